Background: an optimization exercise with open tools, aiming at small area. Do not read the settings as production practice.
RTL that was checked went through simulation tests only; none was proved equivalent to the original.
The runs stand in the order in which they began. Some may have run side by side, so a run need not build on the results above it, and the first need not be the original design.
Some runs may be left out. An edit can pass the tests and still lose a function that they never use.
The RTL of runs 2 to 7 was laid out without a check of its function.

<file path="config.mk">
export PLATFORM = sky130hd
export DESIGN_NAME = CORDIC_tanInv_sqrt
export DESIGN_NICKNAME = CORDIC_tanInv_sqrt
export VERILOG_FILES = /design/flow/design.v
export SDC_FILE = /design/flow/constraint.sdc
export NUM_CORES = 4
export LEC_CHECK = 0
export CAP_MARGIN = 20
export CORE_MARGIN = 2
export CORE_UTILIZATION = 45
export SLEW_MARGIN = 20
</file>
<file path="constraint.sdc">
create_clock -name core_clock -period 7.0 [get_ports {clk}]
set_input_delay 1.4000 -clock core_clock [delete_from_list [all_inputs] [get_ports {clk}]]
set_output_delay 1.4000 -clock core_clock [all_outputs]
set_load 0.01 [all_outputs]
</file>
<file path="design.v">
module CORDIC_tanInv_sqrt(
    output [15:0] X0,   
    output [15:0] Y0,   
    output [15:0] Z0,   
    input  [15:0] Xin,
    input  [15:0] Yin,
    input  [15:0] Zin,   
    input  clk
);
    wire signed [15:0] x_reg [15:0];
    wire signed [15:0] y_reg [15:0];
    wire signed [15:0] z_reg [15:0];
    wire [15:0] x_reg_sh [15:0];
    wire [15:0] y_reg_sh [15:0];
    wire [15:0] sum_x [15:0];
    wire [15:0] sum_y [15:0];
    wire [15:0] sum_z [15:0];
    wire [15:0] y_co;
    wire [15:0] alpha[15:0];
    assign alpha[0]  = 16'h1921;
    assign alpha[1]  = 16'h0ed6;
    assign alpha[2]  = 16'h07d6;
    assign alpha[3]  = 16'h03fa;
    assign alpha[4]  = 16'h01ff;
    assign alpha[5]  = 16'h00ff;
    assign alpha[6]  = 16'h007f;
    assign alpha[7]  = 16'h003f;
    assign alpha[8]  = 16'h001f;
    assign alpha[9]  = 16'h000f;
    assign alpha[10] = 16'h0007;
    assign alpha[11] = 16'h0003;
    assign alpha[12] = 16'h0001;
    assign alpha[13] = 16'h0001;
    assign alpha[14] = 16'h0001;
    assign alpha[15] = 16'h0000;
    Register rx0(x_reg[0], Xin, clk);
    Register ry0(y_reg[0], Yin, clk);
    Register rz0(z_reg[0], Zin, clk);
    assign x_reg_sh[0] = x_reg[0] >>> 0;
    assign y_reg_sh[0] = y_reg[0] >>> 0;
    not n0(y_co[0], y_reg[0][15]);   
    adder_sub ax0(sum_x[0], , x_reg[0], y_reg_sh[0], y_reg[0][15]);
    adder_sub ay0(sum_y[0], , y_reg[0], x_reg_sh[0], y_co[0]);
    adder_sub az0(sum_z[0], , z_reg[0], alpha[0], y_reg[0][15]);
    genvar i;
    generate
        for (i=1; i<16; i=i+1) begin : vectoring_stages
            Register rx(x_reg[i], sum_x[i-1], clk);
            Register ry(y_reg[i], sum_y[i-1], clk);
            Register rz(z_reg[i], sum_z[i-1], clk);
            assign x_reg_sh[i] = x_reg[i] >>> i;
            assign y_reg_sh[i] = y_reg[i] >>> i;
            not yn(y_co[i], y_reg[i][15]);
            adder_sub ax(sum_x[i], , x_reg[i], y_reg_sh[i], y_reg[i][15]);
            adder_sub ay(sum_y[i], , y_reg[i], x_reg_sh[i], y_co[i]);
            adder_sub az(sum_z[i], , z_reg[i], alpha[i], y_reg[i][15]);
        end
    endgenerate
    Register rx16(X0, sum_x[15], clk);
    Register ry16(Y0, sum_y[15], clk);
    Register rz16(Z0, sum_z[15], clk);
endmodule
module adder_sub(
    output signed [15:0] sum,
    output               carry,     
    input  signed [15:0] in1,
    input  signed [15:0] in2,
    input                cin        
);
    assign carry = 0;   
    assign sum = cin ? (in1 - in2) : (in1 + in2);
endmodule
module Register(
    output reg [15:0] q,
    input      [15:0] d,
    input             clk
);
    always @(posedge clk) begin
        q <= d;
    end
endmodule
</file>
<file path="run.sh">
#!/bin/bash
# synth_recipe.tcl (not shown) runs the flow's synth.tcl, then flattens the netlist and writes it again
# the make line also repeats each setting of config.mk as NAME=value (left out here)
make -C /OpenROAD-flow-scripts/flow DESIGN_CONFIG=/design/flow/config.mk WORK_HOME=/design/flow/orfs CLKGATE_MAP_FILE= SYNTH_SCRIPT=/design/flow/synth_recipe.tcl finish
</file>
==> impl_metrics.tcl, run 1 <==
set metrics [dict create \
    hpwl_mm 93.6 \
    via_count 40053 \
    ctsHoldBuffers 0 \
    fillers 10771 \
    tightest_slew_ps 1060 \
    drt_iter0_markers 1814 \
    clock_skew_ps 26.2 \
    rsz0062_at_grt "no" \
    ys.flop_type "dfxtp_1" \
    die_height_um 345 \
    critPathLaunchType "flop" \
    hold_viol_final 0 \
    crit_type "flop to flop" \
    clkSlewWorstSetupHoldPaths_ps 60 \
    final_nets 6809 \
    r2r-start "vectoring_stages[11].ry.q[15]$_DFF_P_" \
    cts_buffer_depth 3 \
    wl_per_cell_um 15.4 \
    area_growth_pct 11.3 \
    root_buffer "clkbuf_16" \
    reg2reg_to "vectoring_stages[12].ry.q[15]$_DFF_P_" \
    yosys_warnings 2 \
    period_needed_ps 3670 \
    routed_wirelength_mm 116 \
    fmax_ghz 0.273 \
    num_rows 124 \
    grt_max_degree 53 \
    ant_nets 0 \
    die-area_um2 119000 \
    hold_slack_ps 319 \
    dr_wl_met2_mm 56.9 \
    gr-total-overflow 0 \
    setup_viol 0 \
    highest_layer "met5" \
    async_reset_ff_share_pct 0 \
    synth_cell_types 80 \
    h-tree-depth 3 \
    fin_area_um2 58100 \
    synth_nets 6668 \
    critPathArrivalTime_ps 4210 \
    critical_path_required_ps 7540 \
    slew_headroom_pct 29.0 \
    cts_made_buffers 92 \
    cts_tree "yes" \
    run_status "complete, no violations" \
    synth.avg_cell_area_um2 9.01 \
    setup.worst_path.end_class "flop" \
    crit_fanout 30 \
    r2r_cells 13 \
    design.core.area_um2 115000 \
    hold_class "flop to flop" \
    synth.cell_area_um2 52200 \
    maxSlewViolCount 0 \
    cts.repair.resized 0 \
    grt_pass1_wl_mm 191 \
    layout-drive-gt1-share_pct 3.68 \
    met3_length_mm 3.31 \
    whs_endpoint "rz16.q[1]$_DFF_P_" \
    grt_pass1_vias 39099 \
    clock_sinks 815 \
    die_x_um 345 \
    port_buffers 96 \
    synth-seq-cells 815 \
    gp_congestion 0.870 \
    period_share_pct 52.4 \
    remaining_drc_errors 0 \
    postSynthCellCount 5796 \
    whs_path_depth 0 \
    m1WireLength_mm 51.8 \
    drv_cap 0 \
    r2r_slack_ps 3330 \
    initial_core_util_pct 45.5 \
    via_per_inst 5.32 \
    clk_latency_ps 680 \
    firstDrtPassIters 5 \
    tns_ps 0 \
    grtUsageTotal_pct 19.3 \
    min_from "vectoring_stages[15].rz.q[1]$_DFF_P_" \
    post-cts-setup-buffer-count 0 \
    io_pins 97 \
    place_area_um2 55000 \
    synth_edf_count 0 \
    antenna_found_initial 3 \
    synth-seq-area-share_pct 31.2 \
]
-- area by class of cell --
type | count | area [um2] | area share [%]
clock buffers | 119 | 2560 | 4.41
well taps | 1512 | 1890 | 3.25
clock inverters | 50 | 608 | 1.05
inverters | 333 | 1250 | 2.15
flip-flops and latches | 815 | 16300 | 28.1
multi-input cells | 4582 | 34400 | 59.2
repair buffers | 113 | 1090 | 1.87
diodes | 2 | 5.00 | 0.00861
-- synthesized netlist by cell type (all sizes together), types with 10 or more instances --
| cell | count | area (um2) |
|---|---|---|
| a211o | 18 | 158 |
| a211oi | 47 | 358 |
| a21boi | 15 | 113 |
| a21o | 226 | 1700 |
| a21oi | 589 | 2950 |
| a221oi | 14 | 123 |
| a31o | 10 | 87.6 |
| a31oi | 57 | 357 |
| a41oi | 11 | 104 |
| and2 | 17 | 106 |
| and3 | 47 | 294 |
| buf | 13 | 55.1 |
| clkbuf | 53 | 199 |
| dfxtp | 815 | 16300 |
| fa | 48 | 961 |
| ha | 775 | 9700 |
| inv | 330 | 1240 |
| mux2 | 17 | 191 |
| mux2i | 23 | 230 |
| nand2 | 271 | 1020 |
| nand2b | 102 | 638 |
| nand3 | 78 | 390 |
| nand4 | 22 | 138 |
| nor2 | 437 | 1640 |
| nor2b | 75 | 469 |
| nor3 | 108 | 541 |
| nor3b | 14 | 105 |
| nor4 | 38 | 244 |
| o211ai | 30 | 225 |
| o21a | 121 | 908 |
| o21ai | 310 | 1550 |
| o21bai | 59 | 443 |
| o311ai | 15 | 131 |
| o31a | 20 | 175 |
| o31ai | 12 | 90.1 |
| o41ai | 25 | 234 |
| or3 | 35 | 219 |
| or4 | 16 | 120 |
| xnor2 | 527 | 4620 |
| xor2 | 246 | 2150 |
-- registers in the layout, summed over array words and instances (netlist names) --
| signal | cells |
|---|---|
| rx16.q | 16 |
| ry16.q | 16 |
| vectoring_stages.ry.q | 240 |
| rz0.q | 16 |
| rx0.q | 16 |
| vectoring_stages.rx.q | 239 |
| vectoring_stages.rz.q | 240 |
| ry0.q | 16 |
| rz16.q | 16 |
-- per-stage QoR --
step,util (%),setup WS [ps],cells
6_report,50.7,3330,7526
5_1_grt,50.7,2850,7525
4_1_cts,50.7,3310,7524
3_5_place_dp,47.9,3320,7355
3_3_place_gp,47.9,3400,7355
2_1_floorplan,-,3410,5796
-- layout by cell type, fill, tap and decap left out, types with 47 or more instances in the layout --
cell,n
clkdlybuf4s50_1,96
a31oi_1,57
nor2b_1,75
nor2_1,437
dfxtp_1,814
a21o_1,226
o21bai_1,59
o21a_1,121
xnor2_1,527
ha_1,775
inv_1,330
clkbuf_16,92
nand2b_1,102
and3_1,47
fa_1,48
nand2_1,271
xor2_1,246
nor3_1,108
a21oi_1,589
nand3_1,78
o21ai_0,301
-- cell families after synthesis --
group           count (synthesis)  synth area share [%]
compound gates               1652                  19.8
xor+xnor                      773                  13.0
fa+ha+maj                     823                  20.4
buf+inv                       399                  2.88
flops                         815                  31.2
mux                            40                 0.807
simple gates                 1294                  11.9
-- critical path: stages (launching register included) --
cell and delay [ps]:
dfxtp_1 300, buf_4 320, clkinv_1 420, nor2_1 360, a21oi_1 130, ha_1 290
a21oi_1 180, o21ai_0 130, and3_1 230, a221o_1 350, a21oi_1 150, o21ai_1 110
a2111oi_0 430, nor3_1 100
-- metal layers --
metal / global-route usage, % / vias up
li1: - / 20902
met1: 23.1 / 18395
met2: 35.4 / 554
met3: 2.45 / 200
met4: 6.68 / 2
met5: 0 / -
-- worst max-delay path by stage --
stage / endpoint / start
final: vectoring_stages[12].ry.q[15]$_DFF_P_ / vectoring_stages[11].ry.q[15]$_DFF_P_
after global routing: vectoring_stages[12].ry.q[15]$_DFF_P_ / vectoring_stages[11].ry.q[15]$_DFF_P_
after CTS: vectoring_stages[12].ry.q[15]$_DFF_P_ / vectoring_stages[11].ry.q[15]$_DFF_P_
after detailed placement: vectoring_stages[12].ry.q[15]$_DFF_P_ / vectoring_stages[11].ry.q[15]$_DFF_P_
after global placement: vectoring_stages[12].ry.q[15]$_DFF_P_ / vectoring_stages[11].ry.q[15]$_DFF_P_
after floorplan: vectoring_stages[15].ry.q[12]$_DFF_P_ / vectoring_stages[14].ry.q[15]$_DFF_P_
Power of run 1 is left out: the tool's default activity adds up to more than one toggle a clock period on the data nets, which glitch-free logic cannot reach.
--- run 2: outline of the changes from run 1 ---
design.v: 81 -> 5573 lines; modules unchanged: 0
  CORDIC_tanInv_sqrt: edited, 62 -> 5573 lines, shown in part
  removed: adder_sub, Register
==> module CORDIC_tanInv_sqrt, changes in run 2, first 53 of 5630 lines <==
@@ -1,62 +1,5573 @@
 module CORDIC_tanInv_sqrt(
-    output [15:0] X0,   
-    output [15:0] Y0,   
-    output [15:0] Z0,   
+    output [15:0] X0,
+    output [15:0] Y0,
+    output [15:0] Z0,
     input  [15:0] Xin,
     input  [15:0] Yin,
-    input  [15:0] Zin,   
+    input  [15:0] Zin,
     input  clk
 );
-    wire signed [15:0] x_reg [15:0];
-    wire signed [15:0] y_reg [15:0];
-    wire signed [15:0] z_reg [15:0];
-    wire [15:0] x_reg_sh [15:0];
-    wire [15:0] y_reg_sh [15:0];
-    wire [15:0] sum_x [15:0];
-    wire [15:0] sum_y [15:0];
-    wire [15:0] sum_z [15:0];
-    wire [15:0] y_co;
-    wire [15:0] alpha[15:0];
-    assign alpha[0]  = 16'h1921;
-    assign alpha[1]  = 16'h0ed6;
-    assign alpha[2]  = 16'h07d6;
-    assign alpha[3]  = 16'h03fa;
-    assign alpha[4]  = 16'h01ff;
-    assign alpha[5]  = 16'h00ff;
-    assign alpha[6]  = 16'h007f;
-    assign alpha[7]  = 16'h003f;
-    assign alpha[8]  = 16'h001f;
-    assign alpha[9]  = 16'h000f;
-    assign alpha[10] = 16'h0007;
-    assign alpha[11] = 16'h0003;
-    assign alpha[12] = 16'h0001;
-    assign alpha[13] = 16'h0001;
-    assign alpha[14] = 16'h0001;
-    assign alpha[15] = 16'h0000;
-    Register rx0(x_reg[0], Xin, clk);
-    Register ry0(y_reg[0], Yin, clk);
-    Register rz0(z_reg[0], Zin, clk);
-    assign x_reg_sh[0] = x_reg[0] >>> 0;
-    assign y_reg_sh[0] = y_reg[0] >>> 0;
-    not n0(y_co[0], y_reg[0][15]);   
-    adder_sub ax0(sum_x[0], , x_reg[0], y_reg_sh[0], y_reg[0][15]);
-    adder_sub ay0(sum_y[0], , y_reg[0], x_reg_sh[0], y_co[0]);
-    adder_sub az0(sum_z[0], , z_reg[0], alpha[0], y_reg[0][15]);
-    genvar i;
-    generate
-        for (i=1; i<16; i=i+1) begin : vectoring_stages
-            Register rx(x_reg[i], sum_x[i-1], clk);
==> impl_metrics.tcl, run 2 <==
set metrics [dict create \
    async_reset_ff_share_pct 0 \
    clock_skew_ps 19.8 \
    yosys.area_share.xor_xnor_pct 8.85 \
    antenna_found_initial 0 \
    grtUsageTotal_pct 12.0 \
    layout-drive-gt1-share_pct 7.17 \
    synth_cell_types 15 \
    synth_most_common_cell "dfxtp_1" \
    setup_viol 0 \
    io_pins 97 \
    r2r-start "e0_15$_DFF_P_" \
    synth.area.mux_share_pct 0 \
    critical_path_required_ps 7530 \
    crit_type "flop to flop" \
    die_x_um 274 \
    period_needed_ps 6690 \
    gr-total-overflow 0 \
    firstDrtPassIters 3 \
    hpwl_mm 31.7 \
    whs_path_depth 0 \
    r2r_slack_ps 310 \
    synth_area_leaders "dfxtp_1, fa_1, ha_1, xnor2_1, inv_1" \
    via_count 14339 \
    tns_ps 0 \
    period_share_pct 95.6 \
    synth-simple-area-share_pct 0.202 \
    h-tree-depth 3 \
    root_buffer "clkbuf_16" \
    clkSlewWorstSetupHoldPaths_ps 60 \
    whs_endpoint "zo_4$_DFF_P_" \
    crit_fanout 4 \
    port_buffers 96 \
    area_growth_pct 14.1 \
    pre_cts_ws_ps 97.2 \
    cts_made_buffers 88 \
    slew_headroom_pct 35.0 \
    hold_class "flop to flop" \
    tightest_slew_ps 973 \
    hold_viol_final 0 \
    die_height_um 274 \
    final_nets 3118 \
    synth.avg_cell_area_um2 14.6 \
    reg2reg_to "e1_15$_DFF_P_" \
    routed_wirelength_mm 40.7 \
    synth_top_family_by_area "adder cells" \
    num_rows 99 \
    min_from "z15_4$_DFF_P_" \
    cts_tree "yes" \
    grt_pass1_wl_mm 73.2 \
    yosysTopAreaCell "dfxtp_1" \
    grt_pass1_vias 16316 \
    synth-seq-area-share_pct 50.6 \
    final_common_cell "dfxtp_1" \
    gp_congestion 0.733 \
    synth_top_area_share_pct 50.6 \
    via_per_inst 4.22 \
    critPathArrivalTime_ps 7220 \
    postSynthCellCount 2245 \
    synth_edf_count 0 \
    clock_sinks 831 \
    drt_iter0_markers 208 \
    die-area_um2 75200 \
    yosys_warnings 1 \
    maxSlewViolCount 0 \
    synth-seq-cells 831 \
    cts_buffer_depth 3 \
    wl_per_cell_um 12.0 \
    drv_cap 0 \
    remaining_drc_errors 0 \
    synth.cell_area_um2 32900 \
    run_status "complete, no violations" \
    diodes 0 \
    synth_nets 2981 \
    ant_nets 0 \
    ctsHoldBuffers 0 \
    critPathLaunchType "flop" \
    final_cell_mix "dfxtp_1, fa_1, inv_1" \
    synth_compound_area_share_pct 0.0381 \
    fillers 6136 \
    design.core.area_um2 72600 \
    r2r_cells 17 \
    synthAdderAreaFrac_pct 35.2 \
    rsz0062_at_grt "no" \
    grt_max_degree 18 \
    clk_latency_ps 620 \
    initial_core_util_pct 45.3 \
    ys.flop_type "dfxtp_1" \
    synth_common_cells "dfxtp_1, fa_1, inv_1, ha_1, xnor2_1" \
    setup_slack_ps 311 \
    setup.worst_path.end_class "flop" \
    fmax_ghz 0.150 \
]
[run 2: repair_timing]
action,4_1_cts,5_1_grt
endpoints found under the setup margin,0,5
setup buffers,0,0
resized for setup,0,4
[run 2: kinds of logic after synthesis]
logic type	count (synthesis)
flip-flops	831
buffers and inverters	384
adder cells (fa/ha/maj)	687
XOR/XNOR	330
AND/OR/NAND/NOR	11
AO/OA/AOI/OAI	2
[run 2: layout make-up]
| cell class | instances | area, um2 | share of cell area [%] |
|---|---|---|---|
| Inverter | 303 | 1140 | 3.03 |
| Multi-Input combinational cell | 1030 | 14600 | 38.8 |
| Tap cell | 959 | 1200 | 3.20 |
| Timing Repair Buffer | 128 | 1200 | 3.20 |
| Clock buffer | 131 | 2600 | 6.92 |
| Sequential cell | 831 | 16600 | 44.4 |
| Clock inverter | 19 | 173 | 0.460 |
[run 2: routing by layer]
| metal | vias to the layer above | wire (um) | global-route usage [%] |
|---|---|---|---|
| met4 | 0 | 1200 | 4.33 |
| met1 | 7057 | 14600 | 11.7 |
| met2 | 165 | 23300 | 24.1 |
| met5 | - | 0 | 0 |
| met3 | 85 | 1540 | 2.82 |
| li1 | 7032 | - | - |
[run 2: through the flow]
step                      hold WS [ps]  instance area, um2  cells  util [%]
after global placement             310               34700   3251      47.8
after CTS                          324               37500   3401      51.7
after detailed placement           312               34700   3251      47.8
final                              323               37500   3401      51.7
after floorplan                    310               32900   2245         -
after global routing               322               37500   3401      51.7
[run 2: how the worst max path moves through the flow]
stage / startpoint / endpoint / slack (ps)
floorplan: e1_15$_DFF_P_ / x2_15$_DFF_P_ / 40
global placement: e1_15$_DFF_P_ / x2_15$_DFF_P_ / 140
detailed placement: e1_15$_DFF_P_ / x2_15$_DFF_P_ / 100
CTS: e1_15$_DFF_P_ / x2_15$_DFF_P_ / 60
global route: e1_15$_DFF_P_ / x2_15$_DFF_P_ / 30
finish: e0_15$_DFF_P_ / e1_15$_DFF_P_ / 310
[run 2: worst max-delay path: stages, from the launching register on]
cell,delay (ps)
dfxtp_1,420
xor2_1,260
inv_1,100
fa_1,420
fa_1,390
fa_1,390
fa_1,400
fa_1,400
fa_1,400
fa_1,390
fa_1,400
fa_1,400
fa_1,410
fa_1,420
fa_1,420
fa_1,410
fa_1,390
xnor2_1,180
Power of run 2 is left out for the same reason.
==> run 3, diff against run 2 <==
--- a/config.mk
+++ b/config.mk
@@ -9,3 +9,4 @@
 export CORE_MARGIN = 2
 export CORE_UTILIZATION = 45
+export CTS_BUF_LIST = sky130_fd_sc_hd__clkbuf_4
 export SLEW_MARGIN = 20
==> impl_metrics.tcl, run 3 <==
set metrics [dict create \
    r2r_slack_ps 280 \
    firstDrtPassIters 4 \
    tns_ps 0 \
    yosysTopAreaCell "dfxtp_1" \
    critical_path_required_ps 7930 \
    reg2reg_to "x2_15$_DFF_P_" \
    synth_area_leaders "dfxtp_1, fa_1, ha_1, xnor2_1, inv_1" \
    cp_num_buf_inv 2 \
    via_per_inst 4.17 \
    rsz0062_at_grt "no" \
    via_count 15129 \
    min_from "z15_5$_DFF_P_" \
    critPathLaunchType "flop" \
    cts_buffer_depth 3 \
    die_x_um 274 \
    synth-seq-cells 831 \
    grt_max_degree 19 \
    drt_iter0_markers 229 \
    port_buffers 96 \
    met3_usage_pct 4.12 \
    setup.worst_path.end_class "flop" \
    final_nets 3239 \
    synth-seq-area-share_pct 50.6 \
    grt_pass1_wl_mm 75.1 \
    area_growth_pct 13.8 \
    whs_endpoint "zo_5$_DFF_P_" \
    gr-total-overflow 0 \
    critPathArrivalTime_ps 7650 \
    period_share_pct 95.9 \
    hold_class "flop to flop" \
    crit_chain "xor2_1 -> inv_1 -> fa_1 -> fa_1 -> fa_1 -> fa_1 -> fa_1 -> fa_1 -> fa_1 -> fa_1 -> fa_1 -> fa_1 -> fa_1 -> fa_1 -> fa_1 -> fa_1 -> inv_1 -> ha_1 -> xor2_1" \
    slew_headroom_pct 35.1 \
    period_needed_ps 6720 \
    r2r-start "e1_15$_DFF_P_" \
    tightest_slew_ps 973 \
    grt_util_met1_pct 11.1 \
    setup_slack_ps 284 \
    synth_most_common_cell "dfxtp_1" \
    design.core.area_um2 72600 \
    setup_viol 0 \
    whs_path_depth 0 \
    io_pins 97 \
    hold_viol_final 0 \
    num_rows 99 \
    async_reset_ff_share_pct 0 \
    synth_edf_count 0 \
    pre_cts_ws_ps 97.2 \
    grtUsageTotal_pct 12.4 \
    clk_latency_ps 1020 \
    cts_tree "yes" \
    critPathMostFrequentCell "fa_1" \
    grt_use_met2_pct 24.4 \
    layout-drive-gt1-share_pct 14.1 \
    die-area_um2 75200 \
    synth.cell_area_um2 32900 \
    synth_nets 2981 \
    cts_made_buffers 209 \
    final_cell_mix "dfxtp_1, fa_1, inv_1" \
    wl_per_cell_um 11.5 \
    hpwl_mm 31.7 \
    root_buffer "clkbuf_4" \
    yosys_warnings 1 \
    r2r_cells 19 \
    crit_fanout 6 \
    maxSlewViolCount 0 \
    crit_type "flop to flop" \
    gp_congestion 0.733 \
    initial_core_util_pct 45.3 \
    die_height_um 274 \
    h-tree-depth 4 \
    synth.avg_cell_area_um2 14.6 \
    clock_sinks 831 \
    remaining_drc_errors 0 \
    clkSlewWorstSetupHoldPaths_ps 60 \
    ys.flop_type "dfxtp_1" \
    clock_skew_ps 67.9 \
    run_status "complete, no violations" \
    slowest_stage "fa_1" \
    critical_path.top_delay_family "adder cells" \
    routed_wirelength_mm 41.6 \
    postSynthCellCount 2245 \
    drv_cap 0 \
    grt_pass1_vias 17415 \
    ant_nets 0 \
    synth_common_cells "dfxtp_1, fa_1, inv_1, ha_1, xnor2_1" \
    antenna_found_initial 2 \
    fmax_ghz 0.149 \
    top_usage_layer "met2" \
    synth_top_area_share_pct 50.6 \
    final_common_cell "dfxtp_1" \
    cp_slowest_stage_delay_ps 450 \
    synth_cell_types 15 \
]
run 3: cell type report:
cell class	instances	area, um2
Inverter	303	1140
Sequential cell	831	16600
Antenna cell	5	12.5
Tap cell	959	1200
Clock buffer	301	2260
Timing Repair Buffer	128	1200
Clock inverter	72	388
Fill cell	6298	35200
Multi-Input combinational cell	1030	14600
run 3: worst max path at each step:
| stage | start | endpoint | slack (ps) | cells after the start |
|---|---|---|---|---|
| 4_1_cts | e1_15$_DFF_P_ | x2_15$_DFF_P_ | 80 | 19 |
| 6_report | e1_15$_DFF_P_ | x2_15$_DFF_P_ | 280 | 19 |
| 2_1_floorplan | e1_15$_DFF_P_ | x2_15$_DFF_P_ | 40 | 20 |
| 3_5_place_dp | e1_15$_DFF_P_ | x2_15$_DFF_P_ | 100 | 19 |
| 5_1_grt | e1_15$_DFF_P_ | x2_15$_DFF_P_ | 3 | 19 |
| 3_3_place_gp | e1_15$_DFF_P_ | x2_15$_DFF_P_ | 140 | 19 |
run 3: worst reg2reg max path: stages, from the launching register on:
cell	delay [ps]
dfxtp_4	410
xor2_1	230
inv_1	120
fa_1	450
fa_1	390
fa_1	390
fa_1	400
fa_1	390
fa_1	390
fa_1	390
fa_1	400
fa_1	390
fa_1	400
fa_1	400
fa_1	390
fa_1	390
fa_1	360
inv_1	70
ha_1	160
xor2_1	140
run 3: cell families (layout without fill, tap and decap cells):
| logic type | count (synthesis) | count (layout) | synth area share [%] |
|---|---|---|---|
| other | 0 | 5 | 0 |
| adder cells (fa/ha/maj) | 687 | 687 | 35.2 |
| AO/OA/AOI/OAI | 2 | 2 | 0.0381 |
| flip-flops | 831 | 831 | 50.6 |
| AND/OR/NAND/NOR | 11 | 11 | 0.202 |
| buffers and inverters | 384 | 804 | 5.12 |
| XOR/XNOR | 330 | 330 | 8.85 |
run 3: layer usage:
layer / wire length, um / share of wire, %
met5: 0 / 0
met4: 979 / 2.4
met3: 2030 / 4.9
met2: 24200 / 58
met1: 14400 / 35
run 3: timing repair:
action | in CTS | in global routing
resized for setup | 0 | 3
endpoints found under the setup margin | 0 | 5
hold buffers | 0 | 0
setup buffers | 0 | 0
run 3: stage by stage:
| step | std cells | area (um2) | util, % | hold slack [ps] |
|---|---|---|---|---|
| floorplan | 2245 | 32900 | - | 310 |
| CTS | 3624 | 37400 | 51.5 | 281 |
| global placement | 3251 | 34700 | 47.8 | 310 |
| detailed placement | 3251 | 34700 | 47.8 | 312 |
| finish | 3629 | 37400 | 51.5 | 284 |
| global route | 3629 | 37400 | 51.5 | 260 |
Power of run 3 is left out for the same reason.
==> run 4, diff against run 3 <==
--- a/config.mk
+++ b/config.mk
@@ -9,4 +9,6 @@
 export CORE_MARGIN = 2
 export CORE_UTILIZATION = 45
-export CTS_BUF_LIST = sky130_fd_sc_hd__clkbuf_4
+export CTS_BUF_LIST = sky130_fd_sc_hd__clkbuf_8
+export CTS_CLUSTER_DIAMETER = 50
+export CTS_CLUSTER_SIZE = 16
 export SLEW_MARGIN = 20
==> impl_metrics.tcl, run 4 <==
set metrics [dict create \
    run_status "complete, no violations" \
    setup.worst_path.end_class "flop" \
    synth_top_area_share_pct 50.6 \
    antenna_found_initial 1 \
    drt_iter0_markers 271 \
    hold_class "flop to flop" \
    top_usage_layer "met2" \
    layout-drive-gt1-share_pct 8.20 \
    synth.cell_area_um2 32900 \
    routed_wirelength_mm 40.6 \
    critical_path_required_ps 7600 \
    period_share_pct 95.6 \
    ctsHoldBuffers 0 \
    synth-seq-area-share_pct 50.6 \
    slew_headroom_pct 35.4 \
    final_common_cell "dfxtp_1" \
    yosysTopAreaCell "dfxtp_1" \
    via_per_inst 4.21 \
    synth_edf_count 0 \
    h-tree-depth 3 \
    root_buffer "clkbuf_8" \
    gr-total-overflow 0 \
    synth_most_common_cell "dfxtp_1" \
    io_pins 97 \
    synth_area_leaders "dfxtp_1, fa_1, ha_1, xnor2_1, inv_1" \
    maxSlewViolCount 0 \
    synth_common_cells "dfxtp_1, fa_1, inv_1, ha_1, xnor2_1" \
    grt_util_met1_pct 11.7 \
    gp_congestion 0.733 \
    post-cts-setup-buffer-count 0 \
    ant_nets 0 \
    setup_viol 0 \
    yosys_warnings 1 \
    cts_made_buffers 86 \
    design.core.area_um2 72600 \
    postSynthCellCount 2245 \
    final_nets 3116 \
    place_area_um2 34700 \
    ys.flop_type "dfxtp_1" \
    synth.avg_cell_area_um2 14.6 \
    fillers 6276 \
    die_x_um 274 \
    crit_fanout 4 \
    setup_slack_ps 309 \
    drv_cap 0 \
    clock_sinks 831 \
    grt_use_met2_pct 23.9 \
    met3_usage_pct 2.46 \
    cts.repair.resized 0 \
    final_cell_mix "dfxtp_1, fa_1, inv_1" \
    fmax_ghz 0.149 \
    grtUsageTotal_pct 12.0 \
    clock_skew_ps 42.9 \
    wl_per_cell_um 11.9 \
    period_needed_ps 6690 \
    r2r_slack_ps 310 \
    remaining_drc_errors 0 \
    regArea_um2 16600 \
    synth_nets 2981 \
    cts_tree "yes" \
    port_buffers 96 \
    grt_pass1_wl_mm 73.0 \
    clk_latency_ps 690 \
    synth_cell_types 15 \
    crit_type "flop to flop" \
    cts_buffer_depth 3 \
    fin_area_um2 36600 \
    pre_cts_ws_ps 97.2 \
    rsz0062_at_grt "no" \
    hold_viol_final 0 \
    critPathArrivalTime_ps 7290 \
    tns_ps 0 \
    critPathLaunchType "flop" \
    hpwl_mm 31.7 \
    via_count 14350 \
    async_reset_ff_share_pct 0 \
    initial_core_util_pct 45.3 \
    clkSlewWorstSetupHoldPaths_ps 90 \
    synth-seq-cells 831 \
    num_rows 99 \
    tightest_slew_ps 968 \
    multi_input_area_um2 14600 \
    die-area_um2 75200 \
    grt_pass1_vias 16231 \
    area_growth_pct 11.5 \
    die_height_um 274 \
    grt_max_degree 18 \
    firstDrtPassIters 4 \
]
run 4: path summary, 6_finish.rpt:
kind | startpoint | to | cells past startpoint
max | e0_15$_DFF_P_ | e1_15$_DFF_P_ | 17
min | z0_0$_DFF_P_ | z1_0$_DFF_P_ | 0
max reg2reg | e0_15$_DFF_P_ | e1_15$_DFF_P_ | 17
min reg2reg | z0_0$_DFF_P_ | z1_0$_DFF_P_ | 0
run 4: final cells by class:
class                           instances  area share [%]
Clock buffer                           95            3.57
Tap cell                              959            3.27
Sequential cell                       831            45.4
Inverter                              303            3.10
Clock inverter                         63            1.61
Multi-Input combinational cell       1030            39.7
Timing Repair Buffer                  128            3.28
Antenna cell                            1         0.00683
run 4: cell families (layout without fill, tap and decap cells):
logic type | count (synthesis) | after routing | synth area share (%)
flops | 831 | 831 | 50.6
fa+ha+maj | 687 | 687 | 35.2
buf+inv | 384 | 589 | 5.12
xor+xnor | 330 | 330 | 8.85
simple gates | 11 | 11 | 0.202
compound gates | 2 | 2 | 0.0381
other cells | 0 | 1 | 0
run 4: per-stage QoR:
stage,hold WS (ps),std cells,utilization [%]
global placement,310,3251,47.8
floorplan,310,2245,-
detailed placement,312,3251,47.8
CTS,331,3409,50.5
global route,341,3410,50.5
finish,329,3410,50.5
run 4: metal layers:
layer  vias to the layer above  part of all wire, %
met1                      7050                   36
li1                       7031                    -
met3                       103                  3.7
met2                       166                   57
met4                         0                  3.4
met5                         -                    0
run 4: worst max-delay path, stage by stage (launching register included):
cell and delay [ps]:
dfxtp_1 430, xor2_1 260, inv_1 100, fa_1 420, fa_1 390, fa_1 390, fa_1 400, fa_1 400
fa_1 400, fa_1 390, fa_1 400, fa_1 400, fa_1 410, fa_1 420, fa_1 420, fa_1 410
fa_1 390, xnor2_1 180
Power of run 4 is left out for the same reason.
==> run 5, diff against run 4 <==
--- a/config.mk
+++ b/config.mk
@@ -9,6 +9,6 @@
 export CORE_MARGIN = 2
 export CORE_UTILIZATION = 45
-export CTS_BUF_LIST = sky130_fd_sc_hd__clkbuf_8
-export CTS_CLUSTER_DIAMETER = 50
-export CTS_CLUSTER_SIZE = 16
+export CTS_BUF_LIST = sky130_fd_sc_hd__clkbuf_16
+export CTS_CLUSTER_DIAMETER = 60
+export CTS_CLUSTER_SIZE = 30
 export SLEW_MARGIN = 20
==> impl_metrics.tcl, run 5 <==
set metrics [dict create \
    h-tree-depth 2 \
    ctsHoldBuffers 0 \
    grt_pass1_wl_mm 72.1 \
    via_per_inst 4.22 \
    critPathLaunchType "flop" \
    fmax_ghz 0.149 \
    period_needed_ps 6700 \
    synth_area_leaders "dfxtp_1, fa_1, ha_1, xnor2_1, inv_1" \
    layout-drive-gt1-share_pct 6.26 \
    synth_common_cells "dfxtp_1, fa_1, inv_1, ha_1, xnor2_1" \
    die_x_um 274 \
    synth-seq-area-share_pct 50.6 \
    cts_tree "yes" \
    antenna_found_initial 0 \
    critPathArrivalTime_ps 7250 \
    wl_per_cell_um 12.0 \
    whs_endpoint "zo_1$_DFF_P_" \
    cp-startpoint "e2_15$_DFF_P_" \
    hpwl_mm 31.7 \
    gp_congestion 0.733 \
    clkSlewWorstSetupHoldPaths_ps 90 \
    drv_cap 0 \
    setup_viol 0 \
    final_util_pct 50.7 \
    synth_edf_count 0 \
    via_count 14159 \
    grtUsageTotal_pct 11.7 \
    synth_cell_types 15 \
    run_status "complete, no violations" \
    synth_most_common_cell "dfxtp_1" \
    synth.avg_cell_area_um2 14.6 \
    yosys_warnings 1 \
    io_pins 97 \
    rsz0062_at_grt "no" \
    tightest_slew_ps 970 \
    die-area_um2 75200 \
    initial_core_util_pct 45.3 \
    remaining_drc_errors 0 \
    root_buffer "clkbuf_16" \
    r2r-start "e2_15$_DFF_P_" \
    async_reset_ff_share_pct 0 \
    synth_nets 2981 \
    port_buffers 96 \
    min_from "z15_1$_DFF_P_" \
    diodes 0 \
    crit_type "flop to flop" \
    hold_class "flop to flop" \
    design.core.area_um2 72600 \
    final_common_cell "dfxtp_1" \
    clk_latency_ps 640 \
    cp_slowest_stage_delay_ps 600 \
    hold_viol_final 0 \
    synth.cell_area_um2 32900 \
    synth-seq-cells 831 \
    clock_skew_ps 32.8 \
    ant_nets 0 \
    whs_path_depth 0 \
    r2r_slack_ps 300 \
    grt_pass1_vias 15971 \
    hold_slack_ps 326 \
    num_rows 99 \
    r2r_cells 19 \
    postSynthCellCount 2245 \
    die_height_um 274 \
    grt_max_degree 31 \
    drt_iter0_markers 294 \
    slew_headroom_pct 35.3 \
    ys.flop_type "dfxtp_1" \
    yosysTopAreaCell "dfxtp_1" \
    period_share_pct 95.8 \
    synth_top_area_share_pct 50.6 \
    area_growth_pct 12.0 \
    setup.worst_path.end_class "flop" \
    firstDrtPassIters 4 \
    slowest_stage "dfxtp_1" \
    critical_path_required_ps 7550 \
    crit_chain "xor2_1 -> inv_1 -> fa_1 -> fa_1 -> fa_1 -> fa_1 -> fa_1 -> fa_1 -> fa_1 -> fa_1 -> fa_1 -> fa_1 -> fa_1 -> fa_1 -> fa_1 -> inv_1 -> ha_1 -> ha_1 -> xor2_1" \
    critPathMostFrequentCell "fa_1" \
    cts_buffer_depth 3 \
    final_nets 3085 \
    cts_made_buffers 55 \
    tns_ps 0 \
    clock_sinks 831 \
    crit_fanout 7 \
    final_cell_mix "dfxtp_1, fa_1, inv_1" \
    gr-total-overflow 0 \
    reg2reg_to "x3_15$_DFF_P_" \
    routed_wirelength_mm 40.1 \
    maxSlewViolCount 0 \
]
## run 5: how the worst max path moves through the flow
stage | slack [ps] | cells after the start | to
2_1_floorplan | 40 | 20 | x2_15$_DFF_P_
3_3_place_gp | 140 | 19 | x2_15$_DFF_P_
3_5_place_dp | 100 | 19 | x2_15$_DFF_P_
4_1_cts | 70 | 19 | x2_15$_DFF_P_
5_1_grt | 30 | 19 | x3_15$_DFF_P_
6_report | 300 | 19 | x3_15$_DFF_P_
## run 5: critical path, delay by kind of cell, from the launching register on
family / cells / cell delay (ps)
adders and majority gates: 15 / 5450
DFF: 1 / 600
xor gates and xnor gates: 2 / 400
buffers and inverters: 2 / 170
## run 5: layout make-up
class	count	area, um2
fillers	6191	35800
well taps	959	1200
multi-input cells	1030	14600
flip-flops and latches	831	16600
inverters	303	1140
repair buffers	128	1200
clock buffers	57	1430
clock inverters	47	627
## run 5: kinds of logic (layout without fill, tap and decap cells)
family                     after synthesis  after routing  synth area share [%]
DFF                                    831            831                  50.6
xor gates and xnor gates               330            330                  8.85
adders and majority gates              687            687                  35.2
and+or+nand+nor                         11             11                 0.202
AOI/OAI and AO/OA                        2              2                0.0381
buffers and inverters                  384            535                  5.12
## run 5: per-layer routing
layer | vias up | wire length [um] | GRT usage, %
li1 | 6959 | - | -
met1 | 6998 | 14700 | 11.8
met2 | 125 | 23000 | 24.0
met3 | 77 | 1280 | 2.01
met4 | 0 | 1090 | 3.76
met5 | - | 0 | 0
## run 5: per-stage QoR
step	cell area, um2	setup WS (ps)	std cells
2_1_floorplan	32900	40.2	2245
3_3_place_gp	34700	137	3251
3_5_place_dp	34700	97.2	3251
4_1_cts	36800	69.2	3355
5_1_grt	36800	27.5	3355
6_report	36800	297	3355
## run 5: what timing repair did
item,CTS,global route
setup endpoints to repair,0,5
gates resized for setup,0,4
buffers inserted,0,0
Power of run 5 is left out for the same reason.
## Run 6: large edit since run 5, in outline
design.v: 5573 -> 5227 lines; modules unchanged: 0
  CORDIC_tanInv_sqrt: edited, 5573 -> 5227 lines, shown in part
==> module CORDIC_tanInv_sqrt, changes in run 6, first 111 of 6939 lines <==
@@ -226,16 +226,16 @@
     wire t217;
     wire t218;
-    wire s219;
-    wire c220;
+    wire t219;
+    wire t220;
     wire t221;
     wire t222;
-    wire s223;
-    wire c224;
+    wire t223;
+    wire t224;
     wire t225;
     wire t226;
-    wire s227;
-    wire c228;
-    wire s229;
-    wire c230;
+    wire t227;
+    wire t228;
+    wire t229;
+    wire t230;
     wire t231;
     wire t232;
@@ -246,123 +246,123 @@
     wire s237;
     wire c238;
-    wire t239;
-    wire t240;
-    wire t241;
-    wire t242;
-    wire t243;
-    wire t244;
-    wire t245;
-    wire t246;
-    wire t247;
-    wire t248;
-    wire t249;
-    wire t250;
-    wire t251;
-    wire t252;
-    wire t253;
-    wire t254;
-    wire t255;
-    wire t256;
-    wire t257;
-    wire t258;
+    wire s239;
+    wire c240;
+    wire s241;
+    wire c242;
+    wire s243;
+    wire c244;
+    wire s245;
+    wire c246;
+    wire s247;
+    wire c248;
+    wire s249;
+    wire c250;
+    wire s251;
+    wire c252;
+    wire s253;
+    wire c254;
+    wire s255;
+    wire c256;
+    wire s257;
+    wire c258;
     wire t259;
-    wire s260;
-    wire c261;
-    wire s262;
-    wire c263;
-    wire s264;
-    wire c265;
-    wire s266;
-    wire c267;
-    wire s268;
-    wire c269;
-    wire s270;
-    wire c271;
-    wire s272;
-    wire c273;
-    wire s274;
-    wire c275;
-    wire s276;
-    wire c277;
-    wire s278;
-    wire c279;
-    wire s280;
-    wire c281;
-    wire s282;
-    wire c283;
-    wire s284;
-    wire c285;
-    wire t286;
-    wire t287;
-    wire t288;
-    wire t289;
-    wire t290;
-    wire t291;
-    wire t292;
-    wire t293;
-    wire t294;
-    wire t295;
-    wire t296;
-    wire t297;
-    wire t298;
-    wire t299;
-    wire t300;
-    wire t301;
--- a/config.mk
+++ b/config.mk
@@ -9,6 +9,6 @@
 export CORE_MARGIN = 2
 export CORE_UTILIZATION = 45
-export CTS_BUF_LIST = sky130_fd_sc_hd__clkbuf_16
-export CTS_CLUSTER_DIAMETER = 60
-export CTS_CLUSTER_SIZE = 30
+export CTS_BUF_LIST = sky130_fd_sc_hd__clkbuf_8
+export CTS_CLUSTER_DIAMETER = 50
+export CTS_CLUSTER_SIZE = 16
 export SLEW_MARGIN = 20
==> impl_metrics.tcl, run 6 <==
set metrics [dict create \
    final_common_cell "dfxtp_1" \
    final_nets 2930 \
    port_buffers 96 \
    die_x_um 269 \
    hpwl_mm 30.3 \
    clock_sinks 840 \
    design.core.area_um2 69700 \
    antenna_found_initial 1 \
    dp_cells 3168 \
    run_status "complete, no violations" \
    yosysTopAreaCell "dfxtp_1" \
    top_usage_layer "met2" \
    drv_cap 0 \
    setup_slack_ps 272 \
    cts_tree "yes" \
    initial_core_util_pct 45.3 \
    synth_cell_types 25 \
    met3_usage_pct 2.78 \
    synth.cell_area_um2 31500 \
    routed_wirelength_mm 39.1 \
    critPathLaunchType "flop" \
    slew_headroom_pct 36.5 \
    regArea_um2 16800 \
    yosys_warnings 1 \
    firstDrtPassIters 3 \
    drt_iter0_markers 261 \
    cts_buffer_depth 3 \
    area_growth_pct 11.6 \
    via_count 13489 \
    synth_nets 2803 \
    tightest_slew_ps 951 \
    post-cts-setup-buffer-count 0 \
    async_reset_ff_share_pct 0 \
    final_cells 3326 \
    fillers 6021 \
    io_pins 97 \
    critPathArrivalTime_ps 7290 \
    clk_latency_ps 690 \
    hold_viol_final 0 \
    cts_made_buffers 87 \
    hold_slack_ps 297 \
    clock_skew_ps 31.7 \
    pre_cts_ws_ps 254 \
    die-area_um2 72200 \
    rsz0062_at_grt "no" \
    synth_common_cells "dfxtp_1, fa_1, inv_1, xnor2_1, ha_1" \
    wl_per_cell_um 11.8 \
    grtUsageTotal_pct 12.1 \
    grt_pass1_wl_mm 70.3 \
    ant_nets 0 \
    grt_max_degree 20 \
    multi_input_area_um2 12800 \
    grt_util_met1_pct 11.9 \
    period_needed_ps 6730 \
    num_rows 97 \
    remaining_drc_errors 0 \
    crit_type "flop to flop" \
    via_per_inst 4.06 \
    root_buffer "clkbuf_8" \
    die_height_um 269 \
    hold_class "flop to flop" \
    grt_pass1_vias 15289 \
    setup_viol 0 \
    critical_path_required_ps 7560 \
    period_share_pct 96.1 \
    crit_fanout 9 \
    layout-drive-gt1-share_pct 7.59 \
    grt_use_met2_pct 24.1 \
    cts.repair.resized 0 \
    synth-seq-area-share_pct 53.3 \
    clkSlewWorstSetupHoldPaths_ps 90 \
    gp_congestion 0.753 \
    ys.flop_type "dfxtp_1" \
    synth-seq-cells 840 \
    synth_top_area_share_pct 53.3 \
    maxSlewViolCount 0 \
    fmax_ghz 0.149 \
    h-tree-depth 3 \
    synth_area_leaders "dfxtp_1, fa_1, xnor2_1, ha_1, inv_1" \
    synth_edf_count 0 \
    synth_most_common_cell "dfxtp_1" \
    final_cell_mix "dfxtp_1, fa_1, inv_1" \
    postSynthCellCount 2190 \
    tns_ps 0 \
    synth.avg_cell_area_um2 14.4 \
    ctsHoldBuffers 0 \
    setup.worst_path.end_class "flop" \
    gr-total-overflow 0 \
]
## run 6: final cells by class
| cell class | instances | area share, % |
|---|---|---|
| Clock buffer | 96 | 3.75 |
| Timing Repair Buffer | 120 | 3.24 |
| Antenna cell | 1 | 0.00711 |
| Multi-Input combinational cell | 908 | 36.4 |
| Inverter | 360 | 3.84 |
| Tap cell | 940 | 3.34 |
| Clock inverter | 61 | 1.63 |
| Sequential cell | 840 | 47.8 |
## run 6: cell families (layout without fill, tap and decap cells)
kind of cell             Yosys count  after routing  synth area share (%)
buffers and inverters            442            637                  6.05
AND/OR/NAND/NOR                   10             10                 0.155
AO/OA/AOI/OAI                     10             10                 0.214
adder cells (fa/ha/maj)          565            565                  31.2
multiplexers                       5              5                 0.178
XOR/XNOR                         318            318                  8.89
other                              0              1                     0
flip-flops                       840            840                  53.3
## run 6: stage by stage
stage	utilization, %	instance area, um2
after floorplan	-	31500
after global placement	47.8	33300
after detailed placement	47.8	33300
after CTS	50.5	35200
after global routing	50.5	35200
final	50.5	35200
## run 6: worst max-delay path, stage by stage (launching register included)
cell     delay [ps]
dfxtp_1         630
xnor2_1         140
ha_1            210
fa_1            390
fa_1            390
fa_1            390
fa_1            390
fa_1            390
fa_1            390
fa_1            390
fa_1            410
fa_1            400
fa_1            390
fa_1            390
fa_1            390
fa_1            400
fa_1            390
xnor2_1         130
## run 6: metal layers
metal  routed length (um)  up-vias
met5                    0        -
met4                 1150        0
met3                 1430       83
met2                22500      161
met1                14100     6539
li1                     -     6706
## run 6: final timing paths
| kind | depth (start not counted) | slack, ps | to | start |
|---|---|---|---|---|
| min reg2reg | 0 | 300 | z13_5$_DFF_P_ | z12_5$_DFF_P_ |
| max reg2reg | 17 | 270 | e3_15$_DFF_P_ | e2_15$_DFF_P_ |
| max | 17 | 270 | e3_15$_DFF_P_ | e2_15$_DFF_P_ |
| min | 0 | 300 | z13_5$_DFF_P_ | z12_5$_DFF_P_ |
Power of run 6 is left out for the same reason.
--- run 7: outline of the changes from run 6 ---
design.v: 5227 -> 4640 lines; modules unchanged: 0
  CORDIC_tanInv_sqrt: edited, 5227 -> 4632 lines, shown in part
  fa_m: new, 4 lines
  ha_m: new, 4 lines
==> module CORDIC_tanInv_sqrt, changes in run 7, first 119 of 6904 lines <==
@@ -24,98 +24,155 @@
     wire t15;
     wire s16;
+    wire c16;
+    wire s17;
     wire c17;
     wire s18;
+    wire c18;
+    wire s19;
     wire c19;
     wire s20;
+    wire c20;
+    wire s21;
     wire c21;
     wire s22;
+    wire c22;
+    wire s23;
     wire c23;
     wire s24;
+    wire c24;
+    wire s25;
     wire c25;
     wire s26;
+    wire c26;
+    wire s27;
     wire c27;
     wire s28;
+    wire c28;
+    wire s29;
     wire c29;
     wire s30;
-    wire c31;
-    wire s32;
-    wire c33;
-    wire s34;
-    wire c35;
-    wire s36;
-    wire c37;
-    wire s38;
-    wire c39;
-    wire s40;
-    wire c41;
-    wire s42;
-    wire c43;
-    wire s44;
-    wire c45;
+    wire c30;
+    wire t31;
+    wire t32;
+    wire t33;
+    wire t34;
+    wire t35;
+    wire t36;
+    wire t37;
+    wire t38;
+    wire t39;
+    wire t40;
+    wire t41;
+    wire t42;
+    wire t43;
+    wire t44;
+    wire t45;
     wire t46;
-    wire t47;
-    wire t48;
-    wire t49;
-    wire t50;
-    wire t51;
-    wire t52;
-    wire t53;
-    wire t54;
-    wire t55;
-    wire t56;
-    wire t57;
-    wire t58;
-    wire t59;
-    wire t60;
-    wire t61;
+    wire s47;
+    wire c47;
+    wire s48;
+    wire c48;
+    wire s49;
+    wire c49;
+    wire s50;
+    wire c50;
+    wire s51;
+    wire c51;
+    wire s52;
+    wire c52;
+    wire s53;
+    wire c53;
+    wire s54;
+    wire c54;
+    wire s55;
+    wire c55;
+    wire s56;
+    wire c56;
+    wire s57;
+    wire c57;
+    wire s58;
+    wire c58;
+    wire s59;
+    wire c59;
+    wire s60;
+    wire c60;
+    wire s61;
+    wire c61;
     wire t62;
-    wire t63;
+    wire nn63;
     wire s64;
+    wire c64;
+    wire s65;
     wire c65;
     wire s66;
+    wire c66;
+    wire s67;
     wire c67;
==> module fa_m as of run 7 <==
module fa_m(input a, input b, input c, output s, output co);
    assign s = a ^ b ^ c;
    assign co = (a & b) | (a & c) | (b & c);
endmodule
==> module ha_m as of run 7 <==
module ha_m(input a, input b, output s, output co);
    assign s = a ^ b;
    assign co = a & b;
endmodule
--- a/config.mk
+++ b/config.mk
@@ -6,4 +6,5 @@
 export NUM_CORES = 4
 export LEC_CHECK = 0
+export ABC_AREA = 1
 export CAP_MARGIN = 20
 export CORE_MARGIN = 2
@@ -13,2 +14,3 @@
 export CTS_CLUSTER_SIZE = 16
 export SLEW_MARGIN = 20
+export SYNTH_HIERARCHICAL = 1
==> impl_metrics.tcl, run 7 <==
set metrics [dict create \
    die-area_um2 71900 \
    setup_viol 0 \
    period_needed_ps 6720 \
    design.core.area_um2 68800 \
    rsz0062_at_grt "no" \
    yosys.area_share.xor_xnor_pct 8.09 \
    slew_headroom_pct 41.6 \
    final_nets 2796 \
    synth.area.mux_share_pct 0 \
    hpwl_mm 31.7 \
    clk_latency_ps 680 \
    die_height_um 268 \
    run_status "complete, no violations" \
    synth.cell_area_um2 31400 \
    via_count 13046 \
    crit_fanout 8 \
    cp-startpoint "e6_15$_DFF_P_" \
    initial_core_util_pct 45.6 \
    slowest_stage "dfxtp_1" \
    min_from "z7_7$_DFF_P_" \
    layout-drive-gt1-share_pct 8.24 \
    critPathArrivalTime_ps 7270 \
    synth_common_cells "dfxtp_1, fa_1, xnor2_1, ha_1, inv_1" \
    synth_top_family_by_area "adder cells" \
    synthAdderAreaFrac_pct 33.4 \
    grtUsageTotal_pct 12.4 \
    synth_top_area_share_pct 53.6 \
    h-tree-depth 3 \
    port_buffers 96 \
    hold_viol_final 0 \
    grt_max_degree 19 \
    yosysTopAreaCell "dfxtp_1" \
    fillers 5795 \
    routed_wirelength_mm 40.3 \
    die_x_um 268 \
    synth-seq-area-share_pct 53.6 \
    synth_nets 2670 \
    ant_nets 0 \
    firstDrtPassIters 4 \
    cts_made_buffers 85 \
    synth_area_leaders "dfxtp_1, fa_1, ha_1, xnor2_1, inv_1" \
    clock_sinks 840 \
    crit_chain "xnor2_1 -> ha_1 -> fa_1 -> fa_1 -> fa_1 -> fa_1 -> fa_1 -> fa_1 -> fa_1 -> fa_1 -> fa_1 -> fa_1 -> fa_1 -> fa_1 -> fa_1 -> fa_1 -> xnor2_1" \
    grt_pass1_wl_mm 71.1 \
    critical_path_required_ps 7550 \
    area_growth_pct 11.4 \
    tightest_slew_ps 874 \
    synth_compound_area_share_pct 0 \
    maxSlewViolCount 0 \
    remaining_drc_errors 0 \
    cts_buffer_depth 3 \
    setup.worst_path.end_class "flop" \
    antenna_found_initial 1 \
    synth-simple-area-share_pct 0.841 \
    synth_most_common_cell "dfxtp_1" \
    postSynthCellCount 2024 \
    synth_cell_types 14 \
    gp_congestion 0.762 \
    cts_tree "yes" \
    synth_edf_count 0 \
    num_rows 96 \
    gr-total-overflow 0 \
    yosys_warnings 7 \
    hold_class "flop to flop" \
    drt_iter0_markers 358 \
    critPathLaunchType "flop" \
    async_reset_ff_share_pct 0 \
    final_cell_mix "dfxtp_1, fa_1, xnor2_1" \
    wl_per_cell_um 12.8 \
    drv_cap 0 \
    via_per_inst 4.14 \
    synth-seq-cells 840 \
    cp_slowest_stage_delay_ps 590 \
    root_buffer "clkbuf_8" \
    ys.flop_type "dfxtp_1" \
    crit_type "flop to flop" \
    io_pins 97 \
    clkSlewWorstSetupHoldPaths_ps 90 \
    period_share_pct 96.0 \
    clock_skew_ps 48.2 \
    tns_ps 0 \
    r2r-start "e6_15$_DFF_P_" \
    grt_pass1_vias 15330 \
    fmax_ghz 0.149 \
    final_common_cell "dfxtp_1" \
    synth.avg_cell_area_um2 15.5 \
    critPathMostFrequentCell "fa_1" \
]
## run 7: changes by cell type after synthesis, sizes merged, moves of 3 or more
cell   before  now
nand2       5   21
o21a        3    0
xnor2     279  254
nand3       1   32
inv       360  160
mux2        5    0
xor2       39   36
buf        81   84
fa        370  403
## run 7: repair_timing
action / CTS / global route
hold buffers: 0 / 0
setup buffers: 0 / 0
resized for setup: 0 / 2
setup endpoints to repair: 0 / 2
## run 7: final cells by class
| class | instances | area [um2] | area share (%) |
|---|---|---|---|
| Clock inverter | 64 | 619 | 1.77 |
| Multi-Input combinational cell | 940 | 13300 | 38.0 |
| Inverter | 160 | 601 | 1.72 |
| Timing Repair Buffer | 123 | 1170 | 3.35 |
| Sequential cell | 840 | 16800 | 48.1 |
| Antenna cell | 2 | 5.00 | 0.0143 |
| Tap cell | 931 | 1160 | 3.33 |
| Clock buffer | 93 | 1280 | 3.66 |
## run 7: logic make-up after synthesis
| kind of cell | count (synthesis) |
|---|---|
| DFF | 840 |
| adders and majority gates | 597 |
| xor gates and xnor gates | 290 |
| buffers and inverters | 244 |
| and+or+nand+nor | 53 |
## run 7: routing by layer
metal,GRT usage (%),wire (um)
met1,12.4,14600
met2,24.8,23300
met3,2.68,1320
met4,4.48,1130
met5,0,0
## run 7: path summary, 6_finish.rpt
check	cells after the start	slack [ps]	endpoint
max reg2reg	17	280	e7_15$_DFF_P_
min	0	320	z8_7$_DFF_P_
min reg2reg	0	320	z8_7$_DFF_P_
max	17	280	e7_15$_DFF_P_
## run 7: through the flow
stage | util, % | hold slack [ps] | area (um2) | worst slack (ps) | cells
final | 50.8 | 323 | 35000 | 277 | 3153
after global routing | 50.8 | 327 | 35000 | 4.00 | 3153
after CTS | 50.8 | 324 | 34900 | 203 | 3151
after detailed placement | 48.0 | 312 | 33000 | 244 | 2994
after global placement | 48.0 | 310 | 33000 | 297 | 2994
after floorplan | - | 310 | 31400 | 86.7 | 2024
## run 7: Yosys stat by module (local to each module, per instance)
module / times used / area (um2) / flip-flops and latches
fa_m: 403 / 20.0 / 0
CORDIC_tanInv_sqrt: 1 / 20900 / 840
ha_m: 192 / 12.5 / 0
## run 7: worst max-delay path, delay by kind of cell (launching register included)
kind	cells	cell delay, ps
XOR/XNOR	2	260
adder cells (fa/ha/maj)	15	5780
flip-flops	1	590
Power of run 7 is left out for the same reason.
--- run 8: outline of the changes from run 7 ---
design.v: 4640 -> 4204 lines; modules unchanged: 2
  CORDIC_tanInv_sqrt: edited, 4632 -> 4196 lines, shown in part
==> module CORDIC_tanInv_sqrt, changes in run 8, first 110 of 4240 lines <==
@@ -660,5 +660,5 @@
     wire c429;
     wire t430;
-    wire nn431;
+    wire t431;
     wire t432;
     wire t433;
@@ -676,23 +676,14 @@
     wire t445;
     wire t446;
-    wire t447;
-    wire s448;
-    wire c448;
-    wire s449;
-    wire c449;
-    wire s450;
-    wire c450;
-    wire s451;
-    wire c451;
-    wire s452;
-    wire c452;
-    wire s453;
-    wire c453;
-    wire s454;
-    wire c454;
-    wire s455;
-    wire c455;
-    wire s456;
-    wire c456;
+    wire nn447;
+    wire t448;
+    wire t449;
+    wire t450;
+    wire t451;
+    wire t452;
+    wire t453;
+    wire t454;
+    wire t455;
+    wire t456;
     wire s457;
     wire c457;
@@ -707,15 +698,24 @@
     wire s462;
     wire c462;
-    wire t463;
-    wire t464;
-    wire t465;
-    wire t466;
-    wire t467;
-    wire t468;
-    wire t469;
-    wire t470;
-    wire t471;
+    wire s463;
+    wire c463;
+    wire s464;
+    wire c464;
+    wire s465;
+    wire c465;
+    wire s466;
+    wire c466;
+    wire s467;
+    wire c467;
+    wire s468;
+    wire c468;
+    wire s469;
+    wire c469;
+    wire s470;
+    wire c470;
+    wire s471;
+    wire c471;
     wire t472;
-    wire t473;
+    wire nn473;
     wire t474;
     wire t475;
@@ -723,14 +723,9 @@
     wire t477;
     wire t478;
-    wire s479;
-    wire c479;
-    wire s480;
-    wire c480;
-    wire s481;
-    wire c481;
-    wire s482;
-    wire c482;
-    wire s483;
-    wire c483;
+    wire t479;
+    wire t480;
+    wire t481;
+    wire t482;
+    wire t483;
     wire s484;
     wire c484;
@@ -753,6 +748,8 @@
     wire s493;
     wire c493;
-    wire t494;
-    wire nn495;
+    wire s494;
+    wire c494;
+    wire s495;
+    wire c495;
     wire s496;
     wire c496;
@@ -762,5 +759,4 @@
     wire c498;
     wire s499;
--- a/config.mk
+++ b/config.mk
@@ -9,8 +9,8 @@
 export CAP_MARGIN = 20
 export CORE_MARGIN = 2
-export CORE_UTILIZATION = 45
+export CORE_UTILIZATION = 60
 export CTS_BUF_LIST = sky130_fd_sc_hd__clkbuf_8
-export CTS_CLUSTER_DIAMETER = 50
-export CTS_CLUSTER_SIZE = 16
+export CTS_CLUSTER_DIAMETER = 40
+export CTS_CLUSTER_SIZE = 20
 export SLEW_MARGIN = 20
 export SYNTH_HIERARCHICAL = 1
==> impl_metrics.tcl, run 8 <==
set metrics [dict create \
    async_reset_ff_share_pct 0 \
    initial_core_util_pct 61.0 \
    firstDrtPassIters 4 \
    synth_compound_area_share_pct 0 \
    multi_input_area_um2 13000 \
    synth.avg_cell_area_um2 16.1 \
    io_pins 97 \
    synth_cell_types 13 \
    area_growth_pct 13.2 \
    hold_viol_final 0 \
    gr-total-overflow 0 \
    crit_chain "xnor2_1 -> fa_1 -> fa_1 -> fa_1 -> fa_1 -> fa_1 -> fa_1 -> fa_1 -> fa_1 -> fa_1 -> fa_1 -> fa_1 -> fa_1 -> fa_1 -> fa_1 -> fa_1 -> xnor2_1" \
    whs_path_depth 0 \
    setup_viol 0 \
    num_rows 82 \
    critPathArrivalTime_ps 7340 \
    regArea_um2 16800 \
    drv_cap 0 \
    synth_nets 2560 \
    critPathLaunchType "flop" \
    final_cell_mix "dfxtp_1, fa_1, ha_1" \
    cts_made_buffers 105 \
    cts_tree "yes" \
    yosys.area_share.xor_xnor_pct 6.56 \
    synth-seq-cells 837 \
    period_share_pct 96.5 \
    port_buffers 96 \
    grt_pass1_vias 14809 \
    ys.flop_type "dfxtp_1" \
    r2r_cells 17 \
    synth.cell_area_um2 30700 \
    yosysTopAreaCell "dfxtp_1" \
    r2r_slack_ps 240 \
    clkSlewWorstSetupHoldPaths_ps 80 \
    setup.worst_path.end_class "flop" \
    layout-drive-gt1-share_pct 11.1 \
    fillers 3540 \
    clk_latency_ps 700 \
    via_per_inst 4.50 \
    postSynthCellCount 1914 \
    cts_buffer_depth 3 \
    critPathMostFrequentCell "fa_1" \
    hpwl_mm 31.7 \
    slew_headroom_pct 31.2 \
    cp_slowest_stage_delay_ps 430 \
    root_buffer "clkbuf_8" \
    r2r-start "y9_15$_DFF_P_" \
    antenna_found_initial 0 \
    die-area_um2 53000 \
    crit_type "flop to flop" \
    critical_path_required_ps 7590 \
    design.core.area_um2 50400 \
    final_nets 2718 \
    reg2reg_to "y10_15$_DFF_P_" \
    tightest_slew_ps 1020 \
    die_x_um 230 \
    remaining_drc_errors 0 \
    h-tree-depth 3 \
    yosys_warnings 7 \
    synth_edf_count 0 \
    run_status "complete, no violations" \
    synth-simple-area-share_pct 0.806 \
    tns_ps 0 \
    diodes 0 \
    ctsHoldBuffers 0 \
    synth_top_area_share_pct 54.5 \
    clock_skew_ps 25.7 \
    ant_nets 0 \
    maxSlewViolCount 0 \
    drt_iter0_markers 259 \
    crit_fanout 4 \
    die_height_um 230 \
    grtUsageTotal_pct 17.3 \
    synthAdderAreaFrac_pct 34.7 \
    clock_sinks 837 \
    fmax_ghz 0.148 \
    slowest_stage "fa_1" \
    period_needed_ps 6760 \
    final_common_cell "dfxtp_1" \
    synth_common_cells "dfxtp_1, fa_1, ha_1, xnor2_1, inv_1" \
    via_count 12751 \
    synth_top_family_by_area "adder cells" \
    routed_wirelength_mm 40.8 \
    synth-seq-area-share_pct 54.5 \
    hold_class "flop to flop" \
    synth_area_leaders "dfxtp_1, fa_1, ha_1, xnor2_1, xor2_1" \
    synth_most_common_cell "dfxtp_1" \
    rsz0062_at_grt "no" \
    grt_max_degree 21 \
    whs_endpoint "z2_4$_DFF_P_" \
    grt_pass1_wl_mm 72.0 \
    wl_per_cell_um 14.4 \
    synth.area.mux_share_pct 0 \
    gp_congestion 0.772 \
    min_from "z1_4$_DFF_P_" \
]
run 8: worst max-delay path by stage:
stage                  start              to  slack (ps)  depth (start not counted)
2_1_floorplan  e0_15$_DFF_P_   x1_15$_DFF_P_         110                         20
3_3_place_gp   e0_15$_DFF_P_   e1_15$_DFF_P_         210                         17
3_5_place_dp   e0_15$_DFF_P_   e1_15$_DFF_P_         110                         17
4_1_cts        e5_15$_DFF_P_   y6_15$_DFF_P_          60                         21
5_1_grt         e0_0$_DFF_P_   x1_15$_DFF_P_          10                         18
6_report       y9_15$_DFF_P_  y10_15$_DFF_P_         240                         17
run 8: worst max-delay path: cells and delay by family (launching register included):
family,cells,cell delay [ps]
xor gates and xnor gates,2,300
adders and majority gates,15,5990
DFF,1,360
run 8: final cells by class:
class / instances / area share [%]
Tap cell: 672 / 2.42
Multi-Input combinational cell: 887 / 37.3
Inverter: 116 / 1.25
Clock buffer: 111 / 4.39
Sequential cell: 837 / 48.2
Timing Repair Buffer: 125 / 3.39
Clock inverter: 87 / 3.05
run 8: layer usage:
| metal | part of all wire [%] | track usage, % | vias to the layer above |
|---|---|---|---|
| li1 | - | - | 6166 |
| met1 | 42 | 21.1 | 6339 |
| met2 | 52 | 30.7 | 157 |
| met3 | 3.4 | 3.87 | 89 |
| met4 | 2.5 | 5.50 | 0 |
| met5 | 0 | 0 | - |
run 8: per-stage QoR:
stage | setup slack (ps) | std cells | hold slack (ps) | utilization [%] | instance area (um2)
global route | 12.1 | 2835 | 321 | 69.1 | 34800
CTS | 62.4 | 2835 | 313 | 69.0 | 34800
global placement | 213 | 2637 | 310 | 63.9 | 32200
detailed placement | 110 | 2637 | 312 | 63.9 | 32200
finish | 244 | 2835 | 321 | 69.1 | 34800
floorplan | 110 | 1914 | 310 | - | 30700
run 8: repair_timing:
item	CTS	global route
hold endpoints to repair	0	0
resized for setup	0	6
setup buffers	0	0
setup endpoints to repair	0	7
run 8: logic make-up after synthesis:
kind of cell	Yosys count
flip-flops	837
adder cells (fa/ha/maj)	597
XOR/XNOR	230
buffers and inverters	190
AND/OR/NAND/NOR	60
run 8: per-module statistics from Yosys (local to each module, per instance):
module | flops+latches | times used | cells inside
CORDIC_tanInv_sqrt | 837 | 1 | 1319
fa_m | 0 | 427 | 1
ha_m | 0 | 168 | 1
Power of run 8 is left out for the same reason.
==> run 9, diff against run 8 <==
--- a/config.mk
+++ b/config.mk
@@ -9,8 +9,8 @@
 export CAP_MARGIN = 20
 export CORE_MARGIN = 2
-export CORE_UTILIZATION = 60
+export CORE_UTILIZATION = 45
 export CTS_BUF_LIST = sky130_fd_sc_hd__clkbuf_8
-export CTS_CLUSTER_DIAMETER = 40
-export CTS_CLUSTER_SIZE = 20
+export CTS_CLUSTER_DIAMETER = 50
+export CTS_CLUSTER_SIZE = 16
 export SLEW_MARGIN = 20
 export SYNTH_HIERARCHICAL = 1
==> impl_metrics.tcl, run 9 <==
set metrics [dict create \
    crit_type "flop to flop" \
    final_cell_mix "dfxtp_1, fa_1, ha_1" \
    crit_cells 17 \
    hold_viol_final 0 \
    slowest_stage "fa_1" \
    crit_fanout 3 \
    grt_pass1_wl_mm 69.4 \
    final_common_cell "dfxtp_1" \
    yosys_warnings 7 \
    synth_area_leaders "dfxtp_1, fa_1, ha_1, xnor2_1, xor2_1" \
    layout-drive-gt1-share_pct 10.1 \
    cts_made_buffers 85 \
    slew_headroom_pct 41.1 \
    remaining_drc_errors 0 \
    met3_length_mm 1.38 \
    cp_num_buf_inv 0 \
    die_x_um 265 \
    ctsHoldBuffers 0 \
    synth_common_cells "dfxtp_1, fa_1, ha_1, xnor2_1, inv_1" \
    setup.worst_path.end_class "flop" \
    synth_top_area_share_pct 54.5 \
    port_buffers 96 \
    clk_latency_ps 670 \
    ant_nets 0 \
    ys.flop_type "dfxtp_1" \
    fmax_ghz 0.146 \
    setup_viol 0 \
    final_cells 2993 \
    initial_core_util_pct 45.6 \
    clkSlewWorstSetupHoldPaths_ps 90 \
    async_reset_ff_share_pct 0 \
    gr-total-overflow 0 \
    synth_nets 2560 \
    routed_wirelength_mm 39.7 \
    antenna_found_initial 1 \
    cts_buffer_depth 3 \
    yosysTopAreaCell "dfxtp_1" \
    dr_wl_met2_mm 21.7 \
    drt_iter0_markers 284 \
    grtUsageTotal_pct 12.3 \
    root_buffer "clkbuf_8" \
    clock_sinks 837 \
    grt_pass1_vias 14760 \
    critical_path_required_ps 7520 \
    dp_cells 2840 \
    wl_per_cell_um 13.3 \
    synth_cell_types 13 \
    num_rows 95 \
    synth-seq-cells 837 \
    tightest_slew_ps 877 \
    area_growth_pct 12.2 \
    r2r_cells 17 \
    multi_input_area_um2 13000 \
    run_status "complete, no violations" \
    io_pins 97 \
    m1WireLength_mm 15.3 \
    synth.cell_area_um2 30700 \
    critPathMostFrequentCell "fa_1" \
    synth.avg_cell_area_um2 16.1 \
    via_per_inst 4.20 \
    design.core.area_um2 67400 \
    h-tree-depth 3 \
    critPathLaunchType "flop" \
    grt_max_degree 19 \
    final_nets 2700 \
    fillers 5560 \
    critical_path.top_delay_family "adder cells" \
    cts_tree "yes" \
    via_count 12557 \
    post-cts-setup-buffer-count 0 \
    die-area_um2 70400 \
    crit_chain "xnor2_1 -> fa_1 -> fa_1 -> fa_1 -> fa_1 -> fa_1 -> fa_1 -> fa_1 -> fa_1 -> fa_1 -> fa_1 -> fa_1 -> fa_1 -> fa_1 -> fa_1 -> fa_2 -> xnor2_2" \
    synth_edf_count 0 \
    clock_skew_ps 25.5 \
    whs_path_depth 0 \
    gp_congestion 0.745 \
    rsz0062_at_grt "no" \
    hold_class "flop to flop" \
    final_util_pct 51.1 \
    drv_cap 0 \
    hpwl_mm 31.2 \
    firstDrtPassIters 4 \
    maxSlewViolCount 0 \
    cp_slowest_stage_delay_ps 420 \
    period_needed_ps 6830 \
    regArea_um2 16800 \
    synth-seq-area-share_pct 54.5 \
    postSynthCellCount 1914 \
    synth_most_common_cell "dfxtp_1" \
    critPathArrivalTime_ps 7350 \
    die_height_um 265 \
    period_share_pct 97.5 \
    highest_layer "met4" \
]
run 9: worst paths after layout:
check / startpoint / end / slack (ps)
worst max-delay path: y8_15$_DFF_P_ / y9_15$_DFF_P_ / 170
worst min-delay path: z10_8$_DFF_P_ / z11_8$_DFF_P_ / 310
worst max register to register: y8_15$_DFF_P_ / y9_15$_DFF_P_ / 170
worst min register to register: z10_8$_DFF_P_ / z11_8$_DFF_P_ / 310
run 9: cell families (layout without fill, tap and decap cells):
family | Yosys count | count (layout) | synth area share [%]
xor+xnor | 230 | 230 | 6.56
fa+ha+maj | 597 | 597 | 34.7
flops | 837 | 837 | 54.5
other cells | 0 | 1 | 0
buf+inv | 190 | 395 | 3.35
simple gates | 60 | 60 | 0.806
run 9: repair_timing:
item,in CTS,in global routing
endpoints found under the hold margin,0,0
resized for setup,3,22
gates cloned,0,0
pin swaps,0,0
endpoints found under the setup margin,2,12
run 9: layout make-up:
cell class,instances,area share (%)
sequential,837,48.7
clock buffer,95,3.79
antenna,1,0.00726
tap,873,3.17
inverter,116,1.26
clock inverter,57,1.81
timing repair buffer,127,3.51
multi-input combinational,887,37.8
run 9: metrics by stage:
| stage | worst slack, ps | hold WS, ps | area (um2) | TNS, ps |
|---|---|---|---|---|
| floorplan | 110 | 310 | 30700 | 0 |
| CTS | 26.0 | 300 | 34400 | 0 |
| global placement | -119 | 310 | 32500 | -119 |
| global route | 4.54 | 310 | 34500 | 0 |
| detailed placement | -104 | 312 | 32500 | -104 |
| finish | 173 | 308 | 34500 | 0 |
run 9: modules after synthesis, one instance, submodules excluded:
module / cells inside / cell area, um2 / flip-flops and latches / copies in the design
CORDIC_tanInv_sqrt: 1319 / 20100 / 837 / 1
fa_m: 1 / 20.0 / 0 / 427
ha_m: 1 / 12.5 / 0 / 168
run 9: routing by layer:
| layer | global-route usage [%] | up-vias |
|---|---|---|
| met5 | 0 | - |
| met4 | 4.72 | 0 |
| met3 | 2.72 | 105 |
| met2 | 23.5 | 167 |
| met1 | 13.2 | 6186 |
| li1 | - | 6099 |
Power of run 9 is left out for the same reason.
==> run 10, diff against run 9 <==
==> flow/run.sh (new file) <==
#!/bin/bash
# Own flow: the standard layout, but with the smallest buffer as the port buffer.
set -euo pipefail
bash standard.sh BUFFER_PORTS_ARGS="-buffer_cell sky130_fd_sc_hd__buf_1" finish > standard_flow.log 2>&1
==> standard.sh (new file) <==
#!/bin/bash
# synth_recipe.tcl (not shown) runs the flow's synth.tcl, then flattens the netlist and writes it again
# the make line also repeats each setting of config.mk as NAME=value (left out here)
make -C /OpenROAD-flow-scripts/flow DESIGN_CONFIG=/design/flow/config.mk WORK_HOME=/design/flow/orfs CLKGATE_MAP_FILE= SYNTH_SCRIPT=/design/flow/synth_recipe.tcl "${@:-finish}"
removed: run.sh
==> impl_metrics.tcl, run 10 <==
set metrics [dict create \
    period_share_pct 97.0 \
    wl_per_cell_um 13.2 \
    grt_pass1_vias 14660 \
    die_x_um 265 \
    yosys_warnings 7 \
    synth_cell_types 13 \
    post-cts-setup-buffer-count 0 \
    critical_path_required_ps 7550 \
    hpwl_mm 31.3 \
    cts_buffer_depth 3 \
    final_common_cell "dfxtp_1" \
    die-area_um2 70400 \
    yosysTopAreaCell "dfxtp_1" \
    grtUsageTotal_pct 12.3 \
    final_cell_mix "dfxtp_1, fa_1, ha_1" \
    crit_fanout 3 \
    io_pins 97 \
    antenna_found_initial 2 \
    synth_edf_count 0 \
    fin_area_um2 33600 \
    via_count 12477 \
    synth.avg_cell_area_um2 16.1 \
    initial_core_util_pct 45.6 \
    grt_max_degree 19 \
    critPathArrivalTime_ps 7340 \
    synth-seq-cells 837 \
    critPathMostFrequentCell "fa_1" \
    remaining_drc_errors 0 \
    fillers 5747 \
    clk_latency_ps 670 \
    crit_chain "xnor2_1 -> fa_1 -> fa_1 -> fa_1 -> fa_1 -> fa_1 -> fa_1 -> fa_1 -> fa_1 -> fa_1 -> fa_1 -> fa_1 -> fa_1 -> fa_1 -> fa_1 -> fa_2 -> xnor2_2" \
    clock_skew_ps 32.1 \
    root_buffer "clkbuf_8" \
    gp_congestion 0.763 \
    ant_nets 0 \
    gr-total-overflow 0 \
    critPathLaunchType "flop" \
    postSynthCellCount 1914 \
    synth_most_common_cell "dfxtp_1" \
    run_status "complete, no violations" \
    synth_nets 2560 \
    design.core.area_um2 67400 \
    die_height_um 265 \
    clock_sinks 837 \
    h-tree-depth 3 \
    place_area_um2 31900 \
    fmax_ghz 0.147 \
    maxSlewViolCount 0 \
    cts_tree "yes" \
    grt_pass1_wl_mm 69.2 \
    setup_viol 0 \
    hold_class "flop to flop" \
    cp_slowest_stage_delay_ps 410 \
    port_buffers 96 \
    cts_made_buffers 78 \
    synth.cell_area_um2 30700 \
    area_growth_pct 9.32 \
    slew_headroom_pct 43.0 \
    synth_top_area_share_pct 54.5 \
    synth-seq-area-share_pct 54.5 \
    firstDrtPassIters 6 \
    drt_iter0_markers 294 \
    tightest_slew_ps 850 \
    regArea_um2 16800 \
    clkSlewWorstSetupHoldPaths_ps 90 \
    num_rows 95 \
    drv_cap 0 \
    synth_area_leaders "dfxtp_1, fa_1, ha_1, xnor2_1, xor2_1" \
    ys.flop_type "dfxtp_1" \
    synth_common_cells "dfxtp_1, fa_1, ha_1, xnor2_1, inv_1" \
    async_reset_ff_share_pct 0 \
    layout-drive-gt1-share_pct 8.84 \
    period_needed_ps 6790 \
    via_per_inst 4.19 \
    crit_type "flop to flop" \
    slowest_stage "fa_1" \
    setup.worst_path.end_class "flop" \
    final_nets 2693 \
    routed_wirelength_mm 39.4 \
    multi_input_area_um2 13000 \
    hold_viol_final 0 \
]
-- run 10: cell count changes in the layout (fill, tap and decap cells not counted), sizes merged --
cell,delta
buf,+96
bufinv,-4
clkbuf,-8
clkdlybuf4s50,-96
clkinv,+2
clkinvlp,-1
diode,+2
inv,-5
-- run 10: worst max-delay path, delay by kind of cell, from the launching register on --
kind / cells / cell delay, ps
XOR/XNOR: 2 / 320
flip-flops: 1 / 370
adder cells (fa/ha/maj): 15 / 6000
-- run 10: layer usage --
| metal | wire length, um | up-vias | track usage, % | share of wire (%) |
|---|---|---|---|---|
| met1 | 15000 | 6183 | 13.1 | 38 |
| met3 | 1770 | 65 | 3.03 | 4.5 |
| met5 | 0 | - | 0 | 0 |
| met4 | 860 | 0 | 3.99 | 2.2 |
| met2 | 21800 | 153 | 23.6 | 55 |
| li1 | - | 6076 | - | - |
-- run 10: final cells by class --
class                           count  share of cell area [%]
Clock inverter                     49                    1.35
Sequential cell                   837                    49.9
Tap cell                          873                    3.25
Inverter                          116                    1.30
Multi-Input combinational cell    887                    38.7
Timing Repair Buffer              127                    1.86
Clock buffer                       87                    3.57
Antenna cell                        3                  0.0224
-- run 10: path summary, 6_finish.rpt --
kind / startpoint / to / slack [ps] / depth (start not counted)
worst max-delay path: y9_15$_DFF_P_ / y10_15$_DFF_P_ / 210 / 17
worst min-delay path: z5_11$_DFF_P_ / z6_11$_DFF_P_ / 310 / 0
worst min register to register: z5_11$_DFF_P_ / z6_11$_DFF_P_ / 310 / 0
worst max register to register: y9_15$_DFF_P_ / y10_15$_DFF_P_ / 210 / 17
-- run 10: through the flow --
stage / hold WS (ps) / setup slack [ps] / instances / util [%] / setup TNS, ps
after detailed placement: 312 / -129 / 2840 / 47.3 / -129
after global placement: 310 / -106 / 2840 / 47.3 / -106
after floorplan: 310 / 110 / 1914 / - / 0
after CTS: 312 / 14.4 / 2976 / 49.8 / 0
final: 312 / 210 / 2979 / 49.8 / 0
after global routing: 319 / -3.15 / 2979 / 49.8 / -3.15
-- run 10: modules after synthesis (local to each module, per instance) --
| module | times used | flip-flops and latches | area [um2] | cells inside |
|---|---|---|---|---|
| CORDIC_tanInv_sqrt | 1 | 837 | 20100 | 1319 |
| fa_m | 427 | 0 | 20.0 | 1 |
| ha_m | 168 | 0 | 12.5 | 1 |
-- run 10: kinds of logic (layout without fill, tap and decap cells) --
| kind of cell | count (synthesis) | in the layout | share of synthesized area, % |
|---|---|---|---|
| DFF | 837 | 837 | 54.5 |
| adders and majority gates | 597 | 597 | 34.7 |
| xor gates and xnor gates | 230 | 230 | 6.56 |
| buffers and inverters | 190 | 379 | 3.35 |
| and+or+nand+nor | 60 | 60 | 0.806 |
| other | 0 | 3 | 0 |
-- run 10: timing repair --
| item | 4_1_cts | 5_1_grt |
|---|---|---|
| hold endpoints to repair | 0 | 0 |
| resized for setup | 2 | 15 |
| hold buffers | 0 | 0 |
| setup endpoints to repair | 2 | 10 |
| pin swaps | 0 | 1 |
Power of run 10 is left out for the same reason.
==> run 11, diff against run 10 <==
==> flow/run.sh (replaced) <==
#!/bin/bash
# Own flow: the standard layout with the smallest buffer as the port buffer and
# a clock tree without dummy loads.
set -euo pipefail
bash standard.sh BUFFER_PORTS_ARGS="-buffer_cell sky130_fd_sc_hd__buf_1" \
  CTS_ARGS="-sink_clustering_enable -repair_clock_nets -buf_list sky130_fd_sc_hd__clkbuf_8 -sink_clustering_size 16 -sink_clustering_max_diameter 50 -dont_use_dummy_load" finish > standard_flow.log 2>&1
==> impl_metrics.tcl, run 11 <==
set metrics [dict create \
    firstDrtPassIters 6 \
    synth_top_area_share_pct 54.5 \
    cp_slowest_stage_delay_ps 430 \
    maxSlewViolCount 0 \
    drt_iter0_markers 305 \
    crit_chain "xnor2_1 -> fa_1 -> fa_1 -> fa_1 -> fa_1 -> fa_1 -> fa_1 -> fa_1 -> fa_1 -> fa_1 -> fa_1 -> fa_1 -> fa_1 -> fa_1 -> fa_1 -> fa_1 -> xnor2_1" \
    min_from "z5_11$_DFF_P_" \
    whs_path_depth 0 \
    die-area_um2 70400 \
    drv_cap 0 \
    synth.cell_area_um2 30700 \
    routed_wirelength_mm 39.2 \
    setup_slack_ps 212 \
    r2r-start "x12_12$_DFF_P_" \
    via_per_inst 4.23 \
    io_pins 97 \
    period_needed_ps 6790 \
    yosysTopAreaCell "dfxtp_1" \
    cts_buffer_depth 3 \
    h-tree-depth 3 \
    slew_headroom_pct 43.0 \
    top_usage_layer "met2" \
    grt_use_met2_pct 23.6 \
    clkSlewWorstSetupHoldPaths_ps 90 \
    clk_latency_ps 660 \
    num_rows 95 \
    critical_path.top_delay_family "adder cells" \
    via_count 12363 \
    die_x_um 265 \
    crit_type "flop to flop" \
    grt_pass1_vias 14585 \
    wl_per_cell_um 13.4 \
    reg2reg_to "y13_15$_DFF_P_" \
    yosys_warnings 7 \
    synth_most_common_cell "dfxtp_1" \
    ys.flop_type "dfxtp_1" \
    period_share_pct 97.0 \
    clock_skew_ps 71.9 \
    grt_pass1_wl_mm 68.8 \
    post-cts-setup-buffer-count 0 \
    cts_made_buffers 78 \
    setup_viol 0 \
    critPathLaunchType "flop" \
    final_nets 2693 \
    r2r_slack_ps 210 \
    critical_path_required_ps 7530 \
    whs_endpoint "z6_11$_DFF_P_" \
    synth_edf_count 0 \
    critPathArrivalTime_ps 7320 \
    area_growth_pct 7.44 \
    hpwl_mm 31.3 \
    remaining_drc_errors 0 \
    root_buffer "clkbuf_8" \
    cts_tree "yes" \
    async_reset_ff_share_pct 0 \
    cp_num_buf_inv 0 \
    r2r_cells 17 \
    port_buffers 96 \
    grt_max_degree 19 \
    design.core.area_um2 67400 \
    postSynthCellCount 1914 \
    synth_nets 2560 \
    final_common_cell "dfxtp_1" \
    grtUsageTotal_pct 12.3 \
    run_status "complete, no violations" \
    antenna_found_initial 2 \
    synth.avg_cell_area_um2 16.1 \
    tightest_slew_ps 850 \
    gp_congestion 0.763 \
    layout-drive-gt1-share_pct 6.65 \
    hold_class "flop to flop" \
    gr-total-overflow 0 \
    synth_cell_types 13 \
    pre_cts_ws_ps -129 \
    synth_common_cells "dfxtp_1, fa_1, ha_1, xnor2_1, inv_1" \
    clock_sinks 837 \
    synth-seq-cells 837 \
    initial_core_util_pct 45.6 \
    grt_util_met1_pct 13.0 \
    regArea_um2 16800 \
    die_height_um 265 \
    critPathMostFrequentCell "fa_1" \
    ant_nets 0 \
    final_cell_mix "dfxtp_1, fa_1, ha_1" \
    setup.worst_path.end_class "flop" \
    hold_viol_final 0 \
    fmax_ghz 0.147 \
    synth-seq-area-share_pct 54.5 \
    slowest_stage "fa_1" \
    fillers 5775 \
    multi_input_area_um2 13000 \
    synth_area_leaders "dfxtp_1, fa_1, ha_1, xnor2_1, xor2_1" \
    crit_fanout 2 \
    met3_usage_pct 2.94 \
]
## run 11: how the worst max path moves through the flow
stage,from,slack (ps),end,cells past startpoint
6_report,x12_12$_DFF_P_,210,y13_15$_DFF_P_,17
5_1_grt,e0_15$_DFF_P_,-6,e1_15$_DFF_P_,17
4_1_cts,e0_15$_DFF_P_,40,e1_15$_DFF_P_,17
3_5_place_dp,e0_15$_DFF_P_,-130,e1_15$_DFF_P_,17
3_3_place_gp,e0_15$_DFF_P_,-110,e1_15$_DFF_P_,17
2_1_floorplan,e0_15$_DFF_P_,110,x1_15$_DFF_P_,20
## run 11: worst reg2reg max path: stages (launching register included)
cell,delay [ps]
dfxtp_1,410
xnor2_1,110
fa_1,410
fa_1,400
fa_1,400
fa_1,400
fa_1,390
fa_1,400
fa_1,390
fa_1,430
fa_1,410
fa_1,390
fa_1,400
fa_1,390
fa_1,390
fa_1,400
fa_1,400
xnor2_1,140
## run 11: repair_timing
item | 4_1_cts | 5_1_grt
gates resized for setup | 2 | 15
hold buffers | 0 | 0
setup endpoints to repair | 2 | 12
pin swaps | 0 | 1
## run 11: area by class of cell
| cell class | instances | share of cell area [%] |
|---|---|---|
| tap | 873 | 3.31 |
| multi-input combinational | 887 | 39.4 |
| timing repair buffer | 127 | 1.88 |
| antenna | 3 | 0.0227 |
| inverter | 116 | 1.32 |
| sequential | 837 | 50.8 |
| clock buffer | 78 | 3.25 |
## run 11: metal layers
layer  routed length [um]  share of wire [%]
met5                    0                  0
met1                14900                 38
met4                  977                2.5
met3                 1720                4.4
met2                21600                 55
## run 11: cells by family (layout without fill, tap and decap cells)
kind of cell,count (synthesis),count (layout),synth area share [%]
other cells,0,3,0
buf+inv,190,321,3.35
fa+ha+maj,597,597,34.7
simple gates,60,60,0.806
xor+xnor,230,230,6.56
flops,837,837,54.5
## run 11: through the flow
stage	hold slack (ps)	instances	area [um2]	utilization [%]	setup TNS, ps
after floorplan	310	1914	30700	-	0
after global placement	310	2840	31900	47.3	-106
after detailed placement	312	2840	31900	47.3	-129
after CTS	277	2918	33000	48.9	0
after global routing	282	2921	33000	49.0	-6.17
final	279	2921	33000	49.0	0
## run 11: modules after synthesis (local to each module, per instance)
module              copies in the design  cells inside  flops+latches  area [um2]
CORDIC_tanInv_sqrt                     1          1319            837       20100
fa_m                                 427             1              0        20.0
ha_m                                 168             1              0        12.5
Power of run 11 is left out for the same reason.
==> run 12, diff against run 11 <==
==> flow/run.sh (replaced) <==
#!/bin/bash
# Own flow: the standard layout with the smallest buffer as the port buffer and
# a clock tree without dummy loads.
set -euo pipefail
bash standard.sh BUFFER_PORTS_ARGS="-buffer_cell sky130_fd_sc_hd__buf_1" \
  CTS_ARGS="-sink_clustering_enable -repair_clock_nets -buf_list sky130_fd_sc_hd__clkbuf_4 -sink_clustering_size 10 -sink_clustering_max_diameter 40 -dont_use_dummy_load" finish > standard_flow.log 2>&1
==> impl_metrics.tcl, run 12 <==
set metrics [dict create \
    grt_pass1_vias 14885 \
    grt_pass1_wl_mm 69.6 \
    gr-total-overflow 0 \
    yosys_warnings 7 \
    slowest_stage "fa_1" \
    clkSlewWorstSetupHoldPaths_ps 100 \
    setup.worst_path.end_class "flop" \
    cts_buffer_depth 3 \
    r2r_cells 17 \
    gp_congestion 0.763 \
    synth-seq-cells 837 \
    setup_viol 0 \
    crit_type "flop to flop" \
    final_util_pct 48.7 \
    yosysTopAreaCell "dfxtp_1" \
    ys.flop_type "dfxtp_1" \
    cts_made_buffers 117 \
    tightest_slew_ps 851 \
    die_x_um 265 \
    synth.avg_cell_area_um2 16.1 \
    crit_fanout 2 \
    synth_cell_types 13 \
    design.core.area_um2 67400 \
    synth_common_cells "dfxtp_1, fa_1, ha_1, xnor2_1, inv_1" \
    via_per_inst 4.26 \
    post-cts-setup-buffer-count 0 \
    clock_skew_ps 111 \
    die_height_um 265 \
    firstDrtPassIters 6 \
    fillers 5840 \
    synth.cell_area_um2 30700 \
    remaining_drc_errors 0 \
    routed_wirelength_mm 39.5 \
    synth_top_area_share_pct 54.5 \
    initial_core_util_pct 45.6 \
    drv_cap 0 \
    root_buffer "clkbuf_4" \
    critPathLaunchType "flop" \
    synth-seq-area-share_pct 54.5 \
    final_common_cell "dfxtp_1" \
    crit_chain "xnor2_1 -> fa_1 -> fa_1 -> fa_1 -> fa_1 -> fa_1 -> fa_1 -> fa_1 -> fa_1 -> fa_1 -> fa_1 -> fa_1 -> fa_1 -> fa_1 -> fa_1 -> fa_1 -> xnor2_1" \
    antenna_found_initial 1 \
    run_status "complete, no violations" \
    layout-drive-gt1-share_pct 8.35 \
    whs_endpoint "z5_9$_DFF_P_" \
    hold_viol_final 0 \
    critPathArrivalTime_ps 7590 \
    synth_nets 2560 \
    fmax_ghz 0.147 \
    final_nets 2732 \
    port_buffers 96 \
    ant_nets 0 \
    critical_path_required_ps 7790 \
    hpwl_mm 31.3 \
    cp_slowest_stage_delay_ps 440 \
    r2r-start "x13_13$_DFF_P_" \
    num_rows 95 \
    slew_headroom_pct 42.9 \
    critPathMostFrequentCell "fa_1" \
    hold_class "flop to flop" \
    drt_iter0_markers 230 \
    grtUsageTotal_pct 12.4 \
    whs_path_depth 0 \
    synth_area_leaders "dfxtp_1, fa_1, ha_1, xnor2_1, xor2_1" \
    cts_tree "yes" \
    maxSlewViolCount 0 \
    die-area_um2 70400 \
    synth_most_common_cell "dfxtp_1" \
    wl_per_cell_um 13.3 \
    period_share_pct 97.2 \
    async_reset_ff_share_pct 0 \
    via_count 12605 \
    grt_max_degree 19 \
    reg2reg_to "y14_15$_DFF_P_" \
    clock_sinks 837 \
    postSynthCellCount 1914 \
    io_pins 97 \
    clk_latency_ps 870 \
    rsz0062_at_grt "yes" \
    final_cell_mix "dfxtp_1, fa_1, ha_1" \
    r2r_slack_ps 200 \
    min_from "z4_9$_DFF_P_" \
    synth_edf_count 0 \
    area_growth_pct 6.81 \
    period_needed_ps 6800 \
    h-tree-depth 3 \
]
## run 12: cell counts after synthesis
No cell type changed its count.
## run 12: worst max-delay path, delay by kind of cell (launching register included)
kind                     cells  cell delay, ps
XOR/XNOR                     2             290
adder cells (fa/ha/maj)     15            6060
flip-flops                   1             360
## run 12: layout make-up
type	instances	area (um2)	share of cell area, %
clock buffers	117	878	2.68
repair buffers	127	622	1.89
multi-input cells	887	13000	39.7
well taps	873	1090	3.33
diodes	1	2.50	0.00763
flip-flops and latches	837	16800	51.1
inverters	116	435	1.33
## run 12: kinds of logic after synthesis
family	after synthesis	share of synthesized area, %
AND/OR/NAND/NOR	60	0.806
flip-flops	837	54.5
adder cells (fa/ha/maj)	597	34.7
buffers and inverters	190	3.35
XOR/XNOR	230	6.56
## run 12: modules after synthesis, one instance, submodules excluded
module,cells,copies in the design
fa_m,1,427
ha_m,1,168
CORDIC_tanInv_sqrt,1319,1
## run 12: how the worst max path moves through the flow
stage	startpoint	end	slack (ps)	cells past startpoint
after global placement	e0_15$_DFF_P_	e1_15$_DFF_P_	-110	17
final	x13_13$_DFF_P_	y14_15$_DFF_P_	200	17
after CTS	e0_15$_DFF_P_	e1_15$_DFF_P_	10	17
after global routing	e0_15$_DFF_P_	e1_15$_DFF_P_	-30	17
after floorplan	e0_15$_DFF_P_	x1_15$_DFF_P_	110	20
after detailed placement	e0_15$_DFF_P_	e1_15$_DFF_P_	-130	17
## run 12: repair_timing
item,4_1_cts,5_1_grt
pin swaps,0,1
hold buffers,0,0
endpoints found under the setup margin,1,12
resized for setup,1,16
## run 12: metrics by stage
| stage | setup slack, ps | setup TNS, ps | cells | hold WS [ps] | cell area (um2) |
|---|---|---|---|---|---|
| 3_5_place_dp | -129 | -129 | 2840 | 312 | 31900 |
| 4_1_cts | 11.9 | 0 | 2957 | 276 | 32800 |
| 6_report | 198 | 0 | 2958 | 280 | 32800 |
| 5_1_grt | -29.7 | -35.0 | 2958 | 273 | 32800 |
| 3_3_place_gp | -106 | -106 | 2840 | 310 | 31900 |
| 2_1_floorplan | 110 | 0 | 1914 | 310 | 30700 |
## run 12: metal layers
| layer | part of all wire [%] | global-route usage (%) | up-vias |
|---|---|---|---|
| met2 | 55 | 23.5 | 183 |
| met5 | 0 | 0 | - |
| met4 | 3.0 | 5.42 | 0 |
| met3 | 4.3 | 2.83 | 96 |
| met1 | 38 | 13.1 | 6182 |
| li1 | - | - | 6144 |
Power of run 12 is left out for the same reason.
==> run 13, diff against run 12 <==
==> flow/run.sh (replaced) <==
#!/bin/bash
# Own flow: the standard layout with the smallest buffer as the port buffer and
# a clock tree without dummy loads.
set -euo pipefail
bash standard.sh BUFFER_PORTS_ARGS="-buffer_cell sky130_fd_sc_hd__buf_1" \
  CTS_ARGS="-sink_clustering_enable -repair_clock_nets -buf_list {sky130_fd_sc_hd__clkbuf_2 sky130_fd_sc_hd__clkbuf_4} -sink_clustering_size 10 -sink_clustering_max_diameter 40 -dont_use_dummy_load" finish > standard_flow.log 2>&1
==> impl_metrics.tcl, run 13 <==
set metrics [dict create \
    antenna_found_initial 1 \
    clkSlewWorstSetupHoldPaths_ps 100 \
    tightest_slew_ps 851 \
    critPathLaunchType "flop" \
    grt_max_degree 19 \
    synth_top_family_by_area "adder cells" \
    layout-drive-gt1-share_pct 8.35 \
    drt_iter0_markers 230 \
    place_area_um2 31900 \
    post-cts-setup-buffer-count 0 \
    remaining_drc_errors 0 \
    grt_pass1_vias 14885 \
    synth.cell_area_um2 30700 \
    h-tree-depth 3 \
    slowest_stage "fa_1" \
    grtUsageTotal_pct 12.4 \
    hold_class "flop to flop" \
    ant_nets 0 \
    synth_compound_area_share_pct 0 \
    r2r-start "x13_13$_DFF_P_" \
    gp_congestion 0.763 \
    routed_wirelength_mm 39.5 \
    tns_ps 0 \
    synthAdderAreaFrac_pct 34.7 \
    cp_slowest_stage_delay_ps 440 \
    reg2reg_to "y14_15$_DFF_P_" \
    critical_path_required_ps 7790 \
    drv_cap 0 \
    synth_common_cells "dfxtp_1, fa_1, ha_1, xnor2_1, inv_1" \
    synth_cell_types 13 \
    die-area_um2 70400 \
    final_common_cell "dfxtp_1" \
    synth-seq-area-share_pct 54.5 \
    die_height_um 265 \
    io_pins 97 \
    num_rows 95 \
    final_cell_mix "dfxtp_1, fa_1, ha_1" \
    ctsHoldBuffers 0 \
    area_growth_pct 6.81 \
    period_share_pct 97.2 \
    synth_nets 2560 \
    cts_made_buffers 117 \
    setup_viol 0 \
    critPathArrivalTime_ps 7590 \
    clock_skew_ps 111 \
    r2r_slack_ps 200 \
    crit_fanout 2 \
    endpoint "y14_15$_DFF_P_" \
    final_nets 2732 \
    cp-startpoint "x13_13$_DFF_P_" \
    initial_core_util_pct 45.6 \
    period_needed_ps 6800 \
    cts_tree "yes" \
    design.core.area_um2 67400 \
    rsz0062_at_grt "yes" \
    slew_headroom_pct 42.9 \
    async_reset_ff_share_pct 0 \
    synth-simple-area-share_pct 0.806 \
    maxSlewViolCount 0 \
    via_per_inst 4.26 \
    synth_edf_count 0 \
    root_buffer "clkbuf_4" \
    die_x_um 265 \
    yosysTopAreaCell "dfxtp_1" \
    synth_area_leaders "dfxtp_1, fa_1, ha_1, xnor2_1, xor2_1" \
    run_status "complete, no violations" \
    fin_area_um2 32800 \
    fillers 5840 \
    clock_sinks 837 \
    crit_type "flop to flop" \
    setup.worst_path.end_class "flop" \
    ys.flop_type "dfxtp_1" \
    cts_buffer_depth 3 \
    critPathMostFrequentCell "fa_1" \
    pre_cts_ws_ps -129 \
    synth_most_common_cell "dfxtp_1" \
    r2r_cells 17 \
    yosys_warnings 7 \
    min_from "z4_9$_DFF_P_" \
    postSynthCellCount 1914 \
    synth-seq-cells 837 \
    fmax_ghz 0.147 \
    synth_top_area_share_pct 54.5 \
    hold_viol_final 0 \
    synth.avg_cell_area_um2 16.1 \
    gr-total-overflow 0 \
    hpwl_mm 31.3 \
    port_buffers 96 \
    firstDrtPassIters 6 \
    grt_pass1_wl_mm 69.6 \
    wl_per_cell_um 13.3 \
    crit_chain "xnor2_1 -> fa_1 -> fa_1 -> fa_1 -> fa_1 -> fa_1 -> fa_1 -> fa_1 -> fa_1 -> fa_1 -> fa_1 -> fa_1 -> fa_1 -> fa_1 -> fa_1 -> fa_1 -> xnor2_1" \
    yosys.area_share.xor_xnor_pct 6.56 \
    synth.area.mux_share_pct 0 \
    setup_slack_ps 198 \
    via_count 12605 \
    clk_latency_ps 870 \
]
run 13: cell counts after synthesis:
No cell type changed its count.
run 13: logic make-up after synthesis:
logic type	after synthesis
xor gates and xnor gates	230
adders and majority gates	597
buffers and inverters	190
DFF	837
and+or+nand+nor	60
run 13: critical path: cells and delay by family (launching register included):
family     cells  cell delay [ps]
fa+ha+maj     15             6060
flops          1              360
xor+xnor       2              290
run 13: worst min-delay path by stage:
stage | cells after the start | to | slack (ps)
finish | 0 | z5_9$_DFF_P_ | 280
global route | 0 | z5_9$_DFF_P_ | 270
CTS | 0 | z5_9$_DFF_P_ | 280
detailed placement | 0 | b10_14_0$_DFF_P_ | 310
global placement | 0 | z8_6$_DFF_P_ | 310
floorplan | 0 | b10_12_0$_DFF_P_ | 310
run 13: per-module statistics from Yosys, one instance, submodules excluded:
module / area, um2 / cells inside / times used
CORDIC_tanInv_sqrt: 20100 / 1319 / 1
fa_m: 20.0 / 1 / 427
ha_m: 12.5 / 1 / 168
run 13: cell type report:
cell class                 instances  area [um2]  share of cell area [%]
antenna                            1        2.50                 0.00763
clock buffer                     117         878                    2.68
inverter                         116         435                    1.33
multi-input combinational        887       13000                    39.7
sequential                       837       16800                    51.1
tap                              873        1090                    3.33
timing repair buffer             127         622                    1.89
run 13: per-stage QoR:
step	hold slack (ps)	instances	util, %
6_report	280	2958	48.7
2_1_floorplan	310	1914	-
5_1_grt	273	2958	48.7
3_5_place_dp	312	2840	47.3
4_1_cts	276	2957	48.6
3_3_place_gp	310	2840	47.3
run 13: routing by layer:
metal	vias up	track usage, %	wire length [um]	part of all wire, %
met5	-	0	0	0
met4	0	5.42	1190	3.0
met3	96	2.83	1700	4.3
met2	183	23.5	21600	55
met1	6182	13.1	15000	38
li1	6144	-	-	-
run 13: repair_timing:
action	4_1_cts	5_1_grt
endpoints found under the hold margin	0	0
gates cloned	0	0
resized for setup	1	16
endpoints found under the setup margin	1	12
pin swaps	0	1
Power of run 13 is left out for the same reason.
==> run 14, diff against run 13 <==
==> flow/run.sh (replaced) <==
#!/bin/bash
# Own flow: the standard layout with the smallest buffer as the port buffer and
# a clock tree without dummy loads.
set -euo pipefail
bash standard.sh BUFFER_PORTS_ARGS="-buffer_cell sky130_fd_sc_hd__buf_1" \
  CTS_ARGS="-sink_clustering_enable -repair_clock_nets -buf_list sky130_fd_sc_hd__clkbuf_4 -sink_clustering_size 12 -sink_clustering_max_diameter 40 -dont_use_dummy_load" finish > standard_flow.log 2>&1
--- a/config.mk
+++ b/config.mk
@@ -6,11 +6,10 @@
 export NUM_CORES = 4
 export LEC_CHECK = 0
-export ABC_AREA = 1
 export CAP_MARGIN = 20
 export CORE_MARGIN = 2
 export CORE_UTILIZATION = 45
-export CTS_BUF_LIST = sky130_fd_sc_hd__clkbuf_8
-export CTS_CLUSTER_DIAMETER = 50
-export CTS_CLUSTER_SIZE = 16
+export CTS_BUF_LIST = sky130_fd_sc_hd__clkbuf_4
+export CTS_CLUSTER_DIAMETER = 40
+export CTS_CLUSTER_SIZE = 10
 export SLEW_MARGIN = 20
 export SYNTH_HIERARCHICAL = 1
==> impl_metrics.tcl, run 14 <==
set metrics [dict create \
    tns_ps 0 \
    setup.worst_path.end_class "flop" \
    wl_per_cell_um 13.5 \
    synth_edf_count 0 \
    postSynthCellCount 1853 \
    critical_path.top_delay_family "adder cells" \
    r2r-start "y10_15$_DFF_P_" \
    final_nets 2664 \
    multi_input_area_um2 12900 \
    slowest_stage "fa_1" \
    final_cell_mix "dfxtp_1, fa_1, ha_1" \
    critical_path_required_ps 7730 \
    synth_area_leaders "dfxtp_1, fa_1, ha_1, xor2_1, xnor2_1" \
    synth-seq-cells 837 \
    via_count 12341 \
    fmax_ghz 0.147 \
    cts_tree "yes" \
    crit_chain "xnor2_1 -> fa_1 -> fa_1 -> fa_1 -> fa_1 -> fa_1 -> fa_1 -> fa_1 -> fa_1 -> fa_1 -> fa_1 -> fa_1 -> fa_1 -> fa_1 -> fa_1 -> fa_1 -> xnor2_1" \
    clock_sinks 837 \
    h-tree-depth 3 \
    grt_pass1_wl_mm 68.5 \
    gp_congestion 0.765 \
    crit_type "flop to flop" \
    antenna_found_initial 2 \
    yosysTopAreaCell "dfxtp_1" \
    remaining_drc_errors 0 \
    ys.flop_type "dfxtp_1" \
    ant_nets 0 \
    synth_top_area_share_pct 54.9 \
    grtUsageTotal_pct 12.3 \
    clock_skew_ps 117 \
    clk_latency_ps 890 \
    ctsHoldBuffers 0 \
    clkSlewWorstSetupHoldPaths_ps 110 \
    port_buffers 96 \
    cts_made_buffers 109 \
    num_rows 95 \
    firstDrtPassIters 4 \
    synth_common_cells "dfxtp_1, fa_1, ha_1, xor2_1, xnor2_1" \
    hold_class "flop to flop" \
    hpwl_mm 31.1 \
    cp-startpoint "y10_15$_DFF_P_" \
    layout-drive-gt1-share_pct 7.99 \
    rsz0062_at_grt "no" \
    tightest_slew_ps 872 \
    drv_cap 0 \
    crit_fanout 3 \
    grt_pass1_vias 14544 \
    drt_iter0_markers 225 \
    min_from "z8_4$_DFF_P_" \
    final_common_cell "dfxtp_1" \
    post-cts-setup-buffer-count 0 \
    die_height_um 264 \
    cts.repair.resized 0 \
    synth.avg_cell_area_um2 16.5 \
    critPathLaunchType "flop" \
    synth_nets 2499 \
    critPathMostFrequentCell "fa_1" \
    via_per_inst 4.26 \
    synth-seq-area-share_pct 54.9 \
    synth_cell_types 12 \
    slew_headroom_pct 41.4 \
    run_status "complete, no violations" \
    async_reset_ff_share_pct 0 \
    yosys_warnings 7 \
    period_needed_ps 6780 \
    die-area_um2 69900 \
    critPathArrivalTime_ps 7510 \
    setup_viol 0 \
    regArea_um2 16800 \
    initial_core_util_pct 45.4 \
    grt_max_degree 19 \
    hold_viol_final 0 \
    cp_slowest_stage_delay_ps 420 \
    routed_wirelength_mm 39.2 \
    cts_buffer_depth 3 \
    gr-total-overflow 0 \
    maxSlewViolCount 0 \
    design.core.area_um2 67200 \
    io_pins 97 \
    root_buffer "clkbuf_4" \
    die_x_um 264 \
    area_growth_pct 6.98 \
    cp_num_buf_inv 0 \
    period_share_pct 96.9 \
    fillers 5816 \
    synth.cell_area_um2 30500 \
    synth_most_common_cell "dfxtp_1" \
]
-- run 14: per-layer routing --
| metal | share of wire [%] | track usage [%] | wire [um] | vias to the layer above |
|---|---|---|---|---|
| li1 | - | - | - | 5962 |
| met1 | 37 | 12.6 | 14600 | 6097 |
| met2 | 55 | 23.8 | 21700 | 177 |
| met3 | 4.3 | 3.02 | 1690 | 105 |
| met4 | 3.0 | 4.78 | 1180 | 0 |
| met5 | 0 | 0 | 0 | - |
-- run 14: cell families after synthesis --
kind of cell               Yosys count  synth area share [%]
adders and majority gates          597                  35.0
buffers and inverters              171                  2.87
xor gates and xnor gates           248                  7.18
DFF                                837                  54.9
-- run 14: worst reg2reg max path, delay by kind of cell, from the launching register on --
kind	cells	cell delay (ps)
XOR/XNOR	2	290
adder cells (fa/ha/maj)	15	5980
flip-flops	1	350
-- run 14: area by class of cell --
type                            count  share of cell area, %
Multi-Input combinational cell    845                   39.7
Inverter                           98                   1.13
Sequential cell                   837                   51.4
Antenna cell                        5                 0.0383
Tap cell                          873                   3.35
Clock buffer                      109                   2.51
Timing Repair Buffer              127                   1.90
-- run 14: worst paths after layout --
check                                       to  slack, ps  cells after the start
worst max-delay path            y11_15$_DFF_P_        220                     17
worst min-delay path              z9_4$_DFF_P_        280                      0
worst max register to register  y11_15$_DFF_P_        220                     17
worst min register to register    z9_4$_DFF_P_        280                      0
-- run 14: metrics by stage --
stage | hold WS [ps] | instances | utilization, % | instance area, um2 | worst slack [ps]
CTS | 288 | 2888 | 48.5 | 32500 | 93.8
detailed placement | 312 | 2779 | 47.2 | 31700 | 107
finish | 282 | 2894 | 48.6 | 32600 | 220
global route | 288 | 2894 | 48.6 | 32600 | 8.28
floorplan | 310 | 1853 | - | 30500 | 34.6
global placement | 310 | 2779 | 47.2 | 31700 | 127
-- run 14: modules after synthesis (local to each module, per instance) --
module,cell area [um2],copies in the design
ha_m,12.5,168
fa_m,20.0,427
CORDIC_tanInv_sqrt,19800,1
Power of run 14 is left out for the same reason.
==> run 15, diff against run 14 <==
==> flow/run.sh (replaced) <==
#!/bin/bash
# Own flow: the standard layout with the smallest buffer as the port buffer and
# a clock tree without dummy loads.
set -euo pipefail
bash standard.sh BUFFER_PORTS_ARGS="-buffer_cell sky130_fd_sc_hd__buf_1" \
  CTS_ARGS="-sink_clustering_enable -repair_clock_nets -buf_list sky130_fd_sc_hd__clkbuf_4 -sink_clustering_size 10 -sink_clustering_max_diameter 40 -dont_use_dummy_load" finish > standard_flow.log 2>&1
==> impl_metrics.tcl, run 15 <==
set metrics [dict create \
    synth_top_area_share_pct 54.9 \
    remaining_drc_errors 0 \
    tightest_slew_ps 886 \
    setup_slack_ps 208 \
    critical_path_required_ps 7730 \
    clock_skew_ps 122 \
    synth_common_cells "dfxtp_1, fa_1, ha_1, xor2_1, xnor2_1" \
    grt_use_met2_pct 24.0 \
    top_usage_layer "met2" \
    cts_made_buffers 114 \
    via_count 12355 \
    critPathLaunchType "flop" \
    wl_per_cell_um 13.6 \
    slew_headroom_pct 40.5 \
    gp_congestion 0.765 \
    synth-seq-area-share_pct 54.9 \
    synth.avg_cell_area_um2 16.5 \
    yosys_warnings 7 \
    antenna_found_initial 1 \
    die-area_um2 69900 \
    fmax_ghz 0.147 \
    grt_pass1_wl_mm 68.6 \
    hold_class "flop to flop" \
    ant_nets 0 \
    final_common_cell "dfxtp_1" \
    ys.flop_type "dfxtp_1" \
    synth.cell_area_um2 30500 \
    routed_wirelength_mm 39.3 \
    final_cell_mix "dfxtp_1, fa_1, ha_1" \
    synth_most_common_cell "dfxtp_1" \
    crit_chain "xnor2_1 -> fa_1 -> fa_1 -> fa_1 -> fa_1 -> fa_1 -> fa_1 -> fa_1 -> fa_1 -> fa_1 -> fa_1 -> fa_1 -> fa_1 -> fa_1 -> fa_1 -> fa_1 -> xnor2_1" \
    hpwl_mm 31.1 \
    critPathMostFrequentCell "fa_1" \
    root_buffer "clkbuf_4" \
    cts_tree "yes" \
    cts_buffer_depth 3 \
    yosysTopAreaCell "dfxtp_1" \
    final_nets 2669 \
    pre_cts_ws_ps 107 \
    synth_area_leaders "dfxtp_1, fa_1, ha_1, xor2_1, xnor2_1" \
    ctsHoldBuffers 0 \
    synth-simple-area-share_pct 0 \
    synth_cell_types 12 \
    synth_edf_count 0 \
    grtUsageTotal_pct 12.3 \
    setup.worst_path.end_class "flop" \
    via_per_inst 4.27 \
    synthAdderAreaFrac_pct 35.0 \
    synth_nets 2499 \
    postSynthCellCount 1853 \
    clkSlewWorstSetupHoldPaths_ps 100 \
    rsz0062_at_grt "no" \
    grt_util_met1_pct 12.5 \
    hold_viol_final 0 \
    setup_viol 0 \
    synth-seq-cells 837 \
    clk_latency_ps 900 \
    run_status "complete, no violations" \
    critPathArrivalTime_ps 7530 \
    grt_pass1_vias 14574 \
    port_buffers 96 \
    die_x_um 264 \
    io_pins 97 \
    layout-drive-gt1-share_pct 8.21 \
    initial_core_util_pct 45.4 \
    firstDrtPassIters 4 \
    crit_fanout 3 \
    cp_slowest_stage_delay_ps 420 \
    synth_top_family_by_area "adder cells" \
    period_share_pct 97.0 \
    die_height_um 264 \
    async_reset_ff_share_pct 0 \
    design.core.area_um2 67200 \
    synth_compound_area_share_pct 0 \
    drt_iter0_markers 238 \
    gr-total-overflow 0 \
    area_growth_pct 7.01 \
    drv_cap 0 \
    num_rows 95 \
    cp_num_buf_inv 0 \
    tns_ps 0 \
    maxSlewViolCount 0 \
    synth.area.mux_share_pct 0 \
    h-tree-depth 3 \
    met3_usage_pct 3.09 \
    crit_type "flop to flop" \
    clock_sinks 837 \
    slowest_stage "fa_1" \
    period_needed_ps 6790 \
    grt_max_degree 19 \
    yosys.area_share.xor_xnor_pct 7.18 \
    critical_path.top_delay_family "adder cells" \
]
[run 15: cell types whose count changed in the layout (fill, tap and decap cells not counted), sizes merged]
| cell | before | now |
|---|---|---|
| diode | 5 | 1 |
| clkbuf | 110 | 115 |
[run 15: worst register-to-register path, stage by stage, from the launching register on]
cell	delay [ps]
dfxtp_2	350
xnor2_1	150
fa_1	420
fa_1	400
fa_1	390
fa_1	410
fa_1	400
fa_1	400
fa_1	390
fa_1	390
fa_1	400
fa_1	390
fa_1	390
fa_1	400
fa_1	390
fa_1	390
fa_1	420
xnor2_1	140
[run 15: kinds of logic after synthesis]
logic type  count (synthesis)
buf+inv                   171
fa+ha+maj                 597
flops                     837
xor+xnor                  248
[run 15: final timing paths]
kind                                startpoint  slack [ps]  cells after the start             end
worst min-delay path             z13_0$_DFF_P_         260                      0   z14_0$_DFF_P_
worst max register to register  y10_15$_DFF_P_         210                     17  y11_15$_DFF_P_
worst max-delay path            y10_15$_DFF_P_         210                     17  y11_15$_DFF_P_
worst min register to register   z13_0$_DFF_P_         260                      0   z14_0$_DFF_P_
[run 15: cell type report]
type / count / area (um2)
fill: 5814 / 34500
sequential: 837 / 16800
multi-input combinational: 845 / 12900
tap: 873 / 1090
clock buffer: 114 / 856
timing repair buffer: 127 / 616
inverter: 98 / 368
antenna: 1 / 2.50
[run 15: layer usage]
| layer | vias to the layer above | wire length [um] |
|---|---|---|
| met1 | 6124 | 14600 |
| met3 | 75 | 1800 |
| met4 | 0 | 943 |
| li1 | 5973 | - |
| met2 | 183 | 22000 |
| met5 | - | 0 |
[run 15: Yosys stat by module, one instance, submodules excluded]
module              flops+latches  cells inside  copies in the design
CORDIC_tanInv_sqrt            837          1258                     1
ha_m                            0             1                   168
fa_m                            0             1                   427
[run 15: timing repair]
| item | in CTS | in global routing |
|---|---|---|
| endpoints found under the setup margin | 0 | 12 |
| setup buffers | 0 | 0 |
| gates resized for setup | 0 | 16 |
[run 15: through the flow]
| stage | hold WS, ps | std cells | utilization [%] | cell area (um2) |
|---|---|---|---|---|
| finish | 259 | 2895 | 48.6 | 32600 |
| CTS | 260 | 2893 | 48.5 | 32600 |
| detailed placement | 312 | 2779 | 47.2 | 31700 |
| global route | 250 | 2895 | 48.6 | 32600 |
| global placement | 310 | 2779 | 47.2 | 31700 |
| floorplan | 310 | 1853 | - | 30500 |
Power of run 15 is left out for the same reason.
==> run 16, diff against run 15 <==
--- a/config.mk
+++ b/config.mk
@@ -9,7 +9,5 @@
 export CORE_MARGIN = 2
 export CORE_UTILIZATION = 45
-export CTS_BUF_LIST = sky130_fd_sc_hd__clkbuf_4
-export CTS_CLUSTER_DIAMETER = 40
-export CTS_CLUSTER_SIZE = 10
+export GPL_TIMING_DRIVEN = 0
 export SLEW_MARGIN = 20
 export SYNTH_HIERARCHICAL = 1
==> impl_metrics.tcl, run 16 <==
set metrics [dict create \
    run_status "complete, no violations" \
    whs_path_depth 0 \
    setup_slack_ps 206 \
    final_cell_mix "dfxtp_1, fa_1, ha_1" \
    crit_cells 17 \
    die_x_um 264 \
    clkSlewWorstSetupHoldPaths_ps 90 \
    slowest_stage "fa_1" \
    port_buffers 96 \
    crit_type "flop to flop" \
    design.core.area_um2 67200 \
    synth_most_common_cell "dfxtp_1" \
    final_cells 2964 \
    clock_skew_ps 113 \
    synth-seq-cells 837 \
    crit_fanout 7 \
    r2r_cells 17 \
    drt_iter0_markers 209 \
    critical_path.top_delay_family "adder cells" \
    layout-drive-gt1-share_pct 13.5 \
    synth_common_cells "dfxtp_1, fa_1, ha_1, xor2_1, xnor2_1" \
    period_needed_ps 6790 \
    synth.cell_area_um2 30500 \
    die-area_um2 69900 \
    root_buffer "clkbuf_4" \
    ctsHoldBuffers 0 \
    grt_max_degree 17 \
    dp_cells 2827 \
    final_common_cell "dfxtp_1" \
    cp_num_buf_inv 0 \
    final_nets 2738 \
    yosysTopAreaCell "dfxtp_1" \
    critical_path_required_ps 7770 \
    synth-seq-area-share_pct 54.9 \
    routed_wirelength_mm 38.6 \
    slew_headroom_pct 40.3 \
    critPathMostFrequentCell "fa_1" \
    antenna_found_initial 1 \
    place_area_um2 32100 \
    synth_edf_count 0 \
    remaining_drc_errors 0 \
    hpwl_mm 29.7 \
    gp_congestion 0.757 \
    hold_class "flop to flop" \
    synth_cell_types 12 \
    yosys_warnings 7 \
    via_per_inst 4.24 \
    area_growth_pct 9.65 \
    critPathArrivalTime_ps 7560 \
    async_reset_ff_share_pct 0 \
    drv_cap 0 \
    crit_chain "xnor2_1 -> fa_1 -> fa_1 -> fa_1 -> fa_1 -> fa_1 -> fa_1 -> fa_1 -> fa_1 -> fa_1 -> fa_1 -> fa_1 -> fa_1 -> fa_1 -> fa_1 -> fa_1 -> xnor2_1" \
    tightest_slew_ps 888 \
    maxSlewViolCount 0 \
    fin_area_um2 33400 \
    ant_nets 0 \
    grt_pass1_wl_mm 68.1 \
    h-tree-depth 3 \
    period_share_pct 97.1 \
    ys.flop_type "dfxtp_1" \
    clock_sinks 837 \
    num_rows 95 \
    wl_per_cell_um 13.0 \
    pre_cts_ws_ps -628 \
    cts_tree "yes" \
    die_height_um 264 \
    firstDrtPassIters 3 \
    grtUsageTotal_pct 12.2 \
    synth.avg_cell_area_um2 16.5 \
    synth_area_leaders "dfxtp_1, fa_1, ha_1, xor2_1, xnor2_1" \
    grt_pass1_vias 14851 \
    cts_made_buffers 116 \
    postSynthCellCount 1853 \
    clk_latency_ps 870 \
    setup.worst_path.end_class "flop" \
    critPathLaunchType "flop" \
    cts_buffer_depth 3 \
    synth_top_area_share_pct 54.9 \
    hold_viol_final 0 \
    synth_nets 2499 \
    hold_slack_ps 289 \
    cp_slowest_stage_delay_ps 420 \
    setup_viol 0 \
    via_count 12572 \
    initial_core_util_pct 45.4 \
    gr-total-overflow 0 \
    fmax_ghz 0.147 \
    io_pins 97 \
]
[run 16: cell counts after synthesis]
Identical to the previous run, type by type.
[run 16: cell families after synthesis]
group	Yosys count	synth area share, %
DFF	837	54.9
buffers and inverters	171	2.87
adders and majority gates	597	35.0
xor gates and xnor gates	248	7.18
[run 16: Yosys stat by module (local to each module, per instance)]
module	flops+latches	copies in the design	area [um2]	cells inside
CORDIC_tanInv_sqrt	837	1	19800	1258
ha_m	0	168	12.5	1
fa_m	0	427	20.0	1
[run 16: what timing repair did]
action | CTS | global route
pin swaps | 1 | 1
buffers inserted | 7 | 16
endpoints found under the setup margin | 29 | 34
gates resized for setup | 47 | 66
[run 16: area by class of cell]
type / instances / area, um2
Clock buffer: 116 / 871
Fill cell: 5782 / 33700
Tap cell: 873 / 1090
Multi-Input combinational cell: 845 / 13100
Sequential cell: 837 / 16800
Inverter: 98 / 375
Timing Repair Buffer: 124 / 593
Antenna cell: 1 / 2.50
Buffer: 70 / 637
[run 16: per-stage QoR]
| step | TNS (ps) | util (%) |
|---|---|---|
| 6_report | 0 | 49.8 |
| 3_5_place_dp | -6260 | 47.8 |
| 5_1_grt | -10.1 | 49.8 |
| 2_1_floorplan | 0 | - |
| 4_1_cts | 0 | 49.3 |
| 3_3_place_gp | -5580 | 47.6 |
[run 16: final timing paths]
path | from | end | slack [ps]
max | y13_15$_DFF_P_ | y14_15$_DFF_P_ | 210
min | z15_0$_DFF_P_ | zo_0$_DFF_P_ | 290
max reg2reg | y13_15$_DFF_P_ | y14_15$_DFF_P_ | 210
min reg2reg | z15_0$_DFF_P_ | zo_0$_DFF_P_ | 290
[run 16: metal layers]
metal | GRT usage [%] | up-vias | wire length, um
li1 | - | 6106 | -
met1 | 11.6 | 6189 | 13100
met2 | 24.5 | 177 | 22600
met3 | 2.81 | 100 | 1670
met4 | 5.42 | 0 | 1220
met5 | 0 | - | 0
Power of run 16 is left out for the same reason.
==> run 17, diff against run 16 <==
--- a/config.mk
+++ b/config.mk
@@ -8,6 +8,5 @@
 export CAP_MARGIN = 20
 export CORE_MARGIN = 2
-export CORE_UTILIZATION = 45
-export GPL_TIMING_DRIVEN = 0
+export CORE_UTILIZATION = 60
 export SLEW_MARGIN = 20
 export SYNTH_HIERARCHICAL = 1
==> impl_metrics.tcl, run 17 <==
set metrics [dict create \
    run_status "complete, no violations" \
    initial_core_util_pct 60.8 \
    final_common_cell "dfxtp_1" \
    maxSlewViolCount 0 \
    critPathLaunchType "flop" \
    rsz0062_at_grt "no" \
    async_reset_ff_share_pct 0 \
    slew_headroom_pct 40.2 \
    critical_path.top_delay_family "adder cells" \
    crit_type "flop to flop" \
    firstDrtPassIters 4 \
    pre_cts_ws_ps 149 \
    die-area_um2 52600 \
    io_pins 97 \
    postSynthCellCount 1853 \
    critical_path_required_ps 7660 \
    synth-seq-cells 837 \
    num_rows 82 \
    via_per_inst 4.57 \
    wl_per_cell_um 14.5 \
    tns_ps 0 \
    design.core.area_um2 50200 \
    grtUsageTotal_pct 16.6 \
    crit_chain "xnor2_1 -> fa_1 -> fa_1 -> fa_1 -> fa_1 -> fa_1 -> fa_1 -> fa_1 -> fa_1 -> fa_1 -> fa_1 -> fa_1 -> fa_1 -> fa_1 -> fa_1 -> fa_1 -> xnor2_1" \
    tightest_slew_ps 890 \
    highest_layer "met4" \
    final_util_pct 64.4 \
    gp_congestion 0.755 \
    cts_tree "yes" \
    slowest_stage "fa_1" \
    cts_made_buffers 110 \
    remaining_drc_errors 0 \
    grt_pass1_wl_mm 69.2 \
    clkSlewWorstSetupHoldPaths_ps 100 \
    die_x_um 229 \
    hold_viol_final 0 \
    h-tree-depth 3 \
    ant_nets 0 \
    synth_common_cells "dfxtp_1, fa_1, ha_1, xor2_1, xnor2_1" \
    critPathArrivalTime_ps 7420 \
    layout-drive-gt1-share_pct 7.63 \
    setup_slack_ps 244 \
    clk_latency_ps 850 \
    gr-total-overflow 0 \
    setup.worst_path.end_class "flop" \
    fmax_ghz 0.148 \
    synth-seq-area-share_pct 54.9 \
    drv_cap 0 \
    period_needed_ps 6760 \
    routed_wirelength_mm 39.1 \
    clock_skew_ps 83.5 \
    antenna_found_initial 1 \
    period_share_pct 96.5 \
    synth_cell_types 12 \
    synth_area_leaders "dfxtp_1, fa_1, ha_1, xor2_1, xnor2_1" \
    hpwl_mm 31.1 \
    grt_max_degree 19 \
    hold_class "flop to flop" \
    ys.flop_type "dfxtp_1" \
    dr_wl_met2_mm 20.5 \
    cp_slowest_stage_delay_ps 430 \
    crit_fanout 3 \
    drt_iter0_markers 264 \
    synth_nets 2499 \
    cp_num_buf_inv 0 \
    cts_buffer_depth 3 \
    critPathMostFrequentCell "fa_1" \
    met3_length_mm 1.67 \
    post-cts-setup-buffer-count 0 \
    root_buffer "clkbuf_4" \
    synth.cell_area_um2 30500 \
    grt_pass1_vias 14455 \
    via_count 12298 \
    synth_most_common_cell "dfxtp_1" \
    synth_top_area_share_pct 54.9 \
    synth.avg_cell_area_um2 16.5 \
    synth_edf_count 0 \
    final_cell_mix "dfxtp_1, fa_1, ha_1" \
    m1WireLength_mm 16.1 \
    die_height_um 229 \
    port_buffers 96 \
    yosys_warnings 7 \
    setup_viol 0 \
    yosysTopAreaCell "dfxtp_1" \
    area_growth_pct 5.93 \
    clock_sinks 837 \
    final_nets 2667 \
]
## run 17: logic make-up (layout without fill, tap and decap cells)
kind of cell  after synthesis  count (layout)  share of synthesized area, %
xor+xnor                  248             248                          7.18
fa+ha+maj                 597             597                          35.0
buf+inv                   171             337                          2.87
flops                     837             837                          54.9
other cells                 0               2                             0
## run 17: worst register-to-register path, stage by stage (launching register included)
cell and delay, ps:
dfxtp_1 390, xnor2_1 120, fa_1 430, fa_1 390, fa_1 390, fa_1 400
fa_1 390, fa_1 390, fa_1 400, fa_1 400, fa_1 440, fa_1 410
fa_1 390, fa_1 390, fa_1 390, fa_1 390, fa_1 410, xnor2_1 140
## run 17: timing repair
action | 4_1_cts | 5_1_grt
hold buffers | 0 | 0
resized for setup | 0 | 6
setup endpoints to repair | 0 | 6
## run 17: stage by stage
stage               instances  area (um2)  hold slack (ps)
finish                   2693       32300              259
global route             2693       32300              288
CTS                      2691       32300              262
detailed placement       2581       31500              312
global placement         2581       31500              310
floorplan                1853       30500              310
## run 17: area by class of cell
type                       count  area [um2]
antenna                        2        5.00
clock buffer                 110         826
fill                        3727       17900
inverter                      98         368
multi-input combinational    845       12900
sequential                   837       16800
tap                          672         841
timing repair buffer         129         608
## run 17: worst paths after layout
path	startpoint	slack (ps)	cells after the start	end
hold reg to reg	z4_6$_DFF_P_	260	0	z5_6$_DFF_P_
setup / recovery	y11_15$_DFF_P_	240	17	y12_15$_DFF_P_
hold / removal	z4_6$_DFF_P_	260	0	z5_6$_DFF_P_
setup reg to reg	y11_15$_DFF_P_	240	17	y12_15$_DFF_P_
## run 17: layer usage
metal	GRT usage (%)	up-vias
li1	-	5954
met1	20.1	6098
met2	29.4	170
met3	3.46	76
met4	5.99	0
met5	0	-
## run 17: Yosys stat by module (local to each module, per instance)
module / cells / times used
CORDIC_tanInv_sqrt: 1258 / 1
ha_m: 1 / 168
fa_m: 1 / 427
Power of run 17 is left out for the same reason.
==> run 18, diff against run 17 <==
--- a/config.mk
+++ b/config.mk
@@ -8,5 +8,5 @@
 export CAP_MARGIN = 20
 export CORE_MARGIN = 2
-export CORE_UTILIZATION = 60
+export CORE_UTILIZATION = 30
 export SLEW_MARGIN = 20
 export SYNTH_HIERARCHICAL = 1
==> impl_metrics.tcl, run 18 <==
set metrics [dict create \
    yosys.area_share.xor_xnor_pct 7.18 \
    gr-total-overflow 0 \
    ctsHoldBuffers 0 \
    critical_path_required_ps 7780 \
    clock_sinks 837 \
    remaining_drc_errors 0 \
    cts_made_buffers 109 \
    slew_headroom_pct 38.3 \
    ys.flop_type "dfxtp_1" \
    crit_fanout 16 \
    wl_per_cell_um 11.6 \
    via_per_inst 3.62 \
    crit_type "flop to flop" \
    fillers 9847 \
    fin_area_um2 33200 \
    synth-seq-cells 837 \
    io_pins 97 \
    final_cells 3378 \
    synthAdderAreaFrac_pct 35.0 \
    synth_top_area_share_pct 54.9 \
    synth-seq-area-share_pct 54.9 \
    final_cell_mix "dfxtp_1, fa_1, ha_1" \
    die-area_um2 104000 \
    via_count 12234 \
    period_needed_ps 6770 \
    setup_viol 0 \
    synth_cell_types 12 \
    antenna_found_initial 2 \
    postSynthCellCount 1853 \
    hpwl_mm 30.8 \
    synth_nets 2499 \
    synth_top_family_by_area "adder cells" \
    cts_tree "yes" \
    synth.cell_area_um2 30500 \
    routed_wirelength_mm 39.1 \
    dp_cells 3267 \
    fmax_ghz 0.148 \
    tns_ps 0 \
    final_nets 2667 \
    synth-simple-area-share_pct 0 \
    synth_common_cells "dfxtp_1, fa_1, ha_1, xor2_1, xnor2_1" \
    design.core.area_um2 100000 \
    drv_cap 0 \
    synth_compound_area_share_pct 0 \
    initial_core_util_pct 30.4 \
    root_buffer "clkbuf_4" \
    clk_latency_ps 900 \
    place_area_um2 32300 \
    hold_viol_final 0 \
    synth_area_leaders "dfxtp_1, fa_1, ha_1, xor2_1, xnor2_1" \
    clkSlewWorstSetupHoldPaths_ps 100 \
    die_x_um 323 \
    ant_nets 0 \
    grtUsageTotal_pct 8.13 \
    async_reset_ff_share_pct 0 \
    critPathArrivalTime_ps 7550 \
    yosys_warnings 7 \
    synth.area.mux_share_pct 0 \
    synth_most_common_cell "dfxtp_1" \
    cp_slowest_stage_delay_ps 440 \
    hold_class "flop to flop" \
    port_buffers 96 \
    firstDrtPassIters 3 \
    cp_num_buf_inv 2 \
    critPathMostFrequentCell "fa_1" \
    run_status "complete, no violations" \
    slowest_stage "fa_1" \
    synth.avg_cell_area_um2 16.5 \
    grt_pass1_vias 14819 \
    synth_edf_count 0 \
    num_rows 116 \
    cts_buffer_depth 3 \
    period_share_pct 96.7 \
    grt_pass1_wl_mm 68.6 \
    r2r_slack_ps 230 \
    layout-drive-gt1-share_pct 7.78 \
    grt_max_degree 19 \
    area_growth_pct 8.81 \
    setup.worst_path.end_class "flop" \
    rsz0062_at_grt "no" \
    critPathLaunchType "flop" \
    die_height_um 323 \
    final_common_cell "dfxtp_1" \
    clock_skew_ps 128 \
    gp_congestion 0.757 \
    crit_chain "buf_12 -> xor2_1 -> inv_1 -> fa_1 -> fa_1 -> fa_1 -> fa_1 -> fa_1 -> fa_1 -> fa_1 -> fa_1 -> fa_1 -> fa_1 -> fa_1 -> fa_1 -> fa_1 -> fa_1 -> xnor2_1" \
    tightest_slew_ps 919 \
    yosysTopAreaCell "dfxtp_1" \
    maxSlewViolCount 0 \
    drt_iter0_markers 186 \
    h-tree-depth 3 \
    critical_path.top_delay_family "adder cells" \
]
-- run 18: per-module statistics from Yosys (local to each module, per instance) --
module              cells  times used  area [um2]  flip-flops and latches
CORDIC_tanInv_sqrt   1258           1       19800                     837
fa_m                    1         427        20.0                       0
ha_m                    1         168        12.5                       0
-- run 18: layout make-up --
type | instances | area, um2 | area share [%]
Antenna cell | 2 | 5.00 | 0.0151
Sequential cell | 837 | 16800 | 50.5
Clock buffer | 109 | 818 | 2.47
Tap cell | 1357 | 1700 | 5.12
Timing Repair Buffer | 130 | 628 | 1.89
Inverter | 98 | 368 | 1.11
Multi-Input combinational cell | 845 | 12900 | 38.9
-- run 18: logic make-up (layout without fill, tap and decap cells) --
kind of cell               after synthesis  count (layout)
DFF                                    837             837
buffers and inverters                  171             337
adders and majority gates              597             597
other                                    0               2
xor gates and xnor gates               248             248
-- run 18: repair_timing --
item                       CTS  global route
setup endpoints to repair    0            11
resized for setup            0             9
setup buffers                0             0
-- run 18: layer usage --
layer	GRT usage, %	part of all wire, %	up-vias
met2	15.7	55	194
met5	0	0	-
met1	8.09	37	5994
li1	-	-	5949
met4	3.35	3.3	0
met3	2.25	4.5	97
-- run 18: stage by stage --
step	utilization (%)	hold WS [ps]	setup WS [ps]
final	33.0	303	231
after CTS	33.0	303	123
after floorplan	-	310	34.6
after global placement	32.2	311	172
after detailed placement	32.2	312	138
after global routing	33.0	308	0.850
-- run 18: path summary, 6_finish.rpt --
| path | start | end | depth (start not counted) |
|---|---|---|---|
| max | e1_15$_DFF_P_ | e2_15$_DFF_P_ | 18 |
| min | z15_3$_DFF_P_ | zo_3$_DFF_P_ | 0 |
| max reg2reg | e1_15$_DFF_P_ | e2_15$_DFF_P_ | 18 |
| min reg2reg | z15_3$_DFF_P_ | zo_3$_DFF_P_ | 0 |
-- run 18: worst register-to-register path: stages (launching register included) --
cell,delay [ps]
dfxtp_1,370
buf_12,170
xor2_1,260
inv_1,100
fa_1,440
fa_1,390
fa_1,400
fa_1,390
fa_1,400
fa_1,400
fa_1,410
fa_1,400
fa_1,390
fa_1,400
fa_1,400
fa_1,420
fa_1,390
fa_1,390
xnor2_1,130
Power of run 18 is left out for the same reason.
==> run 19, diff against run 18 <==
--- a/config.mk
+++ b/config.mk
@@ -8,5 +8,5 @@
 export CAP_MARGIN = 20
 export CORE_MARGIN = 2
-export CORE_UTILIZATION = 30
+export CORE_UTILIZATION = 80
 export SLEW_MARGIN = 20
 export SYNTH_HIERARCHICAL = 1
==> impl_metrics.tcl, run 19 <==
set metrics [dict create \
    run_status "complete, no violations" \
    place_area_um2 31300 \
    crit_chain "xnor2_1 -> fa_1 -> fa_1 -> fa_1 -> fa_1 -> fa_1 -> fa_1 -> fa_1 -> fa_1 -> fa_1 -> fa_1 -> fa_1 -> fa_1 -> fa_1 -> fa_1 -> fa_1 -> xnor2_1" \
    synth_nets 2499 \
    critical_path.top_delay_family "adder cells" \
    synth.cell_area_um2 30500 \
    maxSlewViolCount 0 \
    crit_type "flop to flop" \
    final_nets 2654 \
    die_height_um 199 \
    cts_made_buffers 99 \
    clk_latency_ps 820 \
    final_common_cell "dfxtp_1" \
    initial_core_util_pct 81.2 \
    gp_congestion 0.819 \
    slowest_stage "fa_1" \
    clkSlewWorstSetupHoldPaths_ps 100 \
    die-area_um2 39700 \
    synth-seq-area-share_pct 54.9 \
    postSynthCellCount 1853 \
    yosys_warnings 7 \
    period_share_pct 97.5 \
    reg2reg_to "y8_15$_DFF_P_" \
    synth_common_cells "dfxtp_1, fa_1, ha_1, xor2_1, xnor2_1" \
    wl_per_cell_um 16.7 \
    r2r_cells 17 \
    remaining_drc_errors 0 \
    period_needed_ps 6820 \
    layout-drive-gt1-share_pct 7.38 \
    setup.worst_path.end_class "flop" \
    final_cell_mix "dfxtp_1, fa_1, ha_1" \
    whs_path_depth 0 \
    r2r-start "y7_15$_DFF_P_" \
    min_from "z15_1$_DFF_P_" \
    tightest_slew_ps 1020 \
    synth_area_leaders "dfxtp_1, fa_1, ha_1, xor2_1, xnor2_1" \
    via_count 12545 \
    hold_class "flop to flop" \
    fmax_ghz 0.147 \
    slew_headroom_pct 31.4 \
    grt_pass1_vias 14903 \
    synth_cell_types 12 \
    grtUsageTotal_pct 23.9 \
    port_buffers 96 \
    whs_endpoint "zo_1$_DFF_P_" \
    design.core.area_um2 37600 \
    antenna_found_initial 3 \
    clock_skew_ps 82.7 \
    hold_slack_ps 272 \
    synth-seq-cells 837 \
    async_reset_ff_share_pct 0 \
    yosysTopAreaCell "dfxtp_1" \
    firstDrtPassIters 4 \
    area_growth_pct 5.05 \
    critPathLaunchType "flop" \
    drt_iter0_markers 291 \
    final_cells 2520 \
    synth_most_common_cell "dfxtp_1" \
    via_per_inst 4.98 \
    synth_top_area_share_pct 54.9 \
    post-cts-setup-buffer-count 0 \
    hold_viol_final 0 \
    ys.flop_type "dfxtp_1" \
    routed_wirelength_mm 42.2 \
    drv_cap 0 \
    synth.avg_cell_area_um2 16.5 \
    gr-total-overflow 0 \
    r2r_slack_ps 180 \
    critPathArrivalTime_ps 7470 \
    cp_num_buf_inv 0 \
    grt_pass1_wl_mm 71.4 \
    cp_slowest_stage_delay_ps 420 \
    hpwl_mm 34.0 \
    io_pins 97 \
    fin_area_um2 32000 \
    grt_max_degree 19 \
    critPathMostFrequentCell "fa_1" \
    cts_tree "yes" \
    cts_buffer_depth 3 \
    root_buffer "clkbuf_4" \
    die_x_um 199 \
    num_rows 71 \
    crit_fanout 3 \
    ant_nets 0 \
    h-tree-depth 3 \
    critical_path_required_ps 7650 \
    clock_sinks 837 \
    dp_cells 2418 \
    synth_edf_count 0 \
    setup_viol 0 \
]
-- run 19: per-module statistics from Yosys, one instance, submodules excluded --
module              copies in the design  cells inside
CORDIC_tanInv_sqrt                     1          1258
fa_m                                 427             1
ha_m                                 168             1
-- run 19: layout make-up --
class | count | area, um2
Multi-Input combinational cell | 845 | 12900
Inverter | 98 | 368
Fill cell | 1783 | 5540
Sequential cell | 837 | 16800
Antenna cell | 3 | 7.51
Tap cell | 511 | 639
Clock buffer | 99 | 743
Timing Repair Buffer | 127 | 597
-- run 19: worst max path at each step --
stage                              start              to  slack [ps]  cells after the start
after global routing      x12_12$_DFF_P_  y13_15$_DFF_P_         -20                     17
after detailed placement  y14_15$_DFF_P_  y15_15$_DFF_P_         -20                     17
after CTS                 y14_15$_DFF_P_  y15_15$_DFF_P_          60                     17
final                      y7_15$_DFF_P_   y8_15$_DFF_P_         180                     17
after floorplan            e0_15$_DFF_P_   x1_15$_DFF_P_          30                     19
after global placement    y14_15$_DFF_P_  y15_15$_DFF_P_         240                     17
-- run 19: layer usage --
metal  track usage, %  routed length, um
met5                0                  0
met4             8.54               1080
met3             5.10               1680
met2             44.5              23600
met1             27.1              15800
-- run 19: repair_timing --
action,4_1_cts,5_1_grt
gates cloned,0,0
pin swaps,0,0
hold buffers,0,0
setup endpoints to repair,1,9
gates resized for setup,1,14
-- run 19: cells by family (layout without fill, tap and decap cells) --
family	Yosys count	after routing	share of synthesized area, %
xor gates and xnor gates	248	248	7.18
adders and majority gates	597	597	35.0
buffers and inverters	171	324	2.87
DFF	837	837	54.9
other	0	3	0
-- run 19: worst reg2reg max path: stages, from the launching register on --
cell and delay [ps]:
dfxtp_1 410, xnor2_1 120, fa_1 410, fa_1 400, fa_1 400, fa_1 390
fa_1 400, fa_1 410, fa_1 400, fa_1 410, fa_1 420, fa_1 410
fa_1 400, fa_1 390, fa_1 390, fa_1 390, fa_1 400, xnor2_1 130
-- run 19: metrics by stage --
stage | util, % | TNS [ps] | worst slack (ps)
final | 85.3 | 0 | 175
after global routing | 85.3 | -23.3 | -23.3
after CTS | 85.1 | 0 | 59.0
after detailed placement | 83.2 | -20.6 | -20.6
after global placement | 83.2 | 0 | 243
after floorplan | - | 0 | 34.6
Power of run 19 is left out for the same reason.
==> run 20, diff against run 19 <==
==> flow/run.sh (replaced) <==
#!/bin/bash
# Own flow: the standard layout with the smallest buffer as the port buffer and
# a clock tree without dummy loads.
set -euo pipefail
bash standard.sh BUFFER_PORTS_ARGS="-buffer_cell sky130_fd_sc_hd__buf_1" \
  CTS_ARGS="-sink_clustering_enable -repair_clock_nets -buf_list sky130_fd_sc_hd__clkbuf_4 -sink_clustering_size 11 -sink_clustering_max_diameter 45 -dont_use_dummy_load" finish > standard_flow.log 2>&1
--- a/config.mk
+++ b/config.mk
@@ -8,5 +8,5 @@
 export CAP_MARGIN = 20
 export CORE_MARGIN = 2
-export CORE_UTILIZATION = 80
+export CORE_UTILIZATION = 60
 export SLEW_MARGIN = 20
 export SYNTH_HIERARCHICAL = 1
==> impl_metrics.tcl, run 20 <==
set metrics [dict create \
    antenna_found_initial 1 \
    run_status "complete, no violations" \
    rsz0062_at_grt "no" \
    gp_congestion 0.755 \
    synth_area_leaders "dfxtp_1, fa_1, ha_1, xor2_1, xnor2_1" \
    cts_tree "yes" \
    remaining_drc_errors 0 \
    critPathLaunchType "flop" \
    fillers 3731 \
    die_x_um 229 \
    crit_type "flop to flop" \
    root_buffer "clkbuf_4" \
    place_area_um2 31500 \
    final_nets 2651 \
    clkSlewWorstSetupHoldPaths_ps 100 \
    io_pins 97 \
    firstDrtPassIters 4 \
    layout-drive-gt1-share_pct 6.84 \
    initial_core_util_pct 60.8 \
    critical_path_required_ps 7690 \
    synth-seq-area-share_pct 54.9 \
    via_per_inst 4.57 \
    final_cell_mix "dfxtp_1, fa_1, ha_1" \
    num_rows 82 \
    cts_buffer_depth 3 \
    synthAdderAreaFrac_pct 35.0 \
    grtUsageTotal_pct 16.5 \
    h-tree-depth 3 \
    tightest_slew_ps 872 \
    synth.area.mux_share_pct 0 \
    setup_viol 0 \
    synth_most_common_cell "dfxtp_1" \
    synth-seq-cells 837 \
    ant_nets 0 \
    port_buffers 96 \
    fin_area_um2 32200 \
    grt_pass1_wl_mm 68.6 \
    period_needed_ps 6780 \
    clock_sinks 837 \
    synth-simple-area-share_pct 0 \
    synth_nets 2499 \
    ctsHoldBuffers 0 \
    synth.avg_cell_area_um2 16.5 \
    critPathArrivalTime_ps 7470 \
    die_height_um 229 \
    drt_iter0_markers 257 \
    period_share_pct 96.9 \
    via_count 12228 \
    yosys.area_share.xor_xnor_pct 7.18 \
    synth_top_family_by_area "adder cells" \
    gr-total-overflow 0 \
    async_reset_ff_share_pct 0 \
    tns_ps 0 \
    r2r_slack_ps 220 \
    hold_viol_final 0 \
    whs_path_depth 0 \
    clock_skew_ps 81.5 \
    yosys_warnings 7 \
    synth_common_cells "dfxtp_1, fa_1, ha_1, xor2_1, xnor2_1" \
    r2r_cells 17 \
    area_growth_pct 5.53 \
    cts_made_buffers 94 \
    grt_max_degree 19 \
    ys.flop_type "dfxtp_1" \
    routed_wirelength_mm 38.9 \
    synth_edf_count 0 \
    min_from "z8_3$_DFF_P_" \
    drv_cap 0 \
    wl_per_cell_um 14.5 \
    synth_compound_area_share_pct 0 \
    whs_endpoint "z9_3$_DFF_P_" \
    crit_fanout 4 \
    final_common_cell "dfxtp_1" \
    hpwl_mm 31.1 \
    hold_slack_ps 302 \
    design.core.area_um2 50200 \
    yosysTopAreaCell "dfxtp_1" \
    reg2reg_to "y9_15$_DFF_P_" \
    die-area_um2 52600 \
    grt_pass1_vias 14286 \
    synth_cell_types 12 \
    synth_top_area_share_pct 54.9 \
    slew_headroom_pct 41.5 \
    hold_class "flop to flop" \
    maxSlewViolCount 0 \
    synth.cell_area_um2 30500 \
    fmax_ghz 0.147 \
    setup.worst_path.end_class "flop" \
    r2r-start "y8_15$_DFF_P_" \
    postSynthCellCount 1853 \
    clk_latency_ps 830 \
]
[run 20: cell counts after synthesis]
No cell type changed its count.
[run 20: what timing repair did]
action                     in CTS  in global routing
setup buffers                   0                  0
resized for setup               0                  5
setup endpoints to repair       0                  5
[run 20: area by class of cell]
class                   instances  area [um2]  area share [%]
diodes                          2        5.00          0.0155
clock buffers                  94         706            2.19
inverters                      98         368            1.14
multi-input cells             845       12900            40.1
flip-flops and latches        837       16800            52.1
well taps                     672         841            2.61
repair buffers                129         608            1.89
[run 20: how the worst max path moves through the flow]
| stage | end | depth (start not counted) | slack (ps) | from |
|---|---|---|---|---|
| final | y9_15$_DFF_P_ | 17 | 220 | y8_15$_DFF_P_ |
| after global routing | y14_15$_DFF_P_ | 17 | 6 | y13_15$_DFF_P_ |
| after CTS | e5_15$_DFF_P_ | 17 | 100 | e4_15$_DFF_P_ |
| after detailed placement | y10_15$_DFF_P_ | 17 | 150 | y9_15$_DFF_P_ |
| after global placement | y15_15$_DFF_P_ | 17 | 210 | y14_15$_DFF_P_ |
| after floorplan | x1_15$_DFF_P_ | 19 | 30 | e0_15$_DFF_P_ |
[run 20: stage by stage]
step	setup slack, ps	util (%)	instances
detailed placement	149	62.7	2581
finish	219	64.2	2677
global route	6.41	64.2	2677
global placement	212	62.7	2581
CTS	100	64.1	2675
floorplan	34.6	-	1853
[run 20: critical path, cell delays in order (launching register included)]
cell and delay, ps:
dfxtp_1 410, xnor2_1 120, fa_1 410, fa_1 400, fa_1 400, fa_1 410, fa_1 410, fa_1 400
fa_1 390, fa_1 400, fa_1 400, fa_1 410, fa_1 400, fa_1 390, fa_1 390, fa_1 390
fa_1 390, xnor2_1 140
[run 20: metal layers]
metal | part of all wire (%) | up-vias | global-route usage [%]
li1 | - | 5931 | -
met1 | 41 | 6068 | 19.8
met2 | 52 | 150 | 29.4
met3 | 3.7 | 79 | 3.80
met4 | 2.8 | 0 | 5.44
met5 | 0 | - | 0
[run 20: per-module statistics from Yosys (local to each module, per instance)]
module,area [um2],copies in the design,flops+latches
CORDIC_tanInv_sqrt,19800,1,837
fa_m,20.0,427,0
ha_m,12.5,168,0
[run 20: cell families (layout without fill, tap and decap cells)]
| logic type | after synthesis | after routing |
|---|---|---|
| xor gates and xnor gates | 248 | 248 |
| adders and majority gates | 597 | 597 |
| buffers and inverters | 171 | 321 |
| DFF | 837 | 837 |
| other | 0 | 2 |
Power of run 20 is left out for the same reason.
==> run 21, diff against run 20 <==
==> flow/run.sh (replaced) <==
#!/bin/bash
# Own flow: the standard layout with the smallest buffer as the port buffer and
# a clock tree without dummy loads.
set -euo pipefail
bash standard.sh BUFFER_PORTS_ARGS="-buffer_cell sky130_fd_sc_hd__buf_1" \
  CTS_ARGS="-sink_clustering_enable -repair_clock_nets -buf_list sky130_fd_sc_hd__clkbuf_4 -sink_clustering_size 10 -sink_clustering_max_diameter 40 -dont_use_dummy_load" finish > standard_flow.log 2>&1
--- a/config.mk
+++ b/config.mk
@@ -8,5 +8,5 @@
 export CAP_MARGIN = 20
 export CORE_MARGIN = 2
-export CORE_UTILIZATION = 60
+export CORE_UTILIZATION = 70
 export SLEW_MARGIN = 20
 export SYNTH_HIERARCHICAL = 1
==> impl_metrics.tcl, run 21 <==
set metrics [dict create \
    run_status "complete, no violations" \
    antenna_found_initial 1 \
    synth_edf_count 0 \
    drv_cap 0 \
    synth_common_cells "dfxtp_1, fa_1, ha_1, xor2_1, xnor2_1" \
    setup_viol 0 \
    initial_core_util_pct 70.8 \
    crit_type "flop to flop" \
    final_common_cell "dfxtp_1" \
    wl_per_cell_um 14.9 \
    layout-drive-gt1-share_pct 7.36 \
    cts_tree "yes" \
    yosys_warnings 7 \
    place_area_um2 31300 \
    period_share_pct 96.5 \
    ys.flop_type "dfxtp_1" \
    final_cell_mix "dfxtp_1, fa_1, ha_1" \
    synth_most_common_cell "dfxtp_1" \
    final_util_pct 74.6 \
    gp_congestion 0.783 \
    remaining_drc_errors 0 \
    fin_area_um2 32100 \
    critPathLaunchType "flop" \
    yosysTopAreaCell "dfxtp_1" \
    die_height_um 213 \
    cp_num_buf_inv 0 \
    cts_made_buffers 103 \
    grt_max_degree 19 \
    postSynthCellCount 1853 \
    grt_pass1_vias 14245 \
    grt_pass1_wl_mm 67.3 \
    clock_skew_ps 73.0 \
    cts_buffer_depth 3 \
    fillers 2800 \
    tns_ps 0 \
    clock_sinks 837 \
    synth_nets 2499 \
    hpwl_mm 30.9 \
    hold_slack_ps 310 \
    clk_latency_ps 810 \
    grtUsageTotal_pct 19.4 \
    firstDrtPassIters 4 \
    slowest_stage "fa_1" \
    clkSlewWorstSetupHoldPaths_ps 110 \
    critical_path_required_ps 7710 \
    crit_chain "xnor2_1 -> fa_1 -> fa_1 -> fa_1 -> fa_1 -> fa_1 -> fa_1 -> fa_1 -> fa_1 -> fa_1 -> fa_1 -> fa_1 -> fa_1 -> fa_1 -> fa_1 -> fa_1 -> xnor2_1" \
    drt_iter0_markers 288 \
    synth-seq-area-share_pct 54.9 \
    critical_path.top_delay_family "adder cells" \
    synth_top_area_share_pct 54.9 \
    async_reset_ff_share_pct 0 \
    crit_fanout 4 \
    synth.cell_area_um2 30500 \
    area_growth_pct 5.39 \
    num_rows 76 \
    via_count 12285 \
    die-area_um2 45300 \
    io_pins 97 \
    routed_wirelength_mm 38.7 \
    hold_class "flop to flop" \
    root_buffer "clkbuf_4" \
    synth.avg_cell_area_um2 16.5 \
    slew_headroom_pct 31.9 \
    die_x_um 213 \
    tightest_slew_ps 1010 \
    cp_slowest_stage_delay_ps 430 \
    via_per_inst 4.73 \
    h-tree-depth 3 \
    period_needed_ps 6750 \
    critPathArrivalTime_ps 7470 \
    fmax_ghz 0.148 \
    port_buffers 96 \
    ant_nets 0 \
    synth-seq-cells 837 \
    gr-total-overflow 0 \
    setup.worst_path.end_class "flop" \
    hold_viol_final 0 \
    synth_area_leaders "dfxtp_1, fa_1, ha_1, xor2_1, xnor2_1" \
    critPathMostFrequentCell "fa_1" \
    final_nets 2658 \
    synth_cell_types 12 \
    ctsHoldBuffers 0 \
    design.core.area_um2 43100 \
    maxSlewViolCount 0 \
    rsz0062_at_grt "no" \
]
==> run 21: cell families after synthesis <==
kind of cell	after synthesis	synth area share [%]
XOR/XNOR	248	7.18
flip-flops	837	54.9
adder cells (fa/ha/maj)	597	35.0
buffers and inverters	171	2.87
==> run 21: what timing repair did <==
item	4_1_cts	5_1_grt
setup endpoints to repair	0	7
resized for setup	0	10
buffers inserted	0	0
==> run 21: final timing paths <==
| kind | depth (start not counted) | slack [ps] | endpoint | startpoint |
|---|---|---|---|---|
| min | 0 | 310 | z2_3$_DFF_P_ | z1_3$_DFF_P_ |
| max reg2reg | 17 | 250 | y9_15$_DFF_P_ | y8_15$_DFF_P_ |
| max | 17 | 250 | y9_15$_DFF_P_ | y8_15$_DFF_P_ |
| min reg2reg | 0 | 310 | z2_3$_DFF_P_ | z1_3$_DFF_P_ |
==> run 21: modules after synthesis (local to each module, per instance) <==
module	flip-flops and latches	area (um2)
fa_m	0	20.0
CORDIC_tanInv_sqrt	837	19800
ha_m	0	12.5
==> run 21: stage by stage <==
stage | setup WS, ps | instances
after CTS | 68.9 | 2595
after global routing | 8.65 | 2596
after detailed placement | 92.6 | 2492
after global placement | 232 | 2492
final | 246 | 2596
after floorplan | 34.6 | 1853
==> run 21: area by class of cell <==
class	instances	area (um2)	area share, %
diodes	1	2.50	0.00779
clock buffers	103	773	2.41
inverters	98	368	1.14
multi-input cells	845	12900	40.2
flip-flops and latches	837	16800	52.2
well taps	585	732	2.28
repair buffers	127	593	1.85
==> run 21: routing by layer <==
metal  part of all wire [%]  GRT usage, %  wire, um  vias up
met1                     41          23.4     15900     6126
met3                    4.0          3.96      1570       72
met5                      0             0         0        -
met2                     52          34.3     20200      167
li1                       -             -         -     5920
met4                    2.7          7.69      1050        0
Power of run 21 is left out for the same reason.
==> run 22, diff against run 21 <==
--- a/config.mk
+++ b/config.mk
@@ -6,7 +6,7 @@
 export NUM_CORES = 4
 export LEC_CHECK = 0
-export CAP_MARGIN = 20
+export CAP_MARGIN = 0
 export CORE_MARGIN = 2
 export CORE_UTILIZATION = 70
-export SLEW_MARGIN = 20
+export SLEW_MARGIN = 0
 export SYNTH_HIERARCHICAL = 1
==> impl_metrics.tcl, run 22 <==
set metrics [dict create \
    synth-seq-cells 837 \
    routed_wirelength_mm 38.7 \
    cts_buffer_depth 3 \
    cp_num_buf_inv 0 \
    crit_fanout 4 \
    port_buffers 96 \
    cp_slowest_stage_delay_ps 430 \
    clkSlewWorstSetupHoldPaths_ps 110 \
    pre_cts_ws_ps 92.6 \
    synth_top_area_share_pct 54.9 \
    ant_nets 0 \
    initial_core_util_pct 70.8 \
    crit_type "flop to flop" \
    die_x_um 213 \
    setup_slack_ps 246 \
    die_height_um 213 \
    synth_nets 2499 \
    io_pins 97 \
    synth_most_common_cell "dfxtp_1" \
    synth-seq-area-share_pct 54.9 \
    yosysTopAreaCell "dfxtp_1" \
    remaining_drc_errors 0 \
    clock_skew_ps 73.0 \
    critPathArrivalTime_ps 7470 \
    slowest_stage "fa_1" \
    critical_path_required_ps 7710 \
    num_rows 76 \
    period_needed_ps 6750 \
    ys.flop_type "dfxtp_1" \
    clk_latency_ps 810 \
    gp_congestion 0.783 \
    firstDrtPassIters 4 \
    critPathMostFrequentCell "fa_1" \
    min_from "z1_3$_DFF_P_" \
    cts_made_buffers 103 \
    grt_pass1_vias 14245 \
    hold_viol_final 0 \
    root_buffer "clkbuf_4" \
    ctsHoldBuffers 0 \
    period_share_pct 96.5 \
    critPathLaunchType "flop" \
    via_count 12285 \
    fmax_ghz 0.148 \
    cts_tree "yes" \
    synth_common_cells "dfxtp_1, fa_1, ha_1, xor2_1, xnor2_1" \
    via_per_inst 4.73 \
    gr-total-overflow 0 \
    layout-drive-gt1-share_pct 7.36 \
    setup_viol 0 \
    hpwl_mm 30.9 \
    setup.worst_path.end_class "flop" \
    grt_max_degree 19 \
    cp-startpoint "y8_15$_DFF_P_" \
    postSynthCellCount 1853 \
    slew_headroom_pct 31.9 \
    yosys_warnings 7 \
    tightest_slew_ps 1010 \
    synth_edf_count 0 \
    synth.avg_cell_area_um2 16.5 \
    critical_path.top_delay_family "adder cells" \
    tns_ps 0 \
    design.core.area_um2 43100 \
    crit_chain "xnor2_1 -> fa_1 -> fa_1 -> fa_1 -> fa_1 -> fa_1 -> fa_1 -> fa_1 -> fa_1 -> fa_1 -> fa_1 -> fa_1 -> fa_1 -> fa_1 -> fa_1 -> fa_1 -> xnor2_1" \
    h-tree-depth 3 \
    final_nets 2658 \
    synth_area_leaders "dfxtp_1, fa_1, ha_1, xor2_1, xnor2_1" \
    async_reset_ff_share_pct 0 \
    clock_sinks 837 \
    wl_per_cell_um 14.9 \
    r2r-start "y8_15$_DFF_P_" \
    final_cell_mix "dfxtp_1, fa_1, ha_1" \
    drv_cap 0 \
    final_common_cell "dfxtp_1" \
    die-area_um2 45300 \
    synth.cell_area_um2 30500 \
    area_growth_pct 5.39 \
    synth_cell_types 12 \
    grtUsageTotal_pct 19.4 \
    rsz0062_at_grt "no" \
    post-cts-setup-buffer-count 0 \
    hold_class "flop to flop" \
    antenna_found_initial 1 \
    maxSlewViolCount 0 \
    run_status "complete, no violations" \
    grt_pass1_wl_mm 67.3 \
    cts.repair.resized 0 \
    drt_iter0_markers 288 \
]
## run 22: cell counts after synthesis
No cell type changed its count.
## run 22: modules after synthesis, one instance, submodules excluded
module              times used  flops+latches  area (um2)  cells
CORDIC_tanInv_sqrt           1            837       19800   1258
fa_m                       427              0        20.0      1
ha_m                       168              0        12.5      1
## run 22: cells by family (layout without fill, tap and decap cells)
| family | Yosys count | after routing | share of synthesized area [%] |
|---|---|---|---|
| buf+inv | 171 | 328 | 2.87 |
| xor+xnor | 248 | 248 | 7.18 |
| flops | 837 | 837 | 54.9 |
| fa+ha+maj | 597 | 597 | 35.0 |
| other cells | 0 | 1 | 0 |
## run 22: layer usage
layer | GRT usage [%] | vias up | wire length, um
met5 | 0 | - | 0
met1 | 23.4 | 6126 | 15900
met3 | 3.96 | 72 | 1570
met2 | 34.3 | 167 | 20200
met4 | 7.69 | 0 | 1050
li1 | - | 5920 | -
## run 22: worst register-to-register path, cell delays in order (launching register included)
cell	delay, ps
dfxtp_1	420
xnor2_1	130
fa_1	430
fa_1	430
fa_1	410
fa_1	400
fa_1	400
fa_1	400
fa_1	400
fa_1	390
fa_1	400
fa_1	390
fa_1	390
fa_1	390
fa_1	390
fa_1	400
fa_1	400
xnor2_1	130
## run 22: through the flow
stage / instance area, um2 / utilization (%) / instances / hold WS, ps
floorplan: 30500 / - / 1853 / 310
global placement: 31300 / 72.8 / 2492 / 310
detailed placement: 31300 / 72.8 / 2492 / 312
CTS: 32100 / 74.6 / 2595 / 322
global route: 32100 / 74.6 / 2596 / 317
finish: 32100 / 74.6 / 2596 / 310
## run 22: worst paths after layout
path | slack, ps | cells after the start | to
setup / recovery | 250 | 17 | y9_15$_DFF_P_
hold reg to reg | 310 | 0 | z2_3$_DFF_P_
hold / removal | 310 | 0 | z2_3$_DFF_P_
setup reg to reg | 250 | 17 | y9_15$_DFF_P_
## run 22: cell type report
| cell class | instances | area (um2) |
|---|---|---|
| Sequential cell | 837 | 16800 |
| Multi-Input combinational cell | 845 | 12900 |
| Fill cell | 2800 | 10900 |
| Clock buffer | 103 | 773 |
| Tap cell | 585 | 732 |
| Timing Repair Buffer | 127 | 593 |
| Inverter | 98 | 368 |
| Antenna cell | 1 | 2.50 |
Power of run 22 is left out for the same reason.
==> run 23, diff against run 22 <==
--- a/config.mk
+++ b/config.mk
@@ -6,7 +6,7 @@
 export NUM_CORES = 4
 export LEC_CHECK = 0
-export CAP_MARGIN = 0
+export CAP_MARGIN = 10
 export CORE_MARGIN = 2
 export CORE_UTILIZATION = 70
-export SLEW_MARGIN = 0
+export SLEW_MARGIN = 10
 export SYNTH_HIERARCHICAL = 1
==> impl_metrics.tcl, run 23 <==
set metrics [dict create \
    run_status "complete, no violations" \
    crit_type "flop to flop" \
    cp_num_buf_inv 0 \
    period_needed_ps 6750 \
    r2r_slack_ps 250 \
    synth_cell_types 12 \
    setup_viol 0 \
    ys.flop_type "dfxtp_1" \
    root_buffer "clkbuf_4" \
    io_pins 97 \
    crit_fanout 4 \
    h-tree-depth 3 \
    crit_chain "xnor2_1 -> fa_1 -> fa_1 -> fa_1 -> fa_1 -> fa_1 -> fa_1 -> fa_1 -> fa_1 -> fa_1 -> fa_1 -> fa_1 -> fa_1 -> fa_1 -> fa_1 -> fa_1 -> xnor2_1" \
    post-cts-setup-buffer-count 0 \
    die_height_um 213 \
    ctsHoldBuffers 0 \
    area_growth_pct 5.39 \
    layout-drive-gt1-share_pct 7.36 \
    num_rows 76 \
    wl_per_cell_um 14.9 \
    cp_slowest_stage_delay_ps 430 \
    synth_edf_count 0 \
    async_reset_ff_share_pct 0 \
    port_buffers 96 \
    die_x_um 213 \
    clk_latency_ps 810 \
    synth-seq-area-share_pct 54.9 \
    drt_iter0_markers 288 \
    synth.cell_area_um2 30500 \
    grt_pass1_vias 14245 \
    final_nets 2658 \
    die-area_um2 45300 \
    synth_area_leaders "dfxtp_1, fa_1, ha_1, xor2_1, xnor2_1" \
    firstDrtPassIters 4 \
    design.core.area_um2 43100 \
    setup.worst_path.end_class "flop" \
    synth_most_common_cell "dfxtp_1" \
    hold_viol_final 0 \
    rsz0062_at_grt "no" \
    fmax_ghz 0.148 \
    ant_nets 0 \
    grtUsageTotal_pct 19.4 \
    via_count 12285 \
    yosysTopAreaCell "dfxtp_1" \
    gp_congestion 0.783 \
    tns_ps 0 \
    synth.avg_cell_area_um2 16.5 \
    clkSlewWorstSetupHoldPaths_ps 110 \
    remaining_drc_errors 0 \
    period_share_pct 96.5 \
    tightest_slew_ps 1010 \
    synth_top_area_share_pct 54.9 \
    final_common_cell "dfxtp_1" \
    drv_cap 0 \
    grt_pass1_wl_mm 67.3 \
    cts_buffer_depth 3 \
    hold_class "flop to flop" \
    critical_path.top_delay_family "adder cells" \
    cts_made_buffers 103 \
    gr-total-overflow 0 \
    maxSlewViolCount 0 \
    slew_headroom_pct 31.9 \
    antenna_found_initial 1 \
    cp-startpoint "y8_15$_DFF_P_" \
    synth-seq-cells 837 \
    cts_tree "yes" \
    synth_nets 2499 \
    clock_sinks 837 \
    yosys_warnings 7 \
    critPathMostFrequentCell "fa_1" \
    min_from "z1_3$_DFF_P_" \
    slowest_stage "fa_1" \
    r2r-start "y8_15$_DFF_P_" \
    via_per_inst 4.73 \
    critical_path_required_ps 7710 \
    hpwl_mm 30.9 \
    synth_common_cells "dfxtp_1, fa_1, ha_1, xor2_1, xnor2_1" \
    clock_skew_ps 73.0 \
    critPathLaunchType "flop" \
    routed_wirelength_mm 38.7 \
    postSynthCellCount 1853 \
    critPathArrivalTime_ps 7470 \
    initial_core_util_pct 70.8 \
    final_cell_mix "dfxtp_1, fa_1, ha_1" \
    grt_max_degree 19 \
]
==> run 23: cell counts after synthesis <==
No cell type changed its count.
==> run 23: cell families after synthesis <==
kind of cell               count (synthesis)  synth area share [%]
adders and majority gates                597                  35.0
DFF                                      837                  54.9
xor gates and xnor gates                 248                  7.18
buffers and inverters                    171                  2.87
==> run 23: routing by layer <==
metal | track usage (%) | vias up | wire (um) | share of wire [%]
met2 | 34.3 | 167 | 20200 | 52
met5 | 0 | - | 0 | 0
li1 | - | 5920 | - | -
met3 | 3.96 | 72 | 1570 | 4.0
met1 | 23.4 | 6126 | 15900 | 41
met4 | 7.69 | 0 | 1050 | 2.7
==> run 23: layout make-up <==
class,count,area (um2)
antenna,1,2.50
sequential,837,16800
clock buffer,103,773
fill,2800,10900
timing repair buffer,127,593
inverter,98,368
tap,585,732
multi-input combinational,845,12900
==> run 23: per-stage QoR <==
step | instances | util, % | setup WS, ps | hold slack (ps) | instance area, um2
6_report | 2596 | 74.6 | 246 | 310 | 32100
5_1_grt | 2596 | 74.6 | 8.65 | 317 | 32100
4_1_cts | 2595 | 74.6 | 68.9 | 322 | 32100
3_5_place_dp | 2492 | 72.8 | 92.6 | 312 | 31300
3_3_place_gp | 2492 | 72.8 | 232 | 310 | 31300
2_1_floorplan | 1853 | - | 34.6 | 310 | 30500
==> run 23: what timing repair did <==
action | 4_1_cts | 5_1_grt
resized for setup | 0 | 10
setup endpoints to repair | 0 | 7
endpoints found under the hold margin | 0 | 0
==> run 23: path summary, 6_finish.rpt <==
kind                                       to  cells past startpoint
worst min-delay path             z2_3$_DFF_P_                      0
worst max register to register  y9_15$_DFF_P_                     17
worst min register to register   z2_3$_DFF_P_                      0
worst max-delay path            y9_15$_DFF_P_                     17
==> run 23: worst register-to-register path, cell delays in order (launching register included) <==
cell and delay, ps:
dfxtp_1 420, xnor2_1 130, fa_1 430, fa_1 430, fa_1 410, fa_1 400, fa_1 400, fa_1 400
fa_1 400, fa_1 390, fa_1 400, fa_1 390, fa_1 390, fa_1 390, fa_1 390, fa_1 400
fa_1 400, xnor2_1 130
==> run 23: modules after synthesis, one instance, submodules excluded <==
module,cells inside,flops+latches
CORDIC_tanInv_sqrt,1258,837
fa_m,1,0
ha_m,1,0
Power of run 23 is left out for the same reason.
==> run 24, diff against run 23 <==
--- a/config.mk
+++ b/config.mk
@@ -6,7 +6,7 @@
 export NUM_CORES = 4
 export LEC_CHECK = 0
-export CAP_MARGIN = 10
+export CAP_MARGIN = 20
 export CORE_MARGIN = 2
-export CORE_UTILIZATION = 70
-export SLEW_MARGIN = 10
+export CORE_UTILIZATION = 75
+export SLEW_MARGIN = 20
 export SYNTH_HIERARCHICAL = 1
==> impl_metrics.tcl, run 24 <==
set metrics [dict create \
    slew_headroom_pct 41.0 \
    grtUsageTotal_pct 21.0 \
    critPathLaunchType "flop" \
    synth_common_cells "dfxtp_1, fa_1, ha_1, xor2_1, xnor2_1" \
    ys.flop_type "dfxtp_1" \
    clkSlewWorstSetupHoldPaths_ps 90 \
    ant_nets 0 \
    hpwl_mm 31.5 \
    die-area_um2 42300 \
    die_x_um 206 \
    clk_latency_ps 840 \
    setup_viol 0 \
    crit_chain "xnor2_2 -> fa_1 -> fa_1 -> fa_1 -> fa_1 -> fa_1 -> fa_1 -> fa_1 -> fa_1 -> fa_1 -> fa_1 -> fa_1 -> fa_1 -> fa_1 -> fa_1 -> fa_1 -> xnor2_1" \
    post-cts-setup-buffer-count 0 \
    async_reset_ff_share_pct 0 \
    grt_use_met2_pct 37.9 \
    hold_class "flop to flop" \
    synth-seq-area-share_pct 54.9 \
    wl_per_cell_um 15.6 \
    firstDrtPassIters 4 \
    r2r-start "x15_15$_DFF_P_" \
    root_buffer "clkbuf_4" \
    final_common_cell "dfxtp_1" \
    crit_cells 17 \
    grt_pass1_vias 14535 \
    h-tree-depth 3 \
    initial_core_util_pct 76.4 \
    remaining_drc_errors 0 \
    postSynthCellCount 1853 \
    top_usage_layer "met2" \
    yosys_warnings 7 \
    met3_usage_pct 4.47 \
    tightest_slew_ps 879 \
    cts_tree "yes" \
    cp_num_buf_inv 0 \
    setup.worst_path.end_class "flop" \
    synth_top_area_share_pct 54.9 \
    synth-seq-cells 837 \
    slowest_stage "dfxtp_1" \
    num_rows 73 \
    layout-drive-gt1-share_pct 7.03 \
    critPathArrivalTime_ps 7470 \
    routed_wirelength_mm 39.6 \
    fmax_ghz 0.148 \
    final_nets 2654 \
    area_growth_pct 5.08 \
    synth_edf_count 0 \
    cts_made_buffers 99 \
    clock_skew_ps 121 \
    hold_viol_final 0 \
    multi_input_area_um2 12900 \
    cp_slowest_stage_delay_ps 430 \
    synth_area_leaders "dfxtp_1, fa_1, ha_1, xor2_1, xnor2_1" \
    port_buffers 96 \
    synth_cell_types 12 \
    drt_iter0_markers 316 \
    gr-total-overflow 0 \
    grt_pass1_wl_mm 68.0 \
    crit_fanout 3 \
    whs_path_depth 0 \
    via_count 12309 \
    antenna_found_initial 3 \
    min_from "z4_0$_DFF_P_" \
    yosysTopAreaCell "dfxtp_1" \
    regArea_um2 16800 \
    period_share_pct 96.9 \
    fillers 2241 \
    synth_nets 2499 \
    synth_most_common_cell "dfxtp_1" \
    grt_util_met1_pct 24.6 \
    critical_path_required_ps 7690 \
    cp-startpoint "x15_15$_DFF_P_" \
    critical_path.top_delay_family "adder cells" \
    io_pins 97 \
    maxSlewViolCount 0 \
    ctsHoldBuffers 0 \
    critPathMostFrequentCell "fa_1" \
    tns_ps 0 \
    crit_type "flop to flop" \
    rsz0062_at_grt "no" \
    cts.repair.resized 0 \
    period_needed_ps 6780 \
    grt_max_degree 19 \
    design.core.area_um2 39900 \
    die_height_um 206 \
    gp_congestion 0.818 \
    synth.avg_cell_area_um2 16.5 \
    cts_buffer_depth 3 \
    drv_cap 0 \
    run_status "complete, no violations" \
    final_cell_mix "dfxtp_1, fa_1, ha_1" \
    r2r_cells 17 \
    clock_sinks 837 \
    synth.cell_area_um2 30500 \
    r2r_slack_ps 220 \
    via_per_inst 4.86 \
]
run 24: final cells by class:
cell class | count | area share, %
antenna | 3 | 0.0234
clock buffer | 99 | 2.32
inverter | 98 | 1.15
multi-input combinational | 845 | 40.3
sequential | 837 | 52.3
tap | 525 | 2.05
timing repair buffer | 127 | 1.86
run 24: worst paths after layout:
| check | end |
|---|---|
| max | yo_15$_DFF_P_ |
| min | z5_0$_DFF_P_ |
| min reg2reg | z5_0$_DFF_P_ |
| max reg2reg | yo_15$_DFF_P_ |
run 24: per-layer routing:
layer	part of all wire (%)	wire length, um
met5	0	0
met4	2.8	1110
met3	3.4	1340
met2	54	21200
met1	40	15900
run 24: worst reg2reg max path: stages, from the launching register on:
cell and delay, ps:
dfxtp_1 430, xnor2_2 110, fa_1 430, fa_1 410, fa_1 410, fa_1 420, fa_1 390, fa_1 390
fa_1 390, fa_1 390, fa_1 400, fa_1 390, fa_1 410, fa_1 400, fa_1 400, fa_1 400
fa_1 390, xnor2_1 130
run 24: cell families after synthesis:
kind of cell  count (synthesis)  synth area share (%)
xor+xnor                    248                  7.18
fa+ha+maj                   597                  35.0
buf+inv                     171                  2.87
flops                       837                  54.9
run 24: per-stage QoR:
| stage | worst slack [ps] | instances | instance area, um2 | hold WS [ps] | util [%] |
|---|---|---|---|---|---|
| finish | 220 | 2534 | 32000 | 282 | 80.3 |
| global route | 6.43 | 2533 | 32000 | 304 | 80.3 |
| CTS | 109 | 2531 | 32000 | 290 | 80.2 |
| detailed placement | 136 | 2432 | 31300 | 312 | 78.3 |
| global placement | 246 | 2432 | 31300 | 310 | 78.3 |
| floorplan | 34.6 | 1853 | 30500 | 310 | - |
run 24: modules after synthesis (local to each module, per instance):
module / times used / area, um2 / cells inside / flip-flops and latches
ha_m: 168 / 12.5 / 1 / 0
CORDIC_tanInv_sqrt: 1 / 19800 / 1258 / 837
fa_m: 427 / 20.0 / 1 / 0
Power of run 24 is left out for the same reason.
==> run 25, diff against run 24 <==
==> flow/run.sh (replaced) <==
#!/bin/bash
# Own flow: the standard layout with the smallest buffer as the port buffer and
# a clock tree without dummy loads.
set -euo pipefail
bash standard.sh BUFFER_PORTS_ARGS="-buffer_cell sky130_fd_sc_hd__buf_1" \
  CTS_ARGS="-sink_clustering_enable -repair_clock_nets -buf_list sky130_fd_sc_hd__clkbuf_4 -sink_clustering_size 10 -sink_clustering_max_diameter 60 -dont_use_dummy_load" finish > standard_flow.log 2>&1
--- a/config.mk
+++ b/config.mk
@@ -8,5 +8,5 @@
 export CAP_MARGIN = 20
 export CORE_MARGIN = 2
-export CORE_UTILIZATION = 75
+export CORE_UTILIZATION = 70
 export SLEW_MARGIN = 20
 export SYNTH_HIERARCHICAL = 1
==> impl_metrics.tcl, run 25 <==
set metrics [dict create \
    grt_util_met1_pct 23.6 \
    port_buffers 96 \
    hold_class "flop to flop" \
    synth_edf_count 0 \
    wl_per_cell_um 14.9 \
    min_from "z1_6$_DFF_P_" \
    critPathArrivalTime_ps 7460 \
    gp_congestion 0.783 \
    period_share_pct 97.0 \
    cts_made_buffers 93 \
    postSynthCellCount 1853 \
    io_pins 97 \
    synth_area_leaders "dfxtp_1, fa_1, ha_1, xor2_1, xnor2_1" \
    async_reset_ff_share_pct 0 \
    synth-seq-area-share_pct 54.9 \
    final_cell_mix "dfxtp_1, fa_1, ha_1" \
    clock_sinks 837 \
    grtUsageTotal_pct 19.4 \
    yosys_warnings 7 \
    ant_nets 0 \
    clock_skew_ps 73.5 \
    synth_top_area_share_pct 54.9 \
    cts_buffer_depth 3 \
    gr-total-overflow 0 \
    top_usage_layer "met2" \
    routed_wirelength_mm 38.5 \
    die_height_um 213 \
    maxSlewViolCount 0 \
    fmax_ghz 0.147 \
    ys.flop_type "dfxtp_1" \
    grt_pass1_wl_mm 67.3 \
    post-cts-setup-buffer-count 0 \
    design.core.area_um2 43100 \
    synth-seq-cells 837 \
    hold_viol_final 0 \
    drt_iter0_markers 253 \
    period_needed_ps 6790 \
    crit_type "flop to flop" \
    via_count 12200 \
    synth.cell_area_um2 30500 \
    layout-drive-gt1-share_pct 6.75 \
    cts_tree "yes" \
    remaining_drc_errors 0 \
    cp-startpoint "y8_15$_DFF_P_" \
    grt_max_degree 19 \
    synth_nets 2499 \
    final_nets 2648 \
    crit_fanout 4 \
    initial_core_util_pct 70.8 \
    synth_most_common_cell "dfxtp_1" \
    clkSlewWorstSetupHoldPaths_ps 110 \
    hpwl_mm 30.9 \
    via_per_inst 4.72 \
    h-tree-depth 3 \
    root_buffer "clkbuf_4" \
    setup.worst_path.end_class "flop" \
    firstDrtPassIters 4 \
    num_rows 76 \
    clk_latency_ps 830 \
    drv_cap 0 \
    critPathLaunchType "flop" \
    run_status "complete, no violations" \
    synth_common_cells "dfxtp_1, fa_1, ha_1, xor2_1, xnor2_1" \
    tns_ps 0 \
    area_growth_pct 5.12 \
    met3_usage_pct 3.96 \
    die_x_um 213 \
    synth_cell_types 12 \
    die-area_um2 45300 \
    tightest_slew_ps 1010 \
    grt_pass1_vias 14175 \
    grt_use_met2_pct 34.2 \
    slew_headroom_pct 32.2 \
    antenna_found_initial 1 \
    setup_viol 0 \
    synth.avg_cell_area_um2 16.5 \
    critical_path_required_ps 7670 \
    r2r-start "y8_15$_DFF_P_" \
    yosysTopAreaCell "dfxtp_1" \
    final_common_cell "dfxtp_1" \
    rsz0062_at_grt "no" \
    hold_slack_ps 277 \
]
## run 25: cell counts after synthesis
No cell type changed its count.
## run 25: per-layer routing
metal  wire length [um]  vias to the layer above  part of all wire (%)
li1                   -                     5912                     -
met1              15800                     6062                    41
met2              20100                      157                    52
met3               1570                       69                   4.1
met4               1040                        0                   2.7
met5                  0                        -                     0
## run 25: timing repair
item | in CTS | in global routing
resized for setup | 0 | 8
hold buffers | 0 | 0
setup endpoints to repair | 0 | 7
hold endpoints to repair | 0 | 0
## run 25: Yosys stat by module (local to each module, per instance)
module              area, um2  flops+latches  cells  copies in the design
ha_m                     12.5              0      1                   168
CORDIC_tanInv_sqrt      19800            837   1258                     1
fa_m                     20.0              0      1                   427
## run 25: final timing paths
kind / endpoint / cells after the start / slack, ps
max reg2reg: y9_15$_DFF_P_ / 17 / 210
min reg2reg: z2_6$_DFF_P_ / 0 / 280
min: z2_6$_DFF_P_ / 0 / 280
max: y9_15$_DFF_P_ / 17 / 210
## run 25: layout make-up
| cell class | count | area [um2] |
|---|---|---|
| sequential | 837 | 16800 |
| multi-input combinational | 845 | 12900 |
| antenna | 1 | 2.50 |
| clock buffer | 93 | 698 |
| inverter | 98 | 368 |
| timing repair buffer | 127 | 597 |
| fill | 2792 | 11000 |
| tap | 585 | 732 |
## run 25: critical path, cell delays in order, from the launching register on
cell	delay [ps]
dfxtp_1	430
xnor2_1	130
fa_1	430
fa_1	430
fa_1	410
fa_1	400
fa_1	400
fa_1	400
fa_1	400
fa_1	390
fa_1	400
fa_1	390
fa_1	390
fa_1	390
fa_1	390
fa_1	400
fa_1	400
xnor2_1	130
## run 25: cell families (layout without fill, tap and decap cells)
family / after synthesis / count (layout) / synth area share [%]
DFF: 837 / 837 / 54.9
buffers and inverters: 171 / 318 / 2.87
other: 0 / 1 / 0
adders and majority gates: 597 / 597 / 35.0
xor gates and xnor gates: 248 / 248 / 7.18
## run 25: per-stage QoR
step	util [%]	area, um2	setup slack, ps	instances
2_1_floorplan	-	30500	34.6	1853
3_3_place_gp	72.8	31300	232	2492
3_5_place_dp	72.8	31300	92.6	2492
4_1_cts	74.4	32000	68.6	2585
5_1_grt	74.4	32100	4.20	2586
6_report	74.4	32100	212	2586
Power of run 25 is left out for the same reason.

port drivers added, routing unchanged:
Ports are ideal in the flow. The routed layouts listed here were re-timed in OpenROAD. Step 1: set_driving_cell puts a clkbuf_16 on clk and a buf_2 on each other input, an assumption about the parent block. Step 2 also shifts input and output timing later by t, the mid clock arrival at the registers, as if the neighbouring blocks saw the same clock. Slacks: ideal ports / drivers / drivers and shift; pairs: ideal ports / drivers.
run	t, ns	slack for setup (ns)	hold WS [ns]	worst setup path after step 2	clock arrival spread, ns
run 1	0.740	3.335 / 3.335 / 3.335	0.319 / 0.319 / 0.319	register to register	0.027 / 0.027
run 2	0.673	0.311 / 0.311 / 0.311	0.323 / 0.323 / 0.323	register to register	0.021 / 0.021
run 3	1.040	0.284 / 0.284 / 0.284	0.284 / 0.284 / 0.284	register to register	0.073 / 0.073
run 4	0.724	0.309 / 0.309 / 0.309	0.329 / 0.329 / 0.329	register to register	0.047 / 0.047
run 5	0.678	0.297 / 0.297 / 0.297	0.326 / 0.326 / 0.326	register to register	0.049 / 0.049
run 6	0.731	0.272 / 0.272 / 0.272	0.297 / 0.297 / 0.297	register to register	0.044 / 0.044
run 7	0.714	0.277 / 0.277 / 0.277	0.323 / 0.323 / 0.323	register to register	0.057 / 0.057
run 8	0.736	0.244 / 0.244 / 0.244	0.321 / 0.321 / 0.321	register to register	0.033 / 0.033
run 9	0.710	0.173 / 0.173 / 0.173	0.308 / 0.308 / 0.308	register to register	0.036 / 0.036
run 10	0.712	0.210 / 0.210 / 0.210	0.312 / 0.312 / 0.312	register to register	0.033 / 0.033
run 11	0.680	0.212 / 0.212 / 0.212	0.279 / 0.279 / 0.279	register to register	0.094 / 0.094
run 12	0.879	0.198 / 0.198 / 0.198	0.280 / 0.280 / 0.280	register to register	0.141 / 0.141
run 13	0.879	0.198 / 0.198 / 0.198	0.280 / 0.280 / 0.280	register to register	0.141 / 0.141
run 14	0.885	0.220 / 0.220 / 0.220	0.282 / 0.282 / 0.282	register to register	0.165 / 0.165
run 15	0.881	0.208 / 0.208 / 0.208	0.259 / 0.259 / 0.259	register to register	0.152 / 0.153
run 16	0.879	0.206 / 0.206 / 0.206	0.289 / 0.289 / 0.289	register to register	0.135 / 0.135
run 17	0.842	0.244 / 0.244 / 0.244	0.259 / 0.259 / 0.259	register to register	0.120 / 0.120
run 18	0.893	0.231 / 0.231 / 0.231	0.303 / 0.303 / 0.303	register to register	0.128 / 0.128
run 19	0.837	0.175 / 0.175 / 0.175	0.272 / 0.272 / 0.272	register to register	0.091 / 0.091
run 20	0.848	0.219 / 0.219 / 0.219	0.302 / 0.302 / 0.302	register to register	0.101 / 0.101
run 21	0.838	0.246 / 0.246 / 0.246	0.310 / 0.310 / 0.310	register to register	0.098 / 0.098
run 22	0.838	0.246 / 0.246 / 0.246	0.310 / 0.310 / 0.310	register to register	0.098 / 0.098
run 23	0.838	0.246 / 0.246 / 0.246	0.310 / 0.310 / 0.310	register to register	0.098 / 0.098
run 24	0.831	0.220 / 0.220 / 0.220	0.282 / 0.282 / 0.282	register to register	0.121 / 0.121
run 25	0.848	0.212 / 0.212 / 0.212	0.277 / 0.277 / 0.277	register to register	0.082 / 0.082
After both steps setup and hold are still met in every run listed.
